This design comes from an exercise in tuning for small area on the open sky130 flow, not from production work.
Only simulation tests tie the RTL to the original design; equivalence was not proved.
The runs stand in the order in which they began. Some may have run side by side, so a run need not build on the results above it, and the first need not be the original design.
The series may have gaps, and a smaller design here may also do less where the tests do not look.

$ cat design.v
module lcz80_reg (
	DOBH, 
	DOAL, 
	DOCL, 
	DOBL, 
	DOCH, 
	DOAH, 
	AddrC, 
	AddrA, 
	AddrB, 
	DIH, 
	DIL, 
	clk, 
	CEN, 
	WEH, 
	WEL
);
input  [2:0] AddrC;
output [7:0] DOBH;
input  [2:0] AddrA;
input  [2:0] AddrB;
input  [7:0] DIH;
output [7:0] DOAL;
output [7:0] DOCL;
input  [7:0] DIL;
output [7:0] DOBL;
output [7:0] DOCH;
output [7:0] DOAH;
input  clk, CEN, WEH, WEL;
reg [7:0] RegsH [0:7];
reg [7:0] RegsL [0:7];
always @(posedge clk)
begin
	if (CEN)
	begin
		if (WEH) RegsH[AddrA] <= DIH;
		if (WEL) RegsL[AddrA] <= DIL;
	end
end
assign DOAH = RegsH[AddrA];
assign DOAL = RegsL[AddrA];
assign DOBH = RegsH[AddrB];
assign DOBL = RegsL[AddrB];
assign DOCH = RegsH[AddrC];
assign DOCL = RegsL[AddrC];
wire [15:0] IX = { RegsH[3], RegsL[3] };
wire [15:0] IY = { RegsH[7], RegsL[7] };
endmodule
module lcz80_alu (
  Q, 
  F_Out, 
  Arith16, 
  Z16, 
  ALU_Op, 
  IR, 
  ISet, 
  BusA, 
  BusB, 
  F_In
);
input 		  Arith16;
input 		  Z16;
input  [3:0]  ALU_Op;
input  [5:0]  IR;
input  [1:0]  ISet;
input  [7:0]  BusA;
input  [7:0]  BusB;
input  [7:0]  F_In;
output [7:0]  Q;
output [7:0]  F_Out;
reg [7:0]     Q;
reg [7:0]     F_Out;
function [4:0] AddSub4;
input [3:0] A;
input [3:0] B;
input Sub;
input Carry_In;
begin
  AddSub4 = { 1'b0, A } + { 1'b0, (Sub)?~B:B } + {4'h0,Carry_In};
end
endfunction
function [3:0] AddSub3;
input [2:0] A;
input [2:0] B;
input Sub;
input Carry_In;
begin
  AddSub3 = { 1'b0, A } + { 1'b0, (Sub)?~B:B } + {3'h0,Carry_In};
end
endfunction
function [1:0] AddSub1;
input A;
input B;
input Sub;
input Carry_In;
begin
  AddSub1 = { 1'b0, A } + { 1'b0, (Sub)?~B:B } + {1'h0,Carry_In};
end
endfunction
reg UseCarry;
reg Carry7_v;
reg OverFlow_v;
reg HalfCarry_v;
reg Carry_v;
reg [7:0] Q_v;
reg [7:0] BitMask;
always @(ALU_Op or BusA or BusB or F_In or IR)
begin
	case (IR[5:3])
		3'b000 : BitMask = 8'b00000001;
		3'b001 : BitMask = 8'b00000010;
		3'b010 : BitMask = 8'b00000100; 
		3'b011 : BitMask = 8'b00001000; 
		3'b100 : BitMask = 8'b00010000; 
		3'b101 : BitMask = 8'b00100000; 
		3'b110 : BitMask = 8'b01000000; 
		default: BitMask = 8'b10000000; 
	endcase
	UseCarry = ~ ALU_Op[2] && ALU_Op[0];
	{ HalfCarry_v, Q_v[3:0] } = AddSub4(BusA[3:0], BusB[3:0], ALU_Op[1], ALU_Op[1] ^ (UseCarry && F_In[0]) );
	{ Carry7_v, Q_v[6:4]  } = AddSub3(BusA[6:4], BusB[6:4], ALU_Op[1], HalfCarry_v);
	{ Carry_v, Q_v[7] } = AddSub1(BusA[7], BusB[7], ALU_Op[1], Carry7_v);
	OverFlow_v = Carry_v ^ Carry7_v;
end
reg [7:0] Q_t;
reg [8:0] DAA_Q;
always @ (ALU_Op or Arith16 or BitMask or BusA or BusB
	or Carry_v or F_In or HalfCarry_v or IR or ISet
	or OverFlow_v or Q_v or Z16)
begin
  Q_t = 8'hxx;
  DAA_Q = {9{1'bx}}; 
  F_Out = F_In;
	case (ALU_Op)
		4'b0000, 4'b0001,  4'b0010, 4'b0011, 4'b0100, 4'b0101, 4'b0110, 4'b0111 :
		begin
			F_Out[1] = 1'b0;
			F_Out[0] = 1'b0;
			case (ALU_Op[2:0])
				3'b000, 3'b001 :  
				begin
					Q_t = Q_v;
					F_Out[0] = Carry_v;
					F_Out[4] = HalfCarry_v;
					F_Out[2] = OverFlow_v;
				end
				3'b010, 3'b011, 3'b111 :  
				begin
					Q_t = Q_v;
					F_Out[1] = 1'b1;
					F_Out[0] = ~ Carry_v;
					F_Out[4] = ~ HalfCarry_v;
					F_Out[2] = OverFlow_v;
				end
				3'b100 :  
				begin
					Q_t[7:0] = BusA & BusB;
					F_Out[4] = 1'b1;
				end
				3'b101 :  
				begin
					Q_t[7:0] = BusA ^ BusB;
					F_Out[4] = 1'b0;
				end
				default :  
				begin
					Q_t[7:0] = BusA | BusB;
					F_Out[4] = 1'b0;
				end  
			endcase 
		if (ALU_Op[2:0] == 3'b111 ) 
			begin  
				F_Out[3] = BusB[3];
				F_Out[5] = BusB[5];
			end 
		else 
			begin
				F_Out[3] = Q_t[3];
				F_Out[5] = Q_t[5];
			end
		if (Q_t[7:0] == 8'b00000000 ) 
			begin
				F_Out[6] = 1'b1;
				if (Z16 == 1'b1 ) 
					begin
						F_Out[6] = F_In[6];	 
					end
			end 
		else 
			begin
				F_Out[6] = 1'b0;
			end 
		F_Out[7] = Q_t[7];
		case (ALU_Op[2:0])
			3'b000, 3'b001, 3'b010, 3'b011, 3'b111 : ; 
			default :
				F_Out[2] = ~(^Q_t);                    
		endcase
		if (Arith16 == 1'b1 ) 
			begin
				F_Out[7] = F_In[7];
				F_Out[6] = F_In[6];
				F_Out[2] = F_In[2];
			end
		end  
		4'b1100 :
		begin
			F_Out[4] = F_In[4];
			F_Out[0] = F_In[0];
			DAA_Q[7:0] = BusA;
			DAA_Q[8] = 1'b0;
			if (F_In[1] == 1'b0 ) 
				begin
				if (DAA_Q[3:0] > 9 || F_In[4] == 1'b1 ) 
					begin
						if ((DAA_Q[3:0] > 9) ) 
							begin
								F_Out[4] = 1'b1;
							end 
						else 
							begin
								F_Out[4] = 1'b0;
							end
					DAA_Q = DAA_Q + 6;
					end
				if (DAA_Q[8:4] > 9 || F_In[0] == 1'b1 ) 
					begin
						DAA_Q = DAA_Q + 96;  
					end
				end 
			else 
				begin
					if (DAA_Q[3:0] > 9 || F_In[4] == 1'b1 ) 
						begin
							if (DAA_Q[3:0] > 5 ) 
								begin
									F_Out[4] = 1'b0;
								end
							DAA_Q[7:0] = DAA_Q[7:0] - 6;
						end
					if (BusA > 153 || F_In[0] == 1'b1 ) 
						begin
							DAA_Q = DAA_Q - 352;  
						end
				end
			F_Out[3] = DAA_Q[3];
			F_Out[5] = DAA_Q[5];
			F_Out[0] = F_In[0] || DAA_Q[8];
			Q_t = DAA_Q[7:0];
			if (DAA_Q[7:0] == 8'b00000000 ) 
				begin
					F_Out[6] = 1'b1;
				end 
			else 
				begin
					F_Out[6] = 1'b0;
				end
			F_Out[7] = DAA_Q[7];
			F_Out[2] = ~ (^DAA_Q);
		end
		4'b1101, 4'b1110 :
		begin
			Q_t[7:4] = BusA[7:4];
			if (ALU_Op[0] == 1'b1 ) 
				begin
					Q_t[3:0] = BusB[7:4];
				end 
			else 
				begin
					Q_t[3:0] = BusB[3:0];
				end
			F_Out[4] = 1'b0;
			F_Out[1] = 1'b0;
			F_Out[3] = Q_t[3];
			F_Out[5] = Q_t[5];
			if (Q_t[7:0] == 8'b00000000 ) 
				begin
					F_Out[6] = 1'b1;
				end 
			else 
				begin
					F_Out[6] = 1'b0;
				end
			F_Out[7] = Q_t[7];
			F_Out[2] = ~(^Q_t);
		end
		4'b1001 :
		begin
			Q_t[7:0] = BusB & BitMask;
			F_Out[7] = Q_t[7];
			if (Q_t[7:0] == 8'b00000000 ) 
				begin
					F_Out[6] = 1'b1;
					F_Out[2] = 1'b1;
				end 
			else 
				begin
					F_Out[6] = 1'b0;
					F_Out[2] = 1'b0;
				end
			F_Out[4] = 1'b1;
			F_Out[1] = 1'b0;
			F_Out[3] = 1'b0;
			F_Out[5] = 1'b0;
			if (IR[2:0] != 3'b110 ) 
				begin
					F_Out[3] = BusB[3];
					F_Out[5] = BusB[5];
				end
		end	
		4'b1010 :
			Q_t[7:0] = BusB | BitMask;
		4'b1011 :
			Q_t[7:0] = BusB & ~ BitMask;	
		4'b1000 :
		begin
			case (IR[5:3])
				3'b000 :  
				begin
					Q_t[7:1] = BusA[6:0];
					Q_t[0] = BusA[7];
					F_Out[0] = BusA[7];
				end
				3'b010 :  
				begin
					Q_t[7:1] = BusA[6:0];
					Q_t[0] = F_In[0];
					F_Out[0] = BusA[7];
				end  
				3'b001 :  
				begin
					Q_t[6:0] = BusA[7:1];
					Q_t[7] = BusA[0];
					F_Out[0] = BusA[0];
				end 
				3'b011 :  
				begin                        
					Q_t[6:0] = BusA[7:1];
					Q_t[7] = F_In[0];
					F_Out[0] = BusA[0];
				end
				3'b100 :  
				begin
					Q_t[7:1] = BusA[6:0];
					Q_t[0] = 1'b0;
					F_Out[0] = BusA[7];
				end  
				3'b110 :  
				begin
					Q_t[7:1] = BusA[6:0];
					Q_t[0] = 1'b1;
					F_Out[0] = BusA[7];
				end  
				3'b101 :  
				begin
					Q_t[6:0] = BusA[7:1];
					Q_t[7] = BusA[7];
					F_Out[0] = BusA[0];
				end
				default :  
				begin
					Q_t[6:0] = BusA[7:1];
					Q_t[7] = 1'b0;
					F_Out[0] = BusA[0];
				end
			endcase  
			F_Out[4] = 1'b0;
			F_Out[1] = 1'b0;
			F_Out[3] = Q_t[3];
			F_Out[5] = Q_t[5];
			F_Out[7] = Q_t[7];
			if (Q_t[7:0] == 8'b00000000 ) 
				begin
					F_Out[6] = 1'b1;
				end 
			else 
				begin
					F_Out[6] = 1'b0;
				end
			F_Out[2] = ~(^Q_t);
			if (ISet == 2'b00 ) 
				begin
					F_Out[2] = F_In[2];
					F_Out[7] = F_In[7];
					F_Out[6] = F_In[6];
				end
		end   
		default : ;  
	endcase  
	Q = Q_t;
end
endmodule
module lcz80_mcode (
	MCycles, 
	TStates, 
	Prefix, 
	Inc_PC, 
	Inc_WZ, 
	IncDec_16, 
	Read_To_Reg, 
	Read_To_Acc, 
	Set_BusA_To, 
	Set_BusB_To, 
	ALU_Op, 
	Save_ALU, 
	PreserveC, 
	Arith16, 
	Set_Addr_To, 
	IORQ, 
	Jump, 
	JumpE, 
	JumpXY, 
	Call, 
	RstP, 
	LDZ, 
	LDW, 
	LDSPHL, 
	Special_LD, 
	ExchangeDH, 
	ExchangeRp, 
	ExchangeAF, 
	ExchangeRS, 
	I_DJNZ, 
	I_CPL, 
	I_CCF, 
	I_SCF, 
	I_RETN, 
	I_BT, 
	I_BC, 
	I_BTR, 
	I_RLD, 
	I_RRD, 
	I_INRC, 
	SetDI, 
	SetEI, 
	IMode, 
	Halt, 
	NoRead, 
	Write, 
	IR, 
	ISet, 
	MCycle, 
	F, 
	NMICycle, 
	IntCycle
);
input [7:0]           IR		  ;
input [1:0]           ISet        ;
input [6:0]           MCycle      ;
input [7:0]           F           ;
input                 NMICycle    ;
input                 IntCycle    ;
output [2:0]          MCycles     ;
output [2:0]          TStates     ;
output [1:0]          Prefix      ;  
output                Inc_PC      ;
output                Inc_WZ      ;
output [3:0]          IncDec_16   ;  
output                Read_To_Reg ;
output                Read_To_Acc ;
output [3:0]          Set_BusA_To ;  
output [3:0]          Set_BusB_To ;  
output [3:0]          ALU_Op      ;
output                Save_ALU    ;
output                PreserveC   ;
output                Arith16     ;
output [2:0]          Set_Addr_To ;  
output                IORQ        ;
output                Jump        ;
output                JumpE       ;
output                JumpXY      ;
output                Call        ;
output                RstP        ;
output                LDZ         ;
output                LDW         ;
output                LDSPHL      ;
output [2:0]          Special_LD  ;  
output                ExchangeDH  ;
output                ExchangeRp  ;
output                ExchangeAF  ;
output                ExchangeRS  ;
output                I_DJNZ      ;
output                I_CPL       ;
output                I_CCF       ;
output                I_SCF       ;
output                I_RETN      ;
output                I_BT        ;
output                I_BC        ;
output                I_BTR       ;
output                I_RLD       ;
output                I_RRD       ;
output                I_INRC      ;
output                SetDI       ;
output                SetEI       ;
output [1:0]          IMode       ;
output                Halt        ;
output                NoRead      ;
output                Write   	  ;                
reg [2:0]             MCycles     ;
reg [2:0]             TStates     ;
reg [1:0]             Prefix      ;  
reg                   Inc_PC      ;
reg                   Inc_WZ      ;
reg [3:0]             IncDec_16   ;  
reg                   Read_To_Reg ;
reg                   Read_To_Acc ;
reg [3:0]             Set_BusA_To ;  
reg [3:0]             Set_BusB_To ;  
reg [3:0]             ALU_Op      ;
reg                   Save_ALU    ;
reg                   PreserveC   ;
reg                   Arith16     ;
reg [2:0]             Set_Addr_To ;  
reg                   IORQ        ;
reg                   Jump        ;
reg                   JumpE       ;
reg                   JumpXY      ;
reg                   Call        ;
reg                   RstP        ;
reg                   LDZ         ;
reg                   LDW         ;
reg                   LDSPHL      ;
reg [2:0]             Special_LD  ;  
reg                   ExchangeDH  ;
reg                   ExchangeRp  ;
reg                   ExchangeAF  ;
reg                   ExchangeRS  ;
reg                   I_DJNZ      ;
reg                   I_CPL       ;
reg                   I_CCF       ;
reg                   I_SCF       ;
reg                   I_RETN      ;
reg                   I_BT        ;
reg                   I_BC        ;
reg                   I_BTR       ;
reg                   I_RLD       ;
reg                   I_RRD       ;
reg                   I_INRC      ;
reg                   SetDI       ;
reg                   SetEI       ;
reg [1:0]             IMode       ;
reg                   Halt        ;
reg                   NoRead      ;
reg                   Write   	  ;                
localparam            Mode    = 0;
parameter             aNone   = 3'b111;
parameter             aBC     = 3'b000;
parameter             aDE     = 3'b001;
parameter             aXY     = 3'b010;
parameter             aIOA    = 3'b100;
parameter             aSP     = 3'b101;
parameter             aZI     = 3'b110;
function is_cc_true;
	input [7:0] FF;
	input [2:0] cc;
	begin
		case (cc)
			3'b000  : is_cc_true = FF[6] == 1'b0;  
			3'b001  : is_cc_true = FF[6] == 1'b1;  
			3'b010  : is_cc_true = FF[0] == 1'b0;  
			3'b011  : is_cc_true = FF[0] == 1'b1;  
			3'b100  : is_cc_true = FF[2] == 1'b0;  
			3'b101  : is_cc_true = FF[2] == 1'b1;  
			3'b110  : is_cc_true = FF[7] == 1'b0;  
			3'b111  : is_cc_true = FF[7] == 1'b1;  
		endcase
	end
endfunction 
reg [2:0] DDD;
reg [2:0] SSS;
reg [1:0] DPAIR;
always @ (F or IR or ISet or IntCycle or MCycle
		  or NMICycle)
begin
	DDD = IR[5:3];
	SSS = IR[2:0];
	DPAIR = IR[5:4];
	MCycles = 3'b001;
	if (MCycle[0] ) 
		begin
			TStates = 3'b100;
		end 
	else 
		begin
			TStates = 3'b011;
		end
	Prefix = 2'b00;
	Inc_PC = 1'b0;
	Inc_WZ = 1'b0;
	IncDec_16 = 4'b0000;
	Read_To_Acc = 1'b0;
	Read_To_Reg = 1'b0;
	Set_BusB_To = 4'b0000;
	Set_BusA_To = 4'b0000;
	ALU_Op = { 1'b0, IR[5:3] };
	Save_ALU = 1'b0;
	PreserveC = 1'b0;
	Arith16 = 1'b0;
	IORQ = 1'b0;
	Set_Addr_To = aNone;
	Jump = 1'b0;
	JumpE = 1'b0;
	JumpXY = 1'b0;
	Call = 1'b0;
	RstP = 1'b0;
	LDZ = 1'b0;
	LDW = 1'b0;
	LDSPHL = 1'b0;
	Special_LD = 3'b000;
	ExchangeDH = 1'b0;
	ExchangeRp = 1'b0;
	ExchangeAF = 1'b0;
	ExchangeRS = 1'b0;
	I_DJNZ = 1'b0;
	I_CPL = 1'b0;
	I_CCF = 1'b0;
	I_SCF = 1'b0;
	I_RETN = 1'b0;
	I_BT = 1'b0;
	I_BC = 1'b0;
	I_BTR = 1'b0;
	I_RLD = 1'b0;
	I_RRD = 1'b0;
	I_INRC = 1'b0;
	SetDI = 1'b0;
	SetEI = 1'b0;
	IMode = 2'b11;
	Halt = 1'b0;
	NoRead = 1'b0;
	Write = 1'b0;
	case (ISet)
		2'b00  :
		begin
			casez (IR)
				8'b01zzzzzz :
				begin
					if (IR[5:0] == 6'b110110)
						Halt = 1'b1;
					else if (IR[2:0] == 3'b110)
					begin
						MCycles = 3'b010;
						if (MCycle[0])
							Set_Addr_To = aXY;
						if (MCycle[1])
							begin
								Set_BusA_To[2:0] = DDD;
								Read_To_Reg = 1'b1;
							end
					end
					else if (IR[5:3] == 3'b110)
					begin
						MCycles = 3'b010;
						if (MCycle[0])
							begin
								Set_Addr_To = aXY;
								Set_BusB_To[2:0] = SSS;
								Set_BusB_To[3] = 1'b0;
							end
						if (MCycle[1])
							Write = 1'b1;
					end
					else
					begin
						Set_BusB_To[2:0] = SSS;
						ExchangeRp = 1'b1;
						Set_BusA_To[2:0] = DDD;
						Read_To_Reg = 1'b1;
					end
				end                                
				8'b00zzz110 :
				begin
					if (IR[5:3] == 3'b110)
						begin
							MCycles = 3'b011;
						if (MCycle[1])
						begin
							Inc_PC = 1'b1;
							Set_Addr_To = aXY;
							Set_BusB_To[2:0] = SSS;
							Set_BusB_To[3] = 1'b0;
						end
						if (MCycle[2])
							Write = 1'b1;
						end
					else
						begin
							MCycles = 3'b010;
							if (MCycle[1])
								begin
									Inc_PC = 1'b1;
									Set_BusA_To[2:0] = DDD;
									Read_To_Reg = 1'b1;
								end
					end
				end
				8'b00001010  :
				begin
					MCycles = 3'b010;
					if (MCycle[0])
						Set_Addr_To = aBC;
					if (MCycle[1])
						Read_To_Acc = 1'b1;
				end
				8'b00011010  :
				begin
					MCycles = 3'b010;
					if (MCycle[0])
						Set_Addr_To = aDE;
					if (MCycle[1])
						Read_To_Acc = 1'b1;
				end
				8'b00111010  :
				begin
					MCycles = 3'b100;
					if (MCycle[1])
						begin
							Inc_PC = 1'b1;
							LDZ = 1'b1;
						end
					if (MCycle[2])
						begin
							Set_Addr_To = aZI;
							Inc_PC = 1'b1;
						end
					if (MCycle[3])
						begin
							Read_To_Acc = 1'b1;
						end
				end
				8'b00000010  :
				begin
					MCycles = 3'b010;
					if (MCycle[0])
						begin
							Set_Addr_To = aBC;
							Set_BusB_To = 4'b0111;
						end
					if (MCycle[1])
						begin
							Write = 1'b1;
						end
				end
				8'b00010010  :
				begin
					MCycles = 3'b010;
					case (1'b1)
						MCycle[0] :
							begin
								Set_Addr_To = aDE;
								Set_BusB_To = 4'b0111;
							end
						MCycle[1] :
						Write = 1'b1;
						default :;
					endcase
				end
				8'b00110010  :
				begin
					MCycles = 3'b100;
					case (1'b1)
						MCycle[1] :
							begin
								Inc_PC = 1'b1;
								LDZ = 1'b1;
							end
						MCycle[2] :
							begin
								Set_Addr_To = aZI;
								Inc_PC = 1'b1;
								Set_BusB_To = 4'b0111;
							end
						MCycle[3] :
							begin
								Write = 1'b1;
							end
						default :;
					endcase
				end
				8'b00000001,8'b00010001,8'b00100001,8'b00110001  :
				begin
					MCycles = 3'b011;
					case (1'b1)
						MCycle[1] :
							begin
								Inc_PC = 1'b1;
								Read_To_Reg = 1'b1;
								if (DPAIR == 2'b11 ) 
									begin
										Set_BusA_To[3:0] = 4'b1000;
									end 
								else 
									begin
										Set_BusA_To[2:1] = DPAIR;
										Set_BusA_To[0] = 1'b1;
									end
							end
						MCycle[2] :
							begin
							Inc_PC = 1'b1;
							Read_To_Reg = 1'b1;
							if (DPAIR == 2'b11 ) 
								begin
									Set_BusA_To[3:0] = 4'b1001;
								end 
							else 
								begin
									Set_BusA_To[2:1] = DPAIR;
									Set_BusA_To[0] = 1'b0;
								end
							end
						default :;
					endcase
				end
				8'b00101010  :
				begin
					MCycles = 3'b101;
					case (1'b1)
						MCycle[1] :
							begin
								Inc_PC = 1'b1;
								LDZ = 1'b1;
							end
						MCycle[2] :
							begin
								Set_Addr_To = aZI;
								Inc_PC = 1'b1;
								LDW = 1'b1;
							end
						MCycle[3] :
							begin
								Set_BusA_To[2:0] = 3'b101;  
								Read_To_Reg = 1'b1;
								Inc_WZ = 1'b1;
								Set_Addr_To = aZI;
							end
						MCycle[4] :
							begin
								Set_BusA_To[2:0] = 3'b100;  
								Read_To_Reg = 1'b1;
							end
						default :;
					endcase
				end
				8'b00100010  :
				begin
					MCycles = 3'b101;
					case (1'b1)  
						MCycle[1] :
							begin
								Inc_PC = 1'b1;
								LDZ = 1'b1;
							end
						MCycle[2] :
							begin
								Set_Addr_To = aZI;
								Inc_PC = 1'b1;
								LDW = 1'b1;
								Set_BusB_To = 4'b0101;  
							end
						MCycle[3] :
							begin
								Inc_WZ = 1'b1;
								Set_Addr_To = aZI;
								Write = 1'b1;
								Set_BusB_To = 4'b0100;  
							end
						MCycle[4] :                          
							Write = 1'b1;
						default :;
					endcase
				end
				8'b11111001  :
				begin
					TStates = 3'b110;
					LDSPHL = 1'b1;
				end
				8'b11zz0101 :
				begin
					MCycles = 3'b011;
					case (1'b1)  
						MCycle[0] :
							begin
							TStates = 3'b101;
							IncDec_16 = 4'b1111;
							Set_Addr_To = aSP;
							if (DPAIR == 2'b11 ) 
								begin
									Set_BusB_To = 4'b0111;
								end 
							else
								begin
									Set_BusB_To[2:1] = DPAIR;
									Set_BusB_To[0] = 1'b0;
									Set_BusB_To[3] = 1'b0;
								end
							end
						MCycle[1] :
							begin
							IncDec_16 = 4'b1111;
							Set_Addr_To = aSP;
							if (DPAIR == 2'b11 ) 
								begin
									Set_BusB_To = 4'b1011;
								end 
							else 
								begin
									Set_BusB_To[2:1] = DPAIR;
									Set_BusB_To[0] = 1'b1;
									Set_BusB_To[3] = 1'b0;
								end
							Write = 1'b1;
							end
						MCycle[2] :
							Write = 1'b1;
						default :;
					endcase
				end
				8'b11zz0001 :
				begin
					MCycles = 3'b011;
					case (1'b1)  
						MCycle[0] :
							Set_Addr_To = aSP;
						MCycle[1] :
							begin
							IncDec_16 = 4'b0111;
							Set_Addr_To = aSP;
							Read_To_Reg = 1'b1;
							if (DPAIR == 2'b11 ) 
								begin
									Set_BusA_To[3:0] = 4'b1011;
								end 
							else 
								begin
									Set_BusA_To[2:1] = DPAIR;
									Set_BusA_To[0] = 1'b1;
								end
							end
						MCycle[2] :
							begin
							IncDec_16 = 4'b0111;
							Read_To_Reg = 1'b1;
							if (DPAIR == 2'b11 ) 
								begin
									Set_BusA_To[3:0] = 4'b0111;
								end 
							else 
								begin
									Set_BusA_To[2:1] = DPAIR;
									Set_BusA_To[0] = 1'b0;
								end
							end
						default :;
					endcase
				end
				8'b11101011  :
				begin
					ExchangeDH = 1'b1;
				end
				8'b00001000  :
				begin
					ExchangeAF = 1'b1;
				end
				8'b11011001  :
				begin
					ExchangeRS = 1'b1;
				end
				8'b11100011  :
				begin
					MCycles = 3'b101;
					case (1'b1)  
						MCycle[0] :
							Set_Addr_To = aSP;
						MCycle[1] :
							begin
								Read_To_Reg = 1'b1;
								Set_BusA_To = 4'b0101;
								Set_BusB_To = 4'b0101;
								Set_Addr_To = aSP;
							end
						MCycle[2] :
							begin
								IncDec_16 = 4'b0111;
								Set_Addr_To = aSP;
								TStates = 3'b100;
								Write = 1'b1;
							end
						MCycle[3] :
							begin
								Read_To_Reg = 1'b1;
								Set_BusA_To = 4'b0100;
								Set_BusB_To = 4'b0100;
								Set_Addr_To = aSP;
							end
						MCycle[4] :
							begin
								IncDec_16 = 4'b1111;
								TStates = 3'b101;
								Write = 1'b1;
							end
						default :;
					endcase
				end
				8'b10zzzzzz :
				begin
					if (IR[2:0] == 3'b110)
					begin
						MCycles = 3'b010;
						case (1'b1)  
							MCycle[0] :
								Set_Addr_To = aXY;
							MCycle[1] :
								begin
									Read_To_Reg = 1'b1;
									Save_ALU = 1'b1;
									Set_BusB_To[2:0] = SSS;
									Set_BusA_To[2:0] = 3'b111;
								end
							default :;
						endcase
					end
					else
					begin
						Set_BusB_To[2:0] = SSS;
						Set_BusA_To[2:0] = 3'b111;
						Read_To_Reg = 1'b1;
						Save_ALU = 1'b1;
					end  
				end
				8'b11zzz110 :
				begin
					MCycles = 3'b010;
					if (MCycle[1] ) 
						begin
							Inc_PC = 1'b1;
							Read_To_Reg = 1'b1;
							Save_ALU = 1'b1;
							Set_BusB_To[2:0] = SSS;
							Set_BusA_To[2:0] = 3'b111;
						end
				end
				8'b00zzz100 :
				begin
					if (IR[5:3] == 3'b110)
					begin
						MCycles = 3'b011;
						case (1'b1)
							MCycle[0] :
								Set_Addr_To = aXY;
							MCycle[1] :
								begin
									TStates = 3'b100;
									Set_Addr_To = aXY;
									Read_To_Reg = 1'b1;
									Save_ALU = 1'b1;
									PreserveC = 1'b1;
									ALU_Op = 4'b0000;
									Set_BusB_To = 4'b1010;
									Set_BusA_To[2:0] = DDD;
								end
							MCycle[2] :
								Write = 1'b1;
							default :;
						endcase
					end
					else
					begin
						Set_BusB_To = 4'b1010;
						Set_BusA_To[2:0] = DDD;
						Read_To_Reg = 1'b1;
						Save_ALU = 1'b1;
						PreserveC = 1'b1;
						ALU_Op = 4'b0000;
					end
				end
				8'b00zzz101 :
				begin               
					if (IR[5:3] == 3'b110)
					begin
						MCycles = 3'b011;
						case (1'b1)
							MCycle[0] :
								Set_Addr_To = aXY;
							MCycle[1] :
								begin
									TStates = 3'b100;
									Set_Addr_To = aXY;
									ALU_Op = 4'b0010;
									Read_To_Reg = 1'b1;
									Save_ALU = 1'b1;
									PreserveC = 1'b1;
									Set_BusB_To = 4'b1010;
									Set_BusA_To[2:0] = DDD;
								end
							MCycle[2] :
							Write = 1'b1;
							default :;
						endcase
					end
					else
					begin
						Set_BusB_To = 4'b1010;
						Set_BusA_To[2:0] = DDD;
						Read_To_Reg = 1'b1;
						Save_ALU = 1'b1;
						PreserveC = 1'b1;
						ALU_Op = 4'b0010;
					end
				end
				8'b00100111  :
				begin
					Set_BusA_To[2:0] = 3'b111;
					Read_To_Reg = 1'b1;
					ALU_Op = 4'b1100;
					Save_ALU = 1'b1;
				end
				8'b00101111  :
					I_CPL = 1'b1;
				8'b00111111  :
					I_CCF = 1'b1;
				8'b00110111  :
					I_SCF = 1'b1;
				8'b00000000  :
				begin
					if (NMICycle == 1'b1 ) 
					begin
						MCycles = 3'b011;
						case (1'b1)
							MCycle[0] :
								begin
									TStates = 3'b101;
									IncDec_16 = 4'b1111;
									Set_Addr_To = aSP;
									Set_BusB_To = 4'b1101;
								end
							MCycle[1] :
								begin
									TStates = 3'b100;
									Write = 1'b1;
									IncDec_16 = 4'b1111;
									Set_Addr_To = aSP;
									Set_BusB_To = 4'b1100;
								end
							MCycle[2] :
								begin
									TStates = 3'b100;
									Write = 1'b1;
								end
							default :;
						endcase 
					end 
					else if (IntCycle == 1'b1 ) 
					begin
						MCycles = 3'b101;
						case (1'b1) 
							MCycle[0] :
								begin
									LDZ = 1'b1;
									TStates = 3'b101;
									IncDec_16 = 4'b1111;
									Set_Addr_To = aSP;
									Set_BusB_To = 4'b1101;
								end
							MCycle[1] :
								begin
									TStates = 3'b100;
									Write = 1'b1;
									IncDec_16 = 4'b1111;
									Set_Addr_To = aSP;
									Set_BusB_To = 4'b1100;
								end
							MCycle[2] :
								begin
									TStates = 3'b100;
									Write = 1'b1;
								end
							MCycle[3] :
								begin
									Inc_PC = 1'b1;
									LDZ = 1'b1;
								end
							MCycle[4] :
								Jump = 1'b1;
							default :;
						endcase
					end
				end
				8'b11110011  :
					SetDI = 1'b1;
				8'b11111011  :
					SetEI = 1'b1;
				8'b00zz1001  :
				begin
					MCycles = 3'b011;
					case (1'b1)
						MCycle[1] :
							begin
								NoRead = 1'b1;
								ALU_Op = 4'b0000;
								Read_To_Reg = 1'b1;
								Save_ALU = 1'b1;
								Set_BusA_To[2:0] = 3'b101;
								case (IR[5:4])
									0,1,2  :
										begin
											Set_BusB_To[2:1] = IR[5:4];
											Set_BusB_To[0] = 1'b1;
										end
									default :
										Set_BusB_To = 4'b1000;
								endcase
								TStates = 3'b100;
								Arith16 = 1'b1;
							end
						MCycle[2] :
							begin
								NoRead = 1'b1;
								Read_To_Reg = 1'b1;
								Save_ALU = 1'b1;
								ALU_Op = 4'b0001;
								Set_BusA_To[2:0] = 3'b100;
								case (IR[5:4])
									0,1,2  :
										Set_BusB_To[2:1] = IR[5:4];
									default :
										Set_BusB_To = 4'b1001;
								endcase
								Arith16 = 1'b1;
							end
						default :;
					endcase
				end              
				8'b00zz0011 :
				begin
					TStates = 3'b110;
					IncDec_16[3:2] = 2'b01;
					IncDec_16[1:0] = DPAIR;
				end
				8'b00zz1011 :
				begin
					TStates = 3'b110;
					IncDec_16[3:2] = 2'b11;
					IncDec_16[1:0] = DPAIR;
				end
				8'b00000111,
				8'b00010111,
				8'b00001111,
				8'b00011111 :
				begin
					Set_BusA_To[2:0] = 3'b111;
					ALU_Op = 4'b1000;
					Read_To_Reg = 1'b1;
					Save_ALU = 1'b1;
				end
				8'b11000011  :
				begin
					MCycles = 3'b011;
					if (MCycle[1])
						begin
							Inc_PC = 1'b1;
							LDZ = 1'b1;
						end
					if (MCycle[2])
						begin
							Inc_PC = 1'b1;
							Jump = 1'b1;
						end
				end
				8'b11zzz010  :
				begin
					if (IR[5] == 1'b1  ) 
					begin
						case (IR[4:3])
							2'b00  :
								begin
									MCycles = 3'b010;
									case (1'b1)
										MCycle[0] :
											begin
												Set_Addr_To = aBC;
												Set_BusB_To   = 4'b0111;
											end
										MCycle[1] :
											begin
												Write = 1'b1;
												IORQ = 1'b1;
											end
										default :;
									endcase
								end
							2'b01  :
								begin
									MCycles = 3'b100;
									case (1'b1)
										MCycle[1] :
											begin
												Inc_PC = 1'b1;
												LDZ = 1'b1;
											end
										MCycle[2] :
											begin
												Set_Addr_To = aZI;
												Inc_PC = 1'b1;
												Set_BusB_To = 4'b0111;
											end
										MCycle[3] :
											Write = 1'b1;
										default :;
									endcase
								end 
							2'b10  :
								begin
									MCycles = 3'b010;
									case (1'b1)
										MCycle[0] :
											Set_Addr_To = aBC;
										MCycle[1] :
											begin
												Read_To_Acc = 1'b1;
												IORQ = 1'b1;
											end
										default :;
									endcase
								end
							2'b11  :
								begin
									MCycles = 3'b100;
									case (1'b1)
										MCycle[1] :
											begin
												Inc_PC = 1'b1;
												LDZ = 1'b1;
											end
										MCycle[2] :
											begin
												Set_Addr_To = aZI;
												Inc_PC = 1'b1;
											end
										MCycle[3] :
											Read_To_Acc = 1'b1;
										default :;
									endcase
								end
						endcase
					end 
					else 
					begin
						MCycles = 3'b011;
						case (1'b1)  
							MCycle[1] :
								begin
									Inc_PC = 1'b1;
									LDZ = 1'b1;
								end
							MCycle[2] :
								begin
									Inc_PC = 1'b1;
									if (is_cc_true(F, IR[5:3]) ) 
										begin
											Jump = 1'b1;
										end
								end
							default :;
						endcase
					end
				end
				8'b00011000  :
				begin
					MCycles = 3'b011;
					case (1'b1)
						MCycle[1] :
							Inc_PC = 1'b1;
						MCycle[2] :
							begin
								NoRead = 1'b1;
								JumpE = 1'b1;
								TStates = 3'b101;
							end
						default :;
					endcase
				end 
				8'b001zz000  :
				begin
					MCycles = 3'd3;
					case (1'b1)  
						MCycle[1] :
							begin
							Inc_PC = 1'b1;
							case (IR[4:3])
								0 : MCycles = (F[6]) ? 3'd2 : 3'd3;
								1 : MCycles = (!F[6]) ? 3'd2 : 3'd3;
								2 : MCycles = (F[0]) ? 3'd2 : 3'd3;
								3 : MCycles = (!F[0]) ? 3'd2 : 3'd3;
							endcase
							end
						MCycle[2] :
							begin
								NoRead = 1'b1;
								JumpE = 1'b1;
								TStates = 3'd5;
							end
						default :;
					endcase
				end  
				8'b11101001  :
					JumpXY = 1'b1;
				8'b00010000  :
				begin
					MCycles = 3'b011;
					case (1'b1)  
						MCycle[0] :
							begin
								TStates = 3'b101;
								I_DJNZ = 1'b1;
								Set_BusB_To = 4'b1010;
								Set_BusA_To[2:0] = 3'b000;
								Read_To_Reg = 1'b1;
								Save_ALU = 1'b1;
								ALU_Op = 4'b0010;
							end
						MCycle[1] :
							begin
								I_DJNZ = 1'b1;
								Inc_PC = 1'b1;
							end
						MCycle[2] :
							begin
								NoRead = 1'b1;
								JumpE = 1'b1;
								TStates = 3'b101;
							end
						default :;
					endcase
				end
				8'b11001101  :
				begin
					MCycles = 3'b101;
					case (1'b1)
						MCycle[1] :
							begin
								Inc_PC = 1'b1;
								LDZ = 1'b1;
							end
						MCycle[2] :
							begin
								IncDec_16 = 4'b1111;
								Inc_PC = 1'b1;
								TStates = 3'b100;
								Set_Addr_To = aSP;
								LDW = 1'b1;
								Set_BusB_To = 4'b1101;
							end
						MCycle[3] :
							begin
								Write = 1'b1;
								IncDec_16 = 4'b1111;
								Set_Addr_To = aSP;
								Set_BusB_To = 4'b1100;
							end
						MCycle[4] :
							begin
								Write = 1'b1;
								Call = 1'b1;
							end
						default :;
					endcase
				end
				8'b11zzz100  :
				begin
					if (IR[5] == 1'b0  ) 
						begin
						MCycles = 3'b101;
							case (1'b1)
								MCycle[1] :
									begin
										Inc_PC = 1'b1;
										LDZ = 1'b1;
									end
								MCycle[2] :
									begin
										Inc_PC = 1'b1;
										LDW = 1'b1;
										if (is_cc_true(F, IR[5:3]) ) 
											begin
												IncDec_16 = 4'b1111;
												Set_Addr_To = aSP;
												TStates = 3'b100;
												Set_BusB_To = 4'b1101;
											end 
										else 
											begin
												MCycles = 3'b011;
											end
									end
								MCycle[3] :
									begin
										Write = 1'b1;
										IncDec_16 = 4'b1111;
										Set_Addr_To = aSP;
										Set_BusB_To = 4'b1100;
									end
								MCycle[4] :
									begin
										Write = 1'b1;
										Call = 1'b1;
									end
								default :;
							endcase
						end
				end
				8'b11001001  :
				begin
					MCycles = 3'b011;
					case (1'b1)
						MCycle[0] :
							begin
								TStates = 3'b101;
								Set_Addr_To = aSP;
							end
						MCycle[1] :
							begin
								IncDec_16 = 4'b0111;
								Set_Addr_To = aSP;
								LDZ = 1'b1;
							end
						MCycle[2] :
							begin
								Jump = 1'b1;
								IncDec_16 = 4'b0111;
							end
						default :;
					endcase
				end 
				8'b11000000,8'b11001000,8'b11010000,8'b11011000,8'b11100000,8'b11101000,8'b11110000,8'b11111000  :
				begin                  
					if (IR[5] == 1'b1 ) 
						begin
							case (IR[4:3])
								2'b00  :
									begin
									MCycles = 3'b011;
										case (1'b1)
											MCycle[1] :
												begin
													Inc_PC = 1'b1;
													Set_Addr_To = aIOA;
													Set_BusB_To   = 4'b0111;
												end
											MCycle[2] :
												Write = 1'b1;
											default :;
										endcase
									end
								2'b01  :
									begin
									MCycles = 3'b011;
										case (1'b1)
											MCycle[1] :
												begin
													ALU_Op = 4'b0000;
													Inc_PC = 1'b1;
													Read_To_Reg = 1'b1;
													Save_ALU = 1'b1;
													Set_BusA_To = 4'b1000;
													Set_BusB_To = 4'b0110;
												end
											MCycle[2] :
												begin
													NoRead = 1'b1;
													Read_To_Reg = 1'b1;
													Save_ALU = 1'b1;
													ALU_Op = 4'b0001;
													Set_BusA_To = 4'b1001;
													Set_BusB_To = 4'b1110;         
												end
											default :;
										endcase 
									end
								2'b10  :
									begin
									MCycles = 3'b011;
										case (1'b1)
										MCycle[1] :
											begin
												Inc_PC = 1'b1;
												Set_Addr_To = aIOA;
											end
										MCycle[2] :
											Read_To_Acc = 1'b1;
										default :;
									endcase
									end
								2'b11  :
								begin
									MCycles = 3'b101;
									case (1'b1)
										MCycle[1] :
											begin
												Inc_PC = 1'b1;
												LDZ = 1'b1;
											end
										MCycle[2] :
											begin
												Set_Addr_To = aZI;
												Inc_PC = 1'b1;
												LDW = 1'b1;
											end
										MCycle[3] :
											begin
												Set_BusA_To[2:0] = 3'b101;  
												Read_To_Reg = 1'b1;
												Inc_WZ = 1'b1;
												Set_Addr_To = aZI;
											end
										MCycle[4] :
											begin
												Set_BusA_To[2:0] = 3'b100;  
												Read_To_Reg = 1'b1;
											end
										default :;
									endcase
								end  
							endcase
						end 
					else 
						begin
						MCycles = 3'b011;
						case (1'b1)
							MCycle[0] :
								begin
									if (is_cc_true(F, IR[5:3]) )                              
										begin
											Set_Addr_To = aSP;
										end 
									else 
										begin
											MCycles = 3'b001;
										end
									TStates = 3'b101;
								end
							MCycle[1] :
								begin
									IncDec_16 = 4'b0111;
									Set_Addr_To = aSP;
									LDZ = 1'b1;
								end
							MCycle[2] :
								begin
									Jump = 1'b1;
									IncDec_16 = 4'b0111;
								end
							default :;
						endcase
					end
				end
				8'b11000111,8'b11001111,8'b11010111,8'b11011111,8'b11100111,8'b11101111,8'b11110111,8'b11111111  :
				begin
					MCycles = 3'b011;
					case (1'b1)  
						MCycle[0] :
							begin
								TStates = 3'b101;
								IncDec_16 = 4'b1111;
								Set_Addr_To = aSP;
								Set_BusB_To = 4'b1101;
							end
						MCycle[1] :
							begin
								Write = 1'b1;
								IncDec_16 = 4'b1111;
								Set_Addr_To = aSP;
								Set_BusB_To = 4'b1100;
							end
						MCycle[2] :
							begin
								Write = 1'b1;
								RstP = 1'b1;
							end
						default :;
					endcase
				end
				8'b11011011  :
				begin
					MCycles = 3'b011;
					case (1'b1)
						MCycle[1] :
							begin
								Inc_PC = 1'b1;
								Set_Addr_To = aIOA;
							end
						MCycle[2] :
							begin
								Read_To_Acc = 1'b1;
								IORQ = 1'b1;
							end
						default :;
					endcase
				end
				8'b11010011  :
				begin
					MCycles = 3'b011;
					case (1'b1)
						MCycle[1] :
							begin
								Inc_PC = 1'b1;
								Set_Addr_To = aIOA;
								Set_BusB_To = 4'b0111;
							end
						MCycle[2] :
							begin
								Write = 1'b1;
								IORQ = 1'b1;
							end
						default :;
					endcase
				end
				8'b11001011  :
				begin
					Prefix = 2'b01;
				end              
				8'b11101101  :
				begin
					Prefix = 2'b10;
				end
				8'b11011101,8'b11111101  :
				begin
					Prefix = 2'b11;
				end
			endcase  
		end  
		2'b01  :
		begin
			Set_BusA_To[2:0] = IR[2:0];
			Set_BusB_To[2:0] = IR[2:0];
			casez (IR)
				8'b00000000,8'b00000001,8'b00000010,8'b00000011,8'b00000100,8'b00000101,8'b00000111,
				8'b00010000,8'b00010001,8'b00010010,8'b00010011,8'b00010100,8'b00010101,8'b00010111,
				8'b00001000,8'b00001001,8'b00001010,8'b00001011,8'b00001100,8'b00001101,8'b00001111,
				8'b00011000,8'b00011001,8'b00011010,8'b00011011,8'b00011100,8'b00011101,8'b00011111,
				8'b00100000,8'b00100001,8'b00100010,8'b00100011,8'b00100100,8'b00100101,8'b00100111,
				8'b00101000,8'b00101001,8'b00101010,8'b00101011,8'b00101100,8'b00101101,8'b00101111,
				8'b00110000,8'b00110001,8'b00110010,8'b00110011,8'b00110100,8'b00110101,8'b00110111,
				8'b00111000,8'b00111001,8'b00111010,8'b00111011,8'b00111100,8'b00111101,8'b00111111 :
				begin
					if (MCycle[0] ) 
						begin
							ALU_Op = 4'b1000;
							Read_To_Reg = 1'b1;
							Save_ALU = 1'b1;
						end
				end
				8'b00zzz110  :
				begin
					MCycles = 3'b011;
					case (1'b1)  
						MCycle[0], MCycle[6] :
							Set_Addr_To = aXY;
						MCycle[1] :
							begin
								ALU_Op = 4'b1000;
								Read_To_Reg = 1'b1;
								Save_ALU = 1'b1;
								Set_Addr_To = aXY;
								TStates = 3'b100;
							end
						MCycle[2] :
							Write = 1'b1;
						default :;
					endcase 
				end 
				8'b01000000,8'b01000001,8'b01000010,8'b01000011,8'b01000100,8'b01000101,8'b01000111,
				8'b01001000,8'b01001001,8'b01001010,8'b01001011,8'b01001100,8'b01001101,8'b01001111,
				8'b01010000,8'b01010001,8'b01010010,8'b01010011,8'b01010100,8'b01010101,8'b01010111,
				8'b01011000,8'b01011001,8'b01011010,8'b01011011,8'b01011100,8'b01011101,8'b01011111,
				8'b01100000,8'b01100001,8'b01100010,8'b01100011,8'b01100100,8'b01100101,8'b01100111,
				8'b01101000,8'b01101001,8'b01101010,8'b01101011,8'b01101100,8'b01101101,8'b01101111,
				8'b01110000,8'b01110001,8'b01110010,8'b01110011,8'b01110100,8'b01110101,8'b01110111,
				8'b01111000,8'b01111001,8'b01111010,8'b01111011,8'b01111100,8'b01111101,8'b01111111 :
				begin
					if (MCycle[0] )
						begin
							Set_BusB_To[2:0] = IR[2:0];
							ALU_Op = 4'b1001;
						end
				end
				8'b01000110,8'b01001110,8'b01010110,8'b01011110,8'b01100110,8'b01101110,8'b01110110,8'b01111110  :
				begin
					MCycles = 3'b010;
					case (1'b1)
						MCycle[0], MCycle[6] :
							Set_Addr_To = aXY;
						MCycle[1] :
							begin
								ALU_Op = 4'b1001;
								TStates = 3'b100;
							end
						default :;
					endcase 
				end 
				8'b11000000,8'b11000001,8'b11000010,8'b11000011,8'b11000100,8'b11000101,8'b11000111,
				8'b11001000,8'b11001001,8'b11001010,8'b11001011,8'b11001100,8'b11001101,8'b11001111,
				8'b11010000,8'b11010001,8'b11010010,8'b11010011,8'b11010100,8'b11010101,8'b11010111,
				8'b11011000,8'b11011001,8'b11011010,8'b11011011,8'b11011100,8'b11011101,8'b11011111,
				8'b11100000,8'b11100001,8'b11100010,8'b11100011,8'b11100100,8'b11100101,8'b11100111,
				8'b11101000,8'b11101001,8'b11101010,8'b11101011,8'b11101100,8'b11101101,8'b11101111,
				8'b11110000,8'b11110001,8'b11110010,8'b11110011,8'b11110100,8'b11110101,8'b11110111,
				8'b11111000,8'b11111001,8'b11111010,8'b11111011,8'b11111100,8'b11111101,8'b11111111 :
				begin
					if (MCycle[0] ) 
						begin
							ALU_Op = 4'b1010;
							Read_To_Reg = 1'b1;
							Save_ALU = 1'b1;
						end
				end
				8'b11000110,8'b11001110,8'b11010110,8'b11011110,8'b11100110,8'b11101110,8'b11110110,8'b11111110  :
				begin
					MCycles = 3'b011;
					case (1'b1) 
						MCycle[0], MCycle[6] :
							Set_Addr_To = aXY;
						MCycle[1] :
							begin
								ALU_Op = 4'b1010;
								Read_To_Reg = 1'b1;
								Save_ALU = 1'b1;
								Set_Addr_To = aXY;
								TStates = 3'b100;
							end
						MCycle[2] :
							Write = 1'b1;
						default :;
					endcase 
				end 
				8'b10000000,8'b10000001,8'b10000010,8'b10000011,8'b10000100,8'b10000101,8'b10000111,
				8'b10001000,8'b10001001,8'b10001010,8'b10001011,8'b10001100,8'b10001101,8'b10001111,
				8'b10010000,8'b10010001,8'b10010010,8'b10010011,8'b10010100,8'b10010101,8'b10010111,
				8'b10011000,8'b10011001,8'b10011010,8'b10011011,8'b10011100,8'b10011101,8'b10011111,
				8'b10100000,8'b10100001,8'b10100010,8'b10100011,8'b10100100,8'b10100101,8'b10100111,
				8'b10101000,8'b10101001,8'b10101010,8'b10101011,8'b10101100,8'b10101101,8'b10101111,
				8'b10110000,8'b10110001,8'b10110010,8'b10110011,8'b10110100,8'b10110101,8'b10110111,
				8'b10111000,8'b10111001,8'b10111010,8'b10111011,8'b10111100,8'b10111101,8'b10111111 :
				begin
					if (MCycle[0] ) 
						begin
							ALU_Op = 4'b1011;
							Read_To_Reg = 1'b1;
							Save_ALU = 1'b1;
						end
				end
				8'b10000110,8'b10001110,8'b10010110,8'b10011110,8'b10100110,8'b10101110,8'b10110110,8'b10111110  :
				begin
					MCycles = 3'b011;
					case (1'b1)
						MCycle[0], MCycle[6] :
							Set_Addr_To = aXY;
						MCycle[1] :
							begin
								ALU_Op = 4'b1011;
								Read_To_Reg = 1'b1;
								Save_ALU = 1'b1;
								Set_Addr_To = aXY;
								TStates = 3'b100;
							end
						MCycle[2] :
							Write = 1'b1;
						default :;
					endcase 
				end 
			endcase
		end
		default :
		begin : default_ed_block
			casez (IR)
				8'b01010111  :
				begin
					Special_LD = 3'b100;
					TStates = 3'b101;
				end
				8'b01011111  :
				begin
					Special_LD = 3'b101;
					TStates = 3'b101;
				end
				8'b01000111  :
				begin
					Special_LD = 3'b110;
					TStates = 3'b101;
				end
				8'b01001111  :
				begin
					Special_LD = 3'b111;
					TStates = 3'b101;
				end
				8'b01001011,8'b01011011,8'b01101011,8'b01111011  :
				begin
					MCycles = 3'b101;
					case (1'b1)
						MCycle[1] :
							begin
								Inc_PC = 1'b1;
								LDZ = 1'b1;
							end
						MCycle[2] :
							begin
								Set_Addr_To = aZI;
								Inc_PC = 1'b1;
								LDW = 1'b1;
							end
						MCycle[3] :
							begin
								Read_To_Reg = 1'b1;
								if (IR[5:4] == 2'b11 ) 
									begin
										Set_BusA_To = 4'b1000;
									end 
								else 
									begin
										Set_BusA_To[2:1] = IR[5:4];
										Set_BusA_To[0] = 1'b1;
									end
								Inc_WZ = 1'b1;
								Set_Addr_To = aZI;
							end
						MCycle[4] :
							begin
								Read_To_Reg = 1'b1;
								if (IR[5:4] == 2'b11 ) 
									begin
										Set_BusA_To = 4'b1001;
									end 
								else 
									begin
										Set_BusA_To[2:1] = IR[5:4];
										Set_BusA_To[0] = 1'b0;
									end
							end
						default :;
					endcase
				end
				8'b01000011,8'b01010011,8'b01100011,8'b01110011  :
				begin
					MCycles = 3'b101;
					case (1'b1)  
						MCycle[1] :
							begin
								Inc_PC = 1'b1;
								LDZ = 1'b1;
							end
						MCycle[2] :
							begin
								Set_Addr_To = aZI;
								Inc_PC = 1'b1;
								LDW = 1'b1;
								if (IR[5:4] == 2'b11 ) 
									begin
										Set_BusB_To = 4'b1000;
									end 
								else 
									begin
										Set_BusB_To[2:1] = IR[5:4];
										Set_BusB_To[0] = 1'b1;
										Set_BusB_To[3] = 1'b0;
									end
							end
						MCycle[3] :
							begin
								Inc_WZ = 1'b1;
								Set_Addr_To = aZI;
								Write = 1'b1;
								if (IR[5:4] == 2'b11 ) 
									begin
										Set_BusB_To = 4'b1001;
									end 
								else 
									begin
										Set_BusB_To[2:1] = IR[5:4];
										Set_BusB_To[0] = 1'b0;
										Set_BusB_To[3] = 1'b0;
									end
							end
						MCycle[4] :
							begin
								Write = 1'b1;
							end
						default :;
					endcase 
				end
				8'b10100000 , 8'b10101000 , 8'b10110000 , 8'b10111000  :
				begin
					MCycles = 3'b100;
					case (1'b1)
					MCycle[0] :
						begin
							Set_Addr_To = aXY;
							IncDec_16 = 4'b1100;  
						end
					MCycle[1] :
						begin
							Set_BusB_To = 4'b0110;
							Set_BusA_To[2:0] = 3'b111;
							ALU_Op = 4'b0000;
							Set_Addr_To = aDE;
							if (IR[3] == 1'b0 ) 
								begin
									IncDec_16 = 4'b0110;  
								end 
							else 
								begin
									IncDec_16 = 4'b1110;
								end
						end 
					MCycle[2] :
						begin
							I_BT = 1'b1;
							TStates = 3'b101;
							Write = 1'b1;
							if (IR[3] == 1'b0 ) 
								begin
									IncDec_16 = 4'b0101;  
								end 
							else 
								begin
									IncDec_16 = 4'b1101;
								end
						end
					MCycle[3] :
						begin
							NoRead = 1'b1;
							TStates = 3'b101;
						end
					default :;
					endcase 
				end 
				8'b10100001 , 8'b10101001 , 8'b10110001 , 8'b10111001  :
				begin
					MCycles = 3'b100;
					case (1'b1)
						MCycle[0] :
							begin
								Set_Addr_To = aXY;
								IncDec_16 = 4'b1100;  
							end
						MCycle[1] :
							begin
								Set_BusB_To = 4'b0110;
								Set_BusA_To[2:0] = 3'b111;
								ALU_Op = 4'b0111;
								Save_ALU = 1'b1;
								PreserveC = 1'b1;
								if (IR[3] == 1'b0 ) 
									begin
										IncDec_16 = 4'b0110;
									end 
								else 
									begin
										IncDec_16 = 4'b1110;
									end
							end
						MCycle[2] :
							begin
								NoRead = 1'b1;
								I_BC = 1'b1;
								TStates = 3'b101;
							end
						MCycle[3] :
							begin
								NoRead = 1'b1;
								TStates = 3'b101;
							end
						default :;
					endcase 
				end
				8'b01000100,8'b01001100,8'b01010100,8'b01011100,8'b01100100,8'b01101100,8'b01110100,8'b01111100  :
				begin
					ALU_Op = 4'b0010;
					Set_BusB_To = 4'b0111;
					Set_BusA_To = 4'b1010;
					Read_To_Acc = 1'b1;
					Save_ALU = 1'b1;
				end
				8'b01000110,8'b01001110,8'b01100110,8'b01101110  :
				begin
					IMode = 2'b00;
				end
				8'b01010110,8'b01110110  :
					IMode = 2'b01;
				8'b01011110,8'b01110111  :
					IMode = 2'b10;
				8'b01001010,8'b01011010,8'b01101010,8'b01111010  :
				begin
					MCycles = 3'b011;
					case (1'b1)  
					MCycle[1] :
						begin
							NoRead = 1'b1;
							ALU_Op = 4'b0001;
							Read_To_Reg = 1'b1;
							Save_ALU = 1'b1;
							Set_BusA_To[2:0] = 3'b101;
							case (IR[5:4])
								0,1,2  :
									begin
										Set_BusB_To[2:1] = IR[5:4];
										Set_BusB_To[0] = 1'b1;
									end
								default :
									Set_BusB_To = 4'b1000;
							endcase
						TStates = 3'b100;
						end 
					MCycle[2] :
						begin
							NoRead = 1'b1;
							Read_To_Reg = 1'b1;
							Save_ALU = 1'b1;
							ALU_Op = 4'b0001;
							Set_BusA_To[2:0] = 3'b100;
							case (IR[5:4])
								0,1,2  :
									begin
										Set_BusB_To[2:1] = IR[5:4];
										Set_BusB_To[0] = 1'b0;
									end
								default :
									Set_BusB_To = 4'b1001;
							endcase
						end
					default :;
					endcase
				end
				8'b01000010,8'b01010010,8'b01100010,8'b01110010  :
				begin
					MCycles = 3'b011;
					case (1'b1)
					MCycle[1] :
							begin
								NoRead = 1'b1;
								ALU_Op = 4'b0011;
								Read_To_Reg = 1'b1;
								Save_ALU = 1'b1;
								Set_BusA_To[2:0] = 3'b101;
								case (IR[5:4])
									0,1,2  :
										begin
											Set_BusB_To[2:1] = IR[5:4];
											Set_BusB_To[0] = 1'b1;
										end
									default :
										Set_BusB_To = 4'b1000;
								endcase
								TStates = 3'b100;
							end 
						MCycle[2] :
							begin
								NoRead = 1'b1;
								ALU_Op = 4'b0011;
								Read_To_Reg = 1'b1;
								Save_ALU = 1'b1;
								Set_BusA_To[2:0] = 3'b100;
								case (IR[5:4])
									0,1,2  :
										Set_BusB_To[2:1] = IR[5:4];
									default :
										Set_BusB_To = 4'b1001;
								endcase
							end 
						default :;
					endcase
				end
				8'b01101111  :
				begin
					MCycles = 3'b100;
					case (1'b1)
						MCycle[1] :
							begin
								NoRead = 1'b1;
								Set_Addr_To = aXY;
							end
						MCycle[2] :
							begin
								Read_To_Reg = 1'b1;
								Set_BusB_To[2:0] = 3'b110;
								Set_BusA_To[2:0] = 3'b111;
								ALU_Op = 4'b1101;
								TStates = 3'b100;
								Set_Addr_To = aXY;
								Save_ALU = 1'b1;
							end
						MCycle[3] :
							begin
								I_RLD = 1'b1;
								Write = 1'b1;
							end
						default :;
					endcase
				end
				8'b01100111  :
				begin
					MCycles = 3'b100;
					case (1'b1)
						MCycle[1] :
							Set_Addr_To = aXY;
						MCycle[2] :
							begin
								Read_To_Reg = 1'b1;
								Set_BusB_To[2:0] = 3'b110;
								Set_BusA_To[2:0] = 3'b111;
								ALU_Op = 4'b1110;
								TStates = 3'b100;
								Set_Addr_To = aXY;
								Save_ALU = 1'b1;
							end
						MCycle[3] :
							begin
								I_RRD = 1'b1;
								Write = 1'b1;
							end
						default :;
					endcase
				end 
				8'b01000101,8'b01001101,8'b01010101,8'b01011101,8'b01100101,8'b01101101,8'b01110101,8'b01111101  :
				begin
					MCycles = 3'b011;
					case (1'b1) 
						MCycle[0] :
							Set_Addr_To = aSP;
						MCycle[1] :
							begin
								IncDec_16 = 4'b0111;
								Set_Addr_To = aSP;
								LDZ = 1'b1;
							end
						MCycle[2] :
							begin
								Jump = 1'b1;
								IncDec_16 = 4'b0111;
								I_RETN = 1'b1;
							end
						default :;
					endcase 
				end
				8'b01000000,8'b01001000,8'b01010000,8'b01011000,8'b01100000,8'b01101000,8'b01110000,8'b01111000  :
				begin
					MCycles = 3'b010;
					case (1'b1)
						MCycle[0] :
							Set_Addr_To = aBC;
						MCycle[1] :
							begin
								IORQ = 1'b1;
								if (IR[5:3] != 3'b110 ) 
									begin
										Read_To_Reg = 1'b1;
										Set_BusA_To[2:0] = IR[5:3];
									end
								I_INRC = 1'b1;
							end
						default :;
					endcase 
				end
				8'b01000001,8'b01001001,8'b01010001,8'b01011001,8'b01100001,8'b01101001,8'b01110001,8'b01111001  :
				begin
					MCycles = 3'b010;
					case (1'b1)
						MCycle[0] :
							begin
								Set_Addr_To = aBC;
								Set_BusB_To[2:0]        = IR[5:3];
								if (IR[5:3] == 3'b110 ) 
									begin
										Set_BusB_To[3] = 1'b1;
									end
							end
						MCycle[1] :
							begin
								Write = 1'b1;
								IORQ = 1'b1;
							end
						default :;
					endcase 
				end
				8'b10100010 , 8'b10101010 , 8'b10110010 , 8'b10111010  :
				begin
					MCycles = 3'b100;
					case (1'b1)
						MCycle[0] :
							begin
								Set_Addr_To = aBC;
								Set_BusB_To = 4'b1010;
								Set_BusA_To = 4'b0000;
								Read_To_Reg = 1'b1;
								Save_ALU = 1'b1;
								ALU_Op = 4'b0010;
							end
						MCycle[1] :
							begin
								IORQ = 1'b1;
								Set_BusB_To = 4'b0110;
								Set_Addr_To = aXY;
							end
						MCycle[2] :
							begin
								if (IR[3] == 1'b0 ) 
									begin
										IncDec_16 = 4'b0110;
									end 
								else 
									begin
										IncDec_16 = 4'b1110;
									end
								TStates = 3'b100;
								Write = 1'b1;
								I_BTR = 1'b1;
							end 
						MCycle[3] :
							begin
								NoRead = 1'b1;
								TStates = 3'b101;
							end
						default :;
					endcase
				end 
				8'b10100011 , 8'b10101011 , 8'b10110011 , 8'b10111011  :
				begin
					MCycles = 3'b100;
					case (1'b1)
						MCycle[0] :
							begin
								TStates = 3'b101;
								Set_Addr_To = aXY;
								Set_BusB_To = 4'b1010;
								Set_BusA_To = 4'b0000;
								Read_To_Reg = 1'b1;
								Save_ALU = 1'b1;
								ALU_Op = 4'b0010;
							end
						MCycle[1] :
							begin
								Set_BusB_To = 4'b0110;
								Set_Addr_To = aBC;
								if (IR[3] == 1'b0 ) 
									begin
										IncDec_16 = 4'b0110;
									end 
								else 
									begin
										IncDec_16 = 4'b1110;
									end
							end
						MCycle[2] :
							begin
								if (IR[3] == 1'b0 ) 
									begin
										IncDec_16 = 4'b0010;
									end 
								else 
									begin
										IncDec_16 = 4'b1010;
									end
								IORQ = 1'b1;
								Write = 1'b1;
								I_BTR = 1'b1;
							end
						MCycle[3] :
							begin
								NoRead = 1'b1;
								TStates = 3'b101;
							end
						default :;
					endcase
				end
				default : ;
			endcase                 
		end       
	endcase
	if (MCycle[0] ) 
		begin
			TStates = 3'b100;
		end 
	else 
		begin
			TStates = 3'b011;
		end
    if (MCycle[5] ) 
		begin
			Inc_PC = 1'b1;
			if (Mode == 1 ) 
				begin
					Set_Addr_To = aXY;
					TStates = 3'b100;
					Set_BusB_To[2:0] = SSS;
					Set_BusB_To[3] = 1'b0;
				end
			if (IR == 8'b00110110 || IR == 8'b11001011 ) 
				begin
					Set_Addr_To = aNone;
				end
		end
	if (MCycle[6] ) 
		begin
			if (Mode == 0 ) 
				begin
					TStates = 3'b101;
				end
			if (ISet != 2'b01 ) 
				begin
					Set_Addr_To = aXY;
				end
			Set_BusB_To[2:0] = SSS;
			Set_BusB_To[3] = 1'b0;
			if (IR == 8'b00110110 || ISet == 2'b01 ) 
				begin
					Inc_PC = 1'b1;
				end 
			else 
				begin
					NoRead = 1'b1;
				end
		end
end
endmodule
module lcz80_core (
	m1_n, 
	iorq, 
	no_read, 
	write, 
	rfsh_n, 
	halt_n, 
	busak_n, 
	A, 
	dout, 
	mc,
	ts, 
	intcycle_n, 
	IntE, 
	stop,
	reset_n, 
	clk, 
	cen, 
	wait_n, 
	int_n, 
	nmi_n, 
	busrq_n, 
	dinst, 
	di
);
input     	  reset_n;            
input     	  clk;                
input     	  cen;                
input     	  wait_n;             
input     	  int_n;              
input     	  nmi_n;              
input     	  busrq_n;   
input  [7:0]  dinst;  
input  [7:0]  di;
output [15:0] A;  
output [7:0]  dout;     
output [6:0]  mc;     
output [6:0]  ts;         
output    	  m1_n;               
output    	  iorq;               
output    	  no_read;            
output    	  write;              
output    	  rfsh_n;             
output    	  halt_n;             
output    	  busak_n;            
output        intcycle_n;     
output        IntE;           
output        stop;           
reg    		m1_n;          
reg    		iorq;    
reg    		rfsh_n;            
reg    		halt_n;                
reg    		busak_n;               
reg [15:0]  A; 
reg [7:0]   dout;        
reg [6:0]   mc;        
reg [6:0]   ts;        
reg   		intcycle_n;     
reg   		IntE;           
reg   		stop;           
parameter     aNone    = 3'b111;
parameter     aBC      = 3'b000;
parameter     aDE      = 3'b001;
parameter     aXY      = 3'b010;
parameter     aIOA     = 3'b100;
parameter     aSP      = 3'b101;
parameter     aZI      = 3'b110;
reg  [7:0]    ACC, F;
reg  [7:0]    Ap, Fp;
reg  [7:0]    I;
reg  [6:0]    R;
reg  [15:0]   SP, PC;
reg  [7:0]    RegDIH;
reg  [7:0]    RegDIL;
wire [15:0]   RegBusA;
wire [15:0]   RegBusB;
wire [15:0]   RegBusC;
reg  [2:0]    RegAddrA_r;
reg  [2:0]    RegAddrA;
reg  [2:0]    RegAddrB_r;
reg  [2:0]    RegAddrB;
reg  [2:0]    RegAddrC;
reg           RegWEH;
reg           RegWEL;
reg           Alternate;
reg [15:0]    TmpAddr;
reg [7:0]     IR; 
reg [1:0]     ISet; 
reg [15:0]    RegBusA_r;
reg [15:0]    ID16;
reg [7:0]     Save_Mux;
reg [6:0]     tstate;
reg [6:0]     mcycle;
reg           last_mcycle, last_tstate;
reg           IntE_FF1;
reg           IntE_FF2;
reg           Halt_FF;
reg           BusReq_s;
reg           BusAck;
reg           ClkEn;
reg           NMI_s;
reg           INT_s;
reg [1:0]     IStatus;
reg [7:0]     DI_Reg;
reg           T_Res;
reg [1:0]     XY_State;
reg [2:0]     Pre_XY_F_M;
reg           NextIs_XY_Fetch;
reg           XY_Ind;
reg           No_BTR;
reg           BTR_r;
reg           Auto_Wait;
reg           Auto_Wait_t1;
reg           Auto_Wait_t2;
reg           IncDecZ;
reg  [7:0]    BusB;
reg  [7:0]    BusA;
wire [7:0]    ALU_Q;
wire [7:0]    F_Out;
reg [4:0]     Read_To_Reg_r;
reg           Arith16_r;
reg           Z16_r;
reg [3:0]     ALU_Op_r;
reg           Save_ALU_r;
reg           PreserveC_r;
reg [2:0]     mcycles;
wire [2:0]    mcycles_d;
wire [2:0]    tstates;
reg           IntCycle;
reg           NMICycle;
wire          Inc_PC;
wire          Inc_WZ;
wire [3:0]    IncDec_16;
wire [1:0]    Prefix;
wire          Read_To_Acc;
wire          Read_To_Reg;
wire [3:0]    Set_BusB_To;
wire [3:0]    Set_BusA_To;
wire [3:0]    ALU_Op;
wire          Save_ALU;
wire          PreserveC;
wire          Arith16;
wire [2:0]    Set_Addr_To;
wire          Jump;
wire          JumpE;
wire          JumpXY;
wire          Call;
wire          RstP;
wire          LDZ;
wire          LDW;
wire          LDSPHL;
wire          iorq_i;
wire [2:0]    Special_LD;
wire          ExchangeDH;
wire          ExchangeRp;
wire          ExchangeAF;
wire          ExchangeRS;
wire          I_DJNZ;
wire          I_CPL;
wire          I_CCF;
wire          I_SCF;
wire          I_RETN;
wire          I_BT;
wire          I_BC;
wire          I_BTR;
wire          I_RLD;
wire          I_RRD;
wire          I_INRC;
wire          SetDI;
wire          SetEI;
wire [1:0]    IMode;
wire          Halt;
reg [15:0]    PC16;
reg [15:0]    PC16_B;
reg [15:0]    SP16, SP16_A, SP16_B;
reg [15:0]    ID16_B;
reg           Oldnmi_n;
lcz80_mcode i_mcode (
	.IR                   (IR),
	.ISet                 (ISet),
	.MCycle               (mcycle),
	.F                    (F),
	.NMICycle             (NMICycle),
	.IntCycle             (IntCycle),
	.MCycles              (mcycles_d),
	.TStates              (tstates),
	.Prefix               (Prefix),
	.Inc_PC               (Inc_PC),
	.Inc_WZ               (Inc_WZ),
	.IncDec_16            (IncDec_16),
	.Read_To_Acc          (Read_To_Acc),
	.Read_To_Reg          (Read_To_Reg),
	.Set_BusB_To          (Set_BusB_To),
	.Set_BusA_To          (Set_BusA_To),
	.ALU_Op               (ALU_Op),
	.Save_ALU             (Save_ALU),
	.PreserveC            (PreserveC),
	.Arith16              (Arith16),
	.Set_Addr_To          (Set_Addr_To),
	.IORQ                 (iorq_i),
	.Jump                 (Jump),
	.JumpE                (JumpE),
	.JumpXY               (JumpXY),
	.Call                 (Call),
	.RstP                 (RstP),
	.LDZ                  (LDZ),
	.LDW                  (LDW),
	.LDSPHL               (LDSPHL),
	.Special_LD           (Special_LD),
	.ExchangeDH           (ExchangeDH),
	.ExchangeRp           (ExchangeRp),
	.ExchangeAF           (ExchangeAF),
	.ExchangeRS           (ExchangeRS),
	.I_DJNZ               (I_DJNZ),
	.I_CPL                (I_CPL),
	.I_CCF                (I_CCF),
	.I_SCF                (I_SCF),
	.I_RETN               (I_RETN),
	.I_BT                 (I_BT),
	.I_BC                 (I_BC),
	.I_BTR                (I_BTR),
	.I_RLD                (I_RLD),
	.I_RRD                (I_RRD),
	.I_INRC               (I_INRC),
	.SetDI                (SetDI),
	.SetEI                (SetEI),
	.IMode                (IMode),
	.Halt                 (Halt),
	.NoRead               (no_read),
	.Write                (write)
);
lcz80_alu i_alu (
	.Arith16              (Arith16_r),
	.Z16                  (Z16_r),
	.ALU_Op               (ALU_Op_r),
	.IR                   (IR[5:0]),
	.ISet                 (ISet),
	.BusA                 (BusA),
	.BusB                 (BusB),
	.F_In                 (F),
	.Q                    (ALU_Q),
	.F_Out                (F_Out)
);
function [6:0] number_to_bitvec;
input [2:0] num;
begin
	case (num)
		1 : number_to_bitvec = 7'b0000001;
		2 : number_to_bitvec = 7'b0000010;
		3 : number_to_bitvec = 7'b0000100;
		4 : number_to_bitvec = 7'b0001000;
		5 : number_to_bitvec = 7'b0010000;
		6 : number_to_bitvec = 7'b0100000;
		7 : number_to_bitvec = 7'b1000000;
		default : number_to_bitvec = 7'bx;
	endcase
end
endfunction
function [2:0] mcyc_to_number;
input [6:0] mcyc;
begin
	casez (mcyc)
		7'b1zzzzzz : mcyc_to_number = 3'h7;
		7'b01zzzzz : mcyc_to_number = 3'h6;
		7'b001zzzz : mcyc_to_number = 3'h5;
		7'b0001zzz : mcyc_to_number = 3'h4;
		7'b00001zz : mcyc_to_number = 3'h3;
		7'b000001z : mcyc_to_number = 3'h2;
		7'b0000001 : mcyc_to_number = 3'h1;
		default : mcyc_to_number = 3'h1;
	endcase
end
endfunction
always @(mcycle or mcycles or tstate or tstates)
begin
	case (mcycles)
		1 : last_mcycle = mcycle[0];
		2 : last_mcycle = mcycle[1];
		3 : last_mcycle = mcycle[2];
		4 : last_mcycle = mcycle[3];
		5 : last_mcycle = mcycle[4];
		6 : last_mcycle = mcycle[5];
		7 : last_mcycle = mcycle[6];
		default : last_mcycle = 1'bx;
	endcase
	case (tstates)
		0 : last_tstate = tstate[0];
		1 : last_tstate = tstate[1];
		2 : last_tstate = tstate[2];
		3 : last_tstate = tstate[3];
		4 : last_tstate = tstate[4];
		5 : last_tstate = tstate[5];
		6 : last_tstate = tstate[6];
		default : last_tstate = 1'bx;
	endcase
end
  always @(ALU_Q or BusAck or BusB or DI_Reg
	   or ExchangeRp or IR or Save_ALU_r or Set_Addr_To or XY_Ind
	   or XY_State or cen or last_tstate or mcycle)
    begin
      ClkEn = cen && ~ BusAck;
      if (last_tstate)
        T_Res = 1'b1;
      else T_Res = 1'b0;
      if (XY_State != 2'b00 && XY_Ind == 1'b0 &&
          ((Set_Addr_To == aXY) ||
           (mcycle[0] && IR == 8'b11001011) ||
           (mcycle[0] && IR == 8'b00110110)))
        NextIs_XY_Fetch = 1'b1;
      else 
        NextIs_XY_Fetch = 1'b0;
      if (ExchangeRp)
        Save_Mux = BusB;
      else if (!Save_ALU_r)
        Save_Mux = DI_Reg;
      else
        Save_Mux = ALU_Q;
    end  
  always @ (posedge clk or negedge reset_n)
    begin
      if (reset_n == 1'b0 ) 
        begin
          PC <= 0;   
          A <= 0;
          TmpAddr <= 0;
          IR <= 8'b00000000;
          ISet <= 2'b00;
          XY_State <= 2'b00;
          IStatus <= 2'b00;
          mcycles <= 3'b000;
          dout <= 8'b00000000;
          ACC <= 8'hFF;
          F <= 8'hFF;
          Ap <= 8'hFF;
          Fp <= 8'hFF;
          I <= 0;
          R <= 0;
          SP <= 16'hFFFF;
          Alternate <= 1'b0;
          Read_To_Reg_r <= 5'b00000;
          Arith16_r <= 1'b0;
          BTR_r <= 1'b0;
          Z16_r <= 1'b0;
          ALU_Op_r <= 4'b0000;
          Save_ALU_r <= 1'b0;
          PreserveC_r <= 1'b0;
          XY_Ind <= 1'b0;
        end 
      else 
        begin
          if (ClkEn == 1'b1 ) 
            begin
              ALU_Op_r <= 4'b0000;
              Save_ALU_r <= 1'b0;
              Read_To_Reg_r <= 5'b00000;
              mcycles <= mcycles_d;
              if (IMode != 2'b11 ) 
                begin
                  IStatus <= IMode;
                end
              Arith16_r <= Arith16;
              PreserveC_r <= PreserveC;
              if (ISet == 2'b10 && ALU_Op[2] == 1'b0 && ALU_Op[0] == 1'b1 && mcycle[2] ) 
                begin
                  Z16_r <= 1'b1;
                end 
              else 
                begin
                  Z16_r <= 1'b0;
                end
              if (mcycle[0] && (tstate[1] | tstate[2] | tstate[3] )) 
                begin
                  if (tstate[2] && wait_n == 1'b1 ) 
                    begin
						A[7:0] <= {1'b0, R};
						A[15:8] <= I;
						R[6:0] <= R[6:0] + 1;
                      if (Jump == 1'b0 && Call == 1'b0 && NMICycle == 1'b0 && IntCycle == 1'b0 && ~ (Halt_FF == 1'b1 || Halt == 1'b1) ) 
                        begin
                          PC <= PC16;
                        end
                      if (IntCycle == 1'b1 && IStatus == 2'b01 ) 
                        begin
                          IR <= 8'b11111111;
                        end 
                      else if (Halt_FF == 1'b1 || (IntCycle == 1'b1 && IStatus == 2'b10) || NMICycle == 1'b1 ) 
                        begin
                          IR <= 8'b00000000;
			  TmpAddr[7:0] <= dinst;  
                        end 
                      else 
                        begin
                          IR <= dinst;
                        end
                      ISet <= 2'b00;
                      if (Prefix != 2'b00 ) 
                        begin
                          if (Prefix == 2'b11 ) 
                            begin
                              if (IR[5] == 1'b1 ) 
                                begin
                                  XY_State <= 2'b10;
                                end 
                              else 
                                begin
                                  XY_State <= 2'b01;
                                end
                            end 
                          else 
                            begin
                              if (Prefix == 2'b10 ) 
                                begin
                                  XY_State <= 2'b00;
                                  XY_Ind <= 1'b0;
                                end
                              ISet <= Prefix;
                            end
                        end 
                      else 
                        begin
                          XY_State <= 2'b00;
                          XY_Ind <= 1'b0;
                        end
                    end  
                end 
              else 
                begin
                  if (mcycle[5] ) 
                    begin
                      XY_Ind <= 1'b1;
                      if (Prefix == 2'b01 ) 
                        begin
                          ISet <= 2'b01;
                        end
                    end
                  if (T_Res == 1'b1 ) 
                    begin
                      BTR_r <= (I_BT || I_BC || I_BTR) && ~ No_BTR;
                      if (Jump == 1'b1 ) 
                        begin
                          A[15:8] <= DI_Reg;
                          A[7:0] <= TmpAddr[7:0];
                          PC[15:8] <= DI_Reg;
                          PC[7:0] <= TmpAddr[7:0];
                        end 
                      else if (JumpXY == 1'b1 ) 
                        begin
                          A <= RegBusC;
                          PC <= RegBusC;
                        end else if (Call == 1'b1 || RstP == 1'b1 ) 
                          begin
                            A <= TmpAddr;
                            PC <= TmpAddr;
                          end 
                        else if (last_mcycle && NMICycle == 1'b1 ) 
                          begin
                            A <= 16'b0000000001100110;
                            PC <= 16'b0000000001100110;
                          end 
                        else if (mcycle[2] && IntCycle == 1'b1 && IStatus == 2'b10 ) 
                          begin
                            A[15:8] <= I;
                            A[7:0] <= TmpAddr[7:0];
                            PC[15:8] <= I;
                            PC[7:0] <= TmpAddr[7:0];
                          end 
                        else 
                          begin
                            case (Set_Addr_To)
                              aXY :
                                begin
                                  if (XY_State == 2'b00 ) 
                                    begin
                                      A <= RegBusC;
                                    end 
                                  else 
                                    begin
                                      if (NextIs_XY_Fetch == 1'b1 )
                                        begin
                                          A <= PC;
                                        end 
                                      else 
                                        begin
                                          A <= TmpAddr;
                                        end
                                    end  
                                end  
                              aIOA :
                                begin
                                A[15:8] <= ACC;
                                A[7:0] <= DI_Reg;
                                end  
                              aSP :
                                begin
                                  A <= SP;
                                end
                              aBC :
                                begin
                                  if (iorq_i == 1'b1 ) 
                                    begin
                                      A[15:8] <= 8'hFF;
                                      A[7:0] <= RegBusC[7:0];
                                    end 
                                  else 
                                    begin
                                      A <= RegBusC;
                                    end
                                end  
                              aDE :
                                begin
                                  A <= RegBusC;
                                end
                              aZI :
                                begin                                  
                                  if (Inc_WZ == 1'b1 ) 
                                    begin
                                      A <= TmpAddr + 1;
                                    end 
                                  else 
                                    begin
                                      A[15:8] <= DI_Reg;
                                      A[7:0] <= TmpAddr[7:0];
                                    end
                                end  
                              default   :
                                begin                                    
                                  A <= PC;
                                end
                            endcase  
                          end  
                      Save_ALU_r <= Save_ALU;
                      ALU_Op_r <= ALU_Op;
                      if (I_CPL == 1'b1 ) 
                        begin
                          ACC <= ~ ACC;
                          F[5] <= ~ ACC[5];
                          F[4] <= 1'b1;
                          F[3] <= ~ ACC[3];
                          F[1] <= 1'b1;
                        end
                      if (I_CCF == 1'b1 ) 
                        begin
                          F[0] <= ~ F[0];
                          F[5] <= ACC[5];
                          F[4] <= F[0];
                          F[3] <= ACC[3];
                          F[1] <= 1'b0;
                        end
                      if (I_SCF == 1'b1 ) 
                        begin
                          F[0] <= 1'b1;
                          F[5] <= ACC[5];
                          F[4] <= 1'b0;
                          F[3] <= ACC[3];
                          F[1] <= 1'b0;
                        end
                    end  
                  if (tstate[2] && wait_n == 1'b1 ) 
                    begin
                      if (ISet == 2'b01 && mcycle[6] ) 
                        begin
                          IR <= dinst;
                        end
                      if (JumpE == 1'b1 ) 
                        begin
                          PC <= PC16;
                        end 
                      else if (Inc_PC == 1'b1 ) 
                        begin
                          PC <= PC16;
                        end
                      if (BTR_r == 1'b1 ) 
                        begin
                          PC <= PC16;
                        end
                      if (RstP == 1'b1 ) 
                        begin
                          TmpAddr <= { 10'h0, IR[5:3], 3'h0 };
                        end
                    end
                  if (tstate[3] && mcycle[5] ) 
                    begin
                      TmpAddr <= SP16;
                    end
                  if ((tstate[2] && wait_n == 1'b1) || (tstate[4] && mcycle[0]) ) 
                    begin
                      if (IncDec_16[2:0] == 3'b111 ) 
                        begin
                          SP <= SP16;
                        end
                    end
                  if (LDSPHL == 1'b1 ) 
                    begin
                      SP <= RegBusC;
                    end
                  if (ExchangeAF == 1'b1 ) 
                    begin
                      Ap <= ACC;
                      ACC <= Ap;
                      Fp <= F;
                      F <= Fp;
                    end
                  if (ExchangeRS == 1'b1 ) 
                    begin
                      Alternate <= ~ Alternate;
                    end
                end  
              if (tstate[3] ) 
                begin
                  if (LDZ == 1'b1 ) 
                    begin
                      TmpAddr[7:0] <= DI_Reg;
                    end
                  if (LDW == 1'b1 ) 
                    begin
                      TmpAddr[15:8] <= DI_Reg;
                    end
                  if (Special_LD[2] == 1'b1 ) 
                    begin
                      case (Special_LD[1:0])
                        2'b00 :
                          begin
                            ACC <= I;
                            F[2] <= IntE_FF2;
			    F[6] <= (I == 0);
			    F[7] <= I[7];
			    F[4] <= 0;
			    F[1] <= 0; 
                          end
                        2'b01 :
                          begin
                            ACC <= 0;
                            F[2] <= IntE_FF2;
			    F[6] <= (I == 0);
			    F[7] <= I[7];
			    F[4] <= 0;
			    F[1] <= 0; 
                          end
                        2'b10 :
                          I <= ACC;
                        default : ;                     
                      endcase
                    end
                end  
              if ((I_DJNZ == 1'b0 && Save_ALU_r == 1'b1) || ALU_Op_r == 4'b1001 ) 
                begin
                      F[7:1] <= F_Out[7:1];
                      if (PreserveC_r == 1'b0 ) 
                        begin
                          F[0] <= F_Out[0];
                        end
                end  
              if (T_Res == 1'b1 && I_INRC == 1'b1 ) 
                begin
                  F[4] <= 1'b0;
                  F[1] <= 1'b0;
                  if (DI_Reg[7:0] == 8'b00000000 ) 
                    begin
                      F[6] <= 1'b1;
                    end 
                  else 
                    begin
                      F[6] <= 1'b0;
                    end
                  F[7] <= DI_Reg[7];
                  F[2] <= ~ (^DI_Reg[7:0]);
                end  
              if (tstate[1] && Auto_Wait_t1 == 1'b0 ) 
                begin
                  dout <= BusB;
                  if (I_RLD == 1'b1 ) 
                    begin
                      dout[3:0] <= BusA[3:0];
                      dout[7:4] <= BusB[3:0];
                    end
                  if (I_RRD == 1'b1 ) 
                    begin
                      dout[3:0] <= BusB[7:4];
                      dout[7:4] <= BusA[3:0];
                    end
                end
              if (T_Res == 1'b1 ) 
                begin
                  Read_To_Reg_r[3:0] <= Set_BusA_To;
                  Read_To_Reg_r[4] <= Read_To_Reg;
                  if (Read_To_Acc == 1'b1 ) 
                    begin
                      Read_To_Reg_r[3:0] <= 4'b0111;
                      Read_To_Reg_r[4] <= 1'b1;
                    end
                end
              if (tstate[1] && I_BT == 1'b1 ) 
                begin
                  F[3] <= ALU_Q[3];
                  F[5] <= ALU_Q[1];
                  F[4] <= 1'b0;
                  F[1] <= 1'b0;
                end
              if (I_BC == 1'b1 || I_BT == 1'b1 ) 
                begin
                  F[2] <= IncDecZ;
                end
              if ((tstate[1] && Save_ALU_r == 1'b0 && Auto_Wait_t1 == 1'b0) ||
                  (Save_ALU_r == 1'b1 && ALU_Op_r != 4'b0111) ) 
                begin
                  case (Read_To_Reg_r)
                    5'b10111 :
                      ACC <= Save_Mux;
                    5'b10110 :
                      dout <= Save_Mux;
                    5'b11000 :
                      SP[7:0] <= Save_Mux;
                    5'b11001 :
                      SP[15:8] <= Save_Mux;
                    5'b11011 :
                      F <= Save_Mux;
                    default : ;
                  endcase
                end  
            end  
        end  
    end
  always @ (posedge clk)
    begin
      if (ClkEn == 1'b1 ) 
        begin
          RegAddrA_r <=  { Alternate, Set_BusA_To[2:1] };
          if (XY_Ind == 1'b0 && XY_State != 2'b00 && Set_BusA_To[2:1] == 2'b10 ) 
            begin
              RegAddrA_r <= { XY_State[1],  2'b11 };
            end
          RegAddrB_r <= { Alternate, Set_BusB_To[2:1] };
          if (XY_Ind == 1'b0 && XY_State != 2'b00 && Set_BusB_To[2:1] == 2'b10 ) 
            begin
              RegAddrB_r <= { XY_State[1],  2'b11 };
            end
          RegAddrC <= { Alternate,  Set_Addr_To[1:0] };
          if ((JumpXY == 1'b1 || LDSPHL == 1'b1) ) 
            begin
              RegAddrC <= { Alternate, 2'b10 };
            end
          if (((JumpXY == 1'b1 || LDSPHL == 1'b1) && XY_State != 2'b00) || (mcycle[5]) ) 
            begin
              RegAddrC <= { XY_State[1],  2'b11 };
            end
          if (I_DJNZ == 1'b1 && Save_ALU_r == 1'b1 ) 
            begin
              IncDecZ <= F_Out[6];
            end
          if ((tstate[2] || (tstate[3] && mcycle[0])) && IncDec_16[2:0] == 3'b100 ) 
            begin
              if (ID16 == 0 ) 
                begin
                  IncDecZ <= 1'b0;
                end 
              else 
                begin
                  IncDecZ <= 1'b1;
                end
            end
          RegBusA_r <= RegBusA;
        end
    end  
  always @( Alternate or ExchangeDH or IncDec_16
	   or RegAddrA_r or RegAddrB_r or XY_State or mcycle or tstate)
    begin
      if ((tstate[2] || (tstate[3] && mcycle[0] && IncDec_16[2] == 1'b1)) && XY_State == 2'b00)
        RegAddrA = { Alternate, IncDec_16[1:0] };
      else if ((tstate[2] || (tstate[3] && mcycle[0] && IncDec_16[2] == 1'b1)) && IncDec_16[1:0] == 2'b10)
        RegAddrA = { XY_State[1], 2'b11 };
      else if (ExchangeDH == 1'b1 && tstate[3])
        RegAddrA = { Alternate, 2'b10 };
      else if (ExchangeDH == 1'b1 && tstate[4])
        RegAddrA = { Alternate, 2'b01 };
      else
        RegAddrA = RegAddrA_r;
      if (ExchangeDH == 1'b1 && tstate[3])
        RegAddrB = { Alternate, 2'b01 };
      else
        RegAddrB = RegAddrB_r;
    end  
  always @( ALU_Op_r or Auto_Wait_t1 or ExchangeDH
	   or IncDec_16 or Read_To_Reg_r or Save_ALU_r or mcycle
	   or tstate or wait_n)
    begin
      RegWEH = 1'b0;
      RegWEL = 1'b0;
      if ((tstate[1] && ~Save_ALU_r && ~Auto_Wait_t1) ||
          (Save_ALU_r && (ALU_Op_r != 4'b0111)) ) 
        begin
          case (Read_To_Reg_r)
            5'b10000 , 5'b10001 , 5'b10010 , 5'b10011 , 5'b10100 , 5'b10101 :
              begin
                RegWEH = ~ Read_To_Reg_r[0];
                RegWEL = Read_To_Reg_r[0];
              end  
            default : ;
          endcase  
        end  
      if (ExchangeDH && (tstate[3] || tstate[4]) ) 
        begin
          RegWEH = 1'b1;
          RegWEL = 1'b1;
        end
      if (IncDec_16[2] && ((tstate[2] && wait_n && ~mcycle[0]) || (tstate[3] && mcycle[0])) ) 
        begin
          case (IncDec_16[1:0])
            2'b00 , 2'b01 , 2'b10 :
              begin
                RegWEH = 1'b1;
                RegWEL = 1'b1;
              end  
            default : ;
          endcase
        end
    end  
  always @( ExchangeDH or ID16 or IncDec_16 or RegBusA_r
	   or RegBusB or Save_Mux or mcycle or tstate)
    begin
      RegDIH = Save_Mux;
      RegDIL = Save_Mux;
      if (ExchangeDH == 1'b1 && tstate[3] ) 
        begin
          RegDIH = RegBusB[15:8];
          RegDIL = RegBusB[7:0];
        end
      else if (ExchangeDH == 1'b1 && tstate[4] ) 
        begin
          RegDIH = RegBusA_r[15:8];
          RegDIL = RegBusA_r[7:0];
        end
      else if (IncDec_16[2] == 1'b1 && ((tstate[2] && ~mcycle[0]) || (tstate[3] && mcycle[0])) ) 
        begin
          RegDIH = ID16[15:8];
          RegDIL = ID16[7:0];
        end
    end
  lcz80_reg i_reg
    (
     .clk                  (clk),
     .CEN                  (ClkEn),
     .WEH                  (RegWEH),
     .WEL                  (RegWEL),
     .AddrA                (RegAddrA),
     .AddrB                (RegAddrB),
     .AddrC                (RegAddrC),
     .DIH                  (RegDIH),
     .DIL                  (RegDIL),
     .DOAH                 (RegBusA[15:8]),
     .DOAL                 (RegBusA[7:0]),
     .DOBH                 (RegBusB[15:8]),
     .DOBL                 (RegBusB[7:0]),
     .DOCH                 (RegBusC[15:8]),
     .DOCL                 (RegBusC[7:0])
     );
  always @ (posedge clk)
    begin
      if (ClkEn == 1'b1 ) 
        begin
          case (Set_BusB_To)
            4'b0111 :
              BusB <= ACC;
            4'b0000 , 4'b0001 , 4'b0010 , 4'b0011 , 4'b0100 , 4'b0101 :
              begin
                if (Set_BusB_To[0] == 1'b1 ) 
                  begin
                    BusB <= RegBusB[7:0];
                  end 
                else 
                  begin
                    BusB <= RegBusB[15:8];
                  end
              end
            4'b0110 :
              BusB <= DI_Reg;
            4'b1000 :
              BusB <= SP[7:0];
            4'b1001 :
              BusB <= SP[15:8];
            4'b1010 :
              BusB <= 8'b00000001;
            4'b1011 :
              BusB <= F;
            4'b1100 :
              BusB <= PC[7:0];
            4'b1101 :
              BusB <= PC[15:8];
            4'b1110 :
              BusB <= 8'b00000000;
            default :
              BusB <= 8'h0;
          endcase
          case (Set_BusA_To)
            4'b0111 :
              BusA <= ACC;
            4'b0000 , 4'b0001 , 4'b0010 , 4'b0011 , 4'b0100 , 4'b0101 :
              begin
                if (Set_BusA_To[0] == 1'b1 )
                  begin
                    BusA <= RegBusA[7:0];
                  end 
                else 
                  begin
                    BusA <= RegBusA[15:8];
                  end
              end
            4'b0110 :
              BusA <= DI_Reg;
            4'b1000 :
              BusA <= SP[7:0];
            4'b1001 :
              BusA <= SP[15:8];
            4'b1010 :
              BusA <= 8'b00000000;
            default :
              BusA <=  8'h0;
          endcase
        end
    end
  always @ (posedge clk or negedge reset_n)
    begin
      if (reset_n == 1'b0 ) 
        begin
          rfsh_n <= 1'b1;
        end 
      else
        begin
          if (cen == 1'b1 ) 
            begin
              if (mcycle[0] && ((tstate[2]  && wait_n == 1'b1) || tstate[3]) ) 
                begin
                  rfsh_n <= 1'b0;
                end 
              else 
                begin
                  rfsh_n <= 1'b1;
                end
            end
        end
    end 
  always @( BusAck or Halt_FF or I_DJNZ or IntCycle
	   or IntE_FF1 or di or iorq_i or mcycle or tstate)
    begin
      mc = mcycle;
      ts = tstate;
      DI_Reg = di;
      halt_n = ~ Halt_FF;
      busak_n = ~ BusAck;
      intcycle_n = ~ IntCycle;
      IntE = IntE_FF1;
      iorq = iorq_i;
      stop = I_DJNZ;
    end
  always @ (posedge clk or negedge reset_n)
    begin : sync_inputs
      if (~reset_n) 
        begin
          BusReq_s <= 1'b0;
          INT_s <= 1'b0;
          NMI_s <= 1'b0;
          Oldnmi_n <= 1'b0;
        end 
      else
        begin
          if (cen == 1'b1 ) 
            begin
              BusReq_s <= ~ busrq_n;
              INT_s <= ~ int_n;
              if (NMICycle == 1'b1 ) 
                begin
                  NMI_s <= 1'b0;
                end 
              else if (nmi_n == 1'b0 && Oldnmi_n == 1'b1 ) 
                begin
                  NMI_s <= 1'b1;
                end
              Oldnmi_n <= nmi_n;
            end
        end
    end
  always @ (posedge clk or negedge reset_n)
    begin
      if (reset_n == 1'b0 ) 
        begin
          mcycle <= 7'b0000001;
          tstate <= 7'b0000001;
          Pre_XY_F_M <= 3'b000;
          Halt_FF <= 1'b0;
          BusAck <= 1'b0;
          NMICycle <= 1'b0;
          IntCycle <= 1'b0;
          IntE_FF1 <= 1'b0;
          IntE_FF2 <= 1'b0;
          No_BTR <= 1'b0;
          Auto_Wait_t1 <= 1'b0;
          Auto_Wait_t2 <= 1'b0;
          m1_n <= 1'b1;
        end 
      else
        begin
          if (cen == 1'b1 ) 
            begin
              if (T_Res == 1'b1 ) 
                begin
                  Auto_Wait_t1 <= 1'b0;
                end 
              else 
                begin
		  Auto_Wait_t1 <= Auto_Wait || (iorq_i & ~Auto_Wait_t2);
                end
              Auto_Wait_t2 <= Auto_Wait_t1 & !T_Res;
              No_BTR <= (I_BT && (~ IR[4] || ~ F[2])) ||
                        (I_BC && (~ IR[4] || F[6] || ~ F[2])) ||
                        (I_BTR && (~ IR[4] || F[6]));
              if (tstate[2] ) 
                begin
                  if (SetEI == 1'b1 ) 
                    begin
                      if (!NMICycle)
                        IntE_FF1 <= 1'b1;
                      IntE_FF2 <= 1'b1;
                    end
                  if (I_RETN == 1'b1 ) 
                    begin
                      IntE_FF1 <= IntE_FF2;
                    end
                end
              if (tstate[3] ) 
                begin
                  if (SetDI == 1'b1 ) 
                    begin
                      IntE_FF1 <= 1'b0;
                      IntE_FF2 <= 1'b0;
                    end
                end
              if (IntCycle == 1'b1 || NMICycle == 1'b1 ) 
                begin
                  Halt_FF <= 1'b0;
                end
              if (mcycle[0] && tstate[2] && wait_n == 1'b1 ) 
                begin
                  m1_n <= 1'b1;
                end
              if (BusReq_s == 1'b1 && BusAck == 1'b1 ) 
                begin
                end 
              else 
                begin
                  BusAck <= 1'b0;
                  if (tstate[2] && wait_n == 1'b0 ) 
                    begin
                    end 
                  else if (T_Res == 1'b1 ) 
                    begin
                      if (Halt == 1'b1 ) 
                        begin
                          Halt_FF <= 1'b1;
                        end
                      if (BusReq_s == 1'b1 ) 
                        begin
                          BusAck <= 1'b1;
                        end 
                      else 
                        begin
                          tstate <= 7'b0000010;
                          if (NextIs_XY_Fetch == 1'b1 ) 
                            begin
                              mcycle <= 7'b0100000;
                              Pre_XY_F_M <= mcyc_to_number(mcycle);
                              if (IR == 8'b00110110 ) 
                                begin
                                  Pre_XY_F_M <= 3'b010;
                                end
                            end 
                          else if ((mcycle[6]) || (mcycle[5] && ISet != 2'b01) ) 
                            begin
                              mcycle <= number_to_bitvec(Pre_XY_F_M + 1);
                            end 
                          else if ((last_mcycle) ||
                                   No_BTR == 1'b1 ||
                                   (mcycle[1] && I_DJNZ == 1'b1 && IncDecZ == 1'b1) ) 
                            begin
                              m1_n <= 1'b0;
                              mcycle <= 7'b0000001;
                              IntCycle <= 1'b0;
                              NMICycle <= 1'b0;
                              if (NMI_s == 1'b1 && Prefix == 2'b00 ) 
                                begin
                                  NMICycle <= 1'b1;
                                  IntE_FF1 <= 1'b0;
                                end 
                              else if ((IntE_FF1 == 1'b1 && INT_s == 1'b1) && Prefix == 2'b00 && SetEI == 1'b0 ) 
                                begin
                                  IntCycle <= 1'b1;
                                  IntE_FF1 <= 1'b0;
                                  IntE_FF2 <= 1'b0;
                                end
                            end 
                          else 
                            begin
                              mcycle <= { mcycle[5:0], mcycle[6] };
                            end
                        end
                    end 
                  else 
                    begin    
                      if ( ~(Auto_Wait == 1'b1 && Auto_Wait_t2 == 1'b0) &&
                           ~( iorq_i == 1'b1 && Auto_Wait_t1 == 1'b0) ) 
                        begin
                          tstate <= { tstate[5:0], tstate[6] };
                        end
                    end
                end
              if (tstate[0]) 
                begin
                  m1_n <= 1'b0;
                end
            end
        end
    end
  always @( BTR_r or DI_Reg or IncDec_16 or JumpE or PC
	   or RegBusA or RegBusC or SP or tstate)
    begin
      if (JumpE == 1'b1 ) 
        begin
          PC16_B = { {8{DI_Reg[7]}}, DI_Reg };
        end 
      else if (BTR_r == 1'b1 ) 
        begin
          PC16_B = -2;
        end
      else
        begin
          PC16_B = 1;
        end
      if (tstate[3])
        begin
          SP16_A = RegBusC;
          SP16_B = { {8{DI_Reg[7]}}, DI_Reg };
        end
      else
        begin
          SP16_A = SP;
          if (IncDec_16[3] == 1'b1)
            SP16_B = -1;
          else
            SP16_B = 1;
        end
      if (IncDec_16[3])  
        ID16_B = -1;
      else
        ID16_B = 1;
      ID16 = RegBusA + ID16_B;
      PC16 = PC + PC16_B;
      SP16 = SP16_A + SP16_B;
    end  
  always @( IntCycle or NMICycle or mcycle)
    begin
      Auto_Wait = 1'b0;
      if (IntCycle == 1'b1 || NMICycle == 1'b1 ) 
        begin
          if (mcycle[0] ) 
            begin
              Auto_Wait = 1'b1;
            end
        end
    end  
endmodule  
module lcz80 (
	m1_n, 
	mreq_n, 
	iorq_n, 
	rd_n, 
	wr_n, 
	rfsh_n, 
	halt_n, 
	busak_n, 
	A, 
	dout, 
	reset_n, 
	clk, 
	wait_n, 
	int_n, 
	nmi_n, 
	busrq_n, 
	di
);
parameter T2Write = 1;  
parameter IOWait  = 1;  
input         reset_n; 
input         clk; 
input         wait_n; 
input         int_n; 
input         nmi_n; 
input         busrq_n; 
output        m1_n; 
output        mreq_n; 
output        iorq_n; 
output        rd_n; 
output        wr_n; 
output        rfsh_n; 
output        halt_n; 
output        busak_n; 
output [15:0] A;
input  [7:0]  di;
output [7:0]  dout;
reg           mreq_n; 
reg           iorq_n; 
reg           rd_n; 
reg           wr_n; 
wire          cen;
wire          intcycle_n;
wire          no_read;
wire          write;
wire          iorq;
reg  [7:0]    di_reg;
wire [6:0]    mcycle;
wire [6:0]    tstate;
assign    cen = 1;
lcz80_core  i_core (
	.cen (cen),
	.m1_n (m1_n),
	.iorq (iorq),
	.no_read (no_read),
	.write (write),
	.rfsh_n (rfsh_n),
	.halt_n (halt_n),
	.wait_n (wait_n),
	.int_n (int_n),
	.nmi_n (nmi_n),
	.reset_n (reset_n),
	.busrq_n (busrq_n),
	.busak_n (busak_n),
	.clk (clk),
	.IntE (),
	.stop (),
	.A (A),
	.dinst (di),
	.di (di_reg),
	.dout (dout),
	.mc (mcycle),
	.ts (tstate),
	.intcycle_n (intcycle_n)
);  
always @(posedge clk or negedge reset_n)
begin
	if (!reset_n)
		begin
			rd_n   <= 1'b1;
			wr_n   <= 1'b1;
			iorq_n <= 1'b1;
			mreq_n <= 1'b1;
			di_reg <= 0;
		end
	else
		begin
			rd_n <= 1'b1;
			wr_n <= 1'b1;
			iorq_n <= 1'b1;
			mreq_n <= 1'b1;
			if (mcycle[0])
				begin
					if (tstate[1] || (tstate[2] && wait_n == 1'b0))
						begin
							rd_n <= ~ intcycle_n;
							mreq_n <= ~ intcycle_n;
							iorq_n <= intcycle_n;
						end
					if (tstate[3])
						mreq_n <= 1'b0;
				end         
			else
				begin
					if ((tstate[1] || (tstate[2] && wait_n == 1'b0)) && no_read == 1'b0 && write == 1'b0)
						begin
							rd_n <= 1'b0;
							iorq_n <= ~ iorq;
							mreq_n <= iorq;
						end
					if (T2Write == 0)
						begin                          
							if (tstate[2] && write == 1'b1)
								begin
									wr_n <= 1'b0;
									iorq_n <= ~ iorq;
									mreq_n <= iorq;
								end
						end
					else
						begin
							if ((tstate[1] || (tstate[2] && wait_n == 1'b0)) && write == 1'b1)
								begin
									wr_n <= 1'b0;
									iorq_n <= ~ iorq;
									mreq_n <= iorq;
								end
						end
				end
			if (tstate[2] && wait_n == 1'b1)
				di_reg <= di;
		end
end
endmodule
$ cat run.sh
#!/bin/bash
# synth_recipe.tcl (not shown) runs the flow's synth.tcl, then flattens the netlist and writes it again
# the make line also repeats each setting of config.mk as NAME=value (left out here)
make -C /OpenROAD-flow-scripts/flow DESIGN_CONFIG=/design/flow/config.mk WORK_HOME=/design/flow/orfs CLKGATE_MAP_FILE= SYNTH_SCRIPT=/design/flow/synth_recipe.tcl finish
$ cat config.mk
export PLATFORM = sky130hd
export DESIGN_NAME = lcz80
export DESIGN_NICKNAME = lcz80
export VERILOG_FILES = /design/flow/design.v
export SDC_FILE = /design/flow/constraint.sdc
export NUM_CORES = 4
export LEC_CHECK = 0
export CAP_MARGIN = 20
export CORE_MARGIN = 2
export CORE_UTILIZATION = 40
export SLEW_MARGIN = 20
$ cat constraint.sdc
create_clock -name core_clock -period 11.0 [get_ports {clk}]
set_input_delay 2.2000 -clock core_clock [delete_from_list [all_inputs] [get_ports {clk}]]
set_output_delay 2.2000 -clock core_clock [all_outputs]
set_load 0.01 [all_outputs]
==> impl_metrics.sql, run 1 <==
INSERT INTO impl_metrics (metric_group, metric, value, unit) VALUES
('status', 'run_status', 'timing/DRC/antenna clean', ''),
('detailed_routing', 'detailedRoute.firstPassIterationCount', '9', ''),
('detailed_routing', 'number_of_vias_after_detailed_routing', '39082', ''),
('clock_network', 'cts-buffers-inserted', '48', ''),
('place', 'dpl.hpwl', '156', 'mm'),
('sta', 'fmax', '109', 'MHz'),
('sta', 'final_critical_path_required_period', '9190', 'ps'),
('die', 'dieWidth', '298', 'um'),
('clock_network', 'cts-root-buf', 'clkbuf_16', ''),
('worst_setup_path', 'timing.critical_path.slowest_cell_delay', '790', 'ps'),
('sta', 'worstMarginPinSlew', '1230', 'ps'),
('worst_hold_path', 'min_from', 'i_core.R[6]', ''),
('cells_and_area', 'layout.cells.most_common', 'nand2_1', ''),
('worst_hold_path', 'worstHoldPathCells', '1', ''),
('die', 'start_util', '40.5', '%'),
('worst_setup_path', 'regToRegEndpoint', 'i_core.i_reg.RegsH[5][6]', ''),
('grt', 'gr-usage-all-layers', '45.1', '%'),
('detailed_routing', 'drt-vias-per-instance', '7.13', ''),
('place', 'place_congestion', '1.10', ''),
('cells_and_area', 'area_growth_syn_to_layout', '10.6', '%'),
('cells_and_area', 'post_route_cells_drive_above_1_share', '12.3', '%'),
('sta', 'fin_setup_tns', '0', 'ps'),
('sta', 'max-slew-margin-rel', '17.6', '%'),
('worst_setup_path', 'timing.critical_path.from_type', 'flip-flop', ''),
('clock_network', 'cts_buffer_depth', '3', ''),
('sta', 'worst_clock_skew', '40.2', 'ps'),
('yosys', 'synth.lib_cells_used.distinct', '113', ''),
('clock_network', 'skew_pair_late_insertion_delay', '700', 'ps'),
('sta', 'whs', '468', 'ps'),
('detailed_routing', 'drcViolationCount', '0', ''),
('yosys', 'synthCells', '4363', ''),
('worst_setup_path', 'reg2reg_depth', '29', ''),
('detailed_routing', 'wl_per_cell', '37.7', 'um'),
('yosys', 'synth_enable_flop_cells', '170', ''),
('clock_network', 'post_cts_repair_timing_setup_buffer_count', '0', ''),
('clock_network', 'cts_resized', '0', ''),
('yosys', 'synth-main-ff-cell', 'edfxtp_1', ''),
('worst_setup_path', 'arrival', '9590', 'ps'),
('grt', 'grt_antenna_before_repair', '19', ''),
('cells_and_area', 'final_cell_mix', 'nand2_1 (580), o21ai_0 (368), nor2_1 (359)', ''),
('worst_setup_path', 'worst_path_most_repeated_cell', 'nand2_1', ''),
('clock_network', 'clock_sinks', '366', ''),
('worst_setup_path', 'path_class', 'flip-flop to flip-flop', ''),
('clock_network', 'cts.htree.levels', '2', ''),
('run', 'drv.max_cap_violation_count', '0', ''),
('place', 'port_buffer_count', '45', ''),
('sta', 'post-route-period-util', '83.6', '%'),
('grt', 'via_count_of_the_first_global_routing_pass', '36096', ''),
('die', 'top_level_pins', '46', ''),
('worst_hold_path', 'worstHoldEndpoint', 'i_core.R[6]', ''),
('worst_setup_path', 'critPathCaptureType', 'flip-flop', ''),
('yosys', 'ys.warnings.count', '5', ''),
('yosys', 'synth_nets', '4487', ''),
('die', 'rows', '107', ''),
('worst_setup_path', 'worstPathMaxFanout', '30', ''),
('worst_setup_path', 'critPathSlowestCell', 'dfrtp_2', ''),
('die', 'core-area', '85400', 'um2'),
('die', 'dieArea', '88800', 'um2'),
('sta', 'grt_setup_unrepaired', 'false', ''),
('yosys', 'synth.avg_cell_area', '7.92', 'um2'),
('yosys', 'yosys_register_bits', '366', ''),
('yosys', 'synthDominantCellAreaShare', '14.8', '%'),
('clock_network', 'holdBufCountCts', '0', ''),
('clock_network', 'tritoncts_clock_tree', 'done', ''),
('yosys', 'synth.yosys.seq_area_share', '29.2', '%'),
('worst_setup_path', 'worstSetupStartpoint', 'i_core.IR[0]', ''),
('sta', 'setup_viol_count_final', '0', ''),
('die', 'die_height', '298', 'um'),
('detailed_routing', 'ant_nets', '0', ''),
('grt', 'grt_first_pass_wirelength', '288', 'mm'),
('clock_network', 'cts.clk_slew.worst_paths', '80', 'ps');
==> metal layers <==
layer | global-route usage, % | vias to the layer above | wire, um
li1 | - | 16310 | -
met1 | 57.3 | 19076 | 79100
met2 | 65.7 | 2902 | 86300
met5 | 0 | - | 151
met3 | 14.6 | 772 | 24900
met4 | 29.1 | 22 | 16200
==> worst max-delay path by stage <==
| stage | slack (ps) | depth (start not counted) | endpoint |
|---|---|---|---|
| global placement | 2350 | 29 | i_core.i_reg.RegsH[1][6] |
| global route | 1210 | 29 | i_core.i_reg.RegsH[5][6] |
| CTS | 2190 | 29 | i_core.i_reg.RegsH[5][6] |
| finish | 1810 | 29 | i_core.i_reg.RegsH[5][6] |
| floorplan | 4170 | 32 | i_core.i_reg.RegsH[0][6] |
| detailed placement | 2280 | 29 | i_core.i_reg.RegsH[3][6] |
==> cells by family after synthesis <==
| kind of cell | after synthesis | synth area share, % |
|---|---|---|
| mux | 208 | 7.60 |
| simple gates | 1585 | 21.9 |
| xor+xnor | 103 | 2.65 |
| compound gates | 1505 | 28.7 |
| buf+inv | 486 | 5.82 |
| fa+ha+maj | 110 | 4.15 |
| flops | 366 | 29.2 |
==> synth_stat cells, drive strengths merged (59+ instances only) <==
cell and n:
a211oi 59, a21oi 325, a22oi 77, a31oi 73
buf 101, clkbuf 268, dfrtp 140, edfxtp 170
ha 102, inv 114, mux2i 113, nand2 580
nand3 131, nor2 363, nor3 105, o21ai 386
o22ai 71, xnor2 75
==> stage by stage <==
step | util (%) | std cells | setup WS (ps) | cell area (um2)
after floorplan | - | 4363 | 4170 | 34600
after global placement | 42.8 | 5381 | 2350 | 36600
after detailed placement | 42.8 | 5381 | 2280 | 36600
after CTS | 44.7 | 5470 | 2190 | 38200
after global routing | 44.8 | 5470 | 1210 | 38200
final | 44.8 | 5478 | 1810 | 38300
==> final cells by class <==
type | count | area [um2]
Fill cell | 8762 | 47200
Multi-Input combinational cell | 3511 | 22700
Sequential cell | 366 | 10100
Timing Repair Buffer | 243 | 1940
Tap cell | 1144 | 1430
Clock buffer | 64 | 1360
Inverter | 117 | 440
Clock inverter | 25 | 278
Antenna cell | 8 | 20.0
==> worst max-delay path, delay by kind of cell (launching register included) <==
kind,cells,cell delay (ps)
adders and majority gates,1,510
and+or+nand+nor,9,2370
buffers and inverters,2,690
AOI/OAI and AO/OA,16,4260
DFF,1,790
xor gates and xnor gates,1,230
Power of run 1 is not shown: the default activity estimate is doubtful for this run.
==> run 2, diff against run 1 <==
--- a/design.v
+++ b/design.v
@@ -71,131 +71,93 @@
 reg [7:0]     Q;
 reg [7:0]     F_Out;
-function [4:0] AddSub4;
-input [3:0] A;
-input [3:0] B;
-input Sub;
-input Carry_In;
-begin
-  AddSub4 = { 1'b0, A } + { 1'b0, (Sub)?~B:B } + {4'h0,Carry_In};
-end
-endfunction
-function [3:0] AddSub3;
-input [2:0] A;
-input [2:0] B;
-input Sub;
-input Carry_In;
-begin
-  AddSub3 = { 1'b0, A } + { 1'b0, (Sub)?~B:B } + {3'h0,Carry_In};
-end
-endfunction
-function [1:0] AddSub1;
-input A;
-input B;
-input Sub;
-input Carry_In;
-begin
-  AddSub1 = { 1'b0, A } + { 1'b0, (Sub)?~B:B } + {1'h0,Carry_In};
-end
-endfunction
-reg UseCarry;
-reg Carry7_v;
-reg OverFlow_v;
-reg HalfCarry_v;
-reg Carry_v;
-reg [7:0] Q_v;
-reg [7:0] BitMask;
-always @(ALU_Op or BusA or BusB or F_In or IR)
+wire       Sub = ALU_Op[1];
+wire       Cin = Sub ^ (~ALU_Op[2] & ALU_Op[0] & F_In[0]);
+wire [7:0] Bx  = BusB ^ {8{Sub}};
+wire [4:0] s_lo = {1'b0, BusA[3:0]} + {1'b0, Bx[3:0]} + {4'b0, Cin};
+wire [3:0] s_mid = {1'b0, BusA[6:4]} + {1'b0, Bx[6:4]} + {3'b0, s_lo[4]};
+wire [1:0] s_hi = {1'b0, BusA[7]} + {1'b0, Bx[7]} + {1'b0, s_mid[3]};
+wire [7:0] Q_v = {s_hi[0], s_mid[2:0], s_lo[3:0]};
+wire       HalfCarry_v = s_lo[4];
+wire       Carry7_v = s_mid[3];
+wire       Carry_v = s_hi[1];
+wire       OverFlow_v = Carry_v ^ Carry7_v;
+wire [7:0] BitMask = 8'b1 << IR[5:3];
+wire [3:0] lo = BusA[3:0];
+wire       lo_gt9 = lo[3] & (lo[2] | lo[1]);
+wire       daa_c1 = lo_gt9 | F_In[4];
+wire [8:0] daa_t1_full = {1'b0, BusA} + {1'b0, (daa_c1 ? (F_In[1] ? 8'hFA : 8'h06) : 8'h00)};
+wire [8:0] daa_t1 = {daa_t1_full[8] & ~F_In[1], daa_t1_full[7:0]};
+wire       t1hi_gt9 = daa_t1[8] | (daa_t1[7] & (daa_t1[6] | daa_t1[5]));
+wire       a_gt153 = BusA > 8'd153;
+wire       daa_c2 = F_In[0] | (F_In[1] ? a_gt153 : t1hi_gt9);
+wire [8:0] daa_q = daa_t1 + {1'b0, (daa_c2 ? (F_In[1] ? 8'hA0 : 8'h60) : 8'h00)};
+wire       daa_h = F_In[1] ? (F_In[4] & ~(lo[2] & lo[1]) & ~lo[3]) : lo_gt9;
+reg  [7:0] rot_q;
+reg        rot_c;
+always @(*)
 begin
 	case (IR[5:3])
-		3'b000 : BitMask = 8'b00000001;
-		3'b001 : BitMask = 8'b00000010;
-		3'b010 : BitMask = 8'b00000100; 
-		3'b011 : BitMask = 8'b00001000; 
-		3'b100 : BitMask = 8'b00010000; 
-		3'b101 : BitMask = 8'b00100000; 
-		3'b110 : BitMask = 8'b01000000; 
-		default: BitMask = 8'b10000000; 
+		3'b000 : begin rot_q = {BusA[6:0], BusA[7]}; rot_c = BusA[7]; end  
+		3'b010 : begin rot_q = {BusA[6:0], F_In[0]}; rot_c = BusA[7]; end  
+		3'b001 : begin rot_q = {BusA[0], BusA[7:1]}; rot_c = BusA[0]; end  
+		3'b011 : begin rot_q = {F_In[0], BusA[7:1]}; rot_c = BusA[0]; end  
+		3'b100 : begin rot_q = {BusA[6:0], 1'b0};    rot_c = BusA[7]; end  
+		3'b110 : begin rot_q = {BusA[6:0], 1'b1};    rot_c = BusA[7]; end  
+		3'b101 : begin rot_q = {BusA[7], BusA[7:1]}; rot_c = BusA[0]; end  
+		default: begin rot_q = {1'b0, BusA[7:1]};    rot_c = BusA[0]; end  
 	endcase
-	UseCarry = ~ ALU_Op[2] && ALU_Op[0];
-	{ HalfCarry_v, Q_v[3:0] } = AddSub4(BusA[3:0], BusB[3:0], ALU_Op[1], ALU_Op[1] ^ (UseCarry && F_In[0]) );
-	{ Carry7_v, Q_v[6:4]  } = AddSub3(BusA[6:4], BusB[6:4], ALU_Op[1], HalfCarry_v);
-	{ Carry_v, Q_v[7] } = AddSub1(BusA[7], BusB[7], ALU_Op[1], Carry7_v);
-	OverFlow_v = Carry_v ^ Carry7_v;
 end
 reg [7:0] Q_t;
-reg [8:0] DAA_Q;
-always @ (ALU_Op or Arith16 or BitMask or BusA or BusB
-	or Carry_v or F_In or HalfCarry_v or IR or ISet
-	or OverFlow_v or Q_v or Z16)
+always @(*)
 begin
-  Q_t = 8'hxx;
-  DAA_Q = {9{1'bx}}; 
-  F_Out = F_In;
 	case (ALU_Op)
-		4'b0000, 4'b0001,  4'b0010, 4'b0011, 4'b0100, 4'b0101, 4'b0110, 4'b0111 :
+		4'b0100 : Q_t = BusA & BusB;
+		4'b0101 : Q_t = BusA ^ BusB;
+		4'b0110 : Q_t = BusA | BusB;
+		4'b1000 : Q_t = rot_q;
+		4'b1001 : Q_t = BusB & BitMask;
+		4'b1010 : Q_t = BusB | BitMask;
+		4'b1011 : Q_t = BusB & ~BitMask;
+		4'b1100 : Q_t = daa_q[7:0];
+		4'b1101 : Q_t = {BusA[7:4], BusB[7:4]};
+		4'b1110 : Q_t = {BusA[7:4], BusB[3:0]};
+		default : Q_t = Q_v;
+	endcase
+end
+wire Zero = (Q_t == 8'h00);
+wire Par  = ~(^Q_t);
+always @(*)
+begin
+	Q = Q_t;
+	F_Out = F_In;
+	case (ALU_Op)
+		4'b0000, 4'b0001, 4'b0010, 4'b0011, 4'b0100, 4'b0101, 4'b0110, 4'b0111 :
 		begin
-			F_Out[1] = 1'b0;
-			F_Out[0] = 1'b0;
 			case (ALU_Op[2:0])
-				3'b000, 3'b001 :  
+				3'b000, 3'b001 :
 				begin
-					Q_t = Q_v;
 					F_Out[0] = Carry_v;
 					F_Out[4] = HalfCarry_v;
 					F_Out[2] = OverFlow_v;
 				end
-				3'b010, 3'b011, 3'b111 :  
+				3'b010, 3'b011, 3'b111 :
 				begin
-					Q_t = Q_v;
-					F_Out[1] = 1'b1;
-					F_Out[0] = ~ Carry_v;
-					F_Out[4] = ~ HalfCarry_v;
+					F_Out[0] = ~Carry_v;
+					F_Out[4] = ~HalfCarry_v;
 					F_Out[2] = OverFlow_v;
 				end
-				3'b100 :  
+				default :
 				begin
-					Q_t[7:0] = BusA & BusB;
-					F_Out[4] = 1'b1;
+					F_Out[0] = 1'b0;
+					F_Out[4] = (ALU_Op[2:0] == 3'b100);
+					F_Out[2] = Par;
 				end
-				3'b101 :  
-				begin
-					Q_t[7:0] = BusA ^ BusB;
-					F_Out[4] = 1'b0;
-				end
-				default :  
-				begin
-					Q_t[7:0] = BusA | BusB;
-					F_Out[4] = 1'b0;
-				end  
-			endcase 
-		if (ALU_Op[2:0] == 3'b111 ) 
-			begin  
-				F_Out[3] = BusB[3];
-				F_Out[5] = BusB[5];
-			end 
-		else 
-			begin
-				F_Out[3] = Q_t[3];
-				F_Out[5] = Q_t[5];
-			end
-		if (Q_t[7:0] == 8'b00000000 ) 
-			begin
-				F_Out[6] = 1'b1;
-				if (Z16 == 1'b1 ) 
-					begin
-						F_Out[6] = F_In[6];	 
-					end
-			end 
-		else 
-			begin
-				F_Out[6] = 1'b0;
-			end 
-		F_Out[7] = Q_t[7];
-		case (ALU_Op[2:0])
-			3'b000, 3'b001, 3'b010, 3'b011, 3'b111 : ; 
-			default :
-				F_Out[2] = ~(^Q_t);                    
-		endcase
-		if (Arith16 == 1'b1 ) 
+			endcase
+			F_Out[1] = ALU_Op[1] & ~(ALU_Op[2] & ~ALU_Op[0]);
+			F_Out[3] = (ALU_Op[2:0] == 3'b111) ? BusB[3] : Q_t[3];
+			F_Out[5] = (ALU_Op[2:0] == 3'b111) ? BusB[5] : Q_t[5];
+			F_Out[6] = Zero & ~Z16 | Zero & F_In[6];
+			F_Out[7] = Q_t[7];
+			if (Arith16)
 			begin
 				F_Out[7] = F_In[7];
@@ -203,190 +165,51 @@
 				F_Out[2] = F_In[2];
 			end
-		end  
+		end
 		4'b1100 :
 		begin
-			F_Out[4] = F_In[4];
-			F_Out[0] = F_In[0];
-			DAA_Q[7:0] = BusA;
-			DAA_Q[8] = 1'b0;
-			if (F_In[1] == 1'b0 ) 
-				begin
-				if (DAA_Q[3:0] > 9 || F_In[4] == 1'b1 ) 
-					begin
-						if ((DAA_Q[3:0] > 9) ) 
-							begin
-								F_Out[4] = 1'b1;
-							end 
-						else 
-							begin
-								F_Out[4] = 1'b0;
-							end
-					DAA_Q = DAA_Q + 6;
-					end
-				if (DAA_Q[8:4] > 9 || F_In[0] == 1'b1 ) 
-					begin
-						DAA_Q = DAA_Q + 96;  
-					end
-				end 
-			else 
-				begin
-					if (DAA_Q[3:0] > 9 || F_In[4] == 1'b1 ) 
-						begin
-							if (DAA_Q[3:0] > 5 ) 
-								begin
-									F_Out[4] = 1'b0;
-								end
-							DAA_Q[7:0] = DAA_Q[7:0] - 6;
-						end
-					if (BusA > 153 || F_In[0] == 1'b1 ) 
-						begin
-							DAA_Q = DAA_Q - 352;  
-						end
-				end
-			F_Out[3] = DAA_Q[3];
-			F_Out[5] = DAA_Q[5];
-			F_Out[0] = F_In[0] || DAA_Q[8];
-			Q_t = DAA_Q[7:0];
-			if (DAA_Q[7:0] == 8'b00000000 ) 
-				begin
-					F_Out[6] = 1'b1;
-				end 
-			else 
-				begin
-					F_Out[6] = 1'b0;
-				end
-			F_Out[7] = DAA_Q[7];
-			F_Out[2] = ~ (^DAA_Q);
+			F_Out[4] = daa_h;
+			F_Out[3] = Q_t[3];
+			F_Out[5] = Q_t[5];
+			F_Out[0] = F_In[0] | daa_q[8];
+			F_Out[6] = Zero;
+			F_Out[7] = Q_t[7];
+			F_Out[2] = Par ^ daa_q[8];
 		end
 		4'b1101, 4'b1110 :
 		begin
-			Q_t[7:4] = BusA[7:4];
-			if (ALU_Op[0] == 1'b1 ) 
-				begin
-					Q_t[3:0] = BusB[7:4];
-				end 
-			else 
-				begin
-					Q_t[3:0] = BusB[3:0];
-				end
 			F_Out[4] = 1'b0;
 			F_Out[1] = 1'b0;
 			F_Out[3] = Q_t[3];
 			F_Out[5] = Q_t[5];
-			if (Q_t[7:0] == 8'b00000000 ) 
-				begin
-					F_Out[6] = 1'b1;
-				end 
-			else 
-				begin
-					F_Out[6] = 1'b0;
-				end
+			F_Out[6] = Zero;
 			F_Out[7] = Q_t[7];
-			F_Out[2] = ~(^Q_t);
+			F_Out[2] = Par;
 		end
 		4'b1001 :
 		begin
-			Q_t[7:0] = BusB & BitMask;
 			F_Out[7] = Q_t[7];
-			if (Q_t[7:0] == 8'b00000000 ) 
-				begin
-					F_Out[6] = 1'b1;
-					F_Out[2] = 1'b1;
-				end 
-			else 
-				begin
-					F_Out[6] = 1'b0;
-					F_Out[2] = 1'b0;
-				end
+			F_Out[6] = Zero;
+			F_Out[2] = Zero;
 			F_Out[4] = 1'b1;
 			F_Out[1] = 1'b0;
-			F_Out[3] = 1'b0;
-			F_Out[5] = 1'b0;
-			if (IR[2:0] != 3'b110 ) 
-				begin
-					F_Out[3] = BusB[3];
-					F_Out[5] = BusB[5];
-				end
-		end	
-		4'b1010 :
-			Q_t[7:0] = BusB | BitMask;
-		4'b1011 :
-			Q_t[7:0] = BusB & ~ BitMask;	
+			F_Out[3] = (IR[2:0] != 3'b110) & BusB[3];
+			F_Out[5] = (IR[2:0] != 3'b110) & BusB[5];
+		end
 		4'b1000 :
 		begin
-			case (IR[5:3])
-				3'b000 :  
-				begin
-					Q_t[7:1] = BusA[6:0];
-					Q_t[0] = BusA[7];
-					F_Out[0] = BusA[7];
-				end
-				3'b010 :  
-				begin
-					Q_t[7:1] = BusA[6:0];
-					Q_t[0] = F_In[0];
-					F_Out[0] = BusA[7];
-				end  
-				3'b001 :  
-				begin
-					Q_t[6:0] = BusA[7:1];
-					Q_t[7] = BusA[0];
-					F_Out[0] = BusA[0];
-				end 
-				3'b011 :  
-				begin                        
-					Q_t[6:0] = BusA[7:1];
-					Q_t[7] = F_In[0];
-					F_Out[0] = BusA[0];
-				end
-				3'b100 :  
-				begin
-					Q_t[7:1] = BusA[6:0];
-					Q_t[0] = 1'b0;
-					F_Out[0] = BusA[7];
-				end  
-				3'b110 :  
-				begin
-					Q_t[7:1] = BusA[6:0];
-					Q_t[0] = 1'b1;
-					F_Out[0] = BusA[7];
-				end  
-				3'b101 :  
-				begin
-					Q_t[6:0] = BusA[7:1];
-					Q_t[7] = BusA[7];
-					F_Out[0] = BusA[0];
-				end
-				default :  
-				begin
-					Q_t[6:0] = BusA[7:1];
-					Q_t[7] = 1'b0;
-					F_Out[0] = BusA[0];
-				end
-			endcase  
+			F_Out[0] = rot_c;
 			F_Out[4] = 1'b0;
 			F_Out[1] = 1'b0;
 			F_Out[3] = Q_t[3];
 			F_Out[5] = Q_t[5];
-			F_Out[7] = Q_t[7];
-			if (Q_t[7:0] == 8'b00000000 ) 
-				begin
-					F_Out[6] = 1'b1;
-				end 
-			else 
-				begin
-					F_Out[6] = 1'b0;
-				end
-			F_Out[2] = ~(^Q_t);
-			if (ISet == 2'b00 ) 
-				begin
-					F_Out[2] = F_In[2];
-					F_Out[7] = F_In[7];
-					F_Out[6] = F_In[6];
-				end
-		end   
-		default : ;  
-	endcase  
-	Q = Q_t;
+			if (ISet != 2'b00)
+			begin
+				F_Out[7] = Q_t[7];
+				F_Out[6] = Zero;
+				F_Out[2] = Par;
+			end
+		end
+		default : ;
+	endcase
 end
 endmodule
@@ -570,6 +393,5 @@
 reg [2:0] SSS;
 reg [1:0] DPAIR;
-always @ (F or IR or ISet or IntCycle or MCycle
-		  or NMICycle)
+always @(*)
 begin
 	DDD = IR[5:3];
@@ -2509,5 +2331,4 @@
 reg [7:0]     IR; 
 reg [1:0]     ISet; 
-reg [15:0]    RegBusA_r;
 reg [15:0]    ID16;
 reg [7:0]     Save_Mux;
@@ -2595,5 +2416,5 @@
 reg [15:0]    PC16;
 reg [15:0]    PC16_B;
-reg [15:0]    SP16, SP16_A, SP16_B;
+reg [15:0]    SP16;
 reg [15:0]    ID16_B;
 reg           Oldnmi_n;
@@ -2694,5 +2515,5 @@
 end
 endfunction
-always @(mcycle or mcycles or tstate or tstates)
+always @(*)
 begin
 	case (mcycles)
@@ -2717,7 +2538,5 @@
 	endcase
 end
-  always @(ALU_Q or BusAck or BusB or DI_Reg
-	   or ExchangeRp or IR or Save_ALU_r or Set_Addr_To or XY_Ind
-	   or XY_State or cen or last_tstate or mcycle)
+  always @(*)
     begin
       ClkEn = cen && ~ BusAck;
@@ -2739,4 +2558,21 @@
         Save_Mux = ALU_Q;
     end  
+  reg [15:0] JumpT;
+  reg        JumpT_Sel;
+  always @(*)
+    begin
+      JumpT_Sel = Jump || JumpXY || Call || RstP || (last_mcycle && NMICycle) ||
+                  (mcycle[2] && IntCycle && IStatus == 2'b10);
+      if (Jump)
+        JumpT = { DI_Reg, TmpAddr[7:0] };
+      else if (JumpXY)
+        JumpT = RegBusC;
+      else if (Call || RstP)
+        JumpT = TmpAddr;
+      else if (last_mcycle && NMICycle)
+        JumpT = 16'h0066;
+      else
+        JumpT = { I, TmpAddr[7:0] };
+    end
   always @ (posedge clk or negedge reset_n)
     begin
@@ -2859,32 +2695,9 @@
                     begin
                       BTR_r <= (I_BT || I_BC || I_BTR) && ~ No_BTR;
-                      if (Jump == 1'b1 ) 
+                      if (JumpT_Sel)
                         begin
-                          A[15:8] <= DI_Reg;
-                          A[7:0] <= TmpAddr[7:0];
-                          PC[15:8] <= DI_Reg;
-                          PC[7:0] <= TmpAddr[7:0];
-                        end 
-                      else if (JumpXY == 1'b1 ) 
-                        begin
-                          A <= RegBusC;
-                          PC <= RegBusC;
-                        end else if (Call == 1'b1 || RstP == 1'b1 ) 
-                          begin
-                            A <= TmpAddr;
-                            PC <= TmpAddr;
-                          end 
-                        else if (last_mcycle && NMICycle == 1'b1 ) 
-                          begin
-                            A <= 16'b0000000001100110;
-                            PC <= 16'b0000000001100110;
-                          end 
-                        else if (mcycle[2] && IntCycle == 1'b1 && IStatus == 2'b10 ) 
-                          begin
-                            A[15:8] <= I;
-                            A[7:0] <= TmpAddr[7:0];
-                            PC[15:8] <= I;
-                            PC[7:0] <= TmpAddr[7:0];
-                          end 
+                          A <= JumpT;
+                          PC <= JumpT;
+                        end
                         else 
                           begin
@@ -3003,5 +2816,5 @@
                   if (tstate[3] && mcycle[5] ) 
                     begin
-                      TmpAddr <= SP16;
+                      TmpAddr <= PC16;
                     end
                   if ((tstate[2] && wait_n == 1'b1) || (tstate[4] && mcycle[0]) ) 
@@ -3181,9 +2994,7 @@
                 end
             end
-          RegBusA_r <= RegBusA;
         end
     end  
-  always @( Alternate or ExchangeDH or IncDec_16
-	   or RegAddrA_r or RegAddrB_r or XY_State or mcycle or tstate)
+  always @(*)
     begin
       if ((tstate[2] || (tstate[3] && mcycle[0] && IncDec_16[2] == 1'b1)) && XY_State == 2'b00)
@@ -3202,7 +3013,5 @@
         RegAddrB = RegAddrB_r;
     end  
-  always @( ALU_Op_r or Auto_Wait_t1 or ExchangeDH
-	   or IncDec_16 or Read_To_Reg_r or Save_ALU_r or mcycle
-	   or tstate or wait_n)
+  always @(*)
     begin
       RegWEH = 1'b0;
@@ -3237,6 +3046,5 @@
         end
     end  
-  always @( ExchangeDH or ID16 or IncDec_16 or RegBusA_r
-	   or RegBusB or Save_Mux or mcycle or tstate)
+  always @(*)
     begin
       RegDIH = Save_Mux;
@@ -3249,6 +3057,6 @@
       else if (ExchangeDH == 1'b1 && tstate[4] ) 
         begin
-          RegDIH = RegBusA_r[15:8];
-          RegDIL = RegBusA_r[7:0];
+          RegDIH = BusA;
+          RegDIL = BusB;
         end
       else if (IncDec_16[2] == 1'b1 && ((tstate[2] && ~mcycle[0]) || (tstate[3] && mcycle[0])) ) 
@@ -3280,4 +3088,7 @@
       if (ClkEn == 1'b1 ) 
         begin
+          if (ExchangeDH && tstate[3])
+            BusB <= RegBusA[7:0];
+          else
           case (Set_BusB_To)
             4'b0111 :
@@ -3313,4 +3124,7 @@
               BusB <= 8'h0;
           endcase
+          if (ExchangeDH && tstate[3])
+            BusA <= RegBusA[15:8];
+          else
           case (Set_BusA_To)
             4'b0111 :
@@ -3361,6 +3175,5 @@
         end
     end 
-  always @( BusAck or Halt_FF or I_DJNZ or IntCycle
-	   or IntE_FF1 or di or iorq_i or mcycle or tstate)
+  always @(*)
     begin
       mc = mcycle;
@@ -3541,6 +3354,5 @@
         end
     end
-  always @( BTR_r or DI_Reg or IncDec_16 or JumpE or PC
-	   or RegBusA or RegBusC or SP or tstate)
+  always @(*)
     begin
       if (JumpE == 1'b1 ) 
@@ -3556,17 +3368,4 @@
           PC16_B = 1;
         end
-      if (tstate[3])
-        begin
-          SP16_A = RegBusC;
-          SP16_B = { {8{DI_Reg[7]}}, DI_Reg };
-        end
-      else
-        begin
-          SP16_A = SP;
-          if (IncDec_16[3] == 1'b1)
-            SP16_B = -1;
-          else
-            SP16_B = 1;
-        end
       if (IncDec_16[3])  
         ID16_B = -1;
@@ -3574,8 +3373,9 @@
         ID16_B = 1;
       ID16 = RegBusA + ID16_B;
-      PC16 = PC + PC16_B;
-      SP16 = SP16_A + SP16_B;
+      SP16 = SP + ID16_B;
+      PC16 = (tstate[3] ? RegBusC : PC) +
+             (tstate[3] ? { {8{DI_Reg[7]}}, DI_Reg } : PC16_B);
     end  
-  always @( IntCycle or NMICycle or mcycle)
+  always @(*)
     begin
       Auto_Wait = 1'b0;
==> flow/run.sh (new file) <==
#!/bin/bash
# Own layout flow: the standard flow (standard.sh) unchanged except that
#  - the combinational logic is mapped with an area-oriented ABC script (flow/area.abc)
#    instead of ORFS's speed script; every other synthesis step, and so every register,
#    is the standard synthesis's;
#  - half/full adders are left to ABC (no ADDER_MAP_FILE cell mapping);
#  - CTS runs without dummy loads, with larger sink clusters (CTS_ARGS replaces
#    the CTS settings of config.mk).
set -euo pipefail
W=$(pwd)
F=$W/flow
sed "s|log_cmd abc {\*}\$abc_args|log_cmd abc -script $F/area.abc {*}[lrange \$abc_args 2 end]|" \
  "$FLOW_HOME/scripts/synth.tcl" > "$W/area_synth_orfs.tcl"
grep -q "$F/area.abc" "$W/area_synth_orfs.tcl"
sed "s|\$::env(SCRIPTS_DIR)/synth.tcl|$W/area_synth_orfs.tcl|" "$W/synth_recipe.tcl" > "$W/area_synth.tcl"
grep -q "$W/area_synth_orfs.tcl" "$W/area_synth.tcl"
sed "s|SYNTH_SCRIPT=$W/synth_recipe.tcl|SYNTH_SCRIPT=$W/area_synth.tcl|" "$W/standard.sh" > "$W/area_standard.sh"
grep -q "SYNTH_SCRIPT=$W/area_synth.tcl" "$W/area_standard.sh"
export ADDER_MAP_FILE=
export CTS_ARGS="-sink_clustering_enable -repair_clock_nets -dont_use_dummy_load -sink_clustering_size 30 -sink_clustering_max_diameter 100 -buf_list sky130_fd_sc_hd__clkbuf_16"
bash "$W/area_standard.sh" > "$W/flow.log" 2>&1
==> flow/area.abc (new file) <==
strash
&get -n
&st
&synch2
&dch -f
&nf -R 1000
&st
&synch2
&dch -f
&nf -R 1000
&st
&synch2
&dch -f
&nf -R 1000
&st
&synch2
&dch -f
&nf -R 1000
&st
&synch2
&dch -f
&nf -R 1000
&put
==> standard.sh (new file) <==
#!/bin/bash
# synth_recipe.tcl (not shown) runs the flow's synth.tcl, then flattens the netlist and writes it again
# the make line also repeats each setting of config.mk as NAME=value (left out here)
make -C /OpenROAD-flow-scripts/flow DESIGN_CONFIG=/design/flow/config.mk WORK_HOME=/design/flow/orfs CLKGATE_MAP_FILE= SYNTH_SCRIPT=/design/flow/synth_recipe.tcl "${@:-finish}"
--- a/config.mk
+++ b/config.mk
@@ -6,6 +6,8 @@
 export NUM_CORES = 4
 export LEC_CHECK = 0
-export CAP_MARGIN = 20
+export CAP_MARGIN = 35
 export CORE_MARGIN = 2
-export CORE_UTILIZATION = 40
-export SLEW_MARGIN = 20
+export CORE_UTILIZATION = 45
+export GPL_TIMING_DRIVEN = 0
+export SETUP_SLACK_MARGIN = 0.6
+export SLEW_MARGIN = 35
removed: run.sh
==> impl_metrics.sql, run 2 <==
INSERT INTO impl_metrics (metric_group, metric, value, unit) VALUES
('status', 'run_status', 'timing/DRC/antenna clean', ''),
('yosys', 'ys_top_cells_by_area', 'edfxtp_1 (17%), dfrtp_1 (13%), nand2_1 (7.1%)', ''),
('detailed_routing', 'drcViolationCount', '0', ''),
('clock_network', 'cts.clk_slew.worst_paths', '110', 'ps'),
('yosys', 'synthCells', '3495', ''),
('worst_setup_path', 'cp.required', '11320', 'ps'),
('cells_and_area', 'final_cell_mix', 'nand2_1 (521), nor2_1 (417), a21oi_1 (384)', ''),
('sta', 'worstMarginPinSlew', '1040', 'ps'),
('detailed_routing', 'number_of_vias_after_detailed_routing', '33566', ''),
('yosys', 'yosys-top-cells-count', 'nand2_1 (528), nor2_1 (460), a21oi_1 (389)', ''),
('detailed_routing', 'detailedRoute.firstPassIterationCount', '10', ''),
('die', 'rows', '91', ''),
('sta', 'fmax', '96.0', 'MHz'),
('die', 'core-area', '61500', 'um2'),
('die', 'start_util', '45.3', '%'),
('yosys', 'synth_top_cell_by_area', 'edfxtp_1', ''),
('grt', 'via_count_of_the_first_global_routing_pass', '31132', ''),
('grt', 'grt_first_pass_wirelength', '219', 'mm'),
('clock_network', 'skew_pair_late_insertion_delay', '650', 'ps'),
('worst_setup_path', 'critical_path.top_delay_family', 'simple AND/OR/NAND/NOR gates', ''),
('die', 'dieWidth', '253', 'um'),
('clock_network', 'clock_sinks', '350', ''),
('sta', 'setup_viol_count_final', '0', ''),
('yosys', 'ys.warnings.count', '5', ''),
('clock_network', 'cts.htree.levels', '1', ''),
('yosys', 'synth_enable_flop_cells', '154', ''),
('detailed_routing', 'drt_iter0_markers', '6277', ''),
('yosys', 'synth.avg_cell_area', '7.98', 'um2'),
('cells_and_area', 'layout.cells.most_common', 'nand2_1', ''),
('sta', 'final_critical_path_required_period', '10420', 'ps'),
('worst_setup_path', 'critPathSlowestCell', 'dfrtp_2', ''),
('place', 'post_dp_cell_area', '30600', 'um2'),
('sta', 'fin_setup_tns', '0', 'ps'),
('worst_hold_path', 'worstHoldPathType', 'flip-flop to flip-flop', ''),
('worst_setup_path', 'path_class', 'flip-flop to flip-flop', ''),
('sta', 'timing.final.hold_violations', '0', ''),
('place', 'place_congestion', '1.07', ''),
('grt', 'grt_antenna_before_repair', '6', ''),
('cells_and_area', 'finalNetCount', '3638', ''),
('cells_and_area', 'post_route_cells_drive_above_1_share', '8.45', '%'),
('detailed_routing', 'ant_nets', '0', ''),
('worst_setup_path', 'critPathCaptureType', 'flip-flop', ''),
('grt', 'residual_overflow_from_global_routing', '0', ''),
('clock_network', 'tritoncts_clock_tree', 'done', ''),
('detailed_routing', 'drt-vias-per-instance', '7.60', ''),
('die', 'dieArea', '64000', 'um2'),
('yosys', 'synthDominantCellAreaShare', '16.6', '%'),
('yosys', 'yosys_register_bits', '350', ''),
('cells_and_area', 'reg_top3', 'i_core.i_reg.RegsH (64), i_core.i_reg.RegsL (64)', ''),
('grt', 'gr-usage-all-layers', '46.8', '%'),
('place', 'dpl.hpwl', '113', 'mm'),
('run', 'drv.max_cap_violation_count', '0', ''),
('yosys', 'synth.cell_area', '27900', 'um2'),
('worst_setup_path', 'timing.critical_path.from_type', 'flip-flop', ''),
('clock_network', 'cts-root-buf', 'clkbuf_16', ''),
('sta', 'worst_clock_skew', '137', 'ps'),
('yosys', 'synth-main-ff-cell', 'edfxtp_1', ''),
('die', 'die_height', '253', 'um'),
('sta', 'post-route-period-util', '94.7', '%'),
('place', 'dp.cells', '4384', ''),
('worst_setup_path', 'timing.critical_path.slowest_cell_delay', '760', 'ps'),
('clock_network', 'cts_buffer_depth', '3', ''),
('detailed_routing', 'wl_per_cell', '34.6', 'um'),
('grt', 'grt_max_degree', '76', ''),
('worst_setup_path', 'worstPathMaxFanout', '23', ''),
('yosys', 'post-synth-top-count-cell', 'nand2_1', ''),
('clock_network', 'cts-buffers-inserted', '23', ''),
('worst_setup_path', 'worstPathBufferInverterCount', '2', ''),
('worst_setup_path', 'arrival', '10730', 'ps'),
('sta', 'max-slew-margin-rel', '28.3', '%'),
('yosys', 'synth_nets', '3509', ''),
('die', 'top_level_pins', '46', ''),
('detailed_routing', 'route.final.wire_length', '153', 'mm'),
('sta', 'max_slew_violation_total_from_the_final_report', '0', ''),
('yosys', 'synth.yosys.seq_area_share', '34.4', '%'),
('clock_network', 'holdBufCountCts', '0', ''),
('cells_and_area', 'area_growth_syn_to_layout', '12.5', '%'),
('sta', 'grt_setup_unrepaired', 'false', ''),
('yosys', 'synth.lib_cells_used.distinct', '68', ''),
('place', 'port_buffer_count', '45', ''),
('cells_and_area', 'final_design_area_no_fill', '31400', 'um2'),
('yosys', 'async_set_or_reset_flop_fraction_in_the_synthesized_netlist', '56.0', '%'),
('cells_and_area', 'layout.cells.non_filler', '4414', '');
-- run 2: cell types whose count changed in the layout (fill, tap and decap cells not counted), sizes merged, moves of 52 or more --
cell | before | now
a21oi | 325 | 389
buf | 199 | 60
ha | 102 | 0
inv | 120 | 2
nand2 | 580 | 528
nor2 | 363 | 460
-- run 2: cell families (layout without fill, tap and decap cells) --
| kind of cell | count (synthesis) | after routing | share of synthesized area, % |
|---|---|---|---|
| buffers and inverters | 52 | 179 | 0.700 |
| adder cells (fa/ha/maj) | 5 | 5 | 0.180 |
| other | 0 | 2 | 0 |
| flip-flops | 350 | 350 | 34.4 |
| AND/OR/NAND/NOR | 1477 | 1477 | 23.5 |
| XOR/XNOR | 122 | 122 | 3.83 |
| multiplexers | 150 | 150 | 7.14 |
| AO/OA/AOI/OAI | 1339 | 1339 | 30.2 |
-- run 2: final cells by class --
type / count / area, um2
multi-input cells: 3093 / 18600
inverters: 52 / 210
fillers: 5954 / 30100
repair buffers: 104 / 1340
clock buffers: 23 / 576
diodes: 2 / 5.00
flip-flops and latches: 350 / 9640
well taps: 790 / 988
-- run 2: through the flow --
| step | worst slack (ps) | hold WS (ps) | util (%) |
|---|---|---|---|
| 6_report | 585 | 485 | 51.0 |
| 5_1_grt | 604 | 499 | 51.0 |
| 4_1_cts | 602 | 486 | 50.9 |
| 3_5_place_dp | -530 | 465 | 49.8 |
| 3_3_place_gp | -6720 | 452 | 47.7 |
| 2_1_floorplan | 1100 | 435 | - |
-- run 2: timing repair --
action	4_1_cts	5_1_grt
setup endpoints to repair	41	49
buffers inserted	3	2
pin swaps	1	1
gates resized for setup	12	11
-- run 2: metal layers --
layer / wire length [um] / track usage (%) / up-vias
li1: - / - / 13795
met1: 54300 / 58.5 / 15996
met2: 62300 / 68.1 / 2969
met3: 21500 / 14.3 / 798
met4: 14600 / 34.2 / 8
met5: 57 / 0 / -
-- run 2: final timing paths --
| kind | startpoint | end | slack, ps | depth (start not counted) |
|---|---|---|---|---|
| min in group asynchronous | reset_n | i_core.Pre_XY_F_M[1] | 1570 | 1 |
| setup / recovery | i_core.IR[1] | i_core.i_reg.RegsH[6][7] | 580 | 26 |
| hold / removal | i_core.No_BTR | i_core.BTR_r | 490 | 1 |
| hold reg to reg | i_core.No_BTR | i_core.BTR_r | 490 | 1 |
| setup reg to reg | i_core.IR[1] | i_core.i_reg.RegsH[6][7] | 580 | 26 |
| max in group asynchronous | reset_n | i_core.Ap[4] | 8640 | 2 |
Power of run 2 is not shown: the default activity estimate is doubtful for this run.
==> run 3, diff against run 2 <==
--- a/flow/run.sh
+++ b/flow/run.sh
@@ -5,4 +5,5 @@
 #    is the standard synthesis's;
 #  - half/full adders are left to ABC (no ADDER_MAP_FILE cell mapping);
+#  - ports are buffered with buf_1 cells (BUFFER_PORTS_ARGS);
 #  - CTS runs without dummy loads, with larger sink clusters (CTS_ARGS replaces
 #    the CTS settings of config.mk).
@@ -18,4 +19,5 @@
 grep -q "SYNTH_SCRIPT=$W/area_synth.tcl" "$W/area_standard.sh"
 export ADDER_MAP_FILE=
-export CTS_ARGS="-sink_clustering_enable -repair_clock_nets -dont_use_dummy_load -sink_clustering_size 30 -sink_clustering_max_diameter 100 -buf_list sky130_fd_sc_hd__clkbuf_16"
+export BUFFER_PORTS_ARGS="-inputs -outputs -buffer_cell sky130_fd_sc_hd__buf_1"
+export CTS_ARGS="-sink_clustering_enable -repair_clock_nets -dont_use_dummy_load -sink_clustering_size 20 -sink_clustering_max_diameter 60 -buf_list sky130_fd_sc_hd__clkbuf_16"
 bash "$W/area_standard.sh" > "$W/flow.log" 2>&1
==> impl_metrics.sql, run 3 <==
INSERT INTO impl_metrics (metric_group, metric, value, unit) VALUES
('status', 'run_status', 'timing/DRC/antenna clean', ''),
('clock_network', 'cts.htree.levels', '2', ''),
('worst_setup_path', 'cp.required', '11230', 'ps'),
('cells_and_area', 'final_cell_mix', 'nand2_1 (521), nor2_1 (418), a21oi_1 (383)', ''),
('die', 'top_level_pins', '46', ''),
('grt', 'grt_antenna_before_repair', '5', ''),
('yosys', 'post-synth-top-count-cell', 'nand2_1', ''),
('yosys', 'ys_top_cells_by_area', 'edfxtp_1 (17%), dfrtp_1 (13%), nand2_1 (7.1%)', ''),
('worst_setup_path', 'worstPathMaxFanout', '23', ''),
('die', 'dieArea', '64000', 'um2'),
('yosys', 'ys.warnings.count', '5', ''),
('grt', 'residual_overflow_from_global_routing', '0', ''),
('clock_network', 'cts-root-buf', 'clkbuf_16', ''),
('sta', 'worstMarginPinSlew', '1060', 'ps'),
('die', 'core-area', '61500', 'um2'),
('place', 'dpl.hpwl', '113', 'mm'),
('die', 'die_height', '253', 'um'),
('grt', 'grt_first_pass_wirelength', '218', 'mm'),
('worst_setup_path', 'timing.critical_path.from_type', 'flip-flop', ''),
('place', 'port_buffer_count', '45', ''),
('yosys', 'synth_nets', '3509', ''),
('yosys', 'synth_top_cell_by_area', 'edfxtp_1', ''),
('run', 'drv.max_cap_violation_count', '0', ''),
('die', 'dieWidth', '253', 'um'),
('yosys', 'synth-main-ff-cell', 'edfxtp_1', ''),
('yosys', 'synth.yosys.seq_area_share', '34.4', '%'),
('clock_network', 'cts-buffers-inserted', '37', ''),
('clock_network', 'cts_buffer_depth', '3', ''),
('sta', 'max_slew_violation_total_from_the_final_report', '0', ''),
('cells_and_area', 'reg_top3', 'i_core.i_reg.RegsH (64), i_core.i_reg.RegsL (64)', ''),
('cells_and_area', 'post_route_cells_drive_above_1_share', '8.87', '%'),
('detailed_routing', 'drt-vias-per-instance', '7.58', ''),
('yosys', 'synth.cell_area', '27900', 'um2'),
('sta', 'max-slew-margin-rel', '29.6', '%'),
('grt', 'gr-usage-all-layers', '46.7', '%'),
('cells_and_area', 'fill_cell_count', '5804', ''),
('worst_setup_path', 'path_class', 'flip-flop to flip-flop', ''),
('yosys', 'synthCells', '3495', ''),
('clock_network', 'cts_resized', '14', ''),
('sta', 'final_critical_path_required_period', '10520', 'ps'),
('detailed_routing', 'ant_nets', '0', ''),
('clock_network', 'clock_sinks', '350', ''),
('sta', 'setup_viol_count_final', '0', ''),
('yosys', 'yosys_register_bits', '350', ''),
('detailed_routing', 'drcViolationCount', '0', ''),
('yosys', 'async_set_or_reset_flop_fraction_in_the_synthesized_netlist', '56.0', '%'),
('sta', 'worst_clock_skew', '80.1', 'ps'),
('detailed_routing', 'number_of_vias_after_detailed_routing', '33595', ''),
('worst_setup_path', 'worst_path_most_repeated_cell', 'nor2_1', ''),
('cells_and_area', 'area_growth_syn_to_layout', '13.4', '%'),
('detailed_routing', 'wl_per_cell', '34.5', 'um'),
('sta', 'fmax', '95.0', 'MHz'),
('yosys', 'synthDominantCellAreaShare', '16.6', '%'),
('yosys', 'synth_enable_flop_cells', '154', ''),
('grt', 'via_count_of_the_first_global_routing_pass', '30748', ''),
('die', 'start_util', '45.3', '%'),
('detailed_routing', 'detailedRoute.firstPassIterationCount', '14', ''),
('detailed_routing', 'drt_iter0_markers', '6164', ''),
('worst_setup_path', 'critPathCaptureType', 'flip-flop', ''),
('worst_setup_path', 'arrival', '10760', 'ps'),
('yosys', 'synth.avg_cell_area', '7.98', 'um2'),
('place', 'place_congestion', '1.11', ''),
('worst_hold_path', 'worstHoldPathType', 'flip-flop to flip-flop', ''),
('clock_network', 'post_cts_repair_timing_setup_buffer_count', '0', ''),
('worst_setup_path', 'timing.critical_path.slowest_cell_delay', '810', 'ps'),
('place', 'post_dp_cell_area', '30600', 'um2'),
('sta', 'grt_setup_unrepaired', 'false', ''),
('worst_setup_path', 'critPathSlowestCell', 'dfrtp_2', ''),
('yosys', 'synth.lib_cells_used.distinct', '68', ''),
('sta', 'post-route-period-util', '95.7', '%'),
('grt', 'grt_max_degree', '58', ''),
('clock_network', 'tritoncts_clock_tree', 'done', ''),
('clock_network', 'skew_pair_late_insertion_delay', '600', 'ps'),
('die', 'rows', '91', ''),
('cells_and_area', 'finalNetCount', '3656', ''),
('yosys', 'yosys-top-cells-count', 'nand2_1 (528), nor2_1 (460), a21oi_1 (389)', ''),
('detailed_routing', 'route.final.wire_length', '153', 'mm'),
('clock_network', 'holdBufCountCts', '0', ''),
('clock_network', 'cts.clk_slew.worst_paths', '60', 'ps'),
('sta', 'timing.final.hold_violations', '0', ''),
('cells_and_area', 'layout.cells.most_common', 'nand2_1', ''),
('cells_and_area', 'final_design_area_no_fill', '31600', 'um2');
==> run 3: cell counts after synthesis <==
Identical to the previous run, type by type.
==> run 3: cell type report <==
class                      instances  area, um2  share of cell area (%)
antenna                            3       7.51                  0.0238
clock buffer                      37        926                    2.93
inverter                          52        208                   0.657
multi-input combinational       3093      18600                    58.9
sequential                       350       9630                    30.5
tap                              790        988                    3.13
timing repair buffer             108       1240                    3.94
==> run 3: worst max-delay path, delay by kind of cell (launching register included) <==
family                    cells  cell delay [ps]
AOI/OAI and AO/OA             9             2910
xor gates and xnor gates      1              140
buffers and inverters         3              950
DFF                           1              810
muxes                         1              370
and+or+nand+nor              14             4950
==> run 3: cell families after synthesis <==
logic type | share of synthesized area [%]
xor+xnor | 3.83
flops | 34.4
buf+inv | 0.700
simple gates | 23.5
compound gates | 30.2
mux | 7.14
fa+ha+maj | 0.180
==> run 3: routing by layer <==
| metal | track usage (%) | share of wire [%] |
|---|---|---|
| met5 | 0 | 0.014 |
| met4 | 32.4 | 8.8 |
| met3 | 13.6 | 13 |
| met2 | 70.3 | 42 |
| met1 | 57.5 | 35 |
==> run 3: final timing paths <==
path | end | cells past startpoint | slack, ps | startpoint
worst min-delay path | i_core.BTR_r | 1 | 460 | i_core.No_BTR
worst min register to register | i_core.BTR_r | 1 | 460 | i_core.No_BTR
worst max-delay path | i_core.i_reg.RegsH[1][7] | 28 | 480 | i_core.IR[5]
worst max register to register | i_core.i_reg.RegsH[1][7] | 28 | 480 | i_core.IR[5]
max in group asynchronous | i_core.F[3] | 6 | 8080 | reset_n
min in group asynchronous | i_core.dout[6] | 1 | 1600 | reset_n
==> run 3: stage by stage <==
step | utilization [%] | setup TNS [ps] | std cells | worst slack [ps] | hold WS (ps)
2_1_floorplan | - | 0 | 3495 | 1100 | 435
3_3_place_gp | 47.2 | -1281810 | 4330 | -6940 | 448
3_5_place_dp | 49.7 | -4790 | 4391 | -598 | 451
4_1_cts | 51.3 | 0 | 4428 | 660 | 458
5_1_grt | 51.4 | 0 | 4430 | 638 | 478
6_report | 51.4 | 0 | 4433 | 477 | 460
Power of run 3 is not shown: the default activity estimate is doubtful for this run.
==> run 4, diff against run 3 <==
--- a/flow/run.sh
+++ b/flow/run.sh
@@ -5,5 +5,4 @@
 #    is the standard synthesis's;
 #  - half/full adders are left to ABC (no ADDER_MAP_FILE cell mapping);
-#  - ports are buffered with buf_1 cells (BUFFER_PORTS_ARGS);
 #  - CTS runs without dummy loads, with larger sink clusters (CTS_ARGS replaces
 #    the CTS settings of config.mk).
@@ -19,5 +18,4 @@
 grep -q "SYNTH_SCRIPT=$W/area_synth.tcl" "$W/area_standard.sh"
 export ADDER_MAP_FILE=
-export BUFFER_PORTS_ARGS="-inputs -outputs -buffer_cell sky130_fd_sc_hd__buf_1"
 export CTS_ARGS="-sink_clustering_enable -repair_clock_nets -dont_use_dummy_load -sink_clustering_size 20 -sink_clustering_max_diameter 60 -buf_list sky130_fd_sc_hd__clkbuf_16"
 bash "$W/area_standard.sh" > "$W/flow.log" 2>&1
==> flow/area.abc (replaced) <==
strash
&get -n
&st
&synch2
&dc2
&dch -f
&nf -R 1000
&st
&synch2
&dc2
&dch -f
&nf -R 1000
&st
&synch2
&dc2
&dch -f
&nf -R 1000
&st
&synch2
&dc2
&dch -f
&nf -R 1000
&st
&synch2
&dc2
&dch -f
&nf -R 1000
&st
&dch -f
&nf -R 2000 -E 10
&put
==> impl_metrics.sql, run 4 <==
INSERT INTO impl_metrics (metric_group, metric, value, unit) VALUES
('status', 'run_status', 'timing/DRC/antenna clean', ''),
('grt', 'grt_antenna_before_repair', '7', ''),
('sta', 'max_slew_violation_total_from_the_final_report', '0', ''),
('yosys', 'async_set_or_reset_flop_fraction_in_the_synthesized_netlist', '56.0', '%'),
('die', 'dieArea', '62400', 'um2'),
('worst_setup_path', 'path_class', 'flip-flop to flip-flop', ''),
('worst_setup_path', 'timing.critical_path.slowest_cell_delay', '620', 'ps'),
('yosys', 'ys.warnings.count', '5', ''),
('cells_and_area', 'layout.cells.non_filler', '4284', ''),
('sta', 'fmax', '97.0', 'MHz'),
('place', 'port_buffer_count', '45', ''),
('sta', 'final_critical_path_required_period', '10300', 'ps'),
('yosys', 'synth.avg_cell_area', '8.12', 'um2'),
('worst_setup_path', 'regToRegEndpoint', 'i_core.i_reg.RegsH[1][7]', ''),
('die', 'core-area', '60000', 'um2'),
('detailed_routing', 'drt_iter0_markers', '5692', ''),
('sta', 'post-route-period-util', '93.7', '%'),
('cells_and_area', 'area_growth_syn_to_layout', '14.5', '%'),
('worst_setup_path', 'critPathCaptureType', 'flip-flop', ''),
('sta', 'timing.final.hold_violations', '0', ''),
('grt', 'via_count_of_the_first_global_routing_pass', '30164', ''),
('clock_network', 'clock_sinks', '350', ''),
('clock_network', 'cts-root-buf', 'clkbuf_16', ''),
('clock_network', 'cts.htree.levels', '2', ''),
('worst_hold_path', 'worstHoldPathType', 'flip-flop to flip-flop', ''),
('yosys', 'post-synth-top-count-cell', 'nand2_1', ''),
('run', 'drv.max_cap_violation_count', '0', ''),
('worst_setup_path', 'reg2reg_depth', '34', ''),
('worst_setup_path', 'arrival', '10540', 'ps'),
('detailed_routing', 'ant_nets', '0', ''),
('detailed_routing', 'drcViolationCount', '0', ''),
('place', 'dp.cells', '4239', ''),
('worst_hold_path', 'worstHoldPathCells', '1', ''),
('die', 'top_level_pins', '46', ''),
('detailed_routing', 'detailedRoute.firstPassIterationCount', '7', ''),
('sta', 'setup_viol_count_final', '0', ''),
('clock_network', 'cts-buffers-inserted', '35', ''),
('grt', 'residual_overflow_from_global_routing', '0', ''),
('yosys', 'synth_top_cell_by_area', 'edfxtp_1', ''),
('detailed_routing', 'wl_per_cell', '34.7', 'um'),
('yosys', 'synth.lib_cells_used.distinct', '66', ''),
('yosys', 'yosys_register_bits', '350', ''),
('sta', 'max-slew-margin-rel', '27.2', '%'),
('worst_setup_path', 'critPathSlowestCell', 'dfrtp_4', ''),
('sta', 'worstMarginPinSlew', '1090', 'ps'),
('yosys', 'ys_top_cells_by_area', 'edfxtp_1 (17%), dfrtp_1 (13%), a21oi_1 (6.7%)', ''),
('sta', 'final_critical_path_setup_slack', '695', 'ps'),
('sta', 'grt_setup_unrepaired', 'false', ''),
('worst_hold_path', 'worstHoldEndpoint', 'i_core.BTR_r', ''),
('worst_setup_path', 'worstPathMaxFanout', '37', ''),
('yosys', 'synthCells', '3350', ''),
('detailed_routing', 'drt-vias-per-instance', '7.68', ''),
('die', 'die_height', '250', 'um'),
('grt', 'grt_first_pass_wirelength', '213', 'mm'),
('worst_setup_path', 'reg2reg_slack', '700', 'ps'),
('sta', 'worst_clock_skew', '77.7', 'ps'),
('cells_and_area', 'final_cell_mix', 'nand2_1 (456), nor2_1 (403), a21oi_1 (356)', ''),
('clock_network', 'skew_pair_late_insertion_delay', '600', 'ps'),
('sta', 'fin_setup_tns', '0', 'ps'),
('cells_and_area', 'finalNetCount', '3513', ''),
('yosys', 'yosys-top-cells-count', 'nand2_1 (460), nor2_1 (451), a21oi_1 (366)', ''),
('grt', 'gr-usage-all-layers', '46.1', '%'),
('yosys', 'synth_enable_flop_cells', '154', ''),
('clock_network', 'cts_buffer_depth', '3', ''),
('die', 'dieWidth', '250', 'um'),
('grt', 'grt_max_degree', '76', ''),
('yosys', 'synth.yosys.seq_area_share', '35.3', '%'),
('yosys', 'synth_nets', '3364', ''),
('worst_setup_path', 'critical_path.reg2reg.startpoint', 'i_core.IR[3]', ''),
('worst_setup_path', 'cp.required', '11240', 'ps'),
('detailed_routing', 'number_of_vias_after_detailed_routing', '32901', ''),
('worst_setup_path', 'timing.critical_path.from_type', 'flip-flop', ''),
('cells_and_area', 'post-route-util', '51.9', '%'),
('place', 'dpl.hpwl', '110', 'mm'),
('yosys', 'synthDominantCellAreaShare', '17.0', '%'),
('yosys', 'synth-main-ff-cell', 'edfxtp_1', ''),
('die', 'rows', '90', ''),
('clock_network', 'tritoncts_clock_tree', 'done', ''),
('detailed_routing', 'route.final.wire_length', '149', 'mm'),
('place', 'dp_worst_setup_slack', '-785', 'ps'),
('worst_hold_path', 'min_from', 'i_core.No_BTR', ''),
('die', 'start_util', '45.3', '%'),
('cells_and_area', 'post_route_cells_drive_above_1_share', '9.69', '%'),
('cells_and_area', 'layout.cells.most_common', 'nand2_1', ''),
('place', 'place_congestion', '1.05', ''),
('clock_network', 'cts.clk_slew.worst_paths', '80', 'ps'),
('yosys', 'synth.cell_area', '27200', 'um2'),
('cells_and_area', 'reg_top3', 'i_core.i_reg.RegsH (64), i_core.i_reg.RegsL (64)', ''),
('worst_setup_path', 'worst_path_most_repeated_cell', 'nor2_1', '');
run 4: layer usage:
metal	global-route usage, %	wire length (um)
met1	60.8	55100
met2	66.7	61300
met3	16.1	22700
met4	23.6	9610
met5	0.154	72
run 4: logic make-up after synthesis:
kind of cell | share of synthesized area (%)
mux | 6.92
xor+xnor | 3.15
simple gates | 22.1
buf+inv | 1.20
compound gates | 31.3
flops | 35.3
run 4: stage by stage:
step | hold WS (ps) | cell area, um2
after floorplan | 435 | 27200
final | 465 | 31200
after global routing | 496 | 31100
after global placement | 450 | 28600
after CTS | 459 | 31000
after detailed placement | 452 | 30000
run 4: worst max-delay path by stage:
| stage | startpoint | to | slack, ps |
|---|---|---|---|
| 3_3_place_gp | i_core.IR[3] | i_core.i_reg.RegsH[0][7] | -8360 |
| 4_1_cts | i_core.IR[0] | i_core.i_reg.RegsH[1][7] | 610 |
| 3_5_place_dp | i_core.IR[0] | i_core.i_reg.RegsH[7][5] | -790 |
| 6_report | i_core.IR[3] | i_core.i_reg.RegsH[1][7] | 700 |
| 2_1_floorplan | i_core.IR[3] | i_core.i_reg.RegsH[0][7] | 760 |
| 5_1_grt | i_core.IR[3] | i_core.i_reg.RegsH[1][7] | 580 |
run 4: final cells by class:
class	instances	area, um2
sequential	350	9630
antenna	5	12.5
timing repair buffer	112	1380
multi-input combinational	2913	17900
fill	5649	28900
tap	782	978
inverter	87	353
clock buffer	35	876
run 4: timing repair:
action,CTS,global route
buffers inserted,0,4
gates resized for setup,9,17
pin swaps,0,1
endpoints found under the setup margin,107,73
hold buffers,0,0
run 4: worst max-delay path: cells and delay by family, from the launching register on:
kind	cells	cell delay [ps]
simple gates	19	5190
compound gates	9	2520
buf+inv	5	1290
flops	1	620
xor+xnor	1	240
Power of run 4 is not shown: default switching activity piles up to over one toggle a cycle in this logic, so the estimate is an artifact.
==> run 5, diff against run 4 <==
--- a/flow/run.sh
+++ b/flow/run.sh
@@ -18,4 +18,4 @@
 grep -q "SYNTH_SCRIPT=$W/area_synth.tcl" "$W/area_standard.sh"
 export ADDER_MAP_FILE=
-export CTS_ARGS="-sink_clustering_enable -repair_clock_nets -dont_use_dummy_load -sink_clustering_size 20 -sink_clustering_max_diameter 60 -buf_list sky130_fd_sc_hd__clkbuf_16"
+export CTS_ARGS="-sink_clustering_enable -repair_clock_nets -dont_use_dummy_load -sink_clustering_size 25 -sink_clustering_max_diameter 80 -buf_list sky130_fd_sc_hd__clkbuf_16"
 bash "$W/area_standard.sh" > "$W/flow.log" 2>&1
--- a/config.mk
+++ b/config.mk
@@ -6,8 +6,8 @@
 export NUM_CORES = 4
 export LEC_CHECK = 0
-export CAP_MARGIN = 35
+export CAP_MARGIN = 25
 export CORE_MARGIN = 2
 export CORE_UTILIZATION = 45
 export GPL_TIMING_DRIVEN = 0
 export SETUP_SLACK_MARGIN = 0.6
-export SLEW_MARGIN = 35
+export SLEW_MARGIN = 25
==> impl_metrics.sql, run 5 <==
INSERT INTO impl_metrics (metric_group, metric, value, unit) VALUES
('sta', 'post-route-period-util', '93.4', '%'),
('cells_and_area', 'antenna_cells', '0', ''),
('grt', 'gr-usage-all-layers', '45.9', '%'),
('die', 'top_level_pins', '46', ''),
('die', 'dieArea', '62400', 'um2'),
('sta', 'worst_clock_skew', '65.7', 'ps'),
('yosys', 'synth.yosys.seq_area_share', '35.3', '%'),
('worst_hold_path', 'worstHoldPathCells', '1', ''),
('sta', 'final_critical_path_setup_slack', '730', 'ps'),
('worst_hold_path', 'worstHoldEndpoint', 'i_core.BTR_r', ''),
('detailed_routing', 'ant_nets', '0', ''),
('clock_network', 'cts.clk_slew.worst_paths', '100', 'ps'),
('detailed_routing', 'wl_per_cell', '34.9', 'um'),
('sta', 'grt_setup_unrepaired', 'false', ''),
('cells_and_area', 'post_route_cells_drive_above_1_share', '8.11', '%'),
('sta', 'fmax', '97.4', 'MHz'),
('run', 'drv.max_cap_violation_count', '0', ''),
('yosys', 'post-synth-top-count-cell', 'nand2_1', ''),
('sta', 'max_slew_violation_total_from_the_final_report', '0', ''),
('grt', 'grt_first_pass_wirelength', '213', 'mm'),
('yosys', 'ys_top_cells_by_area', 'edfxtp_1 (17%), dfrtp_1 (13%), a21oi_1 (6.7%)', ''),
('die', 'rows', '90', ''),
('die', 'die_height', '250', 'um'),
('detailed_routing', 'drt-vias-per-instance', '7.73', ''),
('grt', 'grt_max_degree', '76', ''),
('worst_setup_path', 'arrival', '10520', 'ps'),
('grt', 'via_count_of_the_first_global_routing_pass', '30082', ''),
('cells_and_area', 'layout.cells.non_filler', '4259', ''),
('clock_network', 'cts-buffers-inserted', '25', ''),
('cells_and_area', 'layout.cells.most_common', 'nand2_1', ''),
('worst_setup_path', 'path_class', 'flip-flop to flip-flop', ''),
('clock_network', 'skew_pair_late_insertion_delay', '610', 'ps'),
('worst_setup_path', 'critPathCaptureType', 'flip-flop', ''),
('worst_setup_path', 'regToRegEndpoint', 'i_core.i_reg.RegsH[3][7]', ''),
('grt', 'residual_overflow_from_global_routing', '0', ''),
('sta', 'worstMarginPinSlew', '1170', 'ps'),
('yosys', 'synth.lib_cells_used.distinct', '66', ''),
('yosys', 'synth_nets', '3364', ''),
('yosys', 'synth.cell_area', '27200', 'um2'),
('worst_setup_path', 'timing.critical_path.from_type', 'flip-flop', ''),
('clock_network', 'cts.htree.levels', '1', ''),
('place', 'place_congestion', '1.05', ''),
('yosys', 'yosys-top-cells-count', 'nand2_1 (460), nor2_1 (451), a21oi_1 (366)', ''),
('place', 'dp_worst_setup_slack', '-1320', 'ps'),
('place', 'port_buffer_count', '45', ''),
('clock_network', 'cts_buffer_depth', '3', ''),
('worst_hold_path', 'worstHoldPathType', 'flip-flop to flip-flop', ''),
('die', 'start_util', '45.3', '%'),
('yosys', 'synth-main-ff-cell', 'edfxtp_1', ''),
('worst_setup_path', 'reg2reg_depth', '31', ''),
('status', 'run_status', 'timing/DRC/antenna clean', ''),
('place', 'dp.cells', '4230', ''),
('cells_and_area', 'final_cell_mix', 'nand2_1 (457), nor2_1 (418), a21oi_1 (359)', ''),
('clock_network', 'clock_sinks', '350', ''),
('sta', 'setup_viol_count_final', '0', ''),
('die', 'dieWidth', '250', 'um'),
('yosys', 'async_set_or_reset_flop_fraction_in_the_synthesized_netlist', '56.0', '%'),
('yosys', 'yosys_register_bits', '350', ''),
('worst_setup_path', 'reg2reg_slack', '730', 'ps'),
('sta', 'timing.final.hold_violations', '0', ''),
('grt', 'grt_antenna_before_repair', '6', ''),
('worst_setup_path', 'critPathSlowestCell', 'dfrtp_1', ''),
('yosys', 'synth_top_cell_by_area', 'edfxtp_1', ''),
('worst_setup_path', 'cp.required', '11250', 'ps'),
('worst_setup_path', 'timing.critical_path.slowest_cell_delay', '920', 'ps'),
('sta', 'max-slew-margin-rel', '19.9', '%'),
('yosys', 'ys.warnings.count', '5', ''),
('worst_setup_path', 'critical_path.reg2reg.startpoint', 'i_core.IR[6]', ''),
('cells_and_area', 'finalNetCount', '3493', ''),
('yosys', 'synthCells', '3350', ''),
('worst_setup_path', 'worstPathMaxFanout', '37', ''),
('yosys', 'synth_enable_flop_cells', '154', ''),
('sta', 'final_critical_path_required_period', '10270', 'ps'),
('cells_and_area', 'post-route-util', '51.0', '%'),
('yosys', 'synth.avg_cell_area', '8.12', 'um2'),
('place', 'dpl.hpwl', '109', 'mm'),
('clock_network', 'cts-root-buf', 'clkbuf_16', ''),
('sta', 'whs', '490', 'ps'),
('detailed_routing', 'drcViolationCount', '0', ''),
('cells_and_area', 'reg_top3', 'i_core.i_reg.RegsH (64), i_core.i_reg.RegsL (64)', ''),
('yosys', 'synthDominantCellAreaShare', '17.0', '%'),
('detailed_routing', 'number_of_vias_after_detailed_routing', '32910', ''),
('worst_hold_path', 'min_from', 'i_core.No_BTR', ''),
('detailed_routing', 'detailedRoute.firstPassIterationCount', '10', ''),
('cells_and_area', 'area_growth_syn_to_layout', '12.6', '%'),
('clock_network', 'tritoncts_clock_tree', 'done', ''),
('detailed_routing', 'drt_iter0_markers', '5954', ''),
('detailed_routing', 'route.final.wire_length', '149', 'mm'),
('die', 'core-area', '60000', 'um2'),
('worst_setup_path', 'worst_path_most_repeated_cell', 'nor2_1', '');
run 5: how the worst max path moves through the flow:
stage,slack (ps),start,end,depth (start not counted)
global route,700,i_core.IR[3],i_core.i_reg.RegsH[4][7],33
global placement,-8360,i_core.IR[3],i_core.i_reg.RegsH[0][7],27
detailed placement,-1320,i_core.IR[0],i_core.i_reg.RegsH[3][7],29
CTS,680,i_core.IR[2],i_core.i_reg.RegsH[6][7],29
floorplan,760,i_core.IR[3],i_core.i_reg.RegsH[0][7],29
finish,730,i_core.IR[6],i_core.i_reg.RegsH[3][7],31
run 5: per-layer routing:
layer | vias up | routed length [um] | global-route usage, % | part of all wire [%]
li1 | 13403 | - | - | -
met1 | 15837 | 55200 | 61.0 | 37
met2 | 2993 | 61100 | 66.7 | 41
met3 | 671 | 23000 | 15.5 | 15
met4 | 6 | 9390 | 22.8 | 6.3
met5 | - | 37 | 0 | 0.025
run 5: what timing repair did:
item / CTS / global route
endpoints found under the hold margin: 0 / 0
pin swaps: 0 / 1
resized for setup: 13 / 17
hold buffers: 0 / 0
buffers inserted: 0 / 4
endpoints found under the setup margin: 123 / 70
run 5: layout make-up:
type / instances / area (um2)
multi-input cells: 2913 / 17800
flip-flops and latches: 350 / 9630
inverters: 87 / 347
clock buffers: 25 / 626
fillers: 5758 / 29400
well taps: 782 / 978
repair buffers: 102 / 1270
run 5: kinds of logic (layout without fill, tap and decap cells):
kind of cell              Yosys count  after routing  synth area share (%)
DFF                               350            350                  35.3
xor gates and xnor gates           98             98                  3.15
buffers and inverters              87            214                  1.20
and+or+nand+nor                  1362           1362                  22.1
AOI/OAI and AO/OA                1311           1311                  31.3
muxes                             142            142                  6.92
run 5: per-stage QoR:
step / cell area (um2) / setup TNS, ps
finish: 30600 / 0
global route: 30600 / 0
CTS: 30500 / 0
detailed placement: 29800 / -68320
global placement: 28600 / -2098090
floorplan: 27200 / 0
run 5: critical path: cells and delay by family, from the launching register on:
family | cells | cell delay [ps]
buffers and inverters | 2 | 360
AO/OA/AOI/OAI | 9 | 2530
flip-flops | 1 | 920
AND/OR/NAND/NOR | 19 | 5810
XOR/XNOR | 1 | 240
Power of run 5 is left out for the same reason.
==> run 6, diff against run 5 <==
--- a/config.mk
+++ b/config.mk
@@ -6,8 +6,8 @@
 export NUM_CORES = 4
 export LEC_CHECK = 0
-export CAP_MARGIN = 25
+export CAP_MARGIN = 35
 export CORE_MARGIN = 2
 export CORE_UTILIZATION = 45
 export GPL_TIMING_DRIVEN = 0
 export SETUP_SLACK_MARGIN = 0.6
-export SLEW_MARGIN = 25
+export SLEW_MARGIN = 35
==> impl_metrics.sql, run 6 <==
INSERT INTO impl_metrics (metric_group, metric, value, unit) VALUES
('worst_setup_path', 'timing.critical_path.from_type', 'flip-flop', ''),
('cells_and_area', 'reg_top3', 'i_core.i_reg.RegsH (64), i_core.i_reg.RegsL (64)', ''),
('yosys', 'synth-main-ff-cell', 'edfxtp_1', ''),
('clock_network', 'tritoncts_clock_tree', 'done', ''),
('yosys', 'synth_nets', '3364', ''),
('grt', 'grt_max_degree', '76', ''),
('clock_network', 'cts.htree.levels', '1', ''),
('detailed_routing', 'detailedRoute.firstPassIterationCount', '8', ''),
('sta', 'worst_clock_skew', '68.3', 'ps'),
('worst_setup_path', 'timing.critical_path.slowest_cell_delay', '960', 'ps'),
('yosys', 'synth_enable_flop_cells', '154', ''),
('place', 'port_buffer_count', '45', ''),
('worst_setup_path', 'worstPathMaxFanout', '37', ''),
('grt', 'grt_first_pass_wirelength', '213', 'mm'),
('worst_hold_path', 'worstHoldPathType', 'flip-flop to flip-flop', ''),
('detailed_routing', 'met2WireLength', '60.9', 'mm'),
('detailed_routing', 'route.layer.met1.wl', '55.8', 'mm'),
('clock_network', 'skew_pair_late_insertion_delay', '610', 'ps'),
('detailed_routing', 'ant_nets', '0', ''),
('worst_setup_path', 'cp.required', '11250', 'ps'),
('die', 'core-area', '60000', 'um2'),
('cells_and_area', 'post_route_cells_drive_above_1_share', '9.35', '%'),
('detailed_routing', 'drt-vias-per-instance', '7.64', ''),
('sta', 'final_critical_path_required_period', '10460', 'ps'),
('cells_and_area', 'finalNetCount', '3501', ''),
('yosys', 'async_set_or_reset_flop_fraction_in_the_synthesized_netlist', '56.0', '%'),
('detailed_routing', 'wl_per_cell', '34.8', 'um'),
('grt', 'gr-usage-all-layers', '45.9', '%'),
('grt', 'residual_overflow_from_global_routing', '0', ''),
('worst_setup_path', 'critical_path.top_delay_family', 'simple AND/OR/NAND/NOR gates', ''),
('worst_setup_path', 'path_class', 'flip-flop to flip-flop', ''),
('yosys', 'synth.lib_cells_used.distinct', '66', ''),
('die', 'dieWidth', '250', 'um'),
('yosys', 'yosys_register_bits', '350', ''),
('detailed_routing', 'detail_route_met3_wl', '22.2', 'mm'),
('sta', 'setup_viol_count_final', '0', ''),
('worst_hold_path', 'worstHoldPathCells', '1', ''),
('die', 'top_level_pins', '46', ''),
('sta', 'max_slew_violation_total_from_the_final_report', '0', ''),
('sta', 'fmax', '95.6', 'MHz'),
('sta', 'timing.final.hold_violations', '0', ''),
('detailed_routing', 'route.final.wire_length', '148', 'mm'),
('place', 'place_congestion', '1.05', ''),
('clock_network', 'cts.clk_slew.worst_paths', '100', 'ps'),
('sta', 'whs', '464', 'ps'),
('die', 'dieArea', '62400', 'um2'),
('die', 'rows', '90', ''),
('place', 'dpl.hpwl', '110', 'mm'),
('worst_setup_path', 'critPathSlowestCell', 'dfrtp_1', ''),
('clock_network', 'clock_sinks', '350', ''),
('die', 'die_height', '250', 'um'),
('yosys', 'synth_top_cell_by_area', 'edfxtp_1', ''),
('status', 'run_status', 'timing/DRC/antenna clean', ''),
('sta', 'worstMarginPinSlew', '1120', 'ps'),
('yosys', 'yosys-top-cells-count', 'nand2_1 (460), nor2_1 (451), a21oi_1 (366)', ''),
('worst_setup_path', 'arrival', '10700', 'ps'),
('sta', 'post-route-period-util', '95.1', '%'),
('run', 'drv.max_cap_violation_count', '0', ''),
('die', 'start_util', '45.3', '%'),
('yosys', 'synth.cell_area', '27200', 'um2'),
('worst_setup_path', 'reg2reg_depth', '29', ''),
('yosys', 'ys_top_cells_by_area', 'edfxtp_1 (17%), dfrtp_1 (13%), a21oi_1 (6.7%)', ''),
('yosys', 'post-synth-top-count-cell', 'nand2_1', ''),
('sta', 'grt_setup_unrepaired', 'false', ''),
('sta', 'max-slew-margin-rel', '25.0', '%'),
('detailed_routing', 'top_layer', 'met5', ''),
('clock_network', 'cts-buffers-inserted', '24', ''),
('grt', 'via_count_of_the_first_global_routing_pass', '30166', ''),
('worst_setup_path', 'path_depth', '29', ''),
('detailed_routing', 'drcViolationCount', '0', ''),
('clock_network', 'cts-root-buf', 'clkbuf_16', ''),
('yosys', 'synthDominantCellAreaShare', '17.0', '%'),
('cells_and_area', 'layout.cells.most_common', 'nand2_1', ''),
('yosys', 'synth.yosys.seq_area_share', '35.3', '%'),
('detailed_routing', 'number_of_vias_after_detailed_routing', '32651', ''),
('grt', 'grt_antenna_before_repair', '6', ''),
('detailed_routing', 'drt_iter0_markers', '5719', ''),
('clock_network', 'cts_buffer_depth', '3', ''),
('cells_and_area', 'final_cell_mix', 'nand2_1 (456), nor2_1 (403), a21oi_1 (356)', ''),
('yosys', 'synth.avg_cell_area', '8.12', 'um2'),
('worst_setup_path', 'critPathCaptureType', 'flip-flop', ''),
('yosys', 'synthCells', '3350', ''),
('worst_setup_path', 'worst_path_most_repeated_cell', 'nor2_1', ''),
('cells_and_area', 'area_growth_syn_to_layout', '13.4', '%'),
('worst_setup_path', 'worstPathBufferInverterCount', '1', ''),
('yosys', 'ys.warnings.count', '5', '');
[run 6: kinds of logic (layout without fill, tap and decap cells)]
family,Yosys count,count (layout),share of synthesized area (%)
and+or+nand+nor,1362,1362,22.1
AOI/OAI and AO/OA,1311,1311,31.3
buffers and inverters,87,222,1.20
muxes,142,142,6.92
DFF,350,350,35.3
other,0,4,0
xor gates and xnor gates,98,98,3.15
[run 6: layout make-up]
type                            count  area, um2
Fill cell                        5686      29200
Inverter                           87        353
Sequential cell                   350       9630
Timing Repair Buffer              111       1370
Tap cell                          782        978
Antenna cell                        4       10.0
Multi-Input combinational cell   2913      17900
Clock buffer                       24        601
[run 6: layer usage]
metal  up-vias  GRT usage, %
li1      13455             -
met1     15576          60.9
met2      2963          67.0
met3       647          15.4
met4        10          22.7
met5         -             0
[run 6: what timing repair did]
action                     CTS  global route
pin swaps                    0             1
hold buffers                 0             0
resized for setup           11            15
setup endpoints to repair  107            74
setup buffers                0             3
[run 6: worst paths after layout]
check / startpoint / end / slack (ps)
worst max-delay path: i_core.IR[6] / i_core.i_reg.RegsH[4][7] / 540
worst min-delay path: i_core.No_BTR / i_core.BTR_r / 460
worst max register to register: i_core.IR[6] / i_core.i_reg.RegsH[4][7] / 540
worst min register to register: i_core.No_BTR / i_core.BTR_r / 460
max in group asynchronous: reset_n / i_core.ALU_Op_r[1] / 8240
min in group asynchronous: reset_n / i_core.IR[6] / 1580
[run 6: metrics by stage]
| stage | setup WS [ps] | area, um2 | setup TNS (ps) | utilization (%) | cells |
|---|---|---|---|---|---|
| after detailed placement | -785 | 30000 | -23990 | 50.1 | 4239 |
| after CTS | 654 | 30700 | 0 | 51.1 | 4263 |
| after global placement | -8360 | 28600 | -2098090 | 47.7 | 4177 |
| final | 544 | 30900 | 0 | 51.4 | 4271 |
| after global routing | 541 | 30900 | 0 | 51.4 | 4267 |
| after floorplan | 756 | 27200 | 0 | - | 3350 |
Power of run 6 is left out for the same reason.
==> run 7, diff against run 6 <==
--- a/config.mk
+++ b/config.mk
@@ -6,8 +6,8 @@
 export NUM_CORES = 4
 export LEC_CHECK = 0
-export CAP_MARGIN = 35
+export CAP_MARGIN = 20
 export CORE_MARGIN = 2
 export CORE_UTILIZATION = 45
 export GPL_TIMING_DRIVEN = 0
 export SETUP_SLACK_MARGIN = 0.6
-export SLEW_MARGIN = 35
+export SLEW_MARGIN = 20
==> impl_metrics.sql, run 7 <==
INSERT INTO impl_metrics (metric_group, metric, value, unit) VALUES
('yosys', 'main_combinational_cell_family_by_area_after_synthesis', 'compound AO/OA/AOI/OAI gates', ''),
('worst_setup_path', 'path_class', 'flip-flop to flip-flop', ''),
('grt', 'grt_max_degree', '76', ''),
('die', 'dieArea', '62400', 'um2'),
('worst_setup_path', 'arrival', '10480', 'ps'),
('sta', 'max_slew_violation_total_from_the_final_report', '0', ''),
('clock_network', 'skew_pair_late_insertion_delay', '610', 'ps'),
('cells_and_area', 'layout.cells.non_filler', '4264', ''),
('clock_network', 'tritoncts_clock_tree', 'done', ''),
('yosys', 'synth_nets', '3364', ''),
('place', 'post_dp_cell_area', '29700', 'um2'),
('clock_network', 'clock_sinks', '350', ''),
('die', 'dieWidth', '250', 'um'),
('cells_and_area', 'post_route_cells_drive_above_1_share', '7.82', '%'),
('clock_network', 'holdBufCountCts', '0', ''),
('worst_setup_path', 'worstPathMaxFanout', '30', ''),
('yosys', 'ys_top_cells_by_area', 'edfxtp_1 (17%), dfrtp_1 (13%), a21oi_1 (6.7%)', ''),
('sta', 'final_critical_path_setup_slack', '773', 'ps'),
('worst_setup_path', 'critPathSlowestCell', 'nor2_2', ''),
('worst_hold_path', 'min_from', 'i_core.No_BTR', ''),
('place', 'dp.cells', '4232', ''),
('sta', 'post-route-period-util', '93.0', '%'),
('worst_setup_path', 'timing.critical_path.from_type', 'flip-flop', ''),
('detailed_routing', 'drcViolationCount', '0', ''),
('worst_setup_path', 'cp.required', '11250', 'ps'),
('detailed_routing', 'route.final.wire_length', '148', 'mm'),
('detailed_routing', 'drt_iter0_markers', '6145', ''),
('detailed_routing', 'wl_per_cell', '34.8', 'um'),
('worst_setup_path', 'timing.critical_path.slowest_cell_delay', '830', 'ps'),
('yosys', 'synth_xor_xnor_area_share', '3.15', '%'),
('grt', 'residual_overflow_from_global_routing', '0', ''),
('yosys', 'synth.lib_cells_used.distinct', '66', ''),
('sta', 'setup_viol_count_final', '0', ''),
('place', 'dp_worst_setup_slack', '-1800', 'ps'),
('sta', 'fmax', '97.8', 'MHz'),
('die', 'start_util', '45.3', '%'),
('status', 'run_status', 'timing/DRC/antenna clean', ''),
('place', 'place_congestion', '1.05', ''),
('clock_network', 'cts-buffers-inserted', '24', ''),
('yosys', 'synth_top_cell_by_area', 'edfxtp_1', ''),
('cells_and_area', 'final_cell_mix', 'nand2_1 (457), nor2_1 (425), a21oi_1 (360)', ''),
('grt', 'gr-usage-all-layers', '46.1', '%'),
('yosys', 'synthDominantCellAreaShare', '17.0', '%'),
('place', 'port_buffer_count', '45', ''),
('cells_and_area', 'final_design_area_no_fill', '30600', 'um2'),
('clock_network', 'cts-root-buf', 'clkbuf_16', ''),
('yosys', 'post_synth_mux_area_share', '6.92', '%'),
('detailed_routing', 'number_of_vias_after_detailed_routing', '32812', ''),
('sta', 'worstMarginPinSlew', '1220', 'ps'),
('yosys', 'synth.cell_area', '27200', 'um2'),
('die', 'core-area', '60000', 'um2'),
('cells_and_area', 'finalNetCount', '3495', ''),
('worst_setup_path', 'critical_path.reg2reg.startpoint', 'i_core.IR[2]', ''),
('detailed_routing', 'drt-vias-per-instance', '7.70', ''),
('clock_network', 'cts.htree.levels', '1', ''),
('die', 'rows', '90', ''),
('yosys', 'synthSimpleGateAreaFrac', '22.1', '%'),
('detailed_routing', 'detailedRoute.firstPassIterationCount', '12', ''),
('yosys', 'yosys-top-cells-count', 'nand2_1 (460), nor2_1 (451), a21oi_1 (366)', ''),
('worst_hold_path', 'worstHoldPathType', 'flip-flop to flip-flop', ''),
('run', 'drv.max_cap_violation_count', '0', ''),
('sta', 'worst_clock_skew', '60.3', 'ps'),
('clock_network', 'cts_buffer_depth', '3', ''),
('worst_setup_path', 'critPathCaptureType', 'flip-flop', ''),
('cells_and_area', 'reg_top3', 'i_core.i_reg.RegsH (64), i_core.i_reg.RegsL (64)', ''),
('yosys', 'synth_enable_flop_cells', '154', ''),
('cells_and_area', 'layout.cells.most_common', 'nand2_1', ''),
('yosys', 'synth.yosys.seq_area_share', '35.3', '%'),
('grt', 'via_count_of_the_first_global_routing_pass', '30155', ''),
('sta', 'final_critical_path_required_period', '10230', 'ps'),
('yosys', 'synth_adder_area_share', '0', '%'),
('worst_setup_path', 'worstSetupStartpoint', 'i_core.IR[2]', ''),
('grt', 'grt_antenna_before_repair', '5', ''),
('yosys', 'yosys_register_bits', '350', ''),
('detailed_routing', 'ant_nets', '0', ''),
('yosys', 'synth_compound_area_share', '31.3', '%'),
('yosys', 'synthCells', '3350', ''),
('sta', 'grt_setup_unrepaired', 'false', ''),
('yosys', 'synth-main-ff-cell', 'edfxtp_1', ''),
('yosys', 'ys.warnings.count', '5', ''),
('grt', 'grt_first_pass_wirelength', '214', 'mm'),
('sta', 'timing.final.hold_violations', '0', ''),
('cells_and_area', 'area_growth_syn_to_layout', '12.3', '%'),
('yosys', 'synth.avg_cell_area', '8.12', 'um2'),
('yosys', 'post-synth-top-count-cell', 'nand2_1', ''),
('die', 'die_height', '250', 'um'),
('place', 'dpl.hpwl', '109', 'mm'),
('yosys', 'async_set_or_reset_flop_fraction_in_the_synthesized_netlist', '56.0', '%'),
('clock_network', 'cts.clk_slew.worst_paths', '100', 'ps'),
('die', 'top_level_pins', '46', ''),
('sta', 'max-slew-margin-rel', '16.2', '%');
## run 7: cell counts after synthesis
Identical to the previous run, type by type.
## run 7: area by class of cell
cell class	count	area, um2
diodes	3	7.51
multi-input cells	2914	17700
flip-flops and latches	350	9620
fillers	5804	29500
well taps	782	978
clock buffers	24	601
repair buffers	104	1270
inverters	87	348
## run 7: kinds of logic (layout without fill, tap and decap cells)
group                     after synthesis  after routing
AOI/OAI and AO/OA                    1311           1311
xor gates and xnor gates               98             98
buffers and inverters                  87            215
DFF                                   350            350
muxes                                 142            142
other                                   0              3
and+or+nand+nor                      1362           1363
## run 7: final timing paths
check                      cells after the start  slack [ps]                        to
hold reg to reg                                1         490              i_core.BTR_r
max in group asynchronous                      3        8250               i_core.F[3]
setup / recovery                              32         770  i_core.i_reg.RegsH[5][7]
min in group asynchronous                      1        1550          i_core.mcycle[5]
hold / removal                                 1         490              i_core.BTR_r
setup reg to reg                              32         770  i_core.i_reg.RegsH[5][7]
## run 7: what timing repair did
item | CTS | global route
gates cloned | 0 | 1
pin swaps | 0 | 1
buffers inserted | 0 | 1
endpoints found under the setup margin | 191 | 70
resized for setup | 22 | 16
## run 7: critical path: cells and delay by family, from the launching register on
family	cells	cell delay, ps
XOR/XNOR	1	290
AO/OA/AOI/OAI	9	2390
buffers and inverters	3	590
AND/OR/NAND/NOR	19	5830
flip-flops	1	710
## run 7: through the flow
step | setup TNS (ps) | utilization (%) | hold WS, ps
after floorplan | 0 | - | 435
after global placement | -2098090 | 47.7 | 450
after detailed placement | -127020 | 49.5 | 461
after CTS | 0 | 50.6 | 469
after global routing | 0 | 50.9 | 491
final | 0 | 50.9 | 494
## run 7: layer usage
| layer | routed length (um) | vias up | share of wire [%] | GRT usage (%) |
|---|---|---|---|---|
| met5 | 8 | - | 0.0054 | 0 |
| met4 | 9350 | 2 | 6.3 | 22.9 |
| met3 | 22500 | 633 | 15 | 15.2 |
| met2 | 61300 | 2995 | 41 | 66.8 |
| met1 | 55300 | 15744 | 37 | 61.4 |
| li1 | - | 13438 | - | - |
Power of run 7 is left out for the same reason.

## re-timing with driven ports
How much do the figures lean on ideal ports? The routed layouts below were timed once more, with nothing changed but the port constraints.
Step 1, drivers: a clkbuf_16 drives clk and a buf_2 each remaining input, both assumed.
Step 2, shift: input delay + t, output delay - t, t = (earliest + latest rising clock arrival at the registers) / 2. This alone moves slack from input paths to output paths.
a / b / c = ideal ports / drivers / drivers and shift; a / b = the first two.
run	shift t [ns]	setup slack, ns	worst setup path after step 2	pins driven straight from the clock port
run 1	0.747	1.808 / 1.808 / 1.808	register to register	1
run 2	0.641	0.585 / 0.585 / 0.585	register to register	1
run 3	0.634	0.477 / 0.478 / 0.478	register to register	1
run 4	0.622	0.695 / 0.695 / 0.695	register to register	1
run 5	0.642	0.730 / 0.730 / 0.730	register to register	1
run 6	0.645	0.544 / 0.544 / 0.544	register to register	1
run 7	0.643	0.773 / 0.773 / 0.773	register to register	1
After both steps setup and hold are still met in every run listed.
